This design comes from an exercise in tuning for small area, a short achievable clock period and few clock cycles per item on the open sky130 flow, not from production work.
At most, simulation tests tie the RTL to the original design; equivalence was not proved.
Runs are listed by start time; runs that overlapped did not see each other's results, and the first one shown may already differ from the original design.
Not every run is shown, and edits may drop behaviour that the tests do not exercise.
Only the layout flow was run in runs 3 to 5 and 7 to 9; the RTL was not checked for function there.

<file path="design/flow/run.sh">
#!/bin/bash
# synth_recipe.tcl (not shown) runs the flow's synth.tcl, then flattens the netlist and writes it again
# the make line also repeats each setting of config.mk as NAME=value (left out here)
make -C /OpenROAD-flow-scripts/flow DESIGN_CONFIG=/design/flow/config.mk WORK_HOME=/design/flow/orfs CLKGATE_MAP_FILE= SYNTH_SCRIPT=/design/flow/synth_recipe.tcl finish
</file>
<file path="design/flow/config.mk">
export PLATFORM = sky130hd
export DESIGN_NAME = part_2_TOP
export DESIGN_NICKNAME = part_2_TOP
export VERILOG_FILES = /design/flow/design.v
export SDC_FILE = /design/flow/constraint.sdc
export NUM_CORES = 4
export LEC_CHECK = 0
export CAP_MARGIN = 20
export CORE_MARGIN = 2
export CORE_UTILIZATION = 40
export PLACE_DENSITY = 0.6
export SLEW_MARGIN = 20
</file>
<file path="design/flow/constraint.sdc">
create_clock -name core_clock -period 10.0 [get_ports {clk}]
set_input_delay 2.0000 -clock core_clock [delete_from_list [all_inputs] [get_ports {clk}]]
set_output_delay 2.0000 -clock core_clock [all_outputs]
set_load 0.01 [all_outputs]
</file>
<file path="design/flow/design.v">
module part_1 (input clk , rst , ldx , ldt , init_t , init_counter , counter_en , select , input[15:0] Xbus , output [15:0] out , output co , output reg [2:0] count  );
    reg [15:0] Mux_in , X_reg ,T_reg;
    wire[15:0] Mux_out ;
    wire[31:0] Mult_out;
    always @(posedge clk , posedge rst) begin     
        if(rst==1)
            X_reg <= 0;
        else begin
            if(ldx==1)
                X_reg <= Xbus;
        end
    end
    always @(posedge clk , posedge rst) begin     
        if(rst==1)
            T_reg <= 0;
        else begin
            if(init_t==1)
                T_reg <= 16'hFFFF;
            else begin
                if(ldt==1)
                    T_reg <= Mult_out[31:16];
            end
        end
    end
    always @(posedge clk , posedge rst ) begin     
        if(rst==1)
            count <= 0 ;
        else begin
            if(init_counter==1)
                count <= 0 ;
                else begin
                    if(counter_en==1)
                        count <= count+1;
                end
        end
    end
    assign co = (count==3'b111) ? 1 : 0 ;           
    always @(*) begin
         case (count)
            0: Mux_in = 16'hFFFF;
            1: Mux_in = 16'h8000;
            2: Mux_in = 16'h5555;
            3: Mux_in = 16'h4000;
            4: Mux_in = 16'h3333;
            5: Mux_in = 16'h2AAA;
            6: Mux_in = 16'h2492;
            7: Mux_in = 16'h2000;
        endcase
    end
    assign Mux_out = (select==1) ? Mux_in : X_reg ;
    assign Mult_out= Mux_out * T_reg ;
    assign out = T_reg ;
endmodule
module part_1CO (input clk , rst , start , co, output reg ldx , ldt , Init_t , counter_en , Init_counter , select , Done );   
    reg [2:0] ps , ns ;
    parameter IDLE = 0 , START = 1 , load = 2 , Mult1 = 3 , Mult2 = 4 , adding = 5 ;
    always @( posedge clk or posedge rst ) begin
        if(rst==1)
            ps <= IDLE ;
        else
            ps <= ns ;
    end
    always @(*) begin
         ns = IDLE ;
        {ldx , ldt , Init_t , counter_en , Init_counter , select , Done} = 0 ;
        case (ps)
            IDLE: begin
                ns = start ? START : IDLE ;
            end
            START: begin
                ns = start ? START : load ;
            end
            load: begin
                ldx = 1 ; Init_t = 1 ; Init_counter = 1 ;
                ns = Mult1;
            end
            Mult1: begin
                ns = Mult2 ;
                select = 1 ; ldt = 1 ;
            end
            Mult2: begin
                select = 0 ; ldt = 1 ;
                ns = adding ;
            end
            adding: begin
                counter_en = 1 ; Done = 1 ;
                ns = co ? IDLE : Mult1 ;
            end
            default: ns = IDLE ;
        endcase
    end
endmodule
module part_1_TOP (input clk , rst , start , input [15:0] Xbus , output [15:0] Tbus , output Done , co , output [2:0] count );        
    wire ldx , ldt , init_t , init_counter , counter_en , select ;
    part_1 par1(clk , rst , ldx , ldt , init_t , init_counter , counter_en , select , Xbus ,  Tbus ,  co , count );
    part_1CO par2( clk , rst , start , co,  ldx , ldt , init_t , counter_en , init_counter , select , Done );
endmodule
module part_2_DP (input clk , rst , start , ldE , init_E1,init_E2 , input [15:0] Xbus , input [1:0] MOD , output Done , co , output[2:0] count , output [17:0] RBUS );
    reg [17:0] add_out ;
    wire [15:0] Tbus ;
    reg [17:0] E_reg ;
    wire [17:0] add_in ;
    assign add_in = {2'b00,Tbus} ;    
    part_1_TOP ut( clk , rst , start , Xbus , Tbus , Done , co , count);
    always @(posedge clk , posedge rst) begin          
        if(rst==1)
            E_reg <= 0;
        else begin
            if(init_E1==1)
                E_reg <= 18'h10000 ;
            else begin
                if(init_E2==1)
                    E_reg <= 0 ;
                    else begin
                        if(ldE==1)
                            E_reg <= add_out ;
                    end
            end
        end
    end
    parameter e = 0 , sin = 1 , cos = 2 , ln = 3 ;
    always @(posedge clk , posedge rst) begin      
        if(rst==1)
            add_out <= 0;
        else if(Done==1) begin
        add_out <= 0 ;
        case (MOD)
            e:begin
                    add_out <= E_reg + add_in ;
            end
            sin:begin
                if(count==3'b000)
                    add_out <= E_reg + add_in;
                else begin
                    if(count==3'b100)
                        add_out <= E_reg + add_in;
                    else begin
                        if(count==3'b010)
                            add_out <= E_reg - add_in;
                        else begin
                            if(count==3'b110)
                                add_out <= E_reg - add_in;
                        end
                    end
                end
            end
            cos:begin
                if(count==3'b011)
                    add_out <= E_reg + add_in;
                else begin
                    if(count==3'b101)
                        add_out <= E_reg - add_in;
                    else begin
                        if(count==3'b001)
                            add_out <= E_reg - add_in;
                        else begin
                            if(count==3'b111)
                                add_out <= E_reg + add_in;
                        end
                    end
                end
            end
            default: ;
        endcase
        end
    end
    assign RBUS = E_reg ;                          
endmodule
module part_2_CO ( input clk , rst , start , Done , co , input [1:0] MOD , input [2:0] count , output reg Ready , ldE , init_E1 , init_E2 );   
    reg[1:0] ns , ps ;
    parameter IDLE = 0 , START = 1 , WAIT = 2 , ADD = 3 ;
    always @( posedge clk , posedge rst ) begin
        if(rst==1)
            ps <= IDLE ;
        else
            ps <= ns ;
    end
    always @(*) begin
         ns = 0 ;
        {ldE , init_E2,init_E1, Ready} = 0 ;
        case (ps)
            IDLE: begin
                ns = start ? START : IDLE ;
                Ready = 1 ;
            end
            START: begin
                ns = start ? START : WAIT ;
                if(MOD==1)
                    init_E2 = 1 ;
                else
                    init_E1 = 1 ;
            end
            WAIT: begin
                ns = Done ? ADD : WAIT ;
            end
            ADD: begin                          
                ns = co ? IDLE : WAIT ;
                if(MOD==0)
                    ldE = 1 ;
                else begin
                    if(MOD==1) begin
                        if(count[0]==1)
                            ldE=1;
                    end
                    else begin
                        if(MOD==2)
                            if(count[0]==0)
                            ldE=1;
                    end
                end
            end
        endcase
    end
endmodule
module part_Ln (input clk , rst , ldx , ldt , init_t , ldE , init_E , init_counter , counter_en , select , input[15:0] Xbus , output [17:0] out , output co );
    reg[2:0] count ;
    reg [15:0] Mux_in , X_reg , T_reg ;
    wire[15:0] Mux_out ;
    wire[31:0] Mult_out;
    wire [17:0] add_in ;
    reg [17:0] add_out ,E_reg ;
    assign add_in = {2'b00 , T_reg };
    always @(posedge clk , posedge rst) begin
        if(rst==1)
            X_reg <= 0;
        else begin
            if(ldx==1)
                X_reg <= Xbus;
        end
    end
    always @(posedge clk , posedge rst) begin
        if(rst==1)
            T_reg <= 0;
        else begin
            if(init_t==1)
                T_reg <= 16'hFFFF;
            else begin
                if(ldt==1)
                    T_reg <= Mult_out[31:16];
            end
        end
    end
    always @(posedge clk , posedge rst) begin
        if(rst==1)
            E_reg <= 0;
        else begin
            if(init_E==1)
                E_reg <= 18'h0000;
            else begin
                if(ldE==1)
                    E_reg <= add_out ;
            end
        end
    end
    always @(posedge clk , posedge rst ) begin
        if(rst==1)
            count <= 0 ;
        else begin
            if(init_counter==1)
                count <= 0 ;
            else begin
                if(counter_en==1)
                    count <= count+1;
            end
        end
    end
    assign co = (count==3'b111) ? 1 : 0 ;
    always @(*) begin
         case (count)
            0: Mux_in = 16'hFFFF;
            1: Mux_in = 16'h8000;
            2: Mux_in = 16'hAAAA;
            3: Mux_in = 16'hC000;
            4: Mux_in = 16'hCCCC;
            5: Mux_in = 16'hD555;
            6: Mux_in = 16'hD999;
            7: Mux_in = 16'hE000;
        endcase
    end
    assign Mux_out = (select==1) ? Mux_in : X_reg ;
    assign Mult_out= Mux_out * T_reg ;
    always @(*) begin
        case (count)
            0: add_out =  E_reg + add_in ;
            1: add_out =  E_reg - add_in ;
            2: add_out =  E_reg + add_in ;
            3: add_out =  E_reg - add_in ;
            4: add_out =  E_reg + add_in ;
            5: add_out =  E_reg - add_in ;
            6: add_out =  E_reg + add_in ;
            7: add_out =  E_reg - add_in ;
            default: add_out = 0;
        endcase
    end
    assign out = E_reg;
endmodule
module part_LnCO (input clk , rst , start , co, output reg ldx , ldt , init_t , ldE , init_E , counter_en , init_counter , select , Ready );
    reg [2:0] ps , ns ;
    parameter IDLE = 0 , START = 1 , load = 2 , Mult1 = 3 , Mult2 = 4 , adding = 5 ;
    always @( posedge clk or posedge rst ) begin
        if(rst==1)
            ps <= IDLE ;
        else
            ps <= ns ;
    end
    always @(*) begin
         ns = IDLE ;
        { ldx , ldt , init_t , counter_en , init_counter , select , ldE , init_E  , Ready } = 0 ;
        case (ps)
            IDLE: begin
                ns = start ? START : IDLE ;
                Ready = 1 ;
            end
            START: begin
                ns = start ? START : load ;
            end
            load: begin
                ldx = 1 ; init_t = 1 ; init_E = 1 ; init_counter = 1 ;
                ns = Mult1 ;
            end
            Mult1: begin
                ns = Mult2 ;
                select = 1 ; ldt = 1 ;
            end
            Mult2: begin
                select = 0 ; ldt = 1 ;
                ns = adding ;
            end
            adding: begin
                counter_en = 1 ; ldE = 1 ;
                ns = co ? IDLE : Mult1 ;
            end
            default: ns = IDLE ;
        endcase
    end
endmodule
module part_Ln_TOP (input clk , rst , start , input [15:0] Xbus , output Ready , output [17:0] RBUS);
    wire ldx , ldt , init_t , ldE , init_E , init_counter , counter_en , select , co ;
    part_Ln uut(clk , rst , ldx , ldt , init_t , ldE , init_E , init_counter , counter_en , select , Xbus , RBUS ,  co );
    part_LnCO ut( clk , rst , start , co, ldx , ldt , init_t , ldE , init_E , counter_en , init_counter , select , Ready );
endmodule
module part_2_TOP (input clk , rst , start , input [1:0] MOD , input [15:0] Xbus , output Ready , output [17:0] RBUS);
    wire ldE ,  init_E1,init_E2 , Done ,Done1 , Done2 , co ;
    wire [2:0] count ;
    wire [17:0] out1 , out2 ;
    reg [17:0] Final_output ;
    part_2_DP uut1( clk , rst , start , ldE , init_E1,init_E2 , Xbus , MOD , Done , co , count , out1 );      
    part_2_CO uut2(  clk , rst , start , Done , co , MOD , count , Done1 , ldE , init_E1,init_E2 );
    part_Ln_TOP uut3( clk , rst , start , Xbus , Done2 , out2 );                                            
    always @(*) begin
        case (MOD)
           3 : Final_output = out2 ;
           default : Final_output = out1 ;
        endcase
    end
    assign RBUS = Final_output ;
    assign Ready = Done1 & Done2 ;    
endmodule
</file>
==> flow_metrics.py, run 1 <==
metrics = {
    "run_status": {
        "status": "timing/DRC/antenna clean",
    },
    "critical_path": {
        "r2r_cells": 26,
        "r2r-end": "uut3.uut.T_reg[13]$_DFFE_PP0P_",
        "worstSetupEndpoint": "uut3.uut.T_reg[13]$_DFFE_PP0P_",
        "regToRegSetupSlack_ns": 1.58,
        "worstPathArrival_ns": 8.79,
        "r2r-start": "uut3.uut.count[0]$_DFFE_PP0P_",
        "path_class": "reg2reg",
        "startpoint": "uut3.uut.count[0]$_DFFE_PP0P_",
        "worstPathMaxFanout": 24,
        "required_ns": 10.37,
        "start_kind": "register",
        "end_kind": "register",
    },
    "sta": {
        "worst_pin_slew_ns": 1.191,
        "slew_headroom_pct": 20.32,
        "period_needed_ns": 8.421,
        "hold_viol_final": 0,
        "fin_setup_tns_ns": 0,
        "clock.fmax_mhz": 118.8,
        "timing.final.crit_share_pct": 84.21,
        "setup_viol": 0,
        "rsz0062_at_grt": "no",
        "clock_skew_ns": 0.01165,
        "drv_slew": 0,
    },
    "drt": {
        "dr.pass1.iters": 6,
        "num_vias": 18746,
        "viasPerCell": 5.342,
        "drt_wl_total_um": 64400,
        "drtAntennaViolNets": 0,
        "drtIter0Drc": 1119,
        "wl_per_cell_um": 18.35,
        "route.detailed.drc": 0,
    },
    "cts": {
        "post_cts_buffers": 0,
        "clk_pin_slew_worst_paths_ns": 0.07,
        "hold_buffers": 0,
        "ctsResizeCount": 0,
        "cts_sinks": 132,
        "cts_tree": "done",
        "cts-buffers-inserted": 17,
        "cts-root-buf": "clkbuf_16",
        "cts_htree_levels": 4,
        "clk_path_buf_depth": 2,
        "clk_latency_ns": 0.44,
    },
    "synthesis": {
        "synth_seq_cells": 132,
        "syn_area_sq_mm": 0.02438,
        "async_flop_share_pct": 100.0,
        "synth_top_family_by_area": "adder cells",
        "yosysSeqAreaShare_pct": 13.55,
        "synth.distinct_cells": 75,
        "ys_top_cells_by_area": "fa_1, dfrtp_1, ha_1",
        "yosysMostFrequentCell": "inv_1",
        "synth_top_cell_by_area": "fa_1",
        "yosys.area.top_type_share_pct": 31.95,
        "synth-main-ff-cell": "dfrtp_1",
        "syn_avg_cell_area_sq_um": 8.861,
        "synthesis.nets": 3423,
        "synthCells": 2751,
        "synth-simple-area-share_pct": 16.87,
        "synthAdderAreaFrac_pct": 45.39,
        "synth_compound_area_share_pct": 9.229,
        "synth_commonest_cells": "inv_1, nand2_1, fa_1",
        "synth_edf_count": 0,
        "muxShareOfSynthArea_pct": 2.659,
        "synthXorXnorAreaFrac_pct": 2.479,
        "yosysWarnings": 7,
    },
    "floorplan": {
        "boundaryPins": 40,
        "fp.coreArea_sq_mm": 0.06036,
        "die_h_um": 250.9,
        "initial_core_util_pct": 40.39,
        "die_area_sq_mm": 0.06293,
        "num_rows": 90,
        "dieWidth_um": 250.9,
    },
    "finish": {
        "fin_util_pct": 43.39,
        "antennaDiodeCount": 0,
        "fillCellCount": 5887,
        "drive_gt1_share_pct": 5.391,
        "areaGrowthSynthToFinish_pct": 7.443,
        "finalNetCount": 3386,
    },
    "global_route": {
        "grt_pass1_vias": 20123,
        "grt_pass1_wl_um": 107200,
        "grt_antenna_before_repair": 2,
        "grt_max_degree": 70,
        "grt_usage_pct": 21.35,
        "overflow": 0,
    },
    "placed_design": {
        "place_congestion": 0.8673,
        "io_buffer_count": 39,
        "hpwl_um": 51160,
    },
    "min_path": {
        "min_path_type": "reg2reg",
    },
    "flow_run": {
        "maxCapViolCount": 0,
    },
}
==> worst min-delay path by stage <==
| stage | start | to | slack (ns) | depth (start not counted) |
|---|---|---|---|---|
| CTS | uut1.add_out[13]$_DFFE_PP0P_ | uut1.add_out[13]$_DFFE_PP0P_ | 0.48 | 2 |
| floorplan | uut1.add_out[7]$_DFFE_PP0P_ | uut1.add_out[7]$_DFFE_PP0P_ | 0.44 | 2 |
| global placement | uut1.add_out[13]$_DFFE_PP0P_ | uut1.add_out[13]$_DFFE_PP0P_ | 0.45 | 2 |
| global route | uut1.add_out[0]$_DFFE_PP0P_ | uut1.add_out[0]$_DFFE_PP0P_ | 0.50 | 2 |
| detailed placement | uut1.add_out[13]$_DFFE_PP0P_ | uut1.add_out[13]$_DFFE_PP0P_ | 0.46 | 2 |
| finish | uut1.add_out[13]$_DFFE_PP0P_ | uut1.add_out[13]$_DFFE_PP0P_ | 0.48 | 2 |
==> cell families (layout without fill, tap and decap cells) <==
kind of cell / after synthesis / in the layout
buf+inv: 633 / 609
mux: 57 / 57
compound gates: 349 / 349
simple gates: 860 / 860
flops: 132 / 132
xor+xnor: 69 / 69
fa+ha+maj: 651 / 651
==> metrics by stage <==
step	cell area, sq um	setup slack, ns	cells	hold WS, ns
floorplan	24380	2.763	2751	0.4385
global placement	25530	1.812	3477	0.4548
detailed placement	25540	1.641	3477	0.4600
CTS	26190	1.609	3509	0.4754
global route	26190	0.9861	3509	0.5004
finish	26190	1.579	3509	0.4766
==> critical path, cell delays in order (launching register included) <==
cell and delay, ns:
dfrtp_1 0.85, inv_1 0.20, ha_1 0.37, mux2i_1 0.13
nand2_1 0.15, o21a_1 0.72, nand2_1 0.18, fa_1 0.56
fa_1 0.55, fa_1 0.52, inv_1 0.05, fa_1 0.51
fa_1 0.50, inv_1 0.06, fa_1 0.48, inv_1 0.04
ha_1 0.30, nand3_1 0.13, nor4_1 0.50, a221oi_1 0.19
a21oi_2 0.31, nor4_4 0.11, o31ai_1 0.39, a21oi_1 0.17
o21ai_1 0.14, o211ai_1 0.10, a21oi_1 0.15
==> routing by layer <==
metal	track usage (%)	routed length [um]
met3	3.230	3641
met1	28.49	28190
met4	6.224	1649
met5	0	11
met2	36.02	30900
==> layout make-up <==
class / count / area, sq um / area share (%)
well taps: 782 / 978.4 / 3.736
clock inverters: 14 / 212.7 / 0.8121
clock buffers: 18 / 439.2 / 1.677
repair buffers: 71 / 630.6 / 2.408
flip-flops and latches: 132 / 3303 / 12.61
multi-input cells: 1986 / 18720 / 71.49
inverters: 506 / 1904 / 7.271
==> placed cells by master, fill, tap and decap left out, drive strengths merged, types with 47 or more instances in the layout <==
cell / instances
inv: 511
nand2: 394
fa: 389
ha: 262
and2: 191
dfrtp: 132
nor2: 98
a21oi: 94
o21ai: 90
nor3: 63
mux2: 49
xnor2: 47
Testbench counts, summed over its fixed seeds: cycles 34,560, items 1,280.
Power of run 1 is left out: the tool's default activity adds up to more than one toggle a clock period on the data nets, which glitch-free logic cannot reach.
==> inputs of run 2 (changes only) <==
==> design/flow/design.v (replaced) <==
module part_2_TOP (input clk, rst, start, input [1:0] MOD, input [15:0] Xbus,
                   output Ready, output [17:0] RBUS);
    reg        busy;       
    reg        ph;         
    reg        pend;       
    reg [1:0]  mr;         
    reg [2:0]  k;          
    reg [15:0] D;          
    reg [15:0] U;          
    reg [17:0] acc;        
    wire [15:0] t0 = Xbus - {15'd0, Xbus > 16'h8000} - {15'd0, Xbus != 16'd0};
    wire [31:0] prod = D * U;
    wire [15:0] pm = prod[31:16];
    reg [2:0] last;
    always @(*) begin
        case (mr)
            2'd0: last = 3'd6;
            2'd1: last = 3'd6;
            2'd2: last = 3'd5;
            default: last = 3'd7;
        endcase
    end
    wire [2:0] kn = k + 3'd1;
    reg [15:0] cn;
    always @(*) begin
        case ({mr == 2'd3, kn})
            {1'b0, 3'd2}: cn = 16'h5555;
            {1'b0, 3'd3}: cn = 16'h4000;
            {1'b0, 3'd4}: cn = 16'h3333;
            {1'b0, 3'd5}: cn = 16'h2AAA;
            {1'b0, 3'd6}: cn = 16'h2492;
            {1'b0, 3'd7}: cn = 16'h2000;
            {1'b1, 3'd2}: cn = 16'hAAAA;
            {1'b1, 3'd3}: cn = 16'hC000;
            {1'b1, 3'd4}: cn = 16'hCCCC;
            {1'b1, 3'd5}: cn = 16'hD555;
            {1'b1, 3'd6}: cn = 16'hD999;
            {1'b1, 3'd7}: cn = 16'hE000;
            default:      cn = 16'h0000;
        endcase
    end
    reg inc, neg;
    always @(*) begin
        case (mr)
            2'd0: begin inc = (k != 3'd7); neg = 1'b0;  end    
            2'd1: begin inc = ~k[0];       neg = k[1];  end    
            2'd2: begin inc = k[0];        neg = ~k[1]; end    
            default: begin inc = 1'b1;     neg = k[0];  end    
        endcase
    end
    wire [17:0] addend = (pend & inc) ? (neg ? -{2'b00, U} : {2'b00, U}) : 18'd0;
    wire [17:0] sum = acc + addend;
    assign RBUS  = sum;
    assign Ready = ~busy;
    always @(posedge clk or posedge rst) begin
        if (rst) begin
            busy <= 1'b0;
            ph   <= 1'b0;
            pend <= 1'b0;
            mr   <= 2'd0;
            k    <= 3'd0;
        end else if (!busy) begin
            if (start) begin
                busy <= 1'b1;
                ph   <= 1'b1;
                pend <= 1'b0;
                mr   <= MOD;
                k    <= 3'd1;
            end else
                pend <= 1'b0;
        end else if (ph) begin
            ph   <= 1'b0;
            pend <= 1'b1;
            if (k == last)
                busy <= 1'b0;
        end else begin
            ph   <= 1'b1;
            pend <= 1'b0;
            k    <= kn;
        end
    end
    always @(posedge clk) begin
        if (!busy) begin
            if (start) begin
                U <= {1'b0, t0[15:1]};
                D <= Xbus;
                case (MOD)
                    2'd0: acc <= {2'b01, t0};
                    2'd2: acc <= 18'h10000;
                    default: acc <= {2'b00, t0};
                endcase
            end else
                acc <= sum;
        end else begin
            U <= pm;
            if (ph) begin
                D <= cn;
            end else begin
                D <= Xbus;
                acc <= sum;
            end
        end
    end
endmodule
==> run 2 against run 1 <==
  * Die area decreased by 48%
  * Synthesized area fell by 49%
  * Synthesized cell count is 49% lower
  * Core utilization rose by 0.50 points
  * Critical path depth is 13 lower
  * Setup slack better by 1.6 ns
  * Final area shrank 49%
  * Count of clock-buffer cells in the layout fell by 6
  * Worst hold slack gained 0.036 ns
==> flow_metrics.py, run 2 <==
metrics = {
    "critical_path": {
        "start_kind": "register",
        "end_kind": "primary output",
        "required_ns": 8.00,
        "startpoint": "U[10]$_DFFE_PP_",
        "worstPathMaxFanout": 18,
        "r2r-start": "U[7]$_DFFE_PP_",
        "r2r-end": "U[11]$_DFFE_PP_",
        "path_class": "reg2out",
        "regToRegSetupSlack_ns": 3.22,
        "worstSetupEndpoint": "RBUS[17]",
        "worstPathArrival_ns": 4.79,
        "r2r_cells": 21,
    },
    "synthesis": {
        "async_flop_share_pct": 13.79,
        "synth_top_cell_by_area": "fa_1",
        "synthesis.nets": 1753,
        "synth.distinct_cells": 58,
        "yosysMostFrequentCell": "inv_1",
        "yosysSeqAreaShare_pct": 13.69,
        "synth_seq_cells": 58,
        "syn_area_sq_mm": 0.01243,
        "syn_avg_cell_area_sq_um": 8.824,
        "yosysWarnings": 1,
        "synth_commonest_cells": "inv_1, nand2_1, fa_1",
        "synth_edf_count": 50,
        "synth-main-ff-cell": "edfxtp_1",
        "yosys.area.top_type_share_pct": 31.40,
        "synthCells": 1409,
        "ys_top_cells_by_area": "fa_1, ha_1, edfxtp_1",
    },
    "finish": {
        "regMostFlops": "acc",
        "drive_gt1_share_pct": 3.056,
        "fillCellCount": 3033,
        "areaGrowthSynthToFinish_pct": 8.001,
        "finalNetCount": 1746,
        "largest_reg_flops": 18,
        "antennaDiodeCount": 0,
        "final_common_cell": "inv_1",
        "final_cell_mix": "inv_1, nand2_1, fa_1, ha_1, and2_1",
    },
    "floorplan": {
        "initial_core_util_pct": 40.65,
        "boundaryPins": 40,
        "num_rows": 64,
        "die_h_um": 180.3,
        "fp.coreArea_sq_mm": 0.03059,
        "die_area_sq_mm": 0.03251,
        "dieWidth_um": 180.3,
    },
    "flow_run": {
        "maxCapViolCount": 0,
    },
    "sta": {
        "drv_slew": 0,
        "timing.final.crit_share_pct": 67.86,
        "worst_pin_slew_ns": 0.9994,
        "period_needed_ns": 6.786,
        "slew_headroom_pct": 33.37,
        "clock_skew_ns": 0.007634,
        "hold_viol_final": 0,
        "fin_setup_tns_ns": 0,
        "setup_viol": 0,
        "rsz0062_at_grt": "no",
        "clock.fmax_mhz": 147.4,
    },
    "global_route": {
        "use_met2_pct": 33.30,
        "use_met3_pct": 1.880,
        "top_usage_layer": "met2",
        "met1_usage_pct": 28.96,
        "grt_max_degree": 36,
        "grt_pass1_wl_um": 52100,
        "grt_antenna_before_repair": 0,
        "grt_usage_pct": 20.16,
        "overflow": 0,
        "grt_pass1_vias": 9799,
    },
    "cts": {
        "clk_path_buf_depth": 2,
        "cts_sinks": 58,
        "clk_pin_slew_worst_paths_ns": 0.05,
        "cts-root-buf": "clkbuf_16",
        "cts_tree": "done",
        "ctsResizeCount": 0,
        "cts_htree_levels": 3,
        "hold_buffers": 0,
        "post_cts_buffers": 0,
        "clk_latency_ns": 0.34,
        "cts-buffers-inserted": 9,
    },
    "drt": {
        "dr.pass1.iters": 5,
        "wl_per_cell_um": 17.79,
        "drtAntennaViolNets": 0,
        "drt_wl_total_um": 32070,
        "viasPerCell": 5.246,
        "drtIter0Drc": 694,
        "route.detailed.drc": 0,
        "num_vias": 9458,
    },
    "min_path": {
        "min_path_type": "reg2reg",
    },
    "placed_design": {
        "hpwl_um": 24800,
        "io_buffer_count": 39,
        "place_congestion": 0.8647,
    },
    "run_status": {
        "status": "timing/DRC/antenna clean",
    },
}
==> run 2: worst max-delay path, stage by stage, from the launching register on <==
cell	delay (ns)
edfxtp_1	0.79
or4_1	0.72
or3_1	0.42
o31ai_1	0.29
xor2_1	0.20
nor2_1	0.07
ha_1	0.38
a21o_1	0.19
a21oi_1	0.15
o21ai_0	0.11
a21o_1	0.18
a31oi_1	0.17
xnor2_1	0.18
clkdlybuf4s50_1	0.58
==> run 2: cell families (layout without fill, tap and decap cells) <==
| group | count (synthesis) | in the layout | share of synthesized area (%) |
|---|---|---|---|
| and+or+nand+nor | 446 | 446 | 17.29 |
| buffers and inverters | 322 | 320 | 9.741 |
| muxes | 11 | 11 | 0.8856 |
| adders and majority gates | 323 | 323 | 44.28 |
| xor gates and xnor gates | 58 | 58 | 4.086 |
| DFF | 58 | 58 | 13.69 |
| AOI/OAI and AO/OA | 191 | 191 | 10.03 |
==> run 2: layer usage <==
layer / wire, um / vias to the layer above
li1: - / 4435
met1: 14880 / 4780
met2: 15480 / 211
met3: 1216 / 32
met4: 498 / 0
met5: 0 / -
==> run 2: layout make-up <==
class                      count  area [sq um]  area share (%)
clock inverter                 4         23.77          0.1770
timing repair buffer          48         457.9           3.410
clock buffer                  12         267.8           1.994
inverter                     256         960.9           7.156
sequential                    58          1702           12.67
tap                          396         495.5           3.690
multi-input combinational   1029          9520           70.90
==> run 2: worst min-delay path by stage <==
stage / startpoint / cells after the start / endpoint / slack, ns
2_1_floorplan: k[2]$_DFFE_PP0P_ / 1 / busy$_DFF_PP0_ / 0.46
3_3_place_gp: k[2]$_DFFE_PP0P_ / 1 / busy$_DFF_PP0_ / 0.51
3_5_place_dp: k[2]$_DFFE_PP0P_ / 1 / busy$_DFF_PP0_ / 0.51
4_1_cts: k[2]$_DFFE_PP0P_ / 1 / busy$_DFF_PP0_ / 0.52
5_1_grt: ph$_DFFE_PP0P_ / 1 / ph$_DFFE_PP0P_ / 0.55
6_report: k[2]$_DFFE_PP0P_ / 1 / busy$_DFF_PP0_ / 0.51
==> run 2: through the flow <==
step                      cell area [sq um]  cells  hold WS, ns  util [%]  setup WS [ns]
final                                 13430   1803       0.5124     43.90          3.214
after global routing                  13430   1803       0.5541     43.90          2.801
after CTS                             13430   1803       0.5155     43.90          3.217
after detailed placement              13140   1787       0.5071     42.94          3.267
after global placement                13130   1786       0.5091     42.92          3.378
after floorplan                       12430   1409       0.4596         -          3.831
Testbench counts for the RTL of run 2, summed over its fixed seeds: cycles 15,422, items 1,280.
Power of run 2 is left out for the same reason.
==> inputs of run 3 (changes only) <==
--- a/design/flow/design.v
+++ b/design/flow/design.v
@@ -10,6 +10,6 @@
     reg [17:0] acc;        
     wire [15:0] t0 = Xbus - {15'd0, Xbus > 16'h8000} - {15'd0, Xbus != 16'd0};
-    wire [31:0] prod = D * U;
-    wire [15:0] pm = prod[31:16];
+    wire [15:0] pm;
+    mul16hi mu (.a(U), .b(D), .y(pm));
     reg [2:0] last;
     always @(*) begin
@@ -60,45 +60,57 @@
             mr   <= 2'd0;
             k    <= 3'd0;
-        end else if (!busy) begin
-            if (start) begin
-                busy <= 1'b1;
-                ph   <= 1'b1;
-                pend <= 1'b0;
-                mr   <= MOD;
-                k    <= 3'd1;
-            end else
-                pend <= 1'b0;
-        end else if (ph) begin
-            ph   <= 1'b0;
-            pend <= 1'b1;
-            if (k == last)
-                busy <= 1'b0;
         end else begin
-            ph   <= 1'b1;
-            pend <= 1'b0;
-            k    <= kn;
+            pend <= busy & ph;
+            if (!busy) begin
+                if (start) begin
+                    busy <= 1'b1;
+                    ph   <= 1'b1;
+                    mr   <= MOD;
+                    k    <= 3'd1;
+                end
+            end else if (ph) begin
+                ph <= 1'b0;
+                if (k == last)
+                    busy <= 1'b0;
+            end else begin
+                ph <= 1'b1;
+                k  <= kn;
+            end
         end
     end
     always @(posedge clk) begin
-        if (!busy) begin
-            if (start) begin
-                U <= {1'b0, t0[15:1]};
-                D <= Xbus;
-                case (MOD)
-                    2'd0: acc <= {2'b01, t0};
-                    2'd2: acc <= 18'h10000;
-                    default: acc <= {2'b00, t0};
-                endcase
-            end else
-                acc <= sum;
-        end else begin
-            U <= pm;
-            if (ph) begin
-                D <= cn;
-            end else begin
-                D <= Xbus;
-                acc <= sum;
-            end
-        end
+        U <= busy ? pm : {1'b0, t0[15:1]};
+        D <= (busy & ph) ? cn : Xbus;
+        if (!busy & start) begin
+            case (MOD)
+                2'd0: acc <= {2'b01, t0};
+                2'd2: acc <= 18'h10000;
+                default: acc <= {2'b00, t0};
+            endcase
+        end else
+            acc <= sum;
     end
 endmodule
+module mul16hi (input [15:0] a, input [15:0] b, output [15:0] y);
+    wire [17:0] bb = {1'b0, b, 1'b0};
+    wire [31:0] rows [0:8];
+    genvar j;
+    generate
+        for (j = 0; j < 8; j = j + 1) begin : g
+            wire [2:0] r = bb[2*j+2:2*j];
+            wire one = r[0] ^ r[1];
+            wire two = (r == 3'b011) | (r == 3'b100);
+            wire neg = r[2];
+            wire [16:0] m = ({17{one}} & {1'b0, a}) | ({17{two}} & {a, 1'b0});
+            wire [16:0] p = m ^ {17{neg}};
+            wire [31:0] pr = {14'd0, ~neg, p} << (2*j);
+            if (j == 0) assign rows[0] = pr;
+            else        assign rows[j] = pr | ({31'd0, g[j-1].neg} << (2*j-2));
+        end
+    endgenerate
+    assign rows[8] = {b[15] ? a : 16'd0, 1'b0, g[7].neg, 14'd0};
+    localparam [31:0] K = 32'h5556_0000;
+    wire [31:0] s = rows[0] + rows[1] + rows[2] + rows[3] + rows[4] + rows[5]
+                  + rows[6] + rows[7] + rows[8] + K;
+    assign y = s[31:16];
+endmodule
==> run 3 against run 2 <==
  * Die area decreased by 16%
  * Clock skew barely moved
  * Core utilization up 0.68 points
  * Final cell count is 14% lower
  * Setup slack worse by 1.7 ns
  * Synthesized cell count down 14%
  * Fmax is 20% lower
  * Worst hold slack improved by 0.052 ns
  * Count of clock-buffer cells in the layout decreased by 1
  * Critical endpoint is now U[15]$_SDFF_PN0_
  * Still clean on timing, DRC and antenna
  * Critical path depth up 18
  * Sequential share of layout area fell by 2.0 points
  * Routed wire length shrank 12%
==> flow_metrics.py, run 3 <==
metrics = {
    "floorplan": {
        "num_rows": 58,
        "initial_core_util_pct": 40.90,
        "die_area_sq_mm": 0.02720,
        "die_h_um": 164.9,
        "boundaryPins": 40,
        "fp.coreArea_sq_mm": 0.02533,
        "dieWidth_um": 164.9,
    },
    "placed_design": {
        "hpwl_um": 21490,
        "place_congestion": 0.8948,
        "io_buffer_count": 39,
        "place_inst": 1526,
    },
    "cts": {
        "clk_pin_slew_worst_paths_ns": 0.06,
        "cts_sinks": 58,
        "ctsResizeCount": 0,
        "cts_htree_levels": 3,
        "cts_tree": "done",
        "hold_buffers": 0,
        "post_cts_buffers": 0,
        "clk_latency_ns": 0.33,
        "clk_path_buf_depth": 2,
        "cts-root-buf": "clkbuf_16",
        "cts-buffers-inserted": 9,
    },
    "sta": {
        "fin_setup_tns_ns": 0,
        "hold_viol_final": 0,
        "period_needed_ns": 8.446,
        "setup_viol": 0,
        "rsz0062_at_grt": "no",
        "slew_headroom_pct": 29.05,
        "clock_skew_ns": 0.008085,
        "worst_pin_slew_ns": 1.063,
        "drv_slew": 0,
        "timing.final.crit_share_pct": 84.46,
        "clock.fmax_mhz": 118.4,
    },
    "synthesis": {
        "synth_seq_cells": 58,
        "ys_top_cells_by_area": "fa_1, ha_1, xnor2_1",
        "syn_avg_cell_area_sq_um": 8.512,
        "synth_top_cell_by_area": "fa_1",
        "synth_commonest_cells": "xnor2_1, ha_1, inv_1",
        "yosysMostFrequentCell": "xnor2_1",
        "synthCells": 1217,
        "syn_area_sq_mm": 0.01036,
        "synthesis.nets": 1451,
        "synth.distinct_cells": 66,
        "yosys.area.top_type_share_pct": 16.81,
        "synth_edf_count": 0,
        "yosysWarnings": 2,
        "yosysSeqAreaShare_pct": 11.60,
        "synth-main-ff-cell": "dfxtp_1",
        "async_flop_share_pct": 13.79,
    },
    "finish": {
        "regMostFlops": "acc",
        "finalNetCount": 1441,
        "antennaDiodeCount": 0,
        "largest_reg_flops": 18,
        "final_cell_mix": "xnor2_1, ha_1, inv_1, a22oi_1, fa_1",
        "drive_gt1_share_pct": 5.116,
        "instances_no_fill": 1542,
        "register_area_sq_mm": 0.001201,
        "areaGrowthSynthToFinish_pct": 8.987,
        "fin_util_pct": 44.58,
        "multi_input_area_sq_mm": 0.008358,
        "fillCellCount": 2535,
        "final_common_cell": "xnor2_1",
    },
    "drt": {
        "dr.pass1.iters": 7,
        "route.detailed.drc": 0,
        "num_vias": 8657,
        "drtAntennaViolNets": 0,
        "wl_per_cell_um": 18.27,
        "drtIter0Drc": 536,
        "viasPerCell": 5.614,
        "drt_wl_total_um": 28180,
    },
    "critical_path": {
        "worstPathMaxFanout": 20,
        "slowest_delay_ns": 0.60,
        "startpoint": "D[1]$_DFF_P_",
        "r2r_cells": 31,
        "end_kind": "register",
        "path_class": "reg2reg",
        "r2r-start": "D[1]$_DFF_P_",
        "slowest_stage": "ha_1",
        "start_kind": "register",
        "worstPathArrival_ns": 8.62,
        "required_ns": 10.18,
    },
    "global_route": {
        "grt_pass1_vias": 8496,
        "grt_max_degree": 36,
        "grt_pass1_wl_um": 45280,
        "grt_usage_pct": 21.31,
        "grt_antenna_before_repair": 0,
        "overflow": 0,
    },
    "min_path": {
        "min_path_type": "reg2reg",
        "hold_path_depth": 1,
        "worstHoldStart": "k[2]$_DFFE_PP0P_",
    },
    "run_status": {
        "status": "timing/DRC/antenna clean",
    },
    "flow_run": {
        "maxCapViolCount": 0,
    },
}
-- run 3: worst paths after layout --
path                                     endpoint  slack (ns)
worst max-delay path             U[15]$_SDFF_PN0_        1.55
worst min-delay path               busy$_DFF_PP0_        0.56
worst max register to register   U[15]$_SDFF_PN0_        1.55
worst min register to register     busy$_DFF_PP0_        0.56
max in group asynchronous       mr[0]$_DFFE_PP0P_        7.85
min in group asynchronous          ph$_DFFE_PP0P_        1.91
-- run 3: final cells by class --
| class | instances | share of cell area [%] |
|---|---|---|
| multi-input combinational | 949 | 74.03 |
| sequential | 58 | 10.64 |
| timing repair buffer | 64 | 5.120 |
| inverter | 125 | 4.200 |
| tap | 330 | 3.657 |
| clock buffer | 11 | 2.061 |
| clock inverter | 5 | 0.2882 |
-- run 3: metrics by stage --
step	instance area (sq um)	setup slack [ns]	hold slack (ns)
final	11290	1.554	0.5646
after global placement	11020	1.923	0.5458
after CTS	11290	1.647	0.5583
after global routing	11290	0.9030	0.5965
after detailed placement	11020	1.681	0.5527
after floorplan	10360	1.733	0.5033
-- run 3: cells by family (layout without fill, tap and decap cells) --
group,count (synthesis),in the layout,synth area share [%]
xor+xnor,198,198,16.89
buf+inv,210,205,7.767
flops,58,58,11.60
compound gates,291,291,19.42
simple gates,229,229,10.46
mux,18,18,1.836
fa+ha+maj,213,213,32.03
-- run 3: routing by layer --
layer  GRT usage (%)  vias up  routed length [um]  part of all wire [%]
li1                -     4145                   -                     -
met1           29.07     4222               12750                    45
met2           36.06      251               13540                    48
met3           2.361       39                1336                   4.7
met4           5.178        0                 554                   2.0
met5               0        -                   0                     0
-- run 3: critical path: cells and delay by family, from the launching register on --
kind	cells	cell delay, ns
adders and majority gates	7	3.11
DFF	1	0.30
AOI/OAI and AO/OA	15	3.43
buffers and inverters	3	0.45
xor gates and xnor gates	2	0.34
and+or+nand+nor	4	0.66
Power of run 3 is left out for the same reason.
==> inputs of run 4 (changes only) <==
--- a/design/flow/design.v
+++ b/design/flow/design.v
@@ -3,13 +3,15 @@
     reg        busy;       
     reg        ph;         
+    reg        dl;         
     reg        pend;       
     reg [1:0]  mr;         
     reg [2:0]  k;          
-    reg [15:0] D;          
+    reg [7:0]  D;          
     reg [15:0] U;          
+    reg [15:0] P;          
     reg [17:0] acc;        
     wire [15:0] t0 = Xbus - {15'd0, Xbus > 16'h8000} - {15'd0, Xbus != 16'd0};
-    wire [15:0] pm;
-    mul16hi mu (.a(U), .b(D), .y(pm));
+    wire [23:0] s  = {8'd0, P} + U * D;
+    wire [15:0] pn = s[23:8];
     reg [2:0] last;
     always @(*) begin
@@ -40,4 +42,5 @@
         endcase
     end
+    wire cshort = (cn[7:0] == 8'd0);    
     reg inc, neg;
     always @(*) begin
@@ -57,22 +60,28 @@
             busy <= 1'b0;
             ph   <= 1'b0;
+            dl   <= 1'b0;
             pend <= 1'b0;
             mr   <= 2'd0;
             k    <= 3'd0;
         end else begin
-            pend <= busy & ph;
+            pend <= busy & ph & dl;
             if (!busy) begin
                 if (start) begin
                     busy <= 1'b1;
                     ph   <= 1'b1;
+                    dl   <= 1'b0;
                     mr   <= MOD;
                     k    <= 3'd1;
                 end
+            end else if (!dl) begin
+                dl <= 1'b1;
             end else if (ph) begin
                 ph <= 1'b0;
+                dl <= cshort;
                 if (k == last)
                     busy <= 1'b0;
             end else begin
                 ph <= 1'b1;
+                dl <= 1'b0;
                 k  <= kn;
             end
@@ -80,6 +89,18 @@
     end
     always @(posedge clk) begin
-        U <= busy ? pm : {1'b0, t0[15:1]};
-        D <= (busy & ph) ? cn : Xbus;
+        if (!busy) begin
+            U <= {1'b0, t0[15:1]};
+            P <= 16'd0;
+            D <= Xbus[7:0];
+        end else begin
+            U <= dl ? pn : U;
+            P <= dl ? 16'd0 : pn;
+            if (!dl)
+                D <= ph ? Xbus[15:8] : cn[15:8];
+            else if (ph)
+                D <= cshort ? cn[15:8] : cn[7:0];
+            else
+                D <= Xbus[7:0];
+        end
         if (!busy & start) begin
             case (MOD)
@@ -92,25 +113,2 @@
     end
 endmodule
-module mul16hi (input [15:0] a, input [15:0] b, output [15:0] y);
-    wire [17:0] bb = {1'b0, b, 1'b0};
-    wire [31:0] rows [0:8];
-    genvar j;
-    generate
-        for (j = 0; j < 8; j = j + 1) begin : g
-            wire [2:0] r = bb[2*j+2:2*j];
-            wire one = r[0] ^ r[1];
-            wire two = (r == 3'b011) | (r == 3'b100);
-            wire neg = r[2];
-            wire [16:0] m = ({17{one}} & {1'b0, a}) | ({17{two}} & {a, 1'b0});
-            wire [16:0] p = m ^ {17{neg}};
-            wire [31:0] pr = {14'd0, ~neg, p} << (2*j);
-            if (j == 0) assign rows[0] = pr;
-            else        assign rows[j] = pr | ({31'd0, g[j-1].neg} << (2*j-2));
-        end
-    endgenerate
-    assign rows[8] = {b[15] ? a : 16'd0, 1'b0, g[7].neg, 14'd0};
-    localparam [31:0] K = 32'h5556_0000;
-    wire [31:0] s = rows[0] + rows[1] + rows[2] + rows[3] + rows[4] + rows[5]
-                  + rows[6] + rows[7] + rows[8] + K;
-    assign y = s[31:16];
-endmodule
==> run 4 against run 3 <==
  * Still clean on timing, DRC and antenna
  * Routed wire length fell by 19%
  * Non-clock buffer count fell by 20
  * Final cell count fell by 15%
  * Count of clock-buffer cells in the layout rose by 2
  * Register-to-register slack improved by 2.9 ns
  * Highest routed layer unchanged
==> flow_metrics.py, run 4 <==
metrics = {
    "sta": {
        "timing.final.crit_share_pct": 65.88,
        "slew_headroom_pct": 44.53,
        "fin_setup_tns_ns": 0,
        "worst_pin_slew_ns": 0.8300,
        "hold_viol_final": 0,
        "rsz0062_at_grt": "no",
        "drv_slew": 0,
        "clock.fmax_mhz": 151.8,
        "setup_viol": 0,
        "period_needed_ns": 6.588,
        "clock_skew_ns": 0.009446,
    },
    "finish": {
        "multi_input_area_sq_mm": 0.006430,
        "design_area_sq_mm": 0.009627,
        "fillCellCount": 2150,
        "areaGrowthSynthToFinish_pct": 10.26,
        "final_cell_mix": "inv_1, fa_1, nand2_1, and2_1, nor2_1",
        "finalNetCount": 1222,
        "largest_reg_flops": 18,
        "antennaDiodeCount": 0,
        "drive_gt1_share_pct": 3.468,
        "register_area_sq_mm": 0.001536,
        "regMostFlops": "acc",
        "final_common_cell": "inv_1",
    },
    "min_path": {
        "hold_path_depth": 1,
        "min_path_type": "reg2reg",
    },
    "critical_path": {
        "crit_buf_inv": 1,
        "required_ns": 8.00,
        "path_depth": 13,
        "end_kind": "primary output",
        "path_class": "reg2out",
        "cpMostUsedCell": "o21ai_1",
        "slowest_stage": "or4_4",
        "r2r_cells": 15,
        "path_cells": "or4_4, nor3_1, nand2b_1, nor4_1, o21ai_0, a21oi_1, ha_1, a21o_1, a2111o_1, o21ai_1, o21ai_1, xor2_1, clkdlybuf4s50_1",
        "worstPathMaxFanout": 11,
        "start_kind": "register",
        "slowest_delay_ns": 0.64,
        "cp_top_family": "simple AND/OR/NAND/NOR gates",
        "worstPathArrival_ns": 4.59,
    },
    "synthesis": {
        "yosys.area.top_type_share_pct": 23.16,
        "synth_seq_cells": 67,
        "synthesis.nets": 1217,
        "synthCells": 1028,
        "synth-main-ff-cell": "dfxtp_1",
        "yosysSeqAreaShare_pct": 17.60,
        "synth_commonest_cells": "inv_1, fa_1, nand2_1",
        "ys_top_cells_by_area": "fa_1, dfxtp_1, ha_1",
        "syn_area_sq_mm": 0.008731,
        "synth_edf_count": 15,
        "synth.distinct_cells": 67,
        "synth_top_cell_by_area": "fa_1",
        "yosysMostFrequentCell": "inv_1",
        "async_flop_share_pct": 13.43,
        "yosysWarnings": 1,
        "syn_avg_cell_area_sq_um": 8.493,
    },
    "cts": {
        "hold_buffers": 0,
        "clk_latency_ns": 0.34,
        "cts-buffers-inserted": 9,
        "clk_path_buf_depth": 2,
        "clk_pin_slew_worst_paths_ns": 0.06,
        "cts_tree": "done",
        "post_cts_buffers": 0,
        "ctsResizeCount": 0,
        "cts-root-buf": "clkbuf_16",
        "cts_htree_levels": 3,
        "cts_sinks": 67,
    },
    "global_route": {
        "use_met2_pct": 34.53,
        "grt_usage_pct": 21.12,
        "use_met3_pct": 2.605,
        "grt_antenna_before_repair": 0,
        "grt_pass1_wl_um": 37690,
        "met1_usage_pct": 29.32,
        "grt_max_degree": 29,
        "overflow": 0,
        "grt_pass1_vias": 7069,
        "top_usage_layer": "met2",
    },
    "floorplan": {
        "initial_core_util_pct": 40.38,
        "die_area_sq_mm": 0.02303,
        "boundaryPins": 40,
        "num_rows": 54,
        "fp.coreArea_sq_mm": 0.02162,
        "die_h_um": 151.7,
        "dieWidth_um": 151.7,
    },
    "drt": {
        "viasPerCell": 5.282,
        "dr.pass1.iters": 5,
        "drtIter0Drc": 366,
        "num_vias": 6962,
        "drtAntennaViolNets": 0,
        "route.detailed.drc": 0,
        "drt_wl_total_um": 22760,
        "wl_per_cell_um": 17.27,
    },
    "placed_design": {
        "placement.cell_area_sq_mm": 0.009311,
        "hpwl_um": 17900,
        "place_congestion": 0.8524,
        "io_buffer_count": 39,
    },
    "flow_run": {
        "maxCapViolCount": 0,
    },
    "run_status": {
        "status": "timing/DRC/antenna clean",
    },
}
[run 4: per-layer routing]
layer,vias up,routed length [um]
met5,-,0
met4,0,570
met3,38,949
met2,185,10650
met1,3351,10590
li1,3388,-
[run 4: cells by family (layout without fill, tap and decap cells)]
logic type	after synthesis	in the layout	share of synthesized area, %
muxes	21	21	2.436
and+or+nand+nor	334	334	19.76
xor gates and xnor gates	52	52	5.216
AOI/OAI and AO/OA	185	185	13.47
DFF	67	67	17.60
buffers and inverters	201	211	8.756
adders and majority gates	168	168	32.76
[run 4: cell type report]
cell class	count	share of cell area, %
multi-input cells	760	66.79
flip-flops and latches	67	15.96
repair buffers	44	4.445
well taps	280	3.639
inverters	151	5.888
clock inverters	3	0.4549
clock buffers	13	2.820
[run 4: worst paths after layout]
path,start,to,slack [ns]
min in group asynchronous,rst,ph$_DFFE_PP0P_,1.94
worst min-delay path,k[2]$_DFFE_PP0P_,busy$_DFF_PP0_,0.59
worst max-delay path,U[5]$_DFFE_PN_,RBUS[16],3.41
worst max register to register,D[6]$_DFF_P_,U[15]$_SDFFE_PN0P_,4.46
max in group asynchronous,rst,dl$_DFFE_PP0P_,7.80
worst min register to register,k[2]$_DFFE_PP0P_,busy$_DFF_PP0_,0.59
[run 4: through the flow]
| step | std cells | worst slack [ns] | hold WS [ns] | utilization [%] |
|---|---|---|---|---|
| floorplan | 1028 | 4.486 | 0.5167 | - |
| global placement | 1302 | 3.735 | 0.5678 | 43.07 |
| detailed placement | 1302 | 3.581 | 0.5799 | 43.07 |
| CTS | 1318 | 3.399 | 0.5879 | 44.53 |
| global route | 1318 | 3.034 | 0.6536 | 44.53 |
| finish | 1318 | 3.412 | 0.5924 | 44.53 |
[run 4: worst register-to-register path: cells and delay by family, from the launching register on]
kind                     cells  cell delay, ns
AND/OR/NAND/NOR              2            0.82
flip-flops                   1            0.83
adder cells (fa/ha/maj)      5            2.48
AO/OA/AOI/OAI                6            1.23
buffers and inverters        2            0.11
Power of run 4 is left out for the same reason.
==> inputs of run 5 (changes only) <==
--- a/design/flow/config.mk
+++ b/design/flow/config.mk
@@ -6,7 +6,9 @@
 export NUM_CORES = 4
 export LEC_CHECK = 0
+export ABC_CLOCK_PERIOD_IN_PS = 4000
 export CAP_MARGIN = 20
 export CORE_MARGIN = 2
 export CORE_UTILIZATION = 40
 export PLACE_DENSITY = 0.6
+export SETUP_SLACK_MARGIN = 5
 export SLEW_MARGIN = 20
==> run 5 against run 4 <==
  * Critical path depth grew 7
  * Synthesized cell count is the same
  * Highest routed layer unchanged
  * Critical endpoint is now RBUS[17]
  * Largest cell class unchanged
  * Critical path type unchanged
  * Final area grew 19%
  * Sequential share of layout area shrank 2.4 points
  * Still clean on timing, DRC and antenna
==> flow_metrics.py, run 5 <==
metrics = {
    "cts": {
        "hold_buffers": 0,
        "clk_pin_slew_worst_paths_ns": 0.05,
        "cts-root-buf": "clkbuf_16",
        "cts_sinks": 67,
        "clk_latency_ns": 0.34,
        "cts-buffers-inserted": 9,
        "clk_path_buf_depth": 2,
        "cts_tree": "done",
        "cts_htree_levels": 3,
    },
    "critical_path": {
        "r2r_cells": 16,
        "regToRegSetupSlack_ns": 5.04,
        "slowest_delay_ns": 0.42,
        "worstPathMaxFanout": 5,
        "r2r-end": "U[7]$_DFFE_PN_",
        "start_kind": "register",
        "cpMostUsedCell": "buf_6",
        "path_class": "reg2out",
        "required_ns": 8.00,
        "end_kind": "primary output",
        "slowest_stage": "dfrtp_2",
        "path_cells": "buf_6, nor2_2, nor2_1, o21ai_2, buf_6, buf_12, buf_8, buf_6, nor2_4, xnor2_2, nor2_1, ha_1, and3_4, a221oi_2, buf_4, o21a_1, a31oi_4, nor4_2, nor4_4, buf_2",
        "r2r-start": "U[3]$_DFFE_PN_",
        "worstPathArrival_ns": 3.67,
    },
    "global_route": {
        "grt_pass1_wl_um": 40540,
        "grt_usage_pct": 22.85,
        "overflow": 0,
        "grt_pass1_vias": 7525,
        "grt_antenna_before_repair": 0,
        "grt_max_degree": 29,
    },
    "sta": {
        "period_needed_ns": 5.671,
        "fin_setup_tns_ns": 0,
        "hold_viol_final": 0,
        "drv_slew": 0,
        "setup_viol": 0,
        "fin_ws_ns": 4.329,
        "timing.final.crit_share_pct": 56.71,
        "worst_pin_slew_ns": 0.8897,
        "slew_headroom_pct": 40.54,
        "clock_skew_ns": 0.01095,
        "clock.fmax_mhz": 176.3,
        "rsz0062_at_grt": "yes",
    },
    "drt": {
        "wl_met3_um": 1400,
        "dr.max_layer_used": "met4",
        "drtAntennaViolNets": 0,
        "dr.pass1.iters": 5,
        "wl_met1_um": 11640,
        "num_vias": 7780,
        "drt_wl_total_um": 26400,
        "dr_wl_met2_um": 12610,
        "drtIter0Drc": 506,
        "route.detailed.drc": 0,
        "viasPerCell": 5.418,
        "wl_per_cell_um": 18.38,
    },
    "floorplan": {
        "die_area_sq_mm": 0.02303,
        "fp.coreArea_sq_mm": 0.02162,
        "die_h_um": 151.7,
        "num_rows": 54,
        "boundaryPins": 40,
        "dieWidth_um": 151.7,
        "initial_core_util_pct": 40.38,
    },
    "finish": {
        "design_area_sq_mm": 0.01149,
        "regMostFlops": "acc",
        "register_area_sq_mm": 0.001559,
        "areaGrowthSynthToFinish_pct": 31.64,
        "antennaDiodeCount": 0,
        "multi_input_area_sq_mm": 0.007401,
        "finalNetCount": 1340,
        "largest_reg_flops": 18,
        "drive_gt1_share_pct": 27.51,
        "final_common_cell": "inv_1",
        "fillCellCount": 1967,
        "final_cell_mix": "inv_1, buf_4, fa_1, nand2_1, and2_1",
    },
    "placed_design": {
        "hpwl_um": 18100,
        "placement.cell_area_sq_mm": 0.009379,
        "io_buffer_count": 39,
        "place_congestion": 0.9079,
        "dp_slack_ns": 3.874,
    },
    "synthesis": {
        "yosysMostFrequentCell": "inv_1",
        "synth_top_cell_by_area": "fa_1",
        "synth_compound_area_share_pct": 13.47,
        "async_flop_share_pct": 13.43,
        "syn_avg_cell_area_sq_um": 8.493,
        "synth_commonest_cells": "inv_1, fa_1, nand2_1",
        "yosys.area.top_type_share_pct": 23.16,
        "synthCells": 1028,
        "synth-simple-area-share_pct": 19.76,
        "yosysWarnings": 1,
        "synthXorXnorAreaFrac_pct": 5.216,
        "muxShareOfSynthArea_pct": 2.436,
        "synth-main-ff-cell": "dfxtp_1",
        "synth_edf_count": 15,
        "syn_area_sq_mm": 0.008731,
        "synthesis.nets": 1217,
        "synth.distinct_cells": 67,
        "ys_top_cells_by_area": "fa_1, dfxtp_1, ha_1",
        "synth_seq_cells": 67,
        "synth_top_family_by_area": "adder cells",
        "synthAdderAreaFrac_pct": 32.76,
        "yosysSeqAreaShare_pct": 17.60,
    },
    "flow_run": {
        "maxCapViolCount": 0,
    },
    "run_status": {
        "status": "timing/DRC/antenna clean",
    },
    "min_path": {
        "min_path_type": "reg2reg",
        "worstHoldStart": "mr[1]$_DFFE_PP0P_",
        "hold_path_end": "mr[1]$_DFFE_PP0P_",
        "hold_path_depth": 2,
    },
}
-- run 5: cell count changes in the layout (fill, tap and decap cells not counted), sizes merged --
cell | previous run | this run
clkinv | 0 | 3
inv | 152 | 151
dlygate4sd2 | 0 | 4
clkdlybuf4s50 | 39 | 14
dlymetal6s2s | 0 | 1
buf | 5 | 141
clkbuf | 13 | 14
clkinvlp | 1 | 0
-- run 5: cell type report --
cell class	count	area share, %
Clock inverter	4	0.3701
Sequential cell	67	13.56
Multi-Input combinational cell	760	64.39
Tap cell	280	3.048
Clock buffer	12	2.057
Timing Repair Buffer	162	11.64
Inverter	151	4.931
-- run 5: per-layer routing --
metal	global-route usage, %	up-vias
li1	-	3611
met1	31.81	3839
met2	37.36	281
met3	2.605	49
met4	7.037	0
met5	0	-
-- run 5: cells by family after synthesis --
logic type | after synthesis
xor+xnor | 52
buf+inv | 201
simple gates | 334
flops | 67
fa+ha+maj | 168
mux | 21
compound gates | 185
-- run 5: critical path: cells and delay by family (launching register included) --
kind / cells / cell delay (ns)
AOI/OAI and AO/OA: 4 / 0.65
xor gates and xnor gates: 1 / 0.13
adders and majority gates: 1 / 0.34
buffers and inverters: 7 / 0.93
DFF: 1 / 0.42
and+or+nand+nor: 7 / 0.85
-- run 5: stage by stage --
step                util [%]  instances  hold slack, ns
floorplan                  -       1028          0.5167
global placement       43.38       1301          0.5984
detailed placement     43.38       1301          0.5930
CTS                    49.97       1407          0.5750
global route           53.16       1436          0.5934
finish                 53.16       1436          0.5799
-- run 5: worst max-delay path by stage --
| stage | start | endpoint | slack [ns] | cells past startpoint |
|---|---|---|---|---|
| after CTS | U[5]$_DFFE_PN_ | RBUS[17] | 4.33 | 15 |
| after floorplan | Xbus[7] | U[12]$_DFFE_PN_ | 4.74 | 13 |
| final | mr[1]$_DFFE_PP0P_ | RBUS[17] | 4.33 | 20 |
| after detailed placement | Xbus[6] | U[12]$_DFFE_PN_ | 3.87 | 14 |
| after global placement | U[6]$_DFFE_PN_ | RBUS[16] | 3.89 | 13 |
| after global routing | U[5]$_DFFE_PN_ | RBUS[16] | 4.18 | 13 |
-- run 5: timing repair --
item | in CTS | in global routing
gates cloned | 1 | 0
resized for setup | 211 | 98
hold endpoints to repair | 0 | 0
endpoints found under the setup margin | 55 | 44
pin swaps | 69 | 75
buffers inserted | 89 | 29
Power of run 5 is left out for the same reason.
==> inputs of run 6 (changes only) <==
==> design/flow/design.v: back to that of run 2 <==
--- a/design/flow/config.mk
+++ b/design/flow/config.mk
@@ -6,9 +6,9 @@
 export NUM_CORES = 4
 export LEC_CHECK = 0
-export ABC_CLOCK_PERIOD_IN_PS = 4000
+export ABC_CLOCK_PERIOD_IN_PS = 5000
 export CAP_MARGIN = 20
 export CORE_MARGIN = 2
 export CORE_UTILIZATION = 40
 export PLACE_DENSITY = 0.6
-export SETUP_SLACK_MARGIN = 5
+export SETUP_SLACK_MARGIN = 4
 export SLEW_MARGIN = 20
==> run 6 against run 5 <==
  * Via count is 32% higher
  * Critical path depth is 2 higher
  * Sequential share of layout area is 2.3 points lower
  * Register-to-register slack worse by 1.2 ns
  * Fmax is 7.9% lower
  * Clock skew is 0.0034 ns lower
  * Die area is 41% higher
  * Still clean
  * Global-route usage is 1.6 points lower
  * Final cell count is 34% higher
  * Synthesized area is 42% higher
  * Worst hold slack worse by 0.069 ns
  * Final area is 32% higher
==> flow_metrics.py, run 6 <==
metrics = {
    "drt": {
        "route.detailed.drc": 0,
        "viasPerCell": 5.345,
        "drt_wl_total_um": 35160,
        "dr.pass1.iters": 5,
        "drtAntennaViolNets": 0,
        "drtIter0Drc": 687,
        "num_vias": 10305,
        "wl_per_cell_um": 18.24,
    },
    "finish": {
        "finalNetCount": 1871,
        "fillCellCount": 2865,
        "design_area_sq_mm": 0.01515,
        "drive_gt1_share_pct": 16.38,
        "largest_reg_flops": 18,
        "areaGrowthSynthToFinish_pct": 21.82,
        "antennaDiodeCount": 0,
        "regMostFlops": "acc",
        "final_cell_mix": "inv_1, nand2_1, fa_1, ha_1, and2_1",
        "final_common_cell": "inv_1",
        "fin_util_pct": 49.51,
    },
    "synthesis": {
        "synth.distinct_cells": 58,
        "synthesis.nets": 1753,
        "synth_edf_count": 50,
        "ys_top_cells_by_area": "fa_1, ha_1, edfxtp_1",
        "syn_avg_cell_area_sq_um": 8.824,
        "yosysWarnings": 1,
        "synth-main-ff-cell": "edfxtp_1",
        "synth_seq_cells": 58,
        "yosys.area.top_type_share_pct": 31.40,
        "synth_commonest_cells": "inv_1, nand2_1, fa_1",
        "synth_top_cell_by_area": "fa_1",
        "synthCells": 1409,
        "yosysSeqAreaShare_pct": 13.69,
        "yosysMostFrequentCell": "inv_1",
        "syn_area_sq_mm": 0.01243,
        "async_flop_share_pct": 13.79,
    },
    "global_route": {
        "grt_antenna_before_repair": 0,
        "grt_usage_pct": 21.23,
        "grt_pass1_vias": 10498,
        "grt_pass1_wl_um": 55140,
        "overflow": 0,
        "grt_max_degree": 36,
    },
    "floorplan": {
        "dieWidth_um": 180.3,
        "initial_core_util_pct": 40.65,
        "fp.coreArea_sq_mm": 0.03059,
        "num_rows": 64,
        "boundaryPins": 40,
        "die_h_um": 180.3,
        "die_area_sq_mm": 0.03251,
    },
    "placed_design": {
        "placement.cell_area_sq_mm": 0.01313,
        "place_congestion": 0.8602,
        "hpwl_um": 24920,
        "io_buffer_count": 39,
    },
    "critical_path": {
        "slowest_stage": "fa_1",
        "worstPathArrival_ns": 6.21,
        "path_class": "reg2reg",
        "slowest_delay_ns": 0.55,
        "required_ns": 10.06,
        "path_cells": "buf_6, clkbuf_16, and2_4, fa_1, inv_2, fa_2, fa_1, fa_1, inv_2, fa_1, inv_2, fa_1, inv_2, ha_4, nand3_4, o21a_1, a32o_2, a21oi_4, a31oi_4, o31ai_2, xnor2_1, mux2i_1",
        "start_kind": "register",
        "crit_buf_inv": 6,
        "cp_top_family": "adder cells",
        "end_kind": "register",
        "worstPathMaxFanout": 6,
        "cpMostUsedCell": "fa_1",
    },
    "cts": {
        "cts_sinks": 58,
        "hold_buffers": 0,
        "cts-buffers-inserted": 9,
        "clk_pin_slew_worst_paths_ns": 0.05,
        "cts_tree": "done",
        "clk_latency_ns": 0.34,
        "cts_htree_levels": 3,
        "clk_path_buf_depth": 2,
        "cts-root-buf": "clkbuf_16",
    },
    "sta": {
        "period_needed_ns": 6.154,
        "fin_setup_tns_ns": 0,
        "setup_viol": 0,
        "timing.final.crit_share_pct": 61.54,
        "rsz0062_at_grt": "yes",
        "hold_viol_final": 0,
        "clock.fmax_mhz": 162.5,
        "worst_pin_slew_ns": 0.7747,
        "slew_headroom_pct": 48.23,
        "drv_slew": 0,
        "clock_skew_ns": 0.007543,
    },
    "min_path": {
        "min_path_type": "reg2reg",
    },
    "flow_run": {
        "maxCapViolCount": 0,
    },
    "run_status": {
        "status": "timing/DRC/antenna clean",
    },
}
run 6: changes by cell type after synthesis, moves of 7 or more:
cell / before / now
nand2_1: 84 / 198
inv_1: 150 / 256
fa_1: 101 / 195
ha_1: 67 / 128
dfxtp_1: 43 / 0
and2_1: 78 / 113
edfxtp_1: 15 / 50
nor2_1: 76 / 55
clkbuf_1: 45 / 59
mux2i_1: 19 / 11
nand4_1: 2 / 9
run 6: final timing paths:
kind                                        from               end  slack, ns  cells after the start
worst max-delay path              U[4]$_DFFE_PP_   U[13]$_DFFE_PP_       3.85                     22
worst min-delay path            k[2]$_DFFE_PP0P_    busy$_DFF_PP0_       0.51                      1
worst max register to register    U[4]$_DFFE_PP_   U[13]$_DFFE_PP_       3.85                     22
worst min register to register  k[2]$_DFFE_PP0P_    busy$_DFF_PP0_       0.51                      1
max in group asynchronous                    rst  k[0]$_DFFE_PP0P_       7.84                      2
min in group asynchronous                    rst    pend$_DFF_PP0_       1.90                      2
run 6: per-layer routing:
| layer | part of all wire [%] | global-route usage [%] |
|---|---|---|
| met5 | 0 | 0 |
| met4 | 2.6 | 5.097 |
| met1 | 44 | 28.54 |
| met3 | 5.5 | 3.678 |
| met2 | 48 | 35.71 |
run 6: timing repair:
action                     CTS  global route
setup endpoints to repair   27            25
cloned                       0             2
pin swaps                   33            57
setup buffers               99            25
gates resized for setup     56            79
run 6: cell type report:
class	count	area (sq um)	share of cell area (%)
well taps	396	495.5	3.271
repair buffers	173	1657	10.94
clock buffers	10	229.0	1.512
flip-flops and latches	58	1707	11.27
inverters	256	960.9	6.344
multi-input cells	1029	10020	66.13
clock inverters	6	81.33	0.5370
run 6: metrics by stage:
| stage | hold WS, ns | std cells | setup slack (ns) |
|---|---|---|---|
| finish | 0.5110 | 1928 | 3.846 |
| global route | 0.5405 | 1928 | 3.695 |
| CTS | 0.5158 | 1901 | 3.887 |
| detailed placement | 0.5126 | 1786 | 3.229 |
| global placement | 0.5085 | 1786 | 3.376 |
| floorplan | 0.4596 | 1409 | 4.009 |
run 6: logic make-up (layout without fill, tap and decap cells):
logic type      count (synthesis)  in the layout  share of synthesized area, %
simple gates                  446            446                         17.29
fa+ha+maj                     323            323                         44.28
buf+inv                       322            445                         9.741
compound gates                191            191                         10.03
xor+xnor                       58             58                         4.086
flops                          58             58                         13.69
mux                            11             11                        0.8856
Testbench counts for the RTL of run 6, summed over its fixed seeds: cycles 15,422, items 1,280.
Power of run 6 is left out for the same reason.
==> inputs of run 7 (changes only) <==
==> design/flow/design.v (replaced) <==
module part_2_TOP (input clk, rst, start, input [1:0] MOD, input [15:0] Xbus,
                   output Ready, output [17:0] RBUS);
    reg        busy;       
    reg        ph;         
    reg        pend;       
    reg [1:0]  mr;         
    reg [2:0]  k;          
    reg [7:0]  Bone, Btwo, Bneg;   
    reg        Bb15;               
    reg [15:0] U;          
    reg [17:0] acc;        
    wire [15:0] t0 = Xbus - {15'd0, Xbus > 16'h8000} - {15'd0, Xbus != 16'd0};
    wire [15:0] pm;
    mul16hi mu (.a(U), .one(Bone), .two(Btwo), .neg(Bneg), .b15(Bb15), .y(pm));
    reg [2:0] last;
    always @(*) begin
        case (mr)
            2'd0: last = 3'd6;
            2'd1: last = 3'd6;
            2'd2: last = 3'd5;
            default: last = 3'd7;
        endcase
    end
    wire [2:0] kn = k + 3'd1;
    reg [15:0] cn;
    always @(*) begin
        case ({mr == 2'd3, kn})
            {1'b0, 3'd2}: cn = 16'h5555;
            {1'b0, 3'd3}: cn = 16'h4000;
            {1'b0, 3'd4}: cn = 16'h3333;
            {1'b0, 3'd5}: cn = 16'h2AAA;
            {1'b0, 3'd6}: cn = 16'h2492;
            {1'b0, 3'd7}: cn = 16'h2000;
            {1'b1, 3'd2}: cn = 16'hAAAA;
            {1'b1, 3'd3}: cn = 16'hC000;
            {1'b1, 3'd4}: cn = 16'hCCCC;
            {1'b1, 3'd5}: cn = 16'hD555;
            {1'b1, 3'd6}: cn = 16'hD999;
            {1'b1, 3'd7}: cn = 16'hE000;
            default:      cn = 16'h0000;
        endcase
    end
    reg inc, neg;
    always @(*) begin
        case (mr)
            2'd0: begin inc = (k != 3'd7); neg = 1'b0;  end    
            2'd1: begin inc = ~k[0];       neg = k[1];  end    
            2'd2: begin inc = k[0];        neg = ~k[1]; end    
            default: begin inc = 1'b1;     neg = k[0];  end    
        endcase
    end
    wire [17:0] addend = (pend & inc) ? (neg ? -{2'b00, U} : {2'b00, U}) : 18'd0;
    wire [17:0] sum = acc + addend;
    assign RBUS  = sum;
    wire [15:0] dn = (busy & ph) ? cn : Xbus;
    wire [16:0] db = {dn, 1'b0};
    reg [7:0] one_n, two_n, neg_n;
    integer j;
    always @(*) begin
        for (j = 0; j < 8; j = j + 1) begin
            one_n[j] = db[2*j] ^ db[2*j+1];
            two_n[j] = (db[2*j+2] & ~db[2*j+1] & ~db[2*j]) | (~db[2*j+2] & db[2*j+1] & db[2*j]);
            neg_n[j] = db[2*j+2];
        end
    end
    assign Ready = ~busy;
    always @(posedge clk or posedge rst) begin
        if (rst) begin
            busy <= 1'b0;
            ph   <= 1'b0;
            pend <= 1'b0;
            mr   <= 2'd0;
            k    <= 3'd0;
        end else begin
            pend <= busy & ph;
            if (!busy) begin
                if (start) begin
                    busy <= 1'b1;
                    ph   <= 1'b1;
                    mr   <= MOD;
                    k    <= 3'd1;
                end
            end else if (ph) begin
                ph <= 1'b0;
                if (k == last)
                    busy <= 1'b0;
            end else begin
                ph <= 1'b1;
                k  <= kn;
            end
        end
    end
    always @(posedge clk) begin
        U <= busy ? pm : {1'b0, t0[15:1]};
        Bone <= one_n;
        Btwo <= two_n;
        Bneg <= neg_n;
        Bb15 <= dn[15];
        if (!busy & start) begin
            case (MOD)
                2'd0: acc <= {2'b01, t0};
                2'd2: acc <= 18'h10000;
                default: acc <= {2'b00, t0};
            endcase
        end else
            acc <= sum;
    end
endmodule
module mul16hi (input [15:0] a, input [7:0] one, input [7:0] two, input [7:0] neg, input b15, output [15:0] y);
    wire [15:0] b = {b15, 15'd0};
    wire one0 = one[0];
    wire two0 = two[0];
    wire neg0 = neg[0];
    wire one1 = one[1];
    wire two1 = two[1];
    wire neg1 = neg[1];
    wire one2 = one[2];
    wire two2 = two[2];
    wire neg2 = neg[2];
    wire one3 = one[3];
    wire two3 = two[3];
    wire neg3 = neg[3];
    wire one4 = one[4];
    wire two4 = two[4];
    wire neg4 = neg[4];
    wire one5 = one[5];
    wire two5 = two[5];
    wire neg5 = neg[5];
    wire one6 = one[6];
    wire two6 = two[6];
    wire neg6 = neg[6];
    wire one7 = one[7];
    wire two7 = two[7];
    wire neg7 = neg[7];
    wire p0_0 = ((one0 & a[0])) ^ neg0;
    wire p0_1 = ((one0 & a[1]) | (two0 & a[0])) ^ neg0;
    wire p0_2 = ((one0 & a[2]) | (two0 & a[1])) ^ neg0;
    wire p0_3 = ((one0 & a[3]) | (two0 & a[2])) ^ neg0;
    wire p0_4 = ((one0 & a[4]) | (two0 & a[3])) ^ neg0;
    wire p0_5 = ((one0 & a[5]) | (two0 & a[4])) ^ neg0;
    wire p0_6 = ((one0 & a[6]) | (two0 & a[5])) ^ neg0;
    wire p0_7 = ((one0 & a[7]) | (two0 & a[6])) ^ neg0;
    wire p0_8 = ((one0 & a[8]) | (two0 & a[7])) ^ neg0;
    wire p0_9 = ((one0 & a[9]) | (two0 & a[8])) ^ neg0;
    wire p0_10 = ((one0 & a[10]) | (two0 & a[9])) ^ neg0;
    wire p0_11 = ((one0 & a[11]) | (two0 & a[10])) ^ neg0;
    wire p0_12 = ((one0 & a[12]) | (two0 & a[11])) ^ neg0;
    wire p0_13 = ((one0 & a[13]) | (two0 & a[12])) ^ neg0;
    wire p0_14 = ((one0 & a[14]) | (two0 & a[13])) ^ neg0;
    wire p0_15 = ((one0 & a[15]) | (two0 & a[14])) ^ neg0;
    wire p0_16 = ((two0 & a[15])) ^ neg0;
    wire p1_0 = ((one1 & a[0])) ^ neg1;
    wire p1_1 = ((one1 & a[1]) | (two1 & a[0])) ^ neg1;
    wire p1_2 = ((one1 & a[2]) | (two1 & a[1])) ^ neg1;
    wire p1_3 = ((one1 & a[3]) | (two1 & a[2])) ^ neg1;
    wire p1_4 = ((one1 & a[4]) | (two1 & a[3])) ^ neg1;
    wire p1_5 = ((one1 & a[5]) | (two1 & a[4])) ^ neg1;
    wire p1_6 = ((one1 & a[6]) | (two1 & a[5])) ^ neg1;
    wire p1_7 = ((one1 & a[7]) | (two1 & a[6])) ^ neg1;
    wire p1_8 = ((one1 & a[8]) | (two1 & a[7])) ^ neg1;
    wire p1_9 = ((one1 & a[9]) | (two1 & a[8])) ^ neg1;
    wire p1_10 = ((one1 & a[10]) | (two1 & a[9])) ^ neg1;
    wire p1_11 = ((one1 & a[11]) | (two1 & a[10])) ^ neg1;
    wire p1_12 = ((one1 & a[12]) | (two1 & a[11])) ^ neg1;
    wire p1_13 = ((one1 & a[13]) | (two1 & a[12])) ^ neg1;
    wire p1_14 = ((one1 & a[14]) | (two1 & a[13])) ^ neg1;
    wire p1_15 = ((one1 & a[15]) | (two1 & a[14])) ^ neg1;
    wire p1_16 = ((two1 & a[15])) ^ neg1;
    wire p2_0 = ((one2 & a[0])) ^ neg2;
    wire p2_1 = ((one2 & a[1]) | (two2 & a[0])) ^ neg2;
    wire p2_2 = ((one2 & a[2]) | (two2 & a[1])) ^ neg2;
    wire p2_3 = ((one2 & a[3]) | (two2 & a[2])) ^ neg2;
    wire p2_4 = ((one2 & a[4]) | (two2 & a[3])) ^ neg2;
    wire p2_5 = ((one2 & a[5]) | (two2 & a[4])) ^ neg2;
    wire p2_6 = ((one2 & a[6]) | (two2 & a[5])) ^ neg2;
    wire p2_7 = ((one2 & a[7]) | (two2 & a[6])) ^ neg2;
    wire p2_8 = ((one2 & a[8]) | (two2 & a[7])) ^ neg2;
    wire p2_9 = ((one2 & a[9]) | (two2 & a[8])) ^ neg2;
    wire p2_10 = ((one2 & a[10]) | (two2 & a[9])) ^ neg2;
    wire p2_11 = ((one2 & a[11]) | (two2 & a[10])) ^ neg2;
    wire p2_12 = ((one2 & a[12]) | (two2 & a[11])) ^ neg2;
    wire p2_13 = ((one2 & a[13]) | (two2 & a[12])) ^ neg2;
    wire p2_14 = ((one2 & a[14]) | (two2 & a[13])) ^ neg2;
    wire p2_15 = ((one2 & a[15]) | (two2 & a[14])) ^ neg2;
    wire p2_16 = ((two2 & a[15])) ^ neg2;
    wire p3_0 = ((one3 & a[0])) ^ neg3;
    wire p3_1 = ((one3 & a[1]) | (two3 & a[0])) ^ neg3;
    wire p3_2 = ((one3 & a[2]) | (two3 & a[1])) ^ neg3;
    wire p3_3 = ((one3 & a[3]) | (two3 & a[2])) ^ neg3;
    wire p3_4 = ((one3 & a[4]) | (two3 & a[3])) ^ neg3;
    wire p3_5 = ((one3 & a[5]) | (two3 & a[4])) ^ neg3;
    wire p3_6 = ((one3 & a[6]) | (two3 & a[5])) ^ neg3;
    wire p3_7 = ((one3 & a[7]) | (two3 & a[6])) ^ neg3;
    wire p3_8 = ((one3 & a[8]) | (two3 & a[7])) ^ neg3;
    wire p3_9 = ((one3 & a[9]) | (two3 & a[8])) ^ neg3;
    wire p3_10 = ((one3 & a[10]) | (two3 & a[9])) ^ neg3;
    wire p3_11 = ((one3 & a[11]) | (two3 & a[10])) ^ neg3;
    wire p3_12 = ((one3 & a[12]) | (two3 & a[11])) ^ neg3;
    wire p3_13 = ((one3 & a[13]) | (two3 & a[12])) ^ neg3;
    wire p3_14 = ((one3 & a[14]) | (two3 & a[13])) ^ neg3;
    wire p3_15 = ((one3 & a[15]) | (two3 & a[14])) ^ neg3;
    wire p3_16 = ((two3 & a[15])) ^ neg3;
    wire p4_0 = ((one4 & a[0])) ^ neg4;
    wire p4_1 = ((one4 & a[1]) | (two4 & a[0])) ^ neg4;
    wire p4_2 = ((one4 & a[2]) | (two4 & a[1])) ^ neg4;
    wire p4_3 = ((one4 & a[3]) | (two4 & a[2])) ^ neg4;
    wire p4_4 = ((one4 & a[4]) | (two4 & a[3])) ^ neg4;
    wire p4_5 = ((one4 & a[5]) | (two4 & a[4])) ^ neg4;
    wire p4_6 = ((one4 & a[6]) | (two4 & a[5])) ^ neg4;
    wire p4_7 = ((one4 & a[7]) | (two4 & a[6])) ^ neg4;
    wire p4_8 = ((one4 & a[8]) | (two4 & a[7])) ^ neg4;
    wire p4_9 = ((one4 & a[9]) | (two4 & a[8])) ^ neg4;
    wire p4_10 = ((one4 & a[10]) | (two4 & a[9])) ^ neg4;
    wire p4_11 = ((one4 & a[11]) | (two4 & a[10])) ^ neg4;
    wire p4_12 = ((one4 & a[12]) | (two4 & a[11])) ^ neg4;
    wire p4_13 = ((one4 & a[13]) | (two4 & a[12])) ^ neg4;
    wire p4_14 = ((one4 & a[14]) | (two4 & a[13])) ^ neg4;
    wire p4_15 = ((one4 & a[15]) | (two4 & a[14])) ^ neg4;
    wire p4_16 = ((two4 & a[15])) ^ neg4;
    wire p5_0 = ((one5 & a[0])) ^ neg5;
    wire p5_1 = ((one5 & a[1]) | (two5 & a[0])) ^ neg5;
    wire p5_2 = ((one5 & a[2]) | (two5 & a[1])) ^ neg5;
    wire p5_3 = ((one5 & a[3]) | (two5 & a[2])) ^ neg5;
    wire p5_4 = ((one5 & a[4]) | (two5 & a[3])) ^ neg5;
    wire p5_5 = ((one5 & a[5]) | (two5 & a[4])) ^ neg5;
    wire p5_6 = ((one5 & a[6]) | (two5 & a[5])) ^ neg5;
    wire p5_7 = ((one5 & a[7]) | (two5 & a[6])) ^ neg5;
    wire p5_8 = ((one5 & a[8]) | (two5 & a[7])) ^ neg5;
    wire p5_9 = ((one5 & a[9]) | (two5 & a[8])) ^ neg5;
    wire p5_10 = ((one5 & a[10]) | (two5 & a[9])) ^ neg5;
    wire p5_11 = ((one5 & a[11]) | (two5 & a[10])) ^ neg5;
    wire p5_12 = ((one5 & a[12]) | (two5 & a[11])) ^ neg5;
    wire p5_13 = ((one5 & a[13]) | (two5 & a[12])) ^ neg5;
    wire p5_14 = ((one5 & a[14]) | (two5 & a[13])) ^ neg5;
    wire p5_15 = ((one5 & a[15]) | (two5 & a[14])) ^ neg5;
    wire p5_16 = ((two5 & a[15])) ^ neg5;
    wire p6_0 = ((one6 & a[0])) ^ neg6;
    wire p6_1 = ((one6 & a[1]) | (two6 & a[0])) ^ neg6;
    wire p6_2 = ((one6 & a[2]) | (two6 & a[1])) ^ neg6;
    wire p6_3 = ((one6 & a[3]) | (two6 & a[2])) ^ neg6;
    wire p6_4 = ((one6 & a[4]) | (two6 & a[3])) ^ neg6;
    wire p6_5 = ((one6 & a[5]) | (two6 & a[4])) ^ neg6;
    wire p6_6 = ((one6 & a[6]) | (two6 & a[5])) ^ neg6;
    wire p6_7 = ((one6 & a[7]) | (two6 & a[6])) ^ neg6;
    wire p6_8 = ((one6 & a[8]) | (two6 & a[7])) ^ neg6;
    wire p6_9 = ((one6 & a[9]) | (two6 & a[8])) ^ neg6;
    wire p6_10 = ((one6 & a[10]) | (two6 & a[9])) ^ neg6;
    wire p6_11 = ((one6 & a[11]) | (two6 & a[10])) ^ neg6;
    wire p6_12 = ((one6 & a[12]) | (two6 & a[11])) ^ neg6;
    wire p6_13 = ((one6 & a[13]) | (two6 & a[12])) ^ neg6;
    wire p6_14 = ((one6 & a[14]) | (two6 & a[13])) ^ neg6;
    wire p6_15 = ((one6 & a[15]) | (two6 & a[14])) ^ neg6;
    wire p6_16 = ((two6 & a[15])) ^ neg6;
    wire p7_0 = ((one7 & a[0])) ^ neg7;
    wire p7_1 = ((one7 & a[1]) | (two7 & a[0])) ^ neg7;
    wire p7_2 = ((one7 & a[2]) | (two7 & a[1])) ^ neg7;
    wire p7_3 = ((one7 & a[3]) | (two7 & a[2])) ^ neg7;
    wire p7_4 = ((one7 & a[4]) | (two7 & a[3])) ^ neg7;
    wire p7_5 = ((one7 & a[5]) | (two7 & a[4])) ^ neg7;
    wire p7_6 = ((one7 & a[6]) | (two7 & a[5])) ^ neg7;
    wire p7_7 = ((one7 & a[7]) | (two7 & a[6])) ^ neg7;
    wire p7_8 = ((one7 & a[8]) | (two7 & a[7])) ^ neg7;
    wire p7_9 = ((one7 & a[9]) | (two7 & a[8])) ^ neg7;
    wire p7_10 = ((one7 & a[10]) | (two7 & a[9])) ^ neg7;
    wire p7_11 = ((one7 & a[11]) | (two7 & a[10])) ^ neg7;
    wire p7_12 = ((one7 & a[12]) | (two7 & a[11])) ^ neg7;
    wire p7_13 = ((one7 & a[13]) | (two7 & a[12])) ^ neg7;
    wire p7_14 = ((one7 & a[14]) | (two7 & a[13])) ^ neg7;
    wire p7_15 = ((one7 & a[15]) | (two7 & a[14])) ^ neg7;
    wire p7_16 = ((two7 & a[15])) ^ neg7;
    wire n1 = ~neg0 ^ p1_15;
    wire n2 = ~neg0 & p1_15;
    wire n3 = p1_16 ^ p2_14;
    wire n4 = p1_16 & p2_14;
    wire n5 = p0_10 ^ p1_8;
    wire n6 = p0_10 & p1_8;
    wire n7 = p0_11 ^ p1_9;
    wire n8 = p0_11 & p1_9;
    wire n9 = p0_12 ^ p1_10 ^ p2_8;
    wire n10 = (p0_12 & p1_10) | (p0_12 & p2_8) | (p1_10 & p2_8);
    wire n11 = p3_6 ^ p4_4;
    wire n12 = p3_6 & p4_4;
    wire n13 = p0_13 ^ p1_11 ^ p2_9;
    wire n14 = (p0_13 & p1_11) | (p0_13 & p2_9) | (p1_11 & p2_9);
    wire n15 = p3_7 ^ p4_5;
    wire n16 = p3_7 & p4_5;
    wire n17 = p0_14 ^ p1_12 ^ p2_10;
    wire n18 = (p0_14 & p1_12) | (p0_14 & p2_10) | (p1_12 & p2_10);
    wire n19 = p3_8 ^ p4_6 ^ p5_4;
    wire n20 = (p3_8 & p4_6) | (p3_8 & p5_4) | (p4_6 & p5_4);
    wire n21 = p6_2 ^ p7_0;
    wire n22 = p6_2 & p7_0;
    wire n23 = p0_15 ^ p1_13 ^ p2_11;
    wire n24 = (p0_15 & p1_13) | (p0_15 & p2_11) | (p1_13 & p2_11);
    wire n25 = p3_9 ^ p4_7 ^ p5_5;
    wire n26 = (p3_9 & p4_7) | (p3_9 & p5_5) | (p4_7 & p5_5);
    wire n27 = p6_3 ^ p7_1;
    wire n28 = p6_3 & p7_1;
    wire n29 = p0_16 ^ p1_14 ^ p2_12;
    wire n30 = (p0_16 & p1_14) | (p0_16 & p2_12) | (p1_14 & p2_12);
    wire n31 = p3_10 ^ p4_8 ^ p5_6;
    wire n32 = (p3_10 & p4_8) | (p3_10 & p5_6) | (p4_8 & p5_6);
    wire n33 = p6_4 ^ p7_2 ^ (a[0] & b[15]);
    wire n34 = (p6_4 & p7_2) | (p6_4 & (a[0] & b[15])) | (p7_2 & (a[0] & b[15]));
    wire n35 = p2_13 ^ p3_11 ^ p4_9;
    wire n36 = (p2_13 & p3_11) | (p2_13 & p4_9) | (p3_11 & p4_9);
    wire n37 = p5_7 ^ p6_5 ^ p7_3;
    wire n38 = (p5_7 & p6_5) | (p5_7 & p7_3) | (p6_5 & p7_3);
    wire n39 = (a[1] & b[15]) ^ 1'b1 ^ n1;
    wire n40 = ((a[1] & b[15]) & 1'b1) | ((a[1] & b[15]) & n1) | (1'b1 & n1);
    wire n41 = p3_12 ^ p4_10 ^ p5_8;
    wire n42 = (p3_12 & p4_10) | (p3_12 & p5_8) | (p4_10 & p5_8);
    wire n43 = p6_6 ^ p7_4 ^ (a[2] & b[15]);
    wire n44 = (p6_6 & p7_4) | (p6_6 & (a[2] & b[15])) | (p7_4 & (a[2] & b[15]));
    wire n45 = 1'b1 ^ n3 ^ n2;
    wire n46 = (1'b1 & n3) | (1'b1 & n2) | (n3 & n2);
    wire n47 = ~neg1 ^ p2_15 ^ p3_13;
    wire n48 = (~neg1 & p2_15) | (~neg1 & p3_13) | (p2_15 & p3_13);
    wire n49 = p4_11 ^ p5_9 ^ p6_7;
    wire n50 = (p4_11 & p5_9) | (p4_11 & p6_7) | (p5_9 & p6_7);
    wire n51 = p7_5 ^ (a[3] & b[15]) ^ n4;
    wire n52 = (p7_5 & (a[3] & b[15])) | (p7_5 & n4) | ((a[3] & b[15]) & n4);
    wire n53 = p2_16 ^ p3_14 ^ p4_12;
    wire n54 = (p2_16 & p3_14) | (p2_16 & p4_12) | (p3_14 & p4_12);
    wire n55 = p5_10 ^ p6_8 ^ p7_6;
    wire n56 = (p5_10 & p6_8) | (p5_10 & p7_6) | (p6_8 & p7_6);
    wire n57 = (a[4] & b[15]) ^ 1'b1;
    wire n58 = (a[4] & b[15]) & 1'b1;
    wire n59 = ~neg2 ^ p3_15 ^ p4_13;
    wire n60 = (~neg2 & p3_15) | (~neg2 & p4_13) | (p3_15 & p4_13);
    wire n61 = p5_11 ^ p6_9 ^ p7_7;
    wire n62 = (p5_11 & p6_9) | (p5_11 & p7_7) | (p6_9 & p7_7);
    wire n63 = p3_16 ^ p4_14 ^ p5_12;
    wire n64 = (p3_16 & p4_14) | (p3_16 & p5_12) | (p4_14 & p5_12);
    wire n65 = p6_10 ^ p7_8;
    wire n66 = p6_10 & p7_8;
    wire n67 = ~neg3 ^ p4_15 ^ p5_13;
    wire n68 = (~neg3 & p4_15) | (~neg3 & p5_13) | (p4_15 & p5_13);
    wire n69 = p4_16 ^ p5_14;
    wire n70 = p4_16 & p5_14;
    wire n71 = p0_6 ^ p1_4;
    wire n72 = p0_6 & p1_4;
    wire n73 = p0_7 ^ p1_5;
    wire n74 = p0_7 & p1_5;
    wire n75 = p0_8 ^ p1_6 ^ p2_4;
    wire n76 = (p0_8 & p1_6) | (p0_8 & p2_4) | (p1_6 & p2_4);
    wire n77 = p3_2 ^ p4_0;
    wire n78 = p3_2 & p4_0;
    wire n79 = p0_9 ^ p1_7 ^ p2_5;
    wire n80 = (p0_9 & p1_7) | (p0_9 & p2_5) | (p1_7 & p2_5);
    wire n81 = p3_3 ^ p4_1;
    wire n82 = p3_3 & p4_1;
    wire n83 = p2_6 ^ p3_4 ^ p4_2;
    wire n84 = (p2_6 & p3_4) | (p2_6 & p4_2) | (p3_4 & p4_2);
    wire n85 = p5_0 ^ neg5 ^ n5;
    wire n86 = (p5_0 & neg5) | (p5_0 & n5) | (neg5 & n5);
    wire n87 = p2_7 ^ p3_5 ^ p4_3;
    wire n88 = (p2_7 & p3_5) | (p2_7 & p4_3) | (p3_5 & p4_3);
    wire n89 = p5_1 ^ n7 ^ n6;
    wire n90 = (p5_1 & n7) | (p5_1 & n6) | (n7 & n6);
    wire n91 = p5_2 ^ p6_0 ^ neg6;
    wire n92 = (p5_2 & p6_0) | (p5_2 & neg6) | (p6_0 & neg6);
    wire n93 = n9 ^ n11 ^ n8;
    wire n94 = (n9 & n11) | (n9 & n8) | (n11 & n8);
    wire n95 = p5_3 ^ p6_1 ^ n13;
    wire n96 = (p5_3 & p6_1) | (p5_3 & n13) | (p6_1 & n13);
    wire n97 = n15 ^ n10 ^ n12;
    wire n98 = (n15 & n10) | (n15 & n12) | (n10 & n12);
    wire n99 = neg7 ^ n17 ^ n19;
    wire n100 = (neg7 & n17) | (neg7 & n19) | (n17 & n19);
    wire n101 = n21 ^ n14 ^ n16;
    wire n102 = (n21 & n14) | (n21 & n16) | (n14 & n16);
    wire n103 = n23 ^ n25 ^ n27;
    wire n104 = (n23 & n25) | (n23 & n27) | (n25 & n27);
    wire n105 = n18 ^ n20 ^ n22;
    wire n106 = (n18 & n20) | (n18 & n22) | (n20 & n22);
    wire n107 = n29 ^ n31 ^ n33;
    wire n108 = (n29 & n31) | (n29 & n33) | (n31 & n33);
    wire n109 = n24 ^ n26 ^ n28;
    wire n110 = (n24 & n26) | (n24 & n28) | (n26 & n28);
    wire n111 = n35 ^ n37 ^ n39;
    wire n112 = (n35 & n37) | (n35 & n39) | (n37 & n39);
    wire n113 = n30 ^ n32 ^ n34;
    wire n114 = (n30 & n32) | (n30 & n34) | (n32 & n34);
    wire n115 = n41 ^ n43 ^ n45;
    wire n116 = (n41 & n43) | (n41 & n45) | (n43 & n45);
    wire n117 = n36 ^ n38 ^ n40;
    wire n118 = (n36 & n38) | (n36 & n40) | (n38 & n40);
    wire n119 = n47 ^ n49 ^ n51;
    wire n120 = (n47 & n49) | (n47 & n51) | (n49 & n51);
    wire n121 = n42 ^ n44 ^ n46;
    wire n122 = (n42 & n44) | (n42 & n46) | (n44 & n46);
    wire n123 = n53 ^ n55 ^ n57;
    wire n124 = (n53 & n55) | (n53 & n57) | (n55 & n57);
    wire n125 = n48 ^ n50 ^ n52;
    wire n126 = (n48 & n50) | (n48 & n52) | (n50 & n52);
    wire n127 = (a[5] & b[15]) ^ n59 ^ n61;
    wire n128 = ((a[5] & b[15]) & n59) | ((a[5] & b[15]) & n61) | (n59 & n61);
    wire n129 = n54 ^ n56 ^ n58;
    wire n130 = (n54 & n56) | (n54 & n58) | (n56 & n58);
    wire n131 = (a[6] & b[15]) ^ 1'b1 ^ n63;
    wire n132 = ((a[6] & b[15]) & 1'b1) | ((a[6] & b[15]) & n63) | (1'b1 & n63);
    wire n133 = n65 ^ n60 ^ n62;
    wire n134 = (n65 & n60) | (n65 & n62) | (n60 & n62);
    wire n135 = p6_11 ^ p7_9 ^ (a[7] & b[15]);
    wire n136 = (p6_11 & p7_9) | (p6_11 & (a[7] & b[15])) | (p7_9 & (a[7] & b[15]));
    wire n137 = n67 ^ n64 ^ n66;
    wire n138 = (n67 & n64) | (n67 & n66) | (n64 & n66);
    wire n139 = p6_12 ^ p7_10 ^ (a[8] & b[15]);
    wire n140 = (p6_12 & p7_10) | (p6_12 & (a[8] & b[15])) | (p7_10 & (a[8] & b[15]));
    wire n141 = 1'b1 ^ n69 ^ n68;
    wire n142 = (1'b1 & n69) | (1'b1 & n68) | (n69 & n68);
    wire n143 = ~neg4 ^ p5_15 ^ p6_13;
    wire n144 = (~neg4 & p5_15) | (~neg4 & p6_13) | (p5_15 & p6_13);
    wire n145 = p7_11 ^ (a[9] & b[15]) ^ n70;
    wire n146 = (p7_11 & (a[9] & b[15])) | (p7_11 & n70) | ((a[9] & b[15]) & n70);
    wire n147 = p5_16 ^ p6_14 ^ p7_12;
    wire n148 = (p5_16 & p6_14) | (p5_16 & p7_12) | (p6_14 & p7_12);
    wire n149 = (a[10] & b[15]) ^ 1'b1;
    wire n150 = (a[10] & b[15]) & 1'b1;
    wire n151 = ~neg5 ^ p6_15 ^ p7_13;
    wire n152 = (~neg5 & p6_15) | (~neg5 & p7_13) | (p6_15 & p7_13);
    wire n153 = p6_16 ^ p7_14;
    wire n154 = p6_16 & p7_14;
    wire n155 = p0_4 ^ p1_2;
    wire n156 = p0_4 & p1_2;
    wire n157 = p0_5 ^ p1_3;
    wire n158 = p0_5 & p1_3;
    wire n159 = p2_2 ^ p3_0 ^ neg3;
    wire n160 = (p2_2 & p3_0) | (p2_2 & neg3) | (p3_0 & neg3);
    wire n161 = p2_3 ^ p3_1 ^ n73;
    wire n162 = (p2_3 & p3_1) | (p2_3 & n73) | (p3_1 & n73);
    wire n163 = neg4 ^ n75 ^ n77;
    wire n164 = (neg4 & n75) | (neg4 & n77) | (n75 & n77);
    wire n165 = n79 ^ n81 ^ n76;
    wire n166 = (n79 & n81) | (n79 & n76) | (n81 & n76);
    wire n167 = n83 ^ n85 ^ n80;
    wire n168 = (n83 & n85) | (n83 & n80) | (n85 & n80);
    wire n169 = n87 ^ n89 ^ n84;
    wire n170 = (n87 & n89) | (n87 & n84) | (n89 & n84);
    wire n171 = n91 ^ n93 ^ n88;
    wire n172 = (n91 & n93) | (n91 & n88) | (n93 & n88);
    wire n173 = n95 ^ n97 ^ n92;
    wire n174 = (n95 & n97) | (n95 & n92) | (n97 & n92);
    wire n175 = n99 ^ n101 ^ n96;
    wire n176 = (n99 & n101) | (n99 & n96) | (n101 & n96);
    wire n177 = n103 ^ n105 ^ n100;
    wire n178 = (n103 & n105) | (n103 & n100) | (n105 & n100);
    wire n179 = n107 ^ n109 ^ n104;
    wire n180 = (n107 & n109) | (n107 & n104) | (n109 & n104);
    wire n181 = n111 ^ n113 ^ n108;
    wire n182 = (n111 & n113) | (n111 & n108) | (n113 & n108);
    wire n183 = n115 ^ n117 ^ n112;
    wire n184 = (n115 & n117) | (n115 & n112) | (n117 & n112);
    wire n185 = n119 ^ n121 ^ n116;
    wire n186 = (n119 & n121) | (n119 & n116) | (n121 & n116);
    wire n187 = n123 ^ n125 ^ n120;
    wire n188 = (n123 & n125) | (n123 & n120) | (n125 & n120);
    wire n189 = n127 ^ n129 ^ n124;
    wire n190 = (n127 & n129) | (n127 & n124) | (n129 & n124);
    wire n191 = n131 ^ n133 ^ n128;
    wire n192 = (n131 & n133) | (n131 & n128) | (n133 & n128);
    wire n193 = n135 ^ n137 ^ n132;
    wire n194 = (n135 & n137) | (n135 & n132) | (n137 & n132);
    wire n195 = n139 ^ n141 ^ n136;
    wire n196 = (n139 & n141) | (n139 & n136) | (n141 & n136);
    wire n197 = n143 ^ n145 ^ n140;
    wire n198 = (n143 & n145) | (n143 & n140) | (n145 & n140);
    wire n199 = n147 ^ n149 ^ n144;
    wire n200 = (n147 & n149) | (n147 & n144) | (n149 & n144);
    wire n201 = (a[11] & b[15]) ^ n151 ^ n148;
    wire n202 = ((a[11] & b[15]) & n151) | ((a[11] & b[15]) & n148) | (n151 & n148);
    wire n203 = (a[12] & b[15]) ^ 1'b1 ^ n153;
    wire n204 = ((a[12] & b[15]) & 1'b1) | ((a[12] & b[15]) & n153) | (1'b1 & n153);
    wire n205 = ~neg6 ^ p7_15 ^ (a[13] & b[15]);
    wire n206 = (~neg6 & p7_15) | (~neg6 & (a[13] & b[15])) | (p7_15 & (a[13] & b[15]));
    wire n207 = p7_16 ^ (a[14] & b[15]);
    wire n208 = p7_16 & (a[14] & b[15]);
    wire n209 = p0_2 ^ p1_0;
    wire n210 = p0_2 & p1_0;
    wire n211 = p0_3 ^ p1_1;
    wire n212 = p0_3 & p1_1;
    wire n213 = p2_0 ^ neg2 ^ n155;
    wire n214 = (p2_0 & neg2) | (p2_0 & n155) | (neg2 & n155);
    wire n215 = p2_1 ^ n157 ^ n156;
    wire n216 = (p2_1 & n157) | (p2_1 & n156) | (n157 & n156);
    wire n217 = n71 ^ n159 ^ n158;
    wire n218 = (n71 & n159) | (n71 & n158) | (n159 & n158);
    wire n219 = n72 ^ n161 ^ n160;
    wire n220 = (n72 & n161) | (n72 & n160) | (n161 & n160);
    wire n221 = n74 ^ n163 ^ n162;
    wire n222 = (n74 & n163) | (n74 & n162) | (n163 & n162);
    wire n223 = n78 ^ n165 ^ n164;
    wire n224 = (n78 & n165) | (n78 & n164) | (n165 & n164);
    wire n225 = n82 ^ n167 ^ n166;
    wire n226 = (n82 & n167) | (n82 & n166) | (n167 & n166);
    wire n227 = n86 ^ n169 ^ n168;
    wire n228 = (n86 & n169) | (n86 & n168) | (n169 & n168);
    wire n229 = n90 ^ n171 ^ n170;
    wire n230 = (n90 & n171) | (n90 & n170) | (n171 & n170);
    wire n231 = n94 ^ n173 ^ n172;
    wire n232 = (n94 & n173) | (n94 & n172) | (n173 & n172);
    wire n233 = n98 ^ n175 ^ n174;
    wire n234 = (n98 & n175) | (n98 & n174) | (n175 & n174);
    wire n235 = n102 ^ n177 ^ n176;
    wire n236 = (n102 & n177) | (n102 & n176) | (n177 & n176);
    wire n237 = n106 ^ n179 ^ n178;
    wire n238 = (n106 & n179) | (n106 & n178) | (n179 & n178);
    wire n239 = n110 ^ n181 ^ n180;
    wire n240 = (n110 & n181) | (n110 & n180) | (n181 & n180);
    wire n241 = n114 ^ n183 ^ n182;
    wire n242 = (n114 & n183) | (n114 & n182) | (n183 & n182);
    wire n243 = n118 ^ n185 ^ n184;
    wire n244 = (n118 & n185) | (n118 & n184) | (n185 & n184);
    wire n245 = n122 ^ n187 ^ n186;
    wire n246 = (n122 & n187) | (n122 & n186) | (n187 & n186);
    wire n247 = n126 ^ n189 ^ n188;
    wire n248 = (n126 & n189) | (n126 & n188) | (n189 & n188);
    wire n249 = n130 ^ n191 ^ n190;
    wire n250 = (n130 & n191) | (n130 & n190) | (n191 & n190);
    wire n251 = n134 ^ n193 ^ n192;
    wire n252 = (n134 & n193) | (n134 & n192) | (n193 & n192);
    wire n253 = n138 ^ n195 ^ n194;
    wire n254 = (n138 & n195) | (n138 & n194) | (n195 & n194);
    wire n255 = n142 ^ n197 ^ n196;
    wire n256 = (n142 & n197) | (n142 & n196) | (n197 & n196);
    wire n257 = n146 ^ n199 ^ n198;
    wire n258 = (n146 & n199) | (n146 & n198) | (n199 & n198);
    wire n259 = n150 ^ n201 ^ n200;
    wire n260 = (n150 & n201) | (n150 & n200) | (n201 & n200);
    wire n261 = n152 ^ n203 ^ n202;
    wire n262 = (n152 & n203) | (n152 & n202) | (n203 & n202);
    wire n263 = n154 ^ n205 ^ n204;
    wire n264 = (n154 & n205) | (n154 & n204) | (n205 & n204);
    wire n265 = 1'b1 ^ n207 ^ n206;
    wire n266 = (1'b1 & n207) | (1'b1 & n206) | (n207 & n206);
    wire n267 = ~neg7 ^ (a[15] & b[15]) ^ n208;
    wire n268 = (~neg7 & (a[15] & b[15])) | (~neg7 & n208) | ((a[15] & b[15]) & n208);
    wire [31:0] s = {n267, n265, n263, n261, n259, n257, n255, n253, n251, n249, n247, n245, n243, n241, n239, n237, n235, n233, n231, n229, n227, n225, n223, n221, n219, n217, n215, n213, n211, neg1, p0_1, p0_0} + {n266, n264, n262, n260, n258, n256, n254, n252, n250, n248, n246, n244, n242, n240, n238, n236, n234, n232, n230, n228, n226, n224, n222, n220, n218, n216, n214, n212, n210, n209, 1'b0, neg0};
    assign y = s[31:16];
endmodule
--- a/design/flow/config.mk
+++ b/design/flow/config.mk
@@ -6,9 +6,7 @@
 export NUM_CORES = 4
 export LEC_CHECK = 0
-export ABC_CLOCK_PERIOD_IN_PS = 5000
 export CAP_MARGIN = 20
 export CORE_MARGIN = 2
 export CORE_UTILIZATION = 40
 export PLACE_DENSITY = 0.6
-export SETUP_SLACK_MARGIN = 4
 export SLEW_MARGIN = 20
==> run 7 against run 6 <==
  * Count of clock-buffer cells in the layout decreased by 1
  * Worst hold slack gained 0.018 ns
  * Still clean
  * First-iteration DRC count down 14%
  * Sequential share of layout area up 0.97 points
  * Final area is 27% lower
  * Routed wire length shrank 21%
  * Largest cell class unchanged
  * Global-route usage is 0.076 points lower
  * Core utilization shrank 5.2 points
  * Fmax fell by 8.7%
  * Synthesized cell count decreased by 16%
  * Non-clock buffer count decreased by 120
  * Final cell count decreased by 22%
==> flow_metrics.py, run 7 <==
metrics = {
    "cts": {
        "hold_buffers": 0,
        "clk_pin_slew_worst_paths_ns": 0.06,
        "cts_tree": "done",
        "cts-buffers-inserted": 9,
        "post_cts_buffers": 0,
        "ctsResizeCount": 0,
        "cts_htree_levels": 3,
        "cts_sinks": 66,
        "cts-root-buf": "clkbuf_16",
        "clk_latency_ns": 0.34,
        "clk_path_buf_depth": 2,
    },
    "floorplan": {
        "boundaryPins": 40,
        "initial_core_util_pct": 40.73,
        "fp.coreArea_sq_mm": 0.02511,
        "die_area_sq_mm": 0.02686,
        "num_rows": 58,
        "dieWidth_um": 163.9,
        "die_h_um": 163.9,
    },
    "synthesis": {
        "async_flop_share_pct": 12.12,
        "ys_top_cells_by_area": "fa_1, xnor2_1, dfxtp_1",
        "synth_edf_count": 0,
        "yosys.area.top_type_share_pct": 20.16,
        "syn_area_sq_mm": 0.01023,
        "yosysWarnings": 1,
        "yosysSeqAreaShare_pct": 13.31,
        "syn_avg_cell_area_sq_um": 8.638,
        "synth_seq_cells": 66,
        "synthCells": 1184,
        "synth.distinct_cells": 64,
        "yosysMostFrequentCell": "xnor2_1",
        "synth-main-ff-cell": "dfxtp_1",
        "synth_top_cell_by_area": "fa_1",
        "synthesis.nets": 1390,
        "synth_commonest_cells": "xnor2_1, inv_1, a22oi_1",
    },
    "placed_design": {
        "io_buffer_count": 39,
        "place_congestion": 0.8832,
        "hpwl_um": 21620,
    },
    "sta": {
        "setup_viol": 0,
        "period_needed_ns": 6.740,
        "timing.hold.ws_ns": 0.5288,
        "timing.final.crit_share_pct": 67.40,
        "slew_headroom_pct": 39.02,
        "drv_slew": 0,
        "fin_setup_tns_ns": 0,
        "rsz0062_at_grt": "no",
        "clock_skew_ns": 0.006420,
        "hold_viol_final": 0,
        "clock.fmax_mhz": 148.4,
        "worst_pin_slew_ns": 0.9135,
    },
    "drt": {
        "drtAntennaViolNets": 0,
        "dr.pass1.iters": 5,
        "num_vias": 8363,
        "drt_wl_total_um": 27610,
        "route.detailed.drc": 0,
        "wl_per_cell_um": 18.47,
        "drtIter0Drc": 590,
        "viasPerCell": 5.594,
    },
    "critical_path": {
        "slowest_delay_ns": 0.60,
        "slowest_stage": "or4b_1",
        "startpoint": "U[0]$_DFF_P_",
        "r2r_cells": 19,
        "worstPathMaxFanout": 19,
        "worstSetupEndpoint": "RBUS[17]",
        "regToRegSetupSlack_ns": 4.01,
        "r2r-end": "U[7]$_DFF_P_",
        "path_class": "reg2out",
        "worstPathArrival_ns": 4.74,
        "r2r-start": "Bneg[3]$_DFF_P_",
        "path_cells": "inv_1, ha_1, nand2_1, or4b_1, o31ai_1, xor2_1, nor2_1, ha_1, nor2_1, o31ai_1, a21o_1, a41o_1, a311o_1, a21oi_1, xnor2_1, clkdlybuf4s50_1",
        "end_kind": "primary output",
        "required_ns": 8.00,
        "start_kind": "register",
    },
    "global_route": {
        "grt_max_degree": 27,
        "overflow": 0,
        "grt_usage_pct": 21.16,
        "grt_pass1_vias": 8167,
        "grt_antenna_before_repair": 0,
        "grt_pass1_wl_um": 44480,
    },
    "finish": {
        "final_common_cell": "xnor2_1",
        "antennaDiodeCount": 0,
        "areaGrowthSynthToFinish_pct": 8.796,
        "drive_gt1_share_pct": 5.236,
        "final_cell_mix": "xnor2_1, inv_1, a22oi_1, fa_1, ha_1",
        "finalNetCount": 1366,
        "regMostFlops": "acc",
        "largest_reg_flops": 18,
    },
    "flow_run": {
        "maxCapViolCount": 0,
    },
    "run_status": {
        "status": "timing/DRC/antenna clean",
    },
    "min_path": {
        "min_path_type": "reg2reg",
    },
}
==> run 7: changes by cell type after synthesis, moves of 13 or more <==
| cell | previous run | this run |
|---|---|---|
| ha_1 | 128 | 82 |
| a22oi_1 | 0 | 119 |
| o21ai_0 | 46 | 32 |
| xnor2_1 | 37 | 159 |
| fa_1 | 195 | 103 |
| xor2_1 | 21 | 38 |
| nand2_1 | 198 | 74 |
| edfxtp_1 | 50 | 0 |
| inv_1 | 256 | 122 |
| dfxtp_1 | 0 | 58 |
| and2_1 | 113 | 15 |
| clkbuf_1 | 59 | 72 |
==> run 7: cells by family (layout without fill, tap and decap cells) <==
family / after synthesis / count (layout) / synth area share [%]
buffers and inverters: 215 / 196 / 7.989
and+or+nand+nor: 213 / 213 / 9.848
adders and majority gates: 185 / 185 / 30.19
xor gates and xnor gates: 197 / 197 / 16.87
muxes: 16 / 16 / 1.639
AOI/OAI and AO/OA: 292 / 292 / 20.15
DFF: 66 / 66 / 13.31
==> run 7: layout make-up <==
type,count,area (sq um)
clock buffers,9,225.2
clock inverters,7,101.3
fillers,2542,13980
inverters,127,476.7
multi-input cells,903,8054
flip-flops and latches,66,1361
well taps,330,412.9
repair buffers,53,495.5
==> run 7: worst max-delay path, delay by kind of cell, from the launching register on <==
family / cells / cell delay [ns]
buf+inv: 2 / 0.72
compound gates: 6 / 1.31
simple gates: 4 / 1.01
fa+ha+maj: 2 / 0.51
xor+xnor: 2 / 0.32
flops: 1 / 0.52
==> run 7: worst min path at each step <==
stage,startpoint,end,slack (ns),cells after the start
after floorplan,k[2]$_DFFE_PP0P_,busy$_DFF_PP0_,0.46,1
after detailed placement,k[2]$_DFFE_PP0P_,busy$_DFF_PP0_,0.51,1
final,k[2]$_DFFE_PP0P_,busy$_DFF_PP0_,0.53,1
after CTS,k[2]$_DFFE_PP0P_,busy$_DFF_PP0_,0.52,1
after global placement,k[2]$_DFFE_PP0P_,busy$_DFF_PP0_,0.51,1
after global routing,k[2]$_DFFE_PP0P_,busy$_DFF_PP0_,0.55,1
==> run 7: routing by layer <==
metal / routed length (um) / GRT usage, %
met5: 0 / 0
met2: 13140 / 34.30
met1: 12190 / 29.45
met4: 614 / 5.861
met3: 1665 / 3.030
==> run 7: per-stage QoR <==
step	cell area, sq um	util, %	cells	setup slack (ns)
after floorplan	10230	-	1184	4.336
after global placement	10800	43.01	1479	3.739
after detailed placement	10800	43.01	1479	3.676
after CTS	11130	44.31	1495	3.265
after global routing	11130	44.31	1495	2.890
final	11130	44.31	1495	3.260
Power of run 7 is left out for the same reason.
==> inputs of run 8 (changes only) <==
--- a/design/flow/design.v
+++ b/design/flow/design.v
@@ -3,5 +3,4 @@
     reg        busy;       
     reg        ph;         
-    reg        pend;       
     reg [1:0]  mr;         
     reg [2:0]  k;          
@@ -10,5 +9,15 @@
     reg [15:0] U;          
     reg [17:0] acc;        
-    wire [15:0] t0 = Xbus - {15'd0, Xbus > 16'h8000} - {15'd0, Xbus != 16'd0};
+    wire        nz = |Xbus;
+    wire        gt = Xbus[15] & (|Xbus[14:0]);
+    wire        c0 = nz & (~Xbus[0] | gt);
+    wire [14:0] y  = Xbus[15:1];
+    reg  [14:0] h;                     
+    integer i;
+    always @(*) begin
+        for (i = 0; i < 15; i = i + 1)
+            h[i] = y[i] ^ (c0 & ~|(y & ((15'd1 << i) - 15'd1)));
+    end
+    wire [15:0] t0 = {h, Xbus[0] ^ (nz & ~gt)};
     wire [15:0] pm;
     mul16hi mu (.a(U), .one(Bone), .two(Btwo), .neg(Bneg), .b15(Bb15), .y(pm));
@@ -50,6 +59,8 @@
         endcase
     end
-    wire [17:0] addend = (pend & inc) ? (neg ? -{2'b00, U} : {2'b00, U}) : 18'd0;
-    wire [17:0] sum = acc + addend;
+    reg aen, aneg;    
+    wire [17:0] addend = {18{aen}} & ({18{aneg}} ^ {2'b00, U});
+    wire [18:0] sum1 = {acc, 1'b1} + {addend, aen & aneg};
+    wire [17:0] sum = sum1[18:1];
     assign RBUS  = sum;
     wire [15:0] dn = (busy & ph) ? cn : Xbus;
@@ -69,9 +80,11 @@
             busy <= 1'b0;
             ph   <= 1'b0;
-            pend <= 1'b0;
+            aen  <= 1'b0;
+            aneg <= 1'b0;
             mr   <= 2'd0;
             k    <= 3'd0;
         end else begin
-            pend <= busy & ph;
+            aen  <= busy & ph & inc;
+            aneg <= neg;
             if (!busy) begin
                 if (start) begin
==> run 8 against run 7 <==
  * Count of clock-buffer cells in the layout grew 5
  * Global-route usage grew 1.6 points
  * Critical path depth shrank 5
  * Sequential share of layout area is essentially flat
  * Worst hold slack lost 0.017 ns
  * Synthesized area grew 3.1%
  * Critical endpoint unchanged
  * Sequential cell count grew 1
==> flow_metrics.py, run 8 <==
metrics = {
    "run_status": {
        "status": "timing/DRC/antenna clean",
    },
    "cts": {
        "ctsResizeCount": 0,
        "clk_latency_ns": 0.35,
        "clk_pin_slew_worst_paths_ns": 0.05,
        "hold_buffers": 0,
        "post_cts_buffers": 0,
        "cts-buffers-inserted": 9,
        "cts_tree": "done",
        "clk_path_buf_depth": 2,
        "cts-root-buf": "clkbuf_16",
        "cts_htree_levels": 3,
        "cts_sinks": 67,
    },
    "placed_design": {
        "io_buffer_count": 39,
        "place_congestion": 0.8944,
        "hpwl_um": 23070,
    },
    "critical_path": {
        "worstPathArrival_ns": 4.37,
        "path_class": "reg2out",
        "required_ns": 8.00,
        "cp_top_family": "simple AND/OR/NAND/NOR gates",
        "crit_buf_inv": 1,
        "r2r_cells": 15,
        "end_kind": "primary output",
        "worstPathMaxFanout": 18,
        "r2r-end": "U[13]$_DFF_P_",
        "slowest_stage": "dfrtp_1",
        "path_cells": "nand2_1, fa_1, nor2b_1, o21ai_1, a21boi_1, or4b_1, nand3_1, a31o_2, o2111ai_1, nor3b_1, clkdlybuf4s50_1",
        "regToRegSetupSlack_ns": 4.02,
        "r2r-start": "Btwo[3]$_DFF_P_",
        "slowest_delay_ns": 0.99,
        "start_kind": "register",
    },
    "floorplan": {
        "initial_core_util_pct": 40.57,
        "die_area_sq_mm": 0.02767,
        "fp.coreArea_sq_mm": 0.02598,
        "num_rows": 59,
        "die_h_um": 166.3,
        "boundaryPins": 40,
        "dieWidth_um": 166.3,
    },
    "synthesis": {
        "yosysMostFrequentCell": "xnor2_1",
        "synth-main-ff-cell": "dfxtp_1",
        "yosys.area.top_type_share_pct": 19.37,
        "synth_edf_count": 0,
        "async_flop_share_pct": 13.43,
        "synth_top_cell_by_area": "fa_1",
        "yosysWarnings": 1,
        "ys_top_cells_by_area": "fa_1, xnor2_1, dfxtp_1",
        "synthCells": 1256,
        "syn_avg_cell_area_sq_um": 8.393,
        "synth_commonest_cells": "xnor2_1, inv_1, a22oi_1",
        "syn_area_sq_mm": 0.01054,
        "synth_seq_cells": 67,
        "synthesis.nets": 1458,
        "synth.distinct_cells": 62,
        "yosysSeqAreaShare_pct": 13.15,
    },
    "global_route": {
        "grt_pass1_wl_um": 49870,
        "grt_usage_pct": 22.73,
        "grt_pass1_vias": 9053,
        "grt_antenna_before_repair": 0,
        "overflow": 0,
        "grt_max_degree": 28,
    },
    "drt": {
        "drtAntennaViolNets": 0,
        "num_vias": 9046,
        "drt_wl_total_um": 31310,
        "dr_wl_met2_um": 14820,
        "route.detailed.drc": 0,
        "wl_per_cell_um": 20.04,
        "dr.pass1.iters": 6,
        "dr.max_layer_used": "met4",
        "wl_met1_um": 13460,
        "viasPerCell": 5.791,
        "wl_met3_um": 2134,
        "drtIter0Drc": 780,
    },
    "finish": {
        "largest_reg_flops": 18,
        "areaGrowthSynthToFinish_pct": 7.786,
        "regMostFlops": "acc",
        "final_cell_mix": "xnor2_1, inv_1, a22oi_1, fa_1, nand2_1",
        "antennaDiodeCount": 0,
        "drive_gt1_share_pct": 3.097,
        "final_common_cell": "xnor2_1",
        "fillCellCount": 2602,
        "finalNetCount": 1424,
    },
    "sta": {
        "fin_setup_tns_ns": 0,
        "setup_viol": 0,
        "timing.final.crit_share_pct": 63.66,
        "period_needed_ns": 6.366,
        "clock.fmax_mhz": 157.1,
        "drv_slew": 0,
        "hold_viol_final": 0,
        "worst_pin_slew_ns": 0.9985,
        "rsz0062_at_grt": "no",
        "slew_headroom_pct": 33.44,
        "clock_skew_ns": 0.008757,
    },
    "min_path": {
        "hold_path_depth": 1,
        "worstHoldStart": "k[2]$_DFFE_PP0P_",
        "hold_path_end": "busy$_DFF_PP0_",
        "min_path_type": "reg2reg",
    },
    "flow_run": {
        "maxCapViolCount": 0,
    },
}
## run 8: per-layer routing
layer | global-route usage [%] | vias up
met2 | 37.13 | 334
li1 | - | 4216
met1 | 30.49 | 4440
met3 | 4.147 | 56
met4 | 7.496 | 0
met5 | 0 | -
## run 8: final cells by class
class / count / area, sq um / share of cell area [%]
inverter: 131 / 491.7 / 4.328
timing repair buffer: 50 / 473.0 / 4.163
multi-input combinational: 963 / 8303 / 73.08
sequential: 67 / 1386 / 12.20
clock buffer: 14 / 254.0 / 2.235
clock inverter: 2 / 35.03 / 0.3083
tap: 335 / 419.2 / 3.689
## run 8: logic make-up (layout without fill, tap and decap cells)
group                      after synthesis  count (layout)  synth area share (%)
and+or+nand+nor                        239             239                 10.87
muxes                                   13              13                 1.282
xor gates and xnor gates               197             197                 16.37
AOI/OAI and AO/OA                      333             333                 21.50
adders and majority gates              181             181                 28.75
buffers and inverters                  226             197                 8.083
DFF                                     67              67                 13.15
## run 8: stage by stage
step | area, sq um | cells | hold slack [ns] | setup slack [ns] | utilization [%]
after global placement | 11070 | 1546 | 0.5098 | 4.016 | 42.61
after global routing | 11360 | 1562 | 0.5398 | 3.331 | 43.73
final | 11360 | 1562 | 0.5121 | 3.634 | 43.73
after detailed placement | 11070 | 1546 | 0.5123 | 4.013 | 42.61
after CTS | 11360 | 1562 | 0.5179 | 3.621 | 43.73
after floorplan | 10540 | 1256 | 0.4559 | 4.457 | -
## run 8: worst max path at each step
stage                    end             from  cells after the start
6_report            RBUS[17]   aneg$_DFF_PP0_                     11
2_1_floorplan  U[13]$_DFF_P_  Bneg[4]$_DFF_P_                     19
3_5_place_dp        RBUS[17]   aneg$_DFF_PP0_                     11
3_3_place_gp        RBUS[17]   aneg$_DFF_PP0_                     11
5_1_grt             RBUS[17]   aneg$_DFF_PP0_                     11
4_1_cts             RBUS[17]   aneg$_DFF_PP0_                     11
Power of run 8 is left out for the same reason.
==> inputs of run 9 (changes only) <==
--- a/design/flow/config.mk
+++ b/design/flow/config.mk
@@ -10,3 +10,4 @@
 export CORE_UTILIZATION = 40
 export PLACE_DENSITY = 0.6
+export SETUP_SLACK_MARGIN = 4
 export SLEW_MARGIN = 20
==> run 9 against run 8 <==
  * Synthesized cell count unchanged
  * Die area unchanged
  * Final cell count increased by 0.32%
==> flow_metrics.py, run 9 <==
metrics = {
    "sta": {
        "worst_pin_slew_ns": 0.9001,
        "fin_setup_tns_ns": 0,
        "hold_viol_final": 0,
        "period_needed_ns": 5.779,
        "slew_headroom_pct": 39.99,
        "setup_viol": 0,
        "rsz0062_at_grt": "no",
        "timing.hold.ws_ns": 0.5113,
        "clock.fmax_mhz": 173.0,
        "timing.final.crit_share_pct": 57.79,
        "clock_skew_ns": 0.007830,
        "drv_slew": 0,
    },
    "synthesis": {
        "synth_top_cell_by_area": "fa_1",
        "syn_avg_cell_area_sq_um": 8.393,
        "synth.distinct_cells": 62,
        "synthCells": 1256,
        "synth_edf_count": 0,
        "yosysWarnings": 1,
        "synthesis.nets": 1458,
        "syn_area_sq_mm": 0.01054,
        "ys_top_cells_by_area": "fa_1, xnor2_1, dfxtp_1",
        "synth_commonest_cells": "xnor2_1, inv_1, a22oi_1",
        "yosys.area.top_type_share_pct": 19.37,
        "synth-main-ff-cell": "dfxtp_1",
        "yosysSeqAreaShare_pct": 13.15,
        "yosysMostFrequentCell": "xnor2_1",
        "synth_seq_cells": 67,
        "async_flop_share_pct": 13.43,
    },
    "drt": {
        "drtIter0Drc": 746,
        "wl_per_cell_um": 19.90,
        "num_vias": 9020,
        "dr.pass1.iters": 5,
        "route.detailed.drc": 0,
        "drt_wl_total_um": 31180,
        "viasPerCell": 5.756,
        "drtAntennaViolNets": 0,
    },
    "critical_path": {
        "worstPathMaxFanout": 11,
        "path_class": "reg2out",
        "r2r_cells": 18,
        "slowest_delay_ns": 0.56,
        "worstPathArrival_ns": 3.78,
        "required_ns": 8.00,
        "start_kind": "register",
        "slowest_stage": "clkdlybuf4s50_1",
        "cp_top_family": "simple AND/OR/NAND/NOR gates",
        "crit_buf_inv": 2,
        "path_depth": 11,
        "path_cells": "buf_4, xor2_1, and2_1, ha_1, a21oi_1, or4b_4, nand3_1, a31o_2, nor3_1, nor3b_1, clkdlybuf4s50_1",
        "regToRegSetupSlack_ns": 4.37,
        "end_kind": "primary output",
    },
    "global_route": {
        "overflow": 0,
        "grt_usage_pct": 22.73,
        "grt_max_degree": 28,
        "grt_antenna_before_repair": 0,
        "grt_pass1_vias": 9053,
        "grt_pass1_wl_um": 49870,
    },
    "floorplan": {
        "initial_core_util_pct": 40.57,
        "fp.coreArea_sq_mm": 0.02598,
        "die_area_sq_mm": 0.02767,
        "die_h_um": 166.3,
        "dieWidth_um": 166.3,
        "num_rows": 59,
        "boundaryPins": 40,
    },
    "min_path": {
        "min_path_type": "reg2reg",
        "hold_path_depth": 1,
    },
    "finish": {
        "fin_util_pct": 44.05,
        "regMostFlops": "acc",
        "final_common_cell": "xnor2_1",
        "largest_reg_flops": 18,
        "areaGrowthSynthToFinish_pct": 8.582,
        "final_cell_mix": "xnor2_1, inv_1, a22oi_1, fa_1, nand2_1",
        "antennaDiodeCount": 0,
        "fillCellCount": 2599,
        "drive_gt1_share_pct": 5.844,
        "finalNetCount": 1429,
    },
    "cts": {
        "clk_path_buf_depth": 2,
        "cts-buffers-inserted": 9,
        "clk_pin_slew_worst_paths_ns": 0.05,
        "clk_latency_ns": 0.35,
        "cts_htree_levels": 3,
        "cts_sinks": 67,
        "cts_tree": "done",
        "cts-root-buf": "clkbuf_16",
    },
    "placed_design": {
        "io_buffer_count": 39,
        "hpwl_um": 23070,
        "place_congestion": 0.8944,
    },
    "run_status": {
        "status": "timing/DRC/antenna clean",
    },
    "flow_run": {
        "maxCapViolCount": 0,
    },
}
## run 9: through the flow
stage | worst slack [ns] | instance area, sq um | cells
6_report | 4.221 | 11450 | 1567
2_1_floorplan | 4.457 | 10540 | 1256
5_1_grt | 4.000 | 11450 | 1567
3_5_place_dp | 4.013 | 11070 | 1546
4_1_cts | 4.019 | 11360 | 1562
3_3_place_gp | 4.016 | 11070 | 1546
## run 9: routing by layer
| layer | track usage (%) | part of all wire [%] | vias up |
|---|---|---|---|
| li1 | - | - | 4226 |
| met1 | 30.49 | 44 | 4435 |
| met2 | 37.13 | 47 | 303 |
| met3 | 4.147 | 5.9 | 56 |
| met4 | 7.496 | 2.8 | 0 |
| met5 | 0 | 0 | - |
## run 9: logic make-up after synthesis
kind of cell               Yosys count  synth area share, %
AOI/OAI and AO/OA                  333                21.50
and+or+nand+nor                    239                10.87
buffers and inverters              226                8.083
xor gates and xnor gates           197                16.37
adders and majority gates          181                28.75
DFF                                 67                13.15
muxes                               13                1.282
## run 9: final timing paths
path                             startpoint               end
setup reg to reg            Btwo[0]$_DFF_P_     U[13]$_DFF_P_
hold reg to reg            k[2]$_DFFE_PP0P_    busy$_DFF_PP0_
max in group asynchronous               rst    aneg$_DFF_PP0_
min in group asynchronous               rst  k[2]$_DFFE_PP0P_
hold / removal             k[2]$_DFFE_PP0P_    busy$_DFF_PP0_
setup / recovery             aneg$_DFF_PP0_          RBUS[17]
## run 9: final cells by class
class / count / area [sq um] / area share [%]
multi-input combinational: 963 / 8308 / 72.58
sequential: 67 / 1424 / 12.44
timing repair buffer: 55 / 514.2 / 4.493
inverter: 131 / 491.7 / 4.296
tap: 335 / 419.2 / 3.662
clock buffer: 14 / 254.0 / 2.219
clock inverter: 2 / 35.03 / 0.3061
## run 9: what timing repair did
item | CTS | global route
resized for setup | 2 | 30
endpoints found under the setup margin | 9 | 12
hold buffers | 0 | 0
buffers inserted | 0 | 5
cloned | 0 | 0
Power of run 9 is left out for the same reason.
==> inputs of run 10 (changes only) <==
--- a/design/flow/design.v
+++ b/design/flow/design.v
@@ -9,4 +9,6 @@
     reg [15:0] U;          
     reg [17:0] acc;        
+    reg        sh;         
+    reg [1:0]  lo2;
     wire        nz = |Xbus;
     wire        gt = Xbus[15] & (|Xbus[14:0]);
@@ -60,9 +62,11 @@
     end
     reg aen, aneg;    
-    wire [17:0] addend = {18{aen}} & ({18{aneg}} ^ {2'b00, U});
+    wire [15:0] ua = sh ? {U[13:0], lo2} : U;
+    wire [17:0] addend = {18{aen}} & ({18{aneg}} ^ {2'b00, ua});
     wire [18:0] sum1 = {acc, 1'b1} + {addend, aen & aneg};
     wire [17:0] sum = sum1[18:1];
     assign RBUS  = sum;
-    wire [15:0] dn = (busy & ph) ? cn : Xbus;
+    wire skip = busy & ph & (k == 3'd2) & (mr != 2'd3);
+    wire [15:0] dn = (busy & ph & ~skip) ? cn : Xbus;
     wire [16:0] db = {dn, 1'b0};
     reg [7:0] one_n, two_n, neg_n;
@@ -94,4 +98,6 @@
                     k    <= 3'd1;
                 end
+            end else if (skip) begin
+                k <= 3'd3;
             end else if (ph) begin
                 ph <= 1'b0;
@@ -105,5 +111,7 @@
     end
     always @(posedge clk) begin
-        U <= busy ? pm : {1'b0, t0[15:1]};
+        U <= !busy ? {1'b0, t0[15:1]} : skip ? {2'b00, pm[15:2]} : pm;
+        sh <= skip;
+        lo2 <= pm[1:0];
         Bone <= one_n;
         Btwo <= two_n;
--- a/design/flow/config.mk
+++ b/design/flow/config.mk
@@ -10,4 +10,4 @@
 export CORE_UTILIZATION = 40
 export PLACE_DENSITY = 0.6
-export SETUP_SLACK_MARGIN = 4
+export SETUP_SLACK_MARGIN = 5
 export SLEW_MARGIN = 20
==> run 10 against run 9 <==
  * Global-route usage up 1.0 points
  * Still clean on timing, DRC and antenna
  * Clock skew shrank 0.0013 ns
  * Synthesized area up 3.0%
  * Routed wire length increased by 9.1%
==> flow_metrics.py, run 10 <==
metrics = {
    "critical_path": {
        "required_ns": 10.20,
        "r2r_cells": 19,
        "path_class": "reg2reg",
        "worstPathMaxFanout": 5,
        "end_kind": "register",
        "start_kind": "register",
        "worstPathArrival_ns": 5.38,
    },
    "finish": {
        "final_common_cell": "xnor2_1",
        "areaGrowthSynthToFinish_pct": 23.76,
        "finalNetCount": 1527,
        "final_cell_mix": "xnor2_1, inv_1, a22oi_1, fa_1, buf_4",
        "regMostFlops": "acc",
        "largest_reg_flops": 18,
        "antennaDiodeCount": 0,
        "fillCellCount": 2442,
        "drive_gt1_share_pct": 24.02,
    },
    "floorplan": {
        "die_h_um": 168.8,
        "fp.coreArea_sq_mm": 0.02680,
        "die_area_sq_mm": 0.02849,
        "initial_core_util_pct": 40.52,
        "boundaryPins": 40,
        "dieWidth_um": 168.8,
        "num_rows": 60,
    },
    "placed_design": {
        "hpwl_um": 23600,
        "io_buffer_count": 39,
        "place_congestion": 0.9069,
    },
    "drt": {
        "num_vias": 9622,
        "wl_per_cell_um": 20.37,
        "viasPerCell": 5.765,
        "route.detailed.drc": 0,
        "drtIter0Drc": 712,
        "dr.pass1.iters": 6,
        "drt_wl_total_um": 34000,
        "drtAntennaViolNets": 0,
    },
    "sta": {
        "timing.final.crit_share_pct": 51.80,
        "clock.fmax_mhz": 193.1,
        "hold_viol_final": 0,
        "worst_pin_slew_ns": 0.8021,
        "fin_setup_tns_ns": 0,
        "rsz0062_at_grt": "yes",
        "setup_viol": 0,
        "slew_headroom_pct": 45.83,
        "clock_skew_ns": 0.006574,
        "drv_slew": 0,
        "period_needed_ns": 5.180,
    },
    "run_status": {
        "status": "timing/DRC/antenna clean",
    },
    "min_path": {
        "min_path_type": "reg2reg",
        "hold_path_depth": 1,
    },
    "synthesis": {
        "yosys.area.top_type_share_pct": 18.80,
        "synthesis.nets": 1459,
        "synth.distinct_cells": 75,
        "syn_area_sq_mm": 0.01086,
        "ys_top_cells_by_area": "fa_1, xnor2_1, dfxtp_1",
        "async_flop_share_pct": 12.86,
        "synth_commonest_cells": "xnor2_1, a22oi_1, inv_1",
        "yosysSeqAreaShare_pct": 13.32,
        "yosysWarnings": 1,
        "synth_seq_cells": 70,
        "synth_top_cell_by_area": "fa_1",
        "synth-main-ff-cell": "dfxtp_1",
        "yosysMostFrequentCell": "xnor2_1",
        "synthCells": 1256,
        "synth_edf_count": 0,
        "syn_avg_cell_area_sq_um": 8.647,
    },
    "cts": {
        "clk_pin_slew_worst_paths_ns": 0.06,
        "clk_latency_ns": 0.34,
        "cts_sinks": 70,
        "cts-buffers-inserted": 9,
        "cts-root-buf": "clkbuf_16",
        "cts_tree": "done",
        "cts_htree_levels": 3,
        "hold_buffers": 0,
        "clk_path_buf_depth": 2,
    },
    "global_route": {
        "grt_antenna_before_repair": 0,
        "grt_usage_pct": 23.78,
        "grt_pass1_wl_um": 53070,
        "overflow": 0,
        "grt_max_degree": 22,
        "grt_pass1_vias": 9523,
    },
    "flow_run": {
        "maxCapViolCount": 0,
    },
}
## run 10: layer usage
metal	GRT usage [%]	vias up	part of all wire, %
met5	0	-	0
met4	6.484	0	2.0
met3	3.203	53	6.1
met2	39.43	314	48
met1	32.61	4809	44
li1	-	4446	-
## run 10: cells by family (layout without fill, tap and decap cells)
family | count (synthesis) | in the layout | share of synthesized area [%]
mux | 24 | 24 | 2.258
simple gates | 234 | 234 | 11.11
flops | 70 | 70 | 13.32
xor+xnor | 196 | 196 | 15.88
compound gates | 330 | 330 | 21.71
buf+inv | 220 | 292 | 7.719
fa+ha+maj | 182 | 182 | 28.02
## run 10: final timing paths
path	startpoint	to	slack (ns)
setup / recovery	U[5]$_DFF_P_	U[5]$_DFF_P_	4.82
hold / removal	k[2]$_DFFE_PP0P_	busy$_DFF_PP0_	0.57
setup reg to reg	U[5]$_DFF_P_	U[5]$_DFF_P_	4.82
hold reg to reg	k[2]$_DFFE_PP0P_	busy$_DFF_PP0_	0.57
max in group asynchronous	rst	aneg$_DFF_PP0_	7.80
min in group asynchronous	rst	aneg$_DFF_PP0_	1.92
## run 10: timing repair
action / 4_1_cts / 5_1_grt
buffers inserted: 63 / 41
gates cloned: 2 / 0
setup endpoints to repair: 35 / 28
resized for setup: 219 / 56
pin swaps: 61 / 42
## run 10: through the flow
step	hold slack (ns)	utilization (%)	setup WS [ns]	instance area [sq um]	std cells
final	0.5702	50.15	4.820	13440	1669
after global routing	0.6004	50.15	4.671	13440	1669
after CTS	0.5690	48.08	4.831	12890	1628
after detailed placement	0.5545	42.45	3.900	11380	1548
after global placement	0.5628	42.45	3.961	11380	1548
after floorplan	0.5013	-	4.967	10940	1256
## run 10: cell type report
class	count	area, sq um	share of cell area (%)
multi-input combinational	966	9214	68.55
sequential	70	1582	11.77
timing repair buffer	156	1464	10.89
inverter	121	464.2	3.454
tap	341	426.7	3.174
clock buffer	11	242.7	1.806
clock inverter	4	47.55	0.3538
## run 10: worst max-delay path, stage by stage, from the launching register on
cell       delay [ns]
dfxtp_4          0.36
buf_8            0.14
a22oi_2          0.23
xnor2_2          0.10
fa_1             0.57
inv_2            0.05
fa_1             0.47
fa_1             0.54
fa_1             0.46
ha_4             0.26
a21o_1           0.21
nand2b_4         0.15
or3_4            0.34
a211oi_4         0.31
buf_4            0.19
nor3_4           0.05
buf_4            0.17
xor2_2           0.18
nand2b_4         0.15
o2bb2ai_2        0.11
Testbench counts for the RTL of run 10, summed over its fixed seeds: cycles 14,484, items 1,280.
Power of run 10 is left out for the same reason.
==> inputs of run 11 (changes only) <==
--- a/design/flow/config.mk
+++ b/design/flow/config.mk
@@ -10,4 +10,4 @@
 export CORE_UTILIZATION = 40
 export PLACE_DENSITY = 0.6
-export SETUP_SLACK_MARGIN = 5
+export SETUP_SLACK_MARGIN = 4
 export SLEW_MARGIN = 20
==> run 11 against run 10 <==
  * Still clean
  * Setup slack lost 0.65 ns
  * Core utilization shrank 6.2 points
  * Synthesized cell count is the same
  * Clock skew is essentially flat
  * First-iteration DRC count grew 0.70%
  * Critical path type is now reg2out
  * Largest cell class unchanged
==> flow_metrics.py, run 11 <==
metrics = {
    "global_route": {
        "grt_pass1_vias": 8902,
        "grt_max_degree": 27,
        "grt_pass1_wl_um": 49690,
        "grt_antenna_before_repair": 0,
        "overflow": 0,
        "grt_usage_pct": 22.19,
    },
    "min_path": {
        "worstHoldStart": "k[2]$_DFFE_PP0P_",
        "hold_path_end": "busy$_DFF_PP0_",
        "hold_path_depth": 1,
        "min_path_type": "reg2reg",
    },
    "critical_path": {
        "cp_top_family": "compound AO/OA/AOI/OAI gates",
        "regToRegSetupSlack_ns": 4.25,
        "slowest_stage": "dfxtp_2",
        "r2r-start": "Bone[2]$_DFF_P_",
        "worstPathMaxFanout": 19,
        "path_cells": "mux2i_1, xnor2_1, and2_1, ha_1, and2_1, o21ai_0, o21ai_2, a41oi_2, o31ai_4, a221o_1, xnor2_2, clkdlybuf4s50_1",
        "end_kind": "primary output",
        "r2r-end": "U[9]$_DFF_P_",
        "startpoint": "U[3]$_DFF_P_",
        "slowest_delay_ns": 0.64,
        "path_class": "reg2out",
        "start_kind": "register",
        "required_ns": 8.00,
        "crit_buf_inv": 1,
        "cpMostUsedCell": "and2_1",
        "worstPathArrival_ns": 3.83,
        "r2r_cells": 15,
    },
    "synthesis": {
        "synth-main-ff-cell": "dfxtp_1",
        "synth_seq_cells": 70,
        "synth_top_family_by_area": "adder cells",
        "synthAdderAreaFrac_pct": 28.02,
        "syn_avg_cell_area_sq_um": 8.647,
        "synth.distinct_cells": 75,
        "ys_top_cells_by_area": "fa_1, xnor2_1, dfxtp_1",
        "synth_top_cell_by_area": "fa_1",
        "synth_compound_area_share_pct": 21.71,
        "yosysSeqAreaShare_pct": 13.32,
        "yosysMostFrequentCell": "xnor2_1",
        "async_flop_share_pct": 12.86,
        "synth_edf_count": 0,
        "synthXorXnorAreaFrac_pct": 15.88,
        "synthCells": 1256,
        "synth_commonest_cells": "xnor2_1, a22oi_1, inv_1",
        "synth-simple-area-share_pct": 11.11,
        "synthesis.nets": 1459,
        "syn_area_sq_mm": 0.01086,
        "yosys.area.top_type_share_pct": 18.80,
        "muxShareOfSynthArea_pct": 2.258,
        "yosysWarnings": 1,
    },
    "cts": {
        "clk_pin_slew_worst_paths_ns": 0.06,
        "clk_latency_ns": 0.34,
        "cts_sinks": 70,
        "cts_tree": "done",
        "cts-buffers-inserted": 9,
        "cts_htree_levels": 3,
        "hold_buffers": 0,
        "cts-root-buf": "clkbuf_16",
        "clk_path_buf_depth": 2,
    },
    "finish": {
        "final_cell_mix": "xnor2_1, a22oi_1, inv_1, fa_1, nand2_1",
        "regMostFlops": "acc",
        "fin_util_pct": 43.97,
        "finalNetCount": 1427,
        "areaGrowthSynthToFinish_pct": 8.514,
        "antennaDiodeCount": 0,
        "final_common_cell": "xnor2_1",
        "instances_no_fill": 1570,
        "drive_gt1_share_pct": 7.974,
        "largest_reg_flops": 18,
    },
    "drt": {
        "num_vias": 9114,
        "drtIter0Drc": 717,
        "drt_wl_total_um": 31150,
        "route.detailed.drc": 0,
        "viasPerCell": 5.805,
        "wl_per_cell_um": 19.84,
        "drtAntennaViolNets": 0,
        "dr.pass1.iters": 5,
    },
    "sta": {
        "period_needed_ns": 5.829,
        "hold_viol_final": 0,
        "timing.final.crit_share_pct": 58.29,
        "clock.fmax_mhz": 171.6,
        "timing.hold.ws_ns": 0.5539,
        "worst_pin_slew_ns": 0.7938,
        "clock_skew_ns": 0.006296,
        "slew_headroom_pct": 46.95,
        "rsz0062_at_grt": "yes",
        "fin_setup_tns_ns": 0,
        "setup_viol": 0,
        "drv_slew": 0,
    },
    "run_status": {
        "status": "timing/DRC/antenna clean",
    },
    "flow_run": {
        "maxCapViolCount": 0,
    },
    "floorplan": {
        "num_rows": 60,
        "fp.coreArea_sq_mm": 0.02680,
        "die_h_um": 168.8,
        "die_area_sq_mm": 0.02849,
        "boundaryPins": 40,
        "initial_core_util_pct": 40.52,
        "dieWidth_um": 168.8,
    },
    "placed_design": {
        "io_buffer_count": 39,
        "place_inst": 1549,
        "hpwl_um": 23710,
        "place_congestion": 0.8985,
    },
}
==> run 11: per-layer routing <==
metal	global-route usage, %	wire (um)	part of all wire, %
met1	31.30	14340	46
met2	36.53	14620	47
met3	2.923	1682	5.4
met4	4.498	500	1.6
met5	0	0	0
==> run 11: final cells by class <==
class,instances,area [sq um]
flip-flops and latches,70,1488
clock inverters,5,56.30
clock buffers,11,252.7
repair buffers,56,518.0
well taps,341,426.7
inverters,121,454.2
multi-input cells,966,8589
fillers,2689,15020
==> run 11: worst register-to-register path, stage by stage, from the launching register on <==
cell,delay (ns)
dfxtp_1,0.78
a22oi_1,0.24
xnor2_1,0.21
fa_1,0.58
fa_1,0.43
fa_1,0.54
fa_1,0.43
ha_1,0.34
and3_1,0.19
o2111ai_1,0.10
a41oi_1,0.46
a2111o_1,0.33
nand2_1,0.15
o221ai_1,0.31
o221ai_1,0.26
a221oi_2,0.30
==> run 11: stage by stage <==
step	worst slack [ns]	cell area (sq um)
floorplan	4.538	10860
global placement	3.963	11380
detailed placement	3.872	11380
CTS	3.988	11710
global route	3.956	11790
finish	4.171	11790
==> run 11: what timing repair did <==
item,4_1_cts,5_1_grt
gates resized for setup,10,25
endpoints found under the setup margin,10,16
setup buffers,0,5
pin swaps,0,1
==> run 11: logic make-up after synthesis <==
logic type / Yosys count
compound gates: 330
simple gates: 234
buf+inv: 220
xor+xnor: 196
fa+ha+maj: 182
flops: 70
mux: 24
==> run 11: worst max path at each step <==
stage                     to  slack [ns]  cells after the start
3_3_place_gp        RBUS[13]        3.96                     12
3_5_place_dp        RBUS[13]        3.87                     12
4_1_cts             RBUS[13]        3.99                     13
5_1_grt         U[9]$_DFF_P_        3.96                     16
6_report            RBUS[16]        4.17                     12
2_1_floorplan  U[11]$_DFF_P_        4.54                     17
Power of run 11 is left out for the same reason.
==> inputs of run 12 (changes only) <==
--- a/design/flow/config.mk
+++ b/design/flow/config.mk
@@ -6,4 +6,5 @@
 export NUM_CORES = 4
 export LEC_CHECK = 0
+export ABC_CLOCK_PERIOD_IN_PS = 4500
 export CAP_MARGIN = 20
 export CORE_MARGIN = 2
==> run 12 against run 11 <==
  * Core utilization did not move
  * Still clean on timing, DRC and antenna
  * Sequential cell count unchanged
  * Synthesized area is the same
  * Fmax unchanged
  * Critical path type unchanged
  * Die area stayed put
  * First-iteration DRC count unchanged
==> flow_metrics.py, run 12 <==
metrics = {
    "sta": {
        "clock_skew_ns": 0.006296,
        "worst_pin_slew_ns": 0.7938,
        "fin_setup_tns_ns": 0,
        "slew_headroom_pct": 46.95,
        "period_needed_ns": 5.829,
        "hold_viol_final": 0,
        "timing.final.crit_share_pct": 58.29,
        "rsz0062_at_grt": "yes",
        "timing.hold.ws_ns": 0.5539,
        "setup_viol": 0,
        "drv_slew": 0,
        "clock.fmax_mhz": 171.6,
    },
    "finish": {
        "fillCellCount": 2689,
        "finalNetCount": 1427,
        "multi_input_area_sq_mm": 0.008589,
        "final_cell_mix": "xnor2_1, a22oi_1, inv_1, fa_1, nand2_1",
        "final_common_cell": "xnor2_1",
        "largest_reg_flops": 18,
        "drive_gt1_share_pct": 7.974,
        "regMostFlops": "acc",
        "areaGrowthSynthToFinish_pct": 8.514,
        "antennaDiodeCount": 0,
        "register_area_sq_mm": 0.001488,
        "design_area_sq_mm": 0.01179,
    },
    "drt": {
        "num_vias": 9114,
        "drtIter0Drc": 717,
        "dr.pass1.iters": 5,
        "wl_per_cell_um": 19.84,
        "drtAntennaViolNets": 0,
        "route.detailed.drc": 0,
        "drt_wl_total_um": 31150,
        "viasPerCell": 5.805,
    },
    "global_route": {
        "grt_pass1_vias": 8902,
        "grt_usage_pct": 22.19,
        "grt_pass1_wl_um": 49690,
        "grt_max_degree": 27,
        "overflow": 0,
        "grt_antenna_before_repair": 0,
    },
    "flow_run": {
        "maxCapViolCount": 0,
    },
    "placed_design": {
        "place_congestion": 0.8985,
        "placement.cell_area_sq_mm": 0.01138,
        "hpwl_um": 23710,
        "io_buffer_count": 39,
    },
    "synthesis": {
        "synth_top_cell_by_area": "fa_1",
        "synth-main-ff-cell": "dfxtp_1",
        "synthCells": 1256,
        "synth_seq_cells": 70,
        "synthesis.nets": 1459,
        "synth_commonest_cells": "xnor2_1, a22oi_1, inv_1",
        "synth.distinct_cells": 75,
        "async_flop_share_pct": 12.86,
        "syn_area_sq_mm": 0.01086,
        "synth_edf_count": 0,
        "yosysSeqAreaShare_pct": 13.32,
        "ys_top_cells_by_area": "fa_1, xnor2_1, dfxtp_1",
        "syn_avg_cell_area_sq_um": 8.647,
        "yosysMostFrequentCell": "xnor2_1",
        "yosysWarnings": 1,
        "yosys.area.top_type_share_pct": 18.80,
    },
    "critical_path": {
        "r2r_cells": 15,
        "path_class": "reg2out",
        "startpoint": "U[3]$_DFF_P_",
        "path_cells": "mux2i_1, xnor2_1, and2_1, ha_1, and2_1, o21ai_0, o21ai_2, a41oi_2, o31ai_4, a221o_1, xnor2_2, clkdlybuf4s50_1",
        "start_kind": "register",
        "r2r-end": "U[9]$_DFF_P_",
        "worstPathMaxFanout": 19,
        "end_kind": "primary output",
        "required_ns": 8.00,
        "slowest_stage": "dfxtp_2",
        "regToRegSetupSlack_ns": 4.25,
        "slowest_delay_ns": 0.64,
        "worstPathArrival_ns": 3.83,
        "cpMostUsedCell": "and2_1",
        "r2r-start": "Bone[2]$_DFF_P_",
        "worstSetupEndpoint": "RBUS[16]",
    },
    "cts": {
        "clk_path_buf_depth": 2,
        "cts_htree_levels": 3,
        "cts-buffers-inserted": 9,
        "cts_tree": "done",
        "hold_buffers": 0,
        "cts_sinks": 70,
        "clk_pin_slew_worst_paths_ns": 0.06,
        "clk_latency_ns": 0.34,
        "cts-root-buf": "clkbuf_16",
    },
    "floorplan": {
        "boundaryPins": 40,
        "initial_core_util_pct": 40.52,
        "dieWidth_um": 168.8,
        "fp.coreArea_sq_mm": 0.02680,
        "die_area_sq_mm": 0.02849,
        "num_rows": 60,
        "die_h_um": 168.8,
    },
    "min_path": {
        "min_path_type": "reg2reg",
    },
    "run_status": {
        "status": "timing/DRC/antenna clean",
    },
}
run 12: cell counts in the layout (fill, tap and decap cells not counted):
Identical to the previous run, type by type.
run 12: final cells by class:
class                           count  area share [%]
Clock inverter                      5          0.4778
Sequential cell                    70           12.62
Timing Repair Buffer               56           4.395
Clock buffer                       11           2.145
Multi-Input combinational cell    966           72.88
Tap cell                          341           3.620
Inverter                          121           3.854
run 12: stage by stage:
stage / utilization, % / setup WS, ns / std cells
final: 43.97 / 4.171 / 1570
after global routing: 43.97 / 3.956 / 1570
after CTS: 43.69 / 3.988 / 1565
after detailed placement: 42.47 / 3.872 / 1549
after global placement: 42.47 / 3.963 / 1549
after floorplan: - / 4.538 / 1256
run 12: critical path: cells and delay by family (launching register included):
family                   cells  cell delay (ns)
multiplexers                 1             0.18
flip-flops                   1             0.64
adder cells (fa/ha/maj)      1             0.33
AO/OA/AOI/OAI                5             1.15
AND/OR/NAND/NOR              2             0.31
buffers and inverters        1             0.55
XOR/XNOR                     2             0.30
run 12: routing by layer:
metal | GRT usage [%] | share of wire (%) | up-vias
li1 | - | - | 4251
met1 | 31.30 | 46 | 4520
met2 | 36.53 | 47 | 298
met3 | 2.923 | 5.4 | 45
met4 | 4.498 | 1.6 | 0
met5 | 0 | 0 | -
run 12: repair_timing:
action,CTS,global route
resized for setup,10,25
endpoints found under the setup margin,10,16
pin swaps,0,1
endpoints found under the hold margin,0,0
buffers inserted,0,5
run 12: kinds of logic after synthesis:
logic type / synth area share (%)
AO/OA/AOI/OAI: 21.71
AND/OR/NAND/NOR: 11.11
buffers and inverters: 7.719
XOR/XNOR: 15.88
adder cells (fa/ha/maj): 28.02
flip-flops: 13.32
multiplexers: 2.258
run 12: how the worst min path moves through the flow:
stage / startpoint / to / slack [ns] / cells after the start
final: k[2]$_DFFE_PP0P_ / busy$_DFF_PP0_ / 0.55 / 1
after global routing: k[2]$_DFFE_PP0P_ / busy$_DFF_PP0_ / 0.60 / 1
after CTS: k[2]$_DFFE_PP0P_ / busy$_DFF_PP0_ / 0.56 / 1
after detailed placement: k[2]$_DFFE_PP0P_ / busy$_DFF_PP0_ / 0.56 / 1
after global placement: k[2]$_DFFE_PP0P_ / busy$_DFF_PP0_ / 0.57 / 1
after floorplan: k[2]$_DFFE_PP0P_ / busy$_DFF_PP0_ / 0.50 / 1
Power of run 12 is left out for the same reason.
==> inputs of run 13 (changes only) <==
--- a/design/flow/config.mk
+++ b/design/flow/config.mk
@@ -6,9 +6,8 @@
 export NUM_CORES = 4
 export LEC_CHECK = 0
-export ABC_CLOCK_PERIOD_IN_PS = 4500
 export CAP_MARGIN = 20
 export CORE_MARGIN = 2
-export CORE_UTILIZATION = 40
-export PLACE_DENSITY = 0.6
+export CORE_UTILIZATION = 65
+export PLACE_DENSITY = 0.8
 export SETUP_SLACK_MARGIN = 4
 export SLEW_MARGIN = 20
==> run 13 against run 12 <==
  * Synthesized area unchanged
  * Synthesized cell count unchanged
  * Largest cell class unchanged
  * Sequential share of layout area increased by 0.20 points
  * Global-route usage increased by 13 points
  * Register-to-register slack got worse by 0.04 ns
  * Worst hold slack improved by 0.034 ns
  * Via count increased by 4.7%
  * Critical path type unchanged
  * Core utilization increased by 27 points
  * Fmax increased by 0.39%
==> flow_metrics.py, run 13 <==
metrics = {
    "synthesis": {
        "synth_seq_cells": 70,
        "synthesis.nets": 1459,
        "synthAdderAreaFrac_pct": 28.02,
        "syn_avg_cell_area_sq_um": 8.647,
        "synthCells": 1256,
        "async_flop_share_pct": 12.86,
        "synthXorXnorAreaFrac_pct": 15.88,
        "yosys.area.top_type_share_pct": 18.80,
        "synth_edf_count": 0,
        "synth.distinct_cells": 75,
        "muxShareOfSynthArea_pct": 2.258,
        "ys_top_cells_by_area": "fa_1, xnor2_1, dfxtp_1",
        "synth_top_family_by_area": "adder cells",
        "yosysMostFrequentCell": "xnor2_1",
        "yosysSeqAreaShare_pct": 13.32,
        "yosysWarnings": 1,
        "synth_top_cell_by_area": "fa_1",
        "synth_compound_area_share_pct": 21.71,
        "synth_commonest_cells": "xnor2_1, a22oi_1, inv_1",
        "syn_area_sq_mm": 0.01086,
        "synth-simple-area-share_pct": 11.11,
        "synth-main-ff-cell": "dfxtp_1",
    },
    "placed_design": {
        "place_inst": 1425,
        "io_buffer_count": 39,
        "hpwl_um": 22050,
        "place_congestion": 0.9505,
    },
    "floorplan": {
        "dieWidth_um": 133.3,
        "num_rows": 47,
        "boundaryPins": 40,
        "initial_core_util_pct": 65.96,
        "die_h_um": 133.3,
        "fp.coreArea_sq_mm": 0.01647,
        "die_area_sq_mm": 0.01776,
    },
    "drt": {
        "wl_per_cell_um": 21.36,
        "drtAntennaViolNets": 0,
        "viasPerCell": 6.600,
        "dr.pass1.iters": 8,
        "num_vias": 9544,
        "drtIter0Drc": 943,
        "drt_wl_total_um": 30890,
        "route.detailed.drc": 0,
    },
    "sta": {
        "fin_setup_tns_ns": 0,
        "clock.fmax_mhz": 172.2,
        "setup_viol": 0,
        "period_needed_ns": 5.806,
        "rsz0062_at_grt": "yes",
        "hold_viol_final": 0,
        "clock_skew_ns": 0.009422,
        "worst_pin_slew_ns": 0.8249,
        "slew_headroom_pct": 44.29,
        "timing.final.crit_share_pct": 58.06,
        "drv_slew": 0,
    },
    "critical_path": {
        "worstPathArrival_ns": 3.81,
        "slowest_delay_ns": 0.58,
        "path_cells": "mux2i_1, xnor2_1, and2_1, ha_1, nor2b_1, o21a_1, o21ai_0, a21boi_0, o21a_1, o21ai_0, nor2b_1, xnor2_1, clkdlybuf4s50_1",
        "slowest_stage": "dfxtp_2",
        "required_ns": 8.00,
        "worstPathMaxFanout": 19,
        "path_class": "reg2out",
        "start_kind": "register",
        "end_kind": "primary output",
    },
    "finish": {
        "instances_no_fill": 1446,
        "register_area_sq_mm": 0.001489,
        "regMostFlops": "acc",
        "multi_input_area_sq_mm": 0.008581,
        "finalNetCount": 1424,
        "drive_gt1_share_pct": 7.749,
        "final_cell_mix": "xnor2_1, a22oi_1, inv_1, fa_1, nand2_1",
        "final_common_cell": "xnor2_1",
        "largest_reg_flops": 18,
        "areaGrowthSynthToFinish_pct": 6.924,
        "antennaDiodeCount": 0,
        "fillCellCount": 1280,
    },
    "cts": {
        "clk_pin_slew_worst_paths_ns": 0.06,
        "clk_path_buf_depth": 2,
        "clk_latency_ns": 0.34,
        "cts-buffers-inserted": 9,
        "cts_tree": "done",
        "cts_sinks": 70,
        "cts_htree_levels": 3,
        "hold_buffers": 0,
        "cts-root-buf": "clkbuf_16",
    },
    "global_route": {
        "grt_pass1_wl_um": 48620,
        "grt_pass1_vias": 9324,
        "overflow": 0,
        "grt_max_degree": 27,
        "grt_antenna_before_repair": 0,
        "grt_usage_pct": 34.73,
    },
    "run_status": {
        "status": "timing/DRC/antenna clean",
    },
    "flow_run": {
        "maxCapViolCount": 0,
    },
    "min_path": {
        "min_path_type": "reg2reg",
    },
}
## run 13: cell types whose count changed in the layout (fill, tap and decap cells not counted), moves of 2 or more
cell      delta
buf_4        -3
clkbuf_8     -2
clkinv_2     -2
clkinv_4     +2
o21ai_0      +2
o21ai_1      -2
## run 13: layer usage
metal	wire (um)	track usage, %	part of all wire [%]
met2	14360	55.61	46
met1	12520	47.45	41
met3	3083	6.088	10
met5	0	0	0
met4	935	12.65	3.0
## run 13: cell families after synthesis
kind of cell	after synthesis
AND/OR/NAND/NOR	234
AO/OA/AOI/OAI	330
buffers and inverters	220
adder cells (fa/ha/maj)	182
XOR/XNOR	196
flip-flops	70
multiplexers	24
## run 13: layout make-up
| class | count | area share [%] |
|---|---|---|
| clock buffers | 11 | 2.187 |
| multi-input cells | 966 | 73.89 |
| well taps | 220 | 2.370 |
| flip-flops and latches | 70 | 12.82 |
| clock inverters | 5 | 0.5495 |
| repair buffers | 53 | 4.267 |
| inverters | 121 | 3.911 |
## run 13: worst max-delay path: cells and delay by family (launching register included)
family,cells,cell delay (ns)
AOI/OAI and AO/OA,5,1.09
DFF,1,0.58
xor gates and xnor gates,2,0.27
and+or+nand+nor,3,0.51
buffers and inverters,1,0.54
muxes,1,0.16
adders and majority gates,1,0.32
## run 13: stage by stage
step	area [sq um]	worst slack, ns	hold WS [ns]	util (%)
finish	11610	4.194	0.5875	70.52
floorplan	10860	4.538	0.5013	-
detailed placement	11210	4.037	0.5770	68.08
global placement	11210	4.134	0.5398	68.08
global route	11610	3.950	0.6211	70.52
CTS	11540	4.017	0.5855	70.08
## run 13: worst paths after layout
path / startpoint / endpoint / slack [ns] / cells after the start
max in group asynchronous: rst / aneg$_DFF_PP0_ / 7.78 / 2
min: k[2]$_DFFE_PP0P_ / busy$_DFF_PP0_ / 0.59 / 1
max reg2reg: Bone[1]$_DFF_P_ / U[11]$_DFF_P_ / 4.21 / 17
min in group asynchronous: rst / mr[1]$_DFFE_PP0P_ / 1.92 / 2
min reg2reg: k[2]$_DFFE_PP0P_ / busy$_DFF_PP0_ / 0.59 / 1
max: U[1]$_DFF_P_ / RBUS[7] / 4.19 / 13
## run 13: repair_timing
action,4_1_cts,5_1_grt
gates resized for setup,9,24
cloned,0,0
pin swaps,0,1
setup endpoints to repair,10,17
setup buffers,0,5
Power of run 13 is left out for the same reason.
==> inputs of run 14 (changes only) <==
==> design/flow/design.v (replaced) <==
module part_2_TOP (input clk, rst, start, input [1:0] MOD, input [15:0] Xbus,
                   output Ready, output [17:0] RBUS);
    reg        busy;       
    reg        ph;         
    reg [1:0]  mr;         
    reg [2:0]  k;          
    reg [7:0]  Bone, Btwo, Bneg;   
    reg        Bb15;               
    reg [15:0] U;          
    reg [17:0] acc;        
    reg        sh;         
    reg [1:0]  lo2;
    wire        nz = |Xbus;
    wire        gt = Xbus[15] & (|Xbus[14:0]);
    wire        c0 = nz & (~Xbus[0] | gt);
    wire [14:0] y  = Xbus[15:1];
    reg  [14:0] h;                     
    integer i;
    always @(*) begin
        for (i = 0; i < 15; i = i + 1)
            h[i] = y[i] ^ (c0 & ~|(y & ((15'd1 << i) - 15'd1)));
    end
    wire [15:0] t0 = {h, Xbus[0] ^ (nz & ~gt)};
    wire [15:0] pm;
    mul16hi mu (.a(U), .one(Bone), .two(Btwo), .neg(Bneg), .b15(Bb15), .y(pm));
    reg [2:0] last;
    always @(*) begin
        case (mr)
            2'd0: last = 3'd6;
            2'd1: last = 3'd6;
            2'd2: last = 3'd5;
            default: last = 3'd7;
        endcase
    end
    wire [2:0] kn = k + 3'd1;
    reg [15:0] cn;
    always @(*) begin
        case ({mr == 2'd3, kn})
            {1'b0, 3'd2}: cn = 16'h5555;
            {1'b0, 3'd3}: cn = 16'h4000;
            {1'b0, 3'd4}: cn = 16'h3333;
            {1'b0, 3'd5}: cn = 16'h2AAA;
            {1'b0, 3'd6}: cn = 16'h2492;
            {1'b0, 3'd7}: cn = 16'h2000;
            {1'b1, 3'd2}: cn = 16'hAAAA;
            {1'b1, 3'd3}: cn = 16'hC000;
            {1'b1, 3'd4}: cn = 16'hCCCC;
            {1'b1, 3'd5}: cn = 16'hD555;
            {1'b1, 3'd6}: cn = 16'hD999;
            {1'b1, 3'd7}: cn = 16'hE000;
            default:      cn = 16'h0000;
        endcase
    end
    reg inc, neg;
    always @(*) begin
        case (mr)
            2'd0: begin inc = (k != 3'd7); neg = 1'b0;  end    
            2'd1: begin inc = ~k[0];       neg = k[1];  end    
            2'd2: begin inc = k[0];        neg = ~k[1]; end    
            default: begin inc = 1'b1;     neg = k[0];  end    
        endcase
    end
    reg aen, aneg;    
    wire [15:0] ua = sh ? {U[13:0], lo2} : U;
    wire [17:0] addend = {18{aen}} & ({18{aneg}} ^ {2'b00, ua});
    wire [18:0] sum1 = {acc, 1'b1} + {addend, aen & aneg};
    wire [17:0] sum = sum1[18:1];
    assign RBUS  = sum;
    wire skip = busy & ph & (k == 3'd2) & (mr != 2'd3);
    wire [15:0] dn = (busy & ph & ~skip) ? cn : Xbus;
    wire [16:0] db = {dn, 1'b0};
    reg [7:0] one_n, two_n, neg_n;
    integer j;
    always @(*) begin
        for (j = 0; j < 8; j = j + 1) begin
            one_n[j] = db[2*j] ^ db[2*j+1];
            two_n[j] = (db[2*j+2] & ~db[2*j+1] & ~db[2*j]) | (~db[2*j+2] & db[2*j+1] & db[2*j]);
            neg_n[j] = db[2*j+2];
        end
    end
    assign Ready = ~busy;
    always @(posedge clk or posedge rst) begin
        if (rst) begin
            busy <= 1'b0;
            ph   <= 1'b0;
            aen  <= 1'b0;
            aneg <= 1'b0;
            mr   <= 2'd0;
            k    <= 3'd0;
        end else begin
            aen  <= busy & ph & inc;
            aneg <= neg;
            if (!busy) begin
                if (start) begin
                    busy <= 1'b1;
                    ph   <= 1'b1;
                    mr   <= MOD;
                    k    <= 3'd1;
                end
            end else if (skip) begin
                k <= 3'd3;
            end else if (ph) begin
                ph <= 1'b0;
                if (k == last)
                    busy <= 1'b0;
            end else begin
                ph <= 1'b1;
                k  <= kn;
            end
        end
    end
    always @(posedge clk) begin
        U <= !busy ? {1'b0, t0[15:1]} : skip ? {2'b00, pm[15:2]} : pm;
        sh <= skip;
        lo2 <= pm[1:0];
        Bone <= one_n;
        Btwo <= two_n;
        Bneg <= neg_n;
        Bb15 <= dn[15];
        if (!busy & start) begin
            case (MOD)
                2'd0: acc <= {2'b01, t0};
                2'd2: acc <= 18'h10000;
                default: acc <= {2'b00, t0};
            endcase
        end else
            acc <= sum;
    end
endmodule
module mul16hi (input [15:0] a, input [7:0] one, input [7:0] two, input [7:0] neg, input b15, output [15:0] y);
    wire [15:0] b = {b15, 15'd0};
    wire one0 = one[0];
    wire two0 = two[0];
    wire neg0 = neg[0];
    wire one1 = one[1];
    wire two1 = two[1];
    wire neg1 = neg[1];
    wire one2 = one[2];
    wire two2 = two[2];
    wire neg2 = neg[2];
    wire one3 = one[3];
    wire two3 = two[3];
    wire neg3 = neg[3];
    wire one4 = one[4];
    wire two4 = two[4];
    wire neg4 = neg[4];
    wire one5 = one[5];
    wire two5 = two[5];
    wire neg5 = neg[5];
    wire one6 = one[6];
    wire two6 = two[6];
    wire neg6 = neg[6];
    wire one7 = one[7];
    wire two7 = two[7];
    wire neg7 = neg[7];
    wire p0_0 = ((one0 & a[0])) ^ neg0;
    wire p0_1 = ((one0 & a[1]) | (two0 & a[0])) ^ neg0;
    wire p0_2 = ((one0 & a[2]) | (two0 & a[1])) ^ neg0;
    wire p0_3 = ((one0 & a[3]) | (two0 & a[2])) ^ neg0;
    wire p0_4 = ((one0 & a[4]) | (two0 & a[3])) ^ neg0;
    wire p0_5 = ((one0 & a[5]) | (two0 & a[4])) ^ neg0;
    wire p0_6 = ((one0 & a[6]) | (two0 & a[5])) ^ neg0;
    wire p0_7 = ((one0 & a[7]) | (two0 & a[6])) ^ neg0;
    wire p0_8 = ((one0 & a[8]) | (two0 & a[7])) ^ neg0;
    wire p0_9 = ((one0 & a[9]) | (two0 & a[8])) ^ neg0;
    wire p0_10 = ((one0 & a[10]) | (two0 & a[9])) ^ neg0;
    wire p0_11 = ((one0 & a[11]) | (two0 & a[10])) ^ neg0;
    wire p0_12 = ((one0 & a[12]) | (two0 & a[11])) ^ neg0;
    wire p0_13 = ((one0 & a[13]) | (two0 & a[12])) ^ neg0;
    wire p0_14 = ((one0 & a[14]) | (two0 & a[13])) ^ neg0;
    wire p0_15 = ((one0 & a[15]) | (two0 & a[14])) ^ neg0;
    wire p0_16 = ((two0 & a[15])) ^ neg0;
    wire p1_0 = ((one1 & a[0])) ^ neg1;
    wire p1_1 = ((one1 & a[1]) | (two1 & a[0])) ^ neg1;
    wire p1_2 = ((one1 & a[2]) | (two1 & a[1])) ^ neg1;
    wire p1_3 = ((one1 & a[3]) | (two1 & a[2])) ^ neg1;
    wire p1_4 = ((one1 & a[4]) | (two1 & a[3])) ^ neg1;
    wire p1_5 = ((one1 & a[5]) | (two1 & a[4])) ^ neg1;
    wire p1_6 = ((one1 & a[6]) | (two1 & a[5])) ^ neg1;
    wire p1_7 = ((one1 & a[7]) | (two1 & a[6])) ^ neg1;
    wire p1_8 = ((one1 & a[8]) | (two1 & a[7])) ^ neg1;
    wire p1_9 = ((one1 & a[9]) | (two1 & a[8])) ^ neg1;
    wire p1_10 = ((one1 & a[10]) | (two1 & a[9])) ^ neg1;
    wire p1_11 = ((one1 & a[11]) | (two1 & a[10])) ^ neg1;
    wire p1_12 = ((one1 & a[12]) | (two1 & a[11])) ^ neg1;
    wire p1_13 = ((one1 & a[13]) | (two1 & a[12])) ^ neg1;
    wire p1_14 = ((one1 & a[14]) | (two1 & a[13])) ^ neg1;
    wire p1_15 = ((one1 & a[15]) | (two1 & a[14])) ^ neg1;
    wire p1_16 = ((two1 & a[15])) ^ neg1;
    wire p2_0 = ((one2 & a[0])) ^ neg2;
    wire p2_1 = ((one2 & a[1]) | (two2 & a[0])) ^ neg2;
    wire p2_2 = ((one2 & a[2]) | (two2 & a[1])) ^ neg2;
    wire p2_3 = ((one2 & a[3]) | (two2 & a[2])) ^ neg2;
    wire p2_4 = ((one2 & a[4]) | (two2 & a[3])) ^ neg2;
    wire p2_5 = ((one2 & a[5]) | (two2 & a[4])) ^ neg2;
    wire p2_6 = ((one2 & a[6]) | (two2 & a[5])) ^ neg2;
    wire p2_7 = ((one2 & a[7]) | (two2 & a[6])) ^ neg2;
    wire p2_8 = ((one2 & a[8]) | (two2 & a[7])) ^ neg2;
    wire p2_9 = ((one2 & a[9]) | (two2 & a[8])) ^ neg2;
    wire p2_10 = ((one2 & a[10]) | (two2 & a[9])) ^ neg2;
    wire p2_11 = ((one2 & a[11]) | (two2 & a[10])) ^ neg2;
    wire p2_12 = ((one2 & a[12]) | (two2 & a[11])) ^ neg2;
    wire p2_13 = ((one2 & a[13]) | (two2 & a[12])) ^ neg2;
    wire p2_14 = ((one2 & a[14]) | (two2 & a[13])) ^ neg2;
    wire p2_15 = ((one2 & a[15]) | (two2 & a[14])) ^ neg2;
    wire p2_16 = ((two2 & a[15])) ^ neg2;
    wire p3_0 = ((one3 & a[0])) ^ neg3;
    wire p3_1 = ((one3 & a[1]) | (two3 & a[0])) ^ neg3;
    wire p3_2 = ((one3 & a[2]) | (two3 & a[1])) ^ neg3;
    wire p3_3 = ((one3 & a[3]) | (two3 & a[2])) ^ neg3;
    wire p3_4 = ((one3 & a[4]) | (two3 & a[3])) ^ neg3;
    wire p3_5 = ((one3 & a[5]) | (two3 & a[4])) ^ neg3;
    wire p3_6 = ((one3 & a[6]) | (two3 & a[5])) ^ neg3;
    wire p3_7 = ((one3 & a[7]) | (two3 & a[6])) ^ neg3;
    wire p3_8 = ((one3 & a[8]) | (two3 & a[7])) ^ neg3;
    wire p3_9 = ((one3 & a[9]) | (two3 & a[8])) ^ neg3;
    wire p3_10 = ((one3 & a[10]) | (two3 & a[9])) ^ neg3;
    wire p3_11 = ((one3 & a[11]) | (two3 & a[10])) ^ neg3;
    wire p3_12 = ((one3 & a[12]) | (two3 & a[11])) ^ neg3;
    wire p3_13 = ((one3 & a[13]) | (two3 & a[12])) ^ neg3;
    wire p3_14 = ((one3 & a[14]) | (two3 & a[13])) ^ neg3;
    wire p3_15 = ((one3 & a[15]) | (two3 & a[14])) ^ neg3;
    wire p3_16 = ((two3 & a[15])) ^ neg3;
    wire p4_0 = ((one4 & a[0])) ^ neg4;
    wire p4_1 = ((one4 & a[1]) | (two4 & a[0])) ^ neg4;
    wire p4_2 = ((one4 & a[2]) | (two4 & a[1])) ^ neg4;
    wire p4_3 = ((one4 & a[3]) | (two4 & a[2])) ^ neg4;
    wire p4_4 = ((one4 & a[4]) | (two4 & a[3])) ^ neg4;
    wire p4_5 = ((one4 & a[5]) | (two4 & a[4])) ^ neg4;
    wire p4_6 = ((one4 & a[6]) | (two4 & a[5])) ^ neg4;
    wire p4_7 = ((one4 & a[7]) | (two4 & a[6])) ^ neg4;
    wire p4_8 = ((one4 & a[8]) | (two4 & a[7])) ^ neg4;
    wire p4_9 = ((one4 & a[9]) | (two4 & a[8])) ^ neg4;
    wire p4_10 = ((one4 & a[10]) | (two4 & a[9])) ^ neg4;
    wire p4_11 = ((one4 & a[11]) | (two4 & a[10])) ^ neg4;
    wire p4_12 = ((one4 & a[12]) | (two4 & a[11])) ^ neg4;
    wire p4_13 = ((one4 & a[13]) | (two4 & a[12])) ^ neg4;
    wire p4_14 = ((one4 & a[14]) | (two4 & a[13])) ^ neg4;
    wire p4_15 = ((one4 & a[15]) | (two4 & a[14])) ^ neg4;
    wire p4_16 = ((two4 & a[15])) ^ neg4;
    wire p5_0 = ((one5 & a[0])) ^ neg5;
    wire p5_1 = ((one5 & a[1]) | (two5 & a[0])) ^ neg5;
    wire p5_2 = ((one5 & a[2]) | (two5 & a[1])) ^ neg5;
    wire p5_3 = ((one5 & a[3]) | (two5 & a[2])) ^ neg5;
    wire p5_4 = ((one5 & a[4]) | (two5 & a[3])) ^ neg5;
    wire p5_5 = ((one5 & a[5]) | (two5 & a[4])) ^ neg5;
    wire p5_6 = ((one5 & a[6]) | (two5 & a[5])) ^ neg5;
    wire p5_7 = ((one5 & a[7]) | (two5 & a[6])) ^ neg5;
    wire p5_8 = ((one5 & a[8]) | (two5 & a[7])) ^ neg5;
    wire p5_9 = ((one5 & a[9]) | (two5 & a[8])) ^ neg5;
    wire p5_10 = ((one5 & a[10]) | (two5 & a[9])) ^ neg5;
    wire p5_11 = ((one5 & a[11]) | (two5 & a[10])) ^ neg5;
    wire p5_12 = ((one5 & a[12]) | (two5 & a[11])) ^ neg5;
    wire p5_13 = ((one5 & a[13]) | (two5 & a[12])) ^ neg5;
    wire p5_14 = ((one5 & a[14]) | (two5 & a[13])) ^ neg5;
    wire p5_15 = ((one5 & a[15]) | (two5 & a[14])) ^ neg5;
    wire p5_16 = ((two5 & a[15])) ^ neg5;
    wire p6_0 = ((one6 & a[0])) ^ neg6;
    wire p6_1 = ((one6 & a[1]) | (two6 & a[0])) ^ neg6;
    wire p6_2 = ((one6 & a[2]) | (two6 & a[1])) ^ neg6;
    wire p6_3 = ((one6 & a[3]) | (two6 & a[2])) ^ neg6;
    wire p6_4 = ((one6 & a[4]) | (two6 & a[3])) ^ neg6;
    wire p6_5 = ((one6 & a[5]) | (two6 & a[4])) ^ neg6;
    wire p6_6 = ((one6 & a[6]) | (two6 & a[5])) ^ neg6;
    wire p6_7 = ((one6 & a[7]) | (two6 & a[6])) ^ neg6;
    wire p6_8 = ((one6 & a[8]) | (two6 & a[7])) ^ neg6;
    wire p6_9 = ((one6 & a[9]) | (two6 & a[8])) ^ neg6;
    wire p6_10 = ((one6 & a[10]) | (two6 & a[9])) ^ neg6;
    wire p6_11 = ((one6 & a[11]) | (two6 & a[10])) ^ neg6;
    wire p6_12 = ((one6 & a[12]) | (two6 & a[11])) ^ neg6;
    wire p6_13 = ((one6 & a[13]) | (two6 & a[12])) ^ neg6;
    wire p6_14 = ((one6 & a[14]) | (two6 & a[13])) ^ neg6;
    wire p6_15 = ((one6 & a[15]) | (two6 & a[14])) ^ neg6;
    wire p6_16 = ((two6 & a[15])) ^ neg6;
    wire p7_0 = ((one7 & a[0])) ^ neg7;
    wire p7_1 = ((one7 & a[1]) | (two7 & a[0])) ^ neg7;
    wire p7_2 = ((one7 & a[2]) | (two7 & a[1])) ^ neg7;
    wire p7_3 = ((one7 & a[3]) | (two7 & a[2])) ^ neg7;
    wire p7_4 = ((one7 & a[4]) | (two7 & a[3])) ^ neg7;
    wire p7_5 = ((one7 & a[5]) | (two7 & a[4])) ^ neg7;
    wire p7_6 = ((one7 & a[6]) | (two7 & a[5])) ^ neg7;
    wire p7_7 = ((one7 & a[7]) | (two7 & a[6])) ^ neg7;
    wire p7_8 = ((one7 & a[8]) | (two7 & a[7])) ^ neg7;
    wire p7_9 = ((one7 & a[9]) | (two7 & a[8])) ^ neg7;
    wire p7_10 = ((one7 & a[10]) | (two7 & a[9])) ^ neg7;
    wire p7_11 = ((one7 & a[11]) | (two7 & a[10])) ^ neg7;
    wire p7_12 = ((one7 & a[12]) | (two7 & a[11])) ^ neg7;
    wire p7_13 = ((one7 & a[13]) | (two7 & a[12])) ^ neg7;
    wire p7_14 = ((one7 & a[14]) | (two7 & a[13])) ^ neg7;
    wire p7_15 = ((one7 & a[15]) | (two7 & a[14])) ^ neg7;
    wire p7_16 = ((two7 & a[15])) ^ neg7;
    wire w1 = p0_10 ^ p1_8;
    wire w2 = p0_10 & p1_8;
    wire w3 = p0_11 ^ p1_9;
    wire w4 = p0_11 & p1_9;
    wire w5 = p0_12 ^ p1_10 ^ p2_8;
    wire w6 = (p0_12 & p1_10) | (p0_12 & p2_8) | (p1_10 & p2_8);
    wire w7 = p3_6 ^ p4_4;
    wire w8 = p3_6 & p4_4;
    wire w9 = p0_13 ^ p1_11 ^ p2_9;
    wire w10 = (p0_13 & p1_11) | (p0_13 & p2_9) | (p1_11 & p2_9);
    wire w11 = p3_7 ^ p4_5;
    wire w12 = p3_7 & p4_5;
    wire w13 = p0_14 ^ p1_12 ^ p2_10;
    wire w14 = (p0_14 & p1_12) | (p0_14 & p2_10) | (p1_12 & p2_10);
    wire w15 = p3_8 ^ p4_6 ^ p5_4;
    wire w16 = (p3_8 & p4_6) | (p3_8 & p5_4) | (p4_6 & p5_4);
    wire w17 = p6_2 ^ p7_0;
    wire w18 = p6_2 & p7_0;
    wire w19 = p0_15 ^ p1_13 ^ p2_11;
    wire w20 = (p0_15 & p1_13) | (p0_15 & p2_11) | (p1_13 & p2_11);
    wire w21 = p3_9 ^ p4_7 ^ p5_5;
    wire w22 = (p3_9 & p4_7) | (p3_9 & p5_5) | (p4_7 & p5_5);
    wire w23 = p6_3 ^ p7_1;
    wire w24 = p6_3 & p7_1;
    wire w25 = p0_16 ^ p1_14 ^ p2_12;
    wire w26 = (p0_16 & p1_14) | (p0_16 & p2_12) | (p1_14 & p2_12);
    wire w27 = p3_10 ^ p4_8 ^ p5_6;
    wire w28 = (p3_10 & p4_8) | (p3_10 & p5_6) | (p4_8 & p5_6);
    wire w29 = p6_4 ^ p7_2 ^ (a[0] & b[15]);
    wire w30 = (p6_4 & p7_2) | (p6_4 & (a[0] & b[15])) | (p7_2 & (a[0] & b[15]));
    wire w31 = neg0 ^ p1_15 ^ p2_13;
    wire w32 = (neg0 & p1_15) | (neg0 & p2_13) | (p1_15 & p2_13);
    wire w33 = p3_11 ^ p4_9 ^ p5_7;
    wire w34 = (p3_11 & p4_9) | (p3_11 & p5_7) | (p4_9 & p5_7);
    wire w35 = p6_5 ^ p7_3 ^ (a[1] & b[15]);
    wire w36 = (p6_5 & p7_3) | (p6_5 & (a[1] & b[15])) | (p7_3 & (a[1] & b[15]));
    wire w37 = neg0 ^ p1_16 ^ p2_14;
    wire w38 = (neg0 & p1_16) | (neg0 & p2_14) | (p1_16 & p2_14);
    wire w39 = p3_12 ^ p4_10 ^ p5_8;
    wire w40 = (p3_12 & p4_10) | (p3_12 & p5_8) | (p4_10 & p5_8);
    wire w41 = p6_6 ^ p7_4 ^ (a[2] & b[15]);
    wire w42 = (p6_6 & p7_4) | (p6_6 & (a[2] & b[15])) | (p7_4 & (a[2] & b[15]));
    wire w43 = ~neg0 ^ ~neg1 ^ p2_15;
    wire w44 = (~neg0 & ~neg1) | (~neg0 & p2_15) | (~neg1 & p2_15);
    wire w45 = p3_13 ^ p4_11 ^ p5_9;
    wire w46 = (p3_13 & p4_11) | (p3_13 & p5_9) | (p4_11 & p5_9);
    wire w47 = p6_7 ^ p7_5 ^ (a[3] & b[15]);
    wire w48 = (p6_7 & p7_5) | (p6_7 & (a[3] & b[15])) | (p7_5 & (a[3] & b[15]));
    wire w49 = p2_16 ^ p3_14 ^ p4_12;
    wire w50 = (p2_16 & p3_14) | (p2_16 & p4_12) | (p3_14 & p4_12);
    wire w51 = p5_10 ^ p6_8 ^ p7_6;
    wire w52 = (p5_10 & p6_8) | (p5_10 & p7_6) | (p6_8 & p7_6);
    wire w53 = (a[4] & b[15]) ^ 1'b1;
    wire w54 = (a[4] & b[15]) & 1'b1;
    wire w55 = ~neg2 ^ p3_15 ^ p4_13;
    wire w56 = (~neg2 & p3_15) | (~neg2 & p4_13) | (p3_15 & p4_13);
    wire w57 = p5_11 ^ p6_9 ^ p7_7;
    wire w58 = (p5_11 & p6_9) | (p5_11 & p7_7) | (p6_9 & p7_7);
    wire w59 = p3_16 ^ p4_14 ^ p5_12;
    wire w60 = (p3_16 & p4_14) | (p3_16 & p5_12) | (p4_14 & p5_12);
    wire w61 = p6_10 ^ p7_8;
    wire w62 = p6_10 & p7_8;
    wire w63 = ~neg3 ^ p4_15 ^ p5_13;
    wire w64 = (~neg3 & p4_15) | (~neg3 & p5_13) | (p4_15 & p5_13);
    wire w65 = p4_16 ^ p5_14;
    wire w66 = p4_16 & p5_14;
    wire w67 = p0_6 ^ p1_4;
    wire w68 = p0_6 & p1_4;
    wire w69 = p0_7 ^ p1_5;
    wire w70 = p0_7 & p1_5;
    wire w71 = p0_8 ^ p1_6 ^ p2_4;
    wire w72 = (p0_8 & p1_6) | (p0_8 & p2_4) | (p1_6 & p2_4);
    wire w73 = p3_2 ^ p4_0;
    wire w74 = p3_2 & p4_0;
    wire w75 = p0_9 ^ p1_7 ^ p2_5;
    wire w76 = (p0_9 & p1_7) | (p0_9 & p2_5) | (p1_7 & p2_5);
    wire w77 = p3_3 ^ p4_1;
    wire w78 = p3_3 & p4_1;
    wire w79 = p2_6 ^ p3_4 ^ p4_2;
    wire w80 = (p2_6 & p3_4) | (p2_6 & p4_2) | (p3_4 & p4_2);
    wire w81 = p5_0 ^ neg5 ^ w1;
    wire w82 = (p5_0 & neg5) | (p5_0 & w1) | (neg5 & w1);
    wire w83 = p2_7 ^ p3_5 ^ p4_3;
    wire w84 = (p2_7 & p3_5) | (p2_7 & p4_3) | (p3_5 & p4_3);
    wire w85 = p5_1 ^ w3 ^ w2;
    wire w86 = (p5_1 & w3) | (p5_1 & w2) | (w3 & w2);
    wire w87 = p5_2 ^ p6_0 ^ neg6;
    wire w88 = (p5_2 & p6_0) | (p5_2 & neg6) | (p6_0 & neg6);
    wire w89 = w5 ^ w7 ^ w4;
    wire w90 = (w5 & w7) | (w5 & w4) | (w7 & w4);
    wire w91 = p5_3 ^ p6_1 ^ w9;
    wire w92 = (p5_3 & p6_1) | (p5_3 & w9) | (p6_1 & w9);
    wire w93 = w11 ^ w6 ^ w8;
    wire w94 = (w11 & w6) | (w11 & w8) | (w6 & w8);
    wire w95 = neg7 ^ w13 ^ w15;
    wire w96 = (neg7 & w13) | (neg7 & w15) | (w13 & w15);
    wire w97 = w17 ^ w10 ^ w12;
    wire w98 = (w17 & w10) | (w17 & w12) | (w10 & w12);
    wire w99 = w19 ^ w21 ^ w23;
    wire w100 = (w19 & w21) | (w19 & w23) | (w21 & w23);
    wire w101 = w14 ^ w16 ^ w18;
    wire w102 = (w14 & w16) | (w14 & w18) | (w16 & w18);
    wire w103 = w25 ^ w27 ^ w29;
    wire w104 = (w25 & w27) | (w25 & w29) | (w27 & w29);
    wire w105 = w20 ^ w22 ^ w24;
    wire w106 = (w20 & w22) | (w20 & w24) | (w22 & w24);
    wire w107 = w31 ^ w33 ^ w35;
    wire w108 = (w31 & w33) | (w31 & w35) | (w33 & w35);
    wire w109 = w26 ^ w28 ^ w30;
    wire w110 = (w26 & w28) | (w26 & w30) | (w28 & w30);
    wire w111 = w37 ^ w39 ^ w41;
    wire w112 = (w37 & w39) | (w37 & w41) | (w39 & w41);
    wire w113 = w32 ^ w34 ^ w36;
    wire w114 = (w32 & w34) | (w32 & w36) | (w34 & w36);
    wire w115 = w43 ^ w45 ^ w47;
    wire w116 = (w43 & w45) | (w43 & w47) | (w45 & w47);
    wire w117 = w38 ^ w40 ^ w42;
    wire w118 = (w38 & w40) | (w38 & w42) | (w40 & w42);
    wire w119 = w49 ^ w51 ^ w53;
    wire w120 = (w49 & w51) | (w49 & w53) | (w51 & w53);
    wire w121 = w44 ^ w46 ^ w48;
    wire w122 = (w44 & w46) | (w44 & w48) | (w46 & w48);
    wire w123 = (a[5] & b[15]) ^ w55 ^ w57;
    wire w124 = ((a[5] & b[15]) & w55) | ((a[5] & b[15]) & w57) | (w55 & w57);
    wire w125 = w50 ^ w52 ^ w54;
    wire w126 = (w50 & w52) | (w50 & w54) | (w52 & w54);
    wire w127 = (a[6] & b[15]) ^ 1'b1 ^ w59;
    wire w128 = ((a[6] & b[15]) & 1'b1) | ((a[6] & b[15]) & w59) | (1'b1 & w59);
    wire w129 = w61 ^ w56 ^ w58;
    wire w130 = (w61 & w56) | (w61 & w58) | (w56 & w58);
    wire w131 = p6_11 ^ p7_9 ^ (a[7] & b[15]);
    wire w132 = (p6_11 & p7_9) | (p6_11 & (a[7] & b[15])) | (p7_9 & (a[7] & b[15]));
    wire w133 = w63 ^ w60 ^ w62;
    wire w134 = (w63 & w60) | (w63 & w62) | (w60 & w62);
    wire w135 = p6_12 ^ p7_10 ^ (a[8] & b[15]);
    wire w136 = (p6_12 & p7_10) | (p6_12 & (a[8] & b[15])) | (p7_10 & (a[8] & b[15]));
    wire w137 = 1'b1 ^ w65 ^ w64;
    wire w138 = (1'b1 & w65) | (1'b1 & w64) | (w65 & w64);
    wire w139 = ~neg4 ^ p5_15 ^ p6_13;
    wire w140 = (~neg4 & p5_15) | (~neg4 & p6_13) | (p5_15 & p6_13);
    wire w141 = p7_11 ^ (a[9] & b[15]) ^ w66;
    wire w142 = (p7_11 & (a[9] & b[15])) | (p7_11 & w66) | ((a[9] & b[15]) & w66);
    wire w143 = p5_16 ^ p6_14 ^ p7_12;
    wire w144 = (p5_16 & p6_14) | (p5_16 & p7_12) | (p6_14 & p7_12);
    wire w145 = (a[10] & b[15]) ^ 1'b1;
    wire w146 = (a[10] & b[15]) & 1'b1;
    wire w147 = ~neg5 ^ p6_15 ^ p7_13;
    wire w148 = (~neg5 & p6_15) | (~neg5 & p7_13) | (p6_15 & p7_13);
    wire w149 = p6_16 ^ p7_14;
    wire w150 = p6_16 & p7_14;
    wire w151 = p0_4 ^ p1_2;
    wire w152 = p0_4 & p1_2;
    wire w153 = p0_5 ^ p1_3;
    wire w154 = p0_5 & p1_3;
    wire w155 = p2_2 ^ p3_0 ^ neg3;
    wire w156 = (p2_2 & p3_0) | (p2_2 & neg3) | (p3_0 & neg3);
    wire w157 = p2_3 ^ p3_1 ^ w69;
    wire w158 = (p2_3 & p3_1) | (p2_3 & w69) | (p3_1 & w69);
    wire w159 = neg4 ^ w71 ^ w73;
    wire w160 = (neg4 & w71) | (neg4 & w73) | (w71 & w73);
    wire w161 = w75 ^ w77 ^ w72;
    wire w162 = (w75 & w77) | (w75 & w72) | (w77 & w72);
    wire w163 = w79 ^ w81 ^ w76;
    wire w164 = (w79 & w81) | (w79 & w76) | (w81 & w76);
    wire w165 = w83 ^ w85 ^ w80;
    wire w166 = (w83 & w85) | (w83 & w80) | (w85 & w80);
    wire w167 = w87 ^ w89 ^ w84;
    wire w168 = (w87 & w89) | (w87 & w84) | (w89 & w84);
    wire w169 = w91 ^ w93 ^ w88;
    wire w170 = (w91 & w93) | (w91 & w88) | (w93 & w88);
    wire w171 = w95 ^ w97 ^ w92;
    wire w172 = (w95 & w97) | (w95 & w92) | (w97 & w92);
    wire w173 = w99 ^ w101 ^ w96;
    wire w174 = (w99 & w101) | (w99 & w96) | (w101 & w96);
    wire w175 = w103 ^ w105 ^ w100;
    wire w176 = (w103 & w105) | (w103 & w100) | (w105 & w100);
    wire w177 = w107 ^ w109 ^ w104;
    wire w178 = (w107 & w109) | (w107 & w104) | (w109 & w104);
    wire w179 = w111 ^ w113 ^ w108;
    wire w180 = (w111 & w113) | (w111 & w108) | (w113 & w108);
    wire w181 = w115 ^ w117 ^ w112;
    wire w182 = (w115 & w117) | (w115 & w112) | (w117 & w112);
    wire w183 = w119 ^ w121 ^ w116;
    wire w184 = (w119 & w121) | (w119 & w116) | (w121 & w116);
    wire w185 = w123 ^ w125 ^ w120;
    wire w186 = (w123 & w125) | (w123 & w120) | (w125 & w120);
    wire w187 = w127 ^ w129 ^ w124;
    wire w188 = (w127 & w129) | (w127 & w124) | (w129 & w124);
    wire w189 = w131 ^ w133 ^ w128;
    wire w190 = (w131 & w133) | (w131 & w128) | (w133 & w128);
    wire w191 = w135 ^ w137 ^ w132;
    wire w192 = (w135 & w137) | (w135 & w132) | (w137 & w132);
    wire w193 = w139 ^ w141 ^ w136;
    wire w194 = (w139 & w141) | (w139 & w136) | (w141 & w136);
    wire w195 = w143 ^ w145 ^ w140;
    wire w196 = (w143 & w145) | (w143 & w140) | (w145 & w140);
    wire w197 = (a[11] & b[15]) ^ w147 ^ w144;
    wire w198 = ((a[11] & b[15]) & w147) | ((a[11] & b[15]) & w144) | (w147 & w144);
    wire w199 = (a[12] & b[15]) ^ 1'b1 ^ w149;
    wire w200 = ((a[12] & b[15]) & 1'b1) | ((a[12] & b[15]) & w149) | (1'b1 & w149);
    wire w201 = ~neg6 ^ p7_15 ^ (a[13] & b[15]);
    wire w202 = (~neg6 & p7_15) | (~neg6 & (a[13] & b[15])) | (p7_15 & (a[13] & b[15]));
    wire w203 = p7_16 ^ (a[14] & b[15]);
    wire w204 = p7_16 & (a[14] & b[15]);
    wire w205 = p0_2 ^ p1_0;
    wire w206 = p0_2 & p1_0;
    wire w207 = p0_3 ^ p1_1;
    wire w208 = p0_3 & p1_1;
    wire w209 = p2_0 ^ neg2 ^ w151;
    wire w210 = (p2_0 & neg2) | (p2_0 & w151) | (neg2 & w151);
    wire w211 = p2_1 ^ w153 ^ w152;
    wire w212 = (p2_1 & w153) | (p2_1 & w152) | (w153 & w152);
    wire w213 = w67 ^ w155 ^ w154;
    wire w214 = (w67 & w155) | (w67 & w154) | (w155 & w154);
    wire w215 = w68 ^ w157 ^ w156;
    wire w216 = (w68 & w157) | (w68 & w156) | (w157 & w156);
    wire w217 = w70 ^ w159 ^ w158;
    wire w218 = (w70 & w159) | (w70 & w158) | (w159 & w158);
    wire w219 = w74 ^ w161 ^ w160;
    wire w220 = (w74 & w161) | (w74 & w160) | (w161 & w160);
    wire w221 = w78 ^ w163 ^ w162;
    wire w222 = (w78 & w163) | (w78 & w162) | (w163 & w162);
    wire w223 = w82 ^ w165 ^ w164;
    wire w224 = (w82 & w165) | (w82 & w164) | (w165 & w164);
    wire w225 = w86 ^ w167 ^ w166;
    wire w226 = (w86 & w167) | (w86 & w166) | (w167 & w166);
    wire w227 = w90 ^ w169 ^ w168;
    wire w228 = (w90 & w169) | (w90 & w168) | (w169 & w168);
    wire w229 = w94 ^ w171 ^ w170;
    wire w230 = (w94 & w171) | (w94 & w170) | (w171 & w170);
    wire w231 = w98 ^ w173 ^ w172;
    wire w232 = (w98 & w173) | (w98 & w172) | (w173 & w172);
    wire w233 = w102 ^ w175 ^ w174;
    wire w234 = (w102 & w175) | (w102 & w174) | (w175 & w174);
    wire w235 = w106 ^ w177 ^ w176;
    wire w236 = (w106 & w177) | (w106 & w176) | (w177 & w176);
    wire w237 = w110 ^ w179 ^ w178;
    wire w238 = (w110 & w179) | (w110 & w178) | (w179 & w178);
    wire w239 = w114 ^ w181 ^ w180;
    wire w240 = (w114 & w181) | (w114 & w180) | (w181 & w180);
    wire w241 = w118 ^ w183 ^ w182;
    wire w242 = (w118 & w183) | (w118 & w182) | (w183 & w182);
    wire w243 = w122 ^ w185 ^ w184;
    wire w244 = (w122 & w185) | (w122 & w184) | (w185 & w184);
    wire w245 = w126 ^ w187 ^ w186;
    wire w246 = (w126 & w187) | (w126 & w186) | (w187 & w186);
    wire w247 = w130 ^ w189 ^ w188;
    wire w248 = (w130 & w189) | (w130 & w188) | (w189 & w188);
    wire w249 = w134 ^ w191 ^ w190;
    wire w250 = (w134 & w191) | (w134 & w190) | (w191 & w190);
    wire w251 = w138 ^ w193 ^ w192;
    wire w252 = (w138 & w193) | (w138 & w192) | (w193 & w192);
    wire w253 = w142 ^ w195 ^ w194;
    wire w254 = (w142 & w195) | (w142 & w194) | (w195 & w194);
    wire w255 = w146 ^ w197 ^ w196;
    wire w256 = (w146 & w197) | (w146 & w196) | (w197 & w196);
    wire w257 = w148 ^ w199 ^ w198;
    wire w258 = (w148 & w199) | (w148 & w198) | (w199 & w198);
    wire w259 = w150 ^ w201 ^ w200;
    wire w260 = (w150 & w201) | (w150 & w200) | (w201 & w200);
    wire w261 = 1'b1 ^ w203 ^ w202;
    wire w262 = (1'b1 & w203) | (1'b1 & w202) | (w203 & w202);
    wire w263 = ~neg7 ^ (a[15] & b[15]) ^ w204;
    wire w264 = (~neg7 & (a[15] & b[15])) | (~neg7 & w204) | ((a[15] & b[15]) & w204);
    wire [31:0] s = {w263, w261, w259, w257, w255, w253, w251, w249, w247, w245, w243, w241, w239, w237, w235, w233, w231, w229, w227, w225, w223, w221, w219, w217, w215, w213, w211, w209, w207, neg1, p0_1, p0_0} + {w262, w260, w258, w256, w254, w252, w250, w248, w246, w244, w242, w240, w238, w236, w234, w232, w230, w228, w226, w224, w222, w220, w218, w216, w214, w212, w210, w208, w206, w205, 1'b0, neg0};
    assign y = s[31:16];
endmodule
--- a/design/flow/config.mk
+++ b/design/flow/config.mk
@@ -8,6 +8,6 @@
 export CAP_MARGIN = 20
 export CORE_MARGIN = 2
-export CORE_UTILIZATION = 65
-export PLACE_DENSITY = 0.8
+export CORE_UTILIZATION = 40
+export PLACE_DENSITY = 0.6
 export SETUP_SLACK_MARGIN = 4
 export SLEW_MARGIN = 20
==> run 14 against run 13 <==
  * Core utilization decreased by 26 points
  * Critical path depth decreased by 1
  * Still clean on timing, DRC and antenna
  * Non-clock buffer count increased by 9
  * Worst hold slack got worse by 0.032 ns
==> flow_metrics.py, run 14 <==
metrics = {
    "sta": {
        "slew_headroom_pct": 50.64,
        "timing.hold.ws_ns": 0.5554,
        "rsz0062_at_grt": "no",
        "hold_viol_final": 0,
        "timing.final.crit_share_pct": 57.91,
        "drv_slew": 0,
        "clock.fmax_mhz": 172.7,
        "period_needed_ns": 5.791,
        "fin_setup_tns_ns": 0,
        "setup_viol": 0,
        "worst_pin_slew_ns": 0.7405,
        "clock_skew_ns": 0.003131,
    },
    "floorplan": {
        "die_area_sq_mm": 0.02756,
        "boundaryPins": 40,
        "die_h_um": 166.0,
        "fp.coreArea_sq_mm": 0.02591,
        "dieWidth_um": 166.0,
        "initial_core_util_pct": 40.52,
        "num_rows": 59,
    },
    "placed_design": {
        "io_buffer_count": 39,
        "place_inst": 1483,
        "hpwl_um": 22020,
        "placement.cell_area_sq_mm": 0.01097,
        "place_congestion": 0.8917,
    },
    "synthesis": {
        "synth_top_cell_by_area": "fa_1",
        "synth-main-ff-cell": "dfxtp_1",
        "synthesis.nets": 1405,
        "yosys.area.top_type_share_pct": 19.83,
        "yosysWarnings": 1,
        "synth_commonest_cells": "xnor2_1, a22oi_1, fa_1, inv_1, clkbuf_1",
        "ys_top_cells_by_area": "fa_1, xnor2_1, dfxtp_1",
        "synthCells": 1204,
        "synth.distinct_cells": 63,
        "synth_seq_cells": 70,
        "yosysSeqAreaShare_pct": 13.78,
        "async_flop_share_pct": 12.86,
        "syn_avg_cell_area_sq_um": 8.720,
        "yosysMostFrequentCell": "xnor2_1",
        "synth_edf_count": 0,
        "syn_area_sq_mm": 0.01050,
    },
    "global_route": {
        "overflow": 0,
        "grt_max_degree": 25,
        "grt_usage_pct": 21.97,
        "grt_pass1_vias": 8696,
        "grt_pass1_wl_um": 48390,
        "grt_antenna_before_repair": 0,
    },
    "drt": {
        "dr.pass1.iters": 5,
        "num_vias": 8687,
        "drtIter0Drc": 638,
        "wl_per_cell_um": 19.86,
        "drt_wl_total_um": 30090,
        "drtAntennaViolNets": 0,
        "route.detailed.drc": 0,
        "viasPerCell": 5.734,
    },
    "finish": {
        "instances_no_fill": 1515,
        "drive_gt1_share_pct": 7.881,
        "multi_input_area_sq_mm": 0.008260,
        "final_common_cell": "xnor2_1",
        "antennaDiodeCount": 0,
        "design_area_sq_mm": 0.01148,
        "finalNetCount": 1376,
        "fillCellCount": 2570,
        "regMostFlops": "acc",
        "largest_reg_flops": 18,
        "final_cell_mix": "xnor2_1, a22oi_1, fa_1, inv_1, ha_1",
        "register_area_sq_mm": 0.001500,
        "areaGrowthSynthToFinish_pct": 9.308,
    },
    "cts": {
        "cts-buffers-inserted": 9,
        "clk_pin_slew_worst_paths_ns": 0.05,
        "clk_path_buf_depth": 2,
        "cts-root-buf": "clkbuf_16",
        "cts_sinks": 70,
        "cts_htree_levels": 3,
        "cts_tree": "done",
        "hold_buffers": 0,
        "clk_latency_ns": 0.33,
    },
    "flow_run": {
        "maxCapViolCount": 0,
    },
    "critical_path": {
        "worstPathArrival_ns": 3.79,
        "worstPathMaxFanout": 19,
        "required_ns": 8.00,
        "path_class": "reg2out",
        "start_kind": "register",
        "end_kind": "primary output",
    },
    "run_status": {
        "status": "timing/DRC/antenna clean",
    },
    "min_path": {
        "min_path_type": "reg2reg",
    },
}
## run 14: layer usage
metal,wire [um],vias up,track usage (%)
met3,1620,36,2.645
met4,640,0,5.633
met2,14050,281,35.25
met5,0,-,0
met1,13780,4323,31.45
li1,-,4047,-
## run 14: worst paths after layout
path / to / slack [ns] / startpoint / depth (start not counted)
min reg2reg: busy$_DFF_PP0_ / 0.56 / k[2]$_DFFE_PP0P_ / 1
min in group asynchronous: busy$_DFF_PP0_ / 1.93 / rst / 2
max: RBUS[17] / 4.21 / U[7]$_DFF_P_ / 12
min: busy$_DFF_PP0_ / 0.56 / k[2]$_DFFE_PP0P_ / 1
max in group asynchronous: aneg$_DFF_PP0_ / 7.78 / rst / 2
max reg2reg: U[12]$_DFF_P_ / 4.25 / Bone[1]$_DFF_P_ / 16
## run 14: what timing repair did
action                                 4_1_cts  5_1_grt
setup endpoints to repair                   13       18
pin swaps                                    0        1
buffers inserted                             2       14
resized for setup                           12       30
endpoints found under the hold margin        0        0
## run 14: logic make-up (layout without fill, tap and decap cells)
group / Yosys count / count (layout) / share of synthesized area, %
and+or+nand+nor: 208 / 208 / 9.546
buffers and inverters: 211 / 187 / 7.639
xor gates and xnor gates: 200 / 200 / 16.68
AOI/OAI and AO/OA: 310 / 310 / 21.00
adders and majority gates: 180 / 180 / 28.89
muxes: 25 / 25 / 2.467
DFF: 70 / 70 / 13.78
## run 14: critical path, stage by stage, from the launching register on
cell and delay, ns:
dfxtp_2 0.68, mux2i_1 0.17, xnor2_1 0.16, and2_1 0.16, ha_1 0.32, and3_1 0.23
o21a_1 0.13, o31ai_1 0.09, a31o_2 0.27, o21a_1 0.20, a311o_1 0.27, xnor2_1 0.19
clkdlybuf4s50_1 0.56
## run 14: area by class of cell
type / count / area share, %
Clock inverter: 1 / 0.06542
Inverter: 109 / 3.631
Tap cell: 335 / 3.652
Clock buffer: 15 / 2.693
Multi-Input combinational cell: 923 / 71.98
Timing Repair Buffer: 62 / 4.906
Sequential cell: 70 / 13.07
## run 14: stage by stage
stage | util [%] | worst slack [ns]
after floorplan | - | 4.488
after global placement | 42.33 | 3.982
after detailed placement | 42.33 | 3.983
after CTS | 43.68 | 4.010
after global routing | 44.29 | 4.011
final | 44.29 | 4.209
Testbench counts for the RTL of run 14, summed over its fixed seeds: cycles 14,484, items 1,280.
Power of run 14 is left out for the same reason.
==> inputs of run 15 (changes only) <==
--- a/design/flow/config.mk
+++ b/design/flow/config.mk
@@ -10,4 +10,4 @@
 export CORE_UTILIZATION = 40
 export PLACE_DENSITY = 0.6
-export SETUP_SLACK_MARGIN = 4
+export SETUP_SLACK_MARGIN = 5
 export SLEW_MARGIN = 20
==> run 15 against run 14 <==
  * Critical path type unchanged
  * Fmax up 7.1%
  * Worst hold slack better by 0.0087 ns
  * Final cell count up 8.3%
  * Core utilization up 8.0 points
  * Largest cell class unchanged
  * Global-route usage up 2.4 points
  * Register-to-register slack gained 0.44 ns
  * Synthesized area unchanged
  * Setup slack improved by 0.38 ns
  * Still clean
==> flow_metrics.py, run 15 <==
metrics = {
    "critical_path": {
        "worstPathArrival_ns": 3.41,
        "path_class": "reg2out",
        "end_kind": "primary output",
        "cpMostUsedCell": "o21a_1",
        "regToRegSetupSlack_ns": 4.69,
        "r2r_cells": 32,
        "worstPathMaxFanout": 6,
        "slowest_stage": "dfxtp_4",
        "start_kind": "register",
        "required_ns": 8.00,
        "slowest_delay_ns": 0.39,
        "path_cells": "buf_4, buf_8, mux2i_2, xnor2_1, and2_1, ha_4, and3_4, o21a_1, o31ai_2, a31o_2, o21a_1, a311o_1, xnor2_2, clkdlybuf4s15_2",
    },
    "sta": {
        "slew_headroom_pct": 51.28,
        "fin_setup_tns_ns": 0,
        "period_needed_ns": 5.409,
        "drv_slew": 0,
        "timing.final.crit_share_pct": 54.09,
        "rsz0062_at_grt": "yes",
        "hold_viol_final": 0,
        "clock.fmax_mhz": 184.9,
        "setup_viol": 0,
        "clock_skew_ns": 0.009711,
        "worst_pin_slew_ns": 0.7308,
    },
    "drt": {
        "wl_per_cell_um": 20.99,
        "dr.pass1.iters": 7,
        "viasPerCell": 5.748,
        "num_vias": 9432,
        "drtAntennaViolNets": 0,
        "drt_wl_total_um": 34450,
        "route.detailed.drc": 0,
        "drtIter0Drc": 741,
    },
    "synthesis": {
        "synth_seq_cells": 70,
        "ys_top_cells_by_area": "fa_1, xnor2_1, dfxtp_1",
        "syn_area_sq_mm": 0.01050,
        "yosysWarnings": 1,
        "yosysMostFrequentCell": "xnor2_1",
        "async_flop_share_pct": 12.86,
        "yosys.area.top_type_share_pct": 19.83,
        "synthesis.nets": 1405,
        "synth_commonest_cells": "xnor2_1, a22oi_1, fa_1, inv_1, clkbuf_1",
        "syn_avg_cell_area_sq_um": 8.720,
        "synth_top_cell_by_area": "fa_1",
        "synth-main-ff-cell": "dfxtp_1",
        "synth_edf_count": 0,
        "synthCells": 1204,
        "yosysSeqAreaShare_pct": 13.78,
        "synth.distinct_cells": 63,
    },
    "global_route": {
        "overflow": 0,
        "grt_usage_pct": 24.39,
        "grt_antenna_before_repair": 0,
        "grt_pass1_wl_um": 53060,
        "grt_max_degree": 23,
        "grt_pass1_vias": 9425,
    },
    "cts": {
        "hold_buffers": 0,
        "cts-root-buf": "clkbuf_16",
        "cts_tree": "done",
        "clk_path_buf_depth": 2,
        "cts-buffers-inserted": 9,
        "clk_latency_ns": 0.35,
        "clk_pin_slew_worst_paths_ns": 0.06,
        "cts_sinks": 70,
        "cts_htree_levels": 3,
    },
    "run_status": {
        "status": "timing/DRC/antenna clean",
    },
    "floorplan": {
        "fp.coreArea_sq_mm": 0.02591,
        "initial_core_util_pct": 40.52,
        "num_rows": 59,
        "die_area_sq_mm": 0.02756,
        "dieWidth_um": 166.0,
        "die_h_um": 166.0,
        "boundaryPins": 40,
    },
    "finish": {
        "largest_reg_flops": 18,
        "final_cell_mix": "xnor2_1, buf_4, a22oi_1, inv_1, fa_1",
        "drive_gt1_share_pct": 26.34,
        "finalNetCount": 1502,
        "antennaDiodeCount": 0,
        "final_common_cell": "xnor2_1",
        "fillCellCount": 2293,
        "areaGrowthSynthToFinish_pct": 28.95,
        "register_area_sq_mm": 0.001577,
        "multi_input_area_sq_mm": 0.009010,
        "regMostFlops": "acc",
    },
    "placed_design": {
        "place_congestion": 0.8945,
        "io_buffer_count": 39,
        "hpwl_um": 22180,
    },
    "min_path": {
        "min_path_type": "reg2reg",
        "hold_path_depth": 1,
    },
    "flow_run": {
        "maxCapViolCount": 0,
    },
}
[run 15: final timing paths]
kind                                     to              from
min in group asynchronous  k[1]$_DFFE_PP0P_               rst
setup / recovery                   RBUS[17]        sh$_DFF_P_
hold reg to reg              busy$_DFF_PP0_  k[2]$_DFFE_PP0P_
setup reg to reg            acc[12]$_DFF_P_        sh$_DFF_P_
hold / removal               busy$_DFF_PP0_  k[2]$_DFFE_PP0P_
max in group asynchronous    aneg$_DFF_PP0_               rst
[run 15: area by class of cell]
class	instances	share of cell area [%]
clock buffer	10	1.765
clock inverter	6	0.8041
inverter	109	3.124
multi-input combinational	923	66.55
sequential	70	11.65
tap	335	3.096
timing repair buffer	188	13.01
[run 15: worst max-delay path: cells and delay by family, from the launching register on]
family                   cells  cell delay [ns]
AO/OA/AOI/OAI                5             1.01
buffers and inverters        3             0.49
flip-flops                   1             0.39
AND/OR/NAND/NOR              2             0.38
adder cells (fa/ha/maj)      1             0.29
XOR/XNOR                     2             0.26
multiplexers                 1             0.25
[run 15: metal layers]
layer / up-vias / GRT usage, % / part of all wire [%]
met5: - / 0 / 0
met4: 0 / 9.414 / 3.3
met3: 73 / 3.956 / 6.3
met2: 354 / 39.64 / 48
met1: 4691 / 32.62 / 42
li1: 4314 / - / -
[run 15: stage by stage]
step	hold slack (ns)	instances	setup slack [ns]	cell area [sq um]	util, %
finish	0.5640	1641	4.591	13540	52.25
global route	0.6117	1641	4.491	13540	52.25
CTS	0.5601	1621	4.714	13060	50.39
detailed placement	0.5487	1487	4.025	11050	42.66
global placement	0.5520	1487	4.029	11050	42.66
floorplan	0.5013	1204	5.000	10700	-
[run 15: logic make-up (layout without fill, tap and decap cells)]
family                     after synthesis  in the layout  share of synthesized area (%)
and+or+nand+nor                        208            208                          9.546
AOI/OAI and AO/OA                      310            310                          21.00
xor gates and xnor gates               200            200                          16.68
adders and majority gates              180            180                          28.89
muxes                                   25             25                          2.467
DFF                                     70             70                          13.78
buffers and inverters                  211            313                          7.639
[run 15: repair_timing]
item	in CTS	in global routing
resized for setup	216	78
cloned	2	0
setup buffers	116	20
setup endpoints to repair	35	31
pin swaps	86	36
Power of run 15 is left out for the same reason.
==> inputs of run 16 (changes only) <==
--- a/design/flow/config.mk
+++ b/design/flow/config.mk
@@ -10,4 +10,4 @@
 export CORE_UTILIZATION = 40
 export PLACE_DENSITY = 0.6
-export SETUP_SLACK_MARGIN = 5
+export SETUP_SLACK_MARGIN = 4.5
 export SLEW_MARGIN = 20
==> run 16 against run 15 <==
  * Still clean on timing, DRC and antenna
  * Core utilization shrank 6.6 points
  * Count of clock-buffer cells in the layout shrank 1
  * Routed wire length shrank 12%
  * Final cell count shrank 6.6%
  * First-iteration DRC count shrank 6.6%
  * Sequential cell count is the same
  * Global-route usage shrank 2.5 points
==> flow_metrics.py, run 16 <==
metrics = {
    "critical_path": {
        "regToRegSetupSlack_ns": 4.71,
        "worstPathArrival_ns": 3.43,
        "start_kind": "register",
        "slowest_delay_ns": 0.40,
        "path_cells": "buf_4, buf_4, mux2i_1, xnor2_1, and2_1, ha_1, and3_1, o21a_1, o31ai_2, a31o_2, o21a_1, a21oi_1, xor2_1, dlygate4sd2_1",
        "path_class": "reg2out",
        "required_ns": 8.00,
        "r2r-end": "U[13]$_DFF_P_",
        "startpoint": "sh$_DFF_P_",
        "worstPathMaxFanout": 7,
        "r2r_cells": 17,
        "slowest_stage": "dfxtp_4",
        "r2r-start": "Bneg[5]$_DFF_P_",
        "worstSetupEndpoint": "RBUS[15]",
        "end_kind": "primary output",
    },
    "synthesis": {
        "synth_top_cell_by_area": "fa_1",
        "synth_commonest_cells": "xnor2_1, a22oi_1, fa_1, inv_1, clkbuf_1",
        "synthesis.nets": 1405,
        "syn_avg_cell_area_sq_um": 8.720,
        "yosysSeqAreaShare_pct": 13.78,
        "async_flop_share_pct": 12.86,
        "yosys.area.top_type_share_pct": 19.83,
        "synthCells": 1204,
        "yosysWarnings": 1,
        "yosysMostFrequentCell": "xnor2_1",
        "synth-main-ff-cell": "dfxtp_1",
        "synth.distinct_cells": 63,
        "synth_seq_cells": 70,
        "syn_area_sq_mm": 0.01050,
        "synth_edf_count": 0,
        "ys_top_cells_by_area": "fa_1, xnor2_1, dfxtp_1",
    },
    "floorplan": {
        "die_area_sq_mm": 0.02756,
        "fp.coreArea_sq_mm": 0.02591,
        "initial_core_util_pct": 40.52,
        "die_h_um": 166.0,
        "num_rows": 59,
        "boundaryPins": 40,
        "dieWidth_um": 166.0,
    },
    "cts": {
        "hold_buffers": 0,
        "clk_latency_ns": 0.34,
        "cts-root-buf": "clkbuf_16",
        "cts_htree_levels": 3,
        "cts_tree": "done",
        "clk_path_buf_depth": 2,
        "cts-buffers-inserted": 9,
        "cts_sinks": 70,
        "clk_pin_slew_worst_paths_ns": 0.06,
    },
    "drt": {
        "drtAntennaViolNets": 0,
        "num_vias": 8835,
        "viasPerCell": 5.763,
        "route.detailed.drc": 0,
        "drtIter0Drc": 692,
        "dr.pass1.iters": 5,
        "wl_per_cell_um": 19.88,
        "drt_wl_total_um": 30480,
    },
    "sta": {
        "period_needed_ns": 5.431,
        "hold_viol_final": 0,
        "setup_viol": 0,
        "slew_headroom_pct": 51.16,
        "clock.fmax_mhz": 184.1,
        "timing.final.crit_share_pct": 54.31,
        "drv_slew": 0,
        "clock_skew_ns": 0.005786,
        "worst_pin_slew_ns": 0.7326,
        "fin_setup_tns_ns": 0,
        "rsz0062_at_grt": "yes",
    },
    "finish": {
        "regMostFlops": "acc",
        "finalNetCount": 1394,
        "final_common_cell": "xnor2_1",
        "multi_input_area_sq_mm": 0.008387,
        "areaGrowthSynthToFinish_pct": 12.68,
        "register_area_sq_mm": 0.001569,
        "fillCellCount": 2551,
        "antennaDiodeCount": 0,
        "largest_reg_flops": 18,
        "drive_gt1_share_pct": 11.52,
        "final_cell_mix": "xnor2_1, a22oi_1, fa_1, inv_1, ha_1",
    },
    "global_route": {
        "grt_antenna_before_repair": 0,
        "grt_pass1_wl_um": 48170,
        "use_met2_pct": 35.85,
        "grt_pass1_vias": 8703,
        "use_met3_pct": 2.169,
        "overflow": 0,
        "top_usage_layer": "met2",
        "grt_usage_pct": 21.88,
        "met1_usage_pct": 31.17,
        "grt_max_degree": 25,
    },
    "run_status": {
        "status": "timing/DRC/antenna clean",
    },
    "placed_design": {
        "io_buffer_count": 39,
        "hpwl_um": 22190,
        "place_congestion": 0.8823,
    },
    "min_path": {
        "min_path_type": "reg2reg",
    },
    "flow_run": {
        "maxCapViolCount": 0,
    },
}
-- run 16: cell counts after synthesis --
No cell type changed its count.
-- run 16: how the worst min path moves through the flow --
stage	depth (start not counted)	from	slack (ns)	endpoint
after global placement	1	k[2]$_DFFE_PP0P_	0.56	k[2]$_DFFE_PP0P_
after floorplan	1	k[2]$_DFFE_PP0P_	0.50	busy$_DFF_PP0_
final	1	k[2]$_DFFE_PP0P_	0.58	busy$_DFF_PP0_
after global routing	1	mr[1]$_DFFE_PP0P_	0.62	aneg$_DFF_PP0_
after CTS	1	k[2]$_DFFE_PP0P_	0.57	busy$_DFF_PP0_
after detailed placement	1	k[2]$_DFFE_PP0P_	0.56	k[2]$_DFFE_PP0P_
-- run 16: logic make-up after synthesis --
kind of cell,after synthesis,synth area share [%]
xor gates and xnor gates,200,16.68
DFF,70,13.78
muxes,25,2.467
and+or+nand+nor,208,9.546
AOI/OAI and AO/OA,310,21.00
adders and majority gates,180,28.89
buffers and inverters,211,7.639
-- run 16: area by class of cell --
cell class	count	share of cell area, %
clock buffer	9	1.904
clock inverter	7	0.6240
inverter	109	3.522
multi-input combinational	923	70.89
sequential	70	13.26
tap	335	3.543
timing repair buffer	80	6.251
-- run 16: through the flow --
| step | cells | worst slack (ns) | hold slack (ns) | instance area, sq um | util [%] |
|---|---|---|---|---|---|
| finish | 1533 | 4.569 | 0.5800 | 11830 | 45.66 |
| floorplan | 1204 | 4.516 | 0.5013 | 10500 | - |
| global route | 1533 | 4.373 | 0.6244 | 11830 | 45.66 |
| detailed placement | 1483 | 3.938 | 0.5603 | 10970 | 42.33 |
| global placement | 1483 | 4.000 | 0.5575 | 10970 | 42.33 |
| CTS | 1511 | 4.276 | 0.5728 | 11460 | 44.25 |
-- run 16: per-layer routing --
layer / up-vias / wire, um
li1: 4087 / -
met5: - / 0
met3: 30 / 1664
met1: 4422 / 13630
met2: 296 / 14740
met4: 0 / 447
-- run 16: critical path, delay by kind of cell (launching register included) --
family	cells	cell delay (ns)
AO/OA/AOI/OAI	5	0.86
XOR/XNOR	2	0.31
adder cells (fa/ha/maj)	1	0.35
buffers and inverters	3	0.57
flip-flops	1	0.40
multiplexers	1	0.21
AND/OR/NAND/NOR	2	0.40
-- run 16: what timing repair did --
action	4_1_cts	5_1_grt
gates resized for setup	65	53
setup buffers	12	22
setup endpoints to repair	27	22
pin swaps	1	5
endpoints found under the hold margin	0	0
Power of run 16 is left out for the same reason.
==> inputs of run 17 (changes only) <==
--- a/design/flow/design.v
+++ b/design/flow/design.v
@@ -9,6 +9,5 @@
     reg [15:0] U;          
     reg [17:0] acc;        
-    reg        sh;         
-    reg [1:0]  lo2;
+    reg [1:0]  lo2;        
     wire        nz = |Xbus;
     wire        gt = Xbus[15] & (|Xbus[14:0]);
@@ -61,8 +60,9 @@
         endcase
     end
-    reg aen, aneg;    
-    wire [15:0] ua = sh ? {U[13:0], lo2} : U;
-    wire [17:0] addend = {18{aen}} & ({18{aneg}} ^ {2'b00, ua});
-    wire [18:0] sum1 = {acc, 1'b1} + {addend, aen & aneg};
+    reg sp, sn, sp2, sn2, asub;
+    wire [15:0] u2 = {U[13:0], lo2};
+    wire [15:0] ad = ({16{sp}} & U) | ({16{sn}} & ~U) | ({16{sp2}} & u2) | ({16{sn2}} & ~u2);
+    wire [17:0] addend = {{2{asub}}, ad};
+    wire [18:0] sum1 = {acc, 1'b1} + {addend, asub};
     wire [17:0] sum = sum1[18:1];
     assign RBUS  = sum;
@@ -84,11 +84,17 @@
             busy <= 1'b0;
             ph   <= 1'b0;
-            aen  <= 1'b0;
-            aneg <= 1'b0;
+            sp   <= 1'b0;
+            sn   <= 1'b0;
+            sp2  <= 1'b0;
+            sn2  <= 1'b0;
+            asub <= 1'b0;
             mr   <= 2'd0;
             k    <= 3'd0;
         end else begin
-            aen  <= busy & ph & inc;
-            aneg <= neg;
+            sp   <= busy & ph & inc & ~neg & ~skip;
+            sn   <= busy & ph & inc & neg & ~skip;
+            sp2  <= busy & ph & inc & ~neg & skip;
+            sn2  <= busy & ph & inc & neg & skip;
+            asub <= busy & ph & inc & neg;
             if (!busy) begin
                 if (start) begin
@@ -112,5 +118,4 @@
     always @(posedge clk) begin
         U <= !busy ? {1'b0, t0[15:1]} : skip ? {2'b00, pm[15:2]} : pm;
-        sh <= skip;
         lo2 <= pm[1:0];
         Bone <= one_n;
--- a/design/flow/config.mk
+++ b/design/flow/config.mk
@@ -10,4 +10,4 @@
 export CORE_UTILIZATION = 40
 export PLACE_DENSITY = 0.6
-export SETUP_SLACK_MARGIN = 4.5
+export SETUP_SLACK_MARGIN = 4.75
 export SLEW_MARGIN = 20
==> run 17 against run 16 <==
  * Sequential cell count up 2
  * Still clean on timing, DRC and antenna
  * Non-clock buffer count up 51
  * Critical endpoint is now RBUS[16]
  * Final area up 5.9%
  * Via count up 2.4%
  * Largest cell class unchanged
==> flow_metrics.py, run 17 <==
metrics = {
    "run_status": {
        "status": "timing/DRC/antenna clean",
    },
    "synthesis": {
        "synth-main-ff-cell": "dfxtp_1",
        "synth_edf_count": 0,
        "async_flop_share_pct": 16.67,
        "syn_avg_cell_area_sq_um": 8.642,
        "synthesis.nets": 1411,
        "yosysWarnings": 1,
        "synthCells": 1210,
        "yosysSeqAreaShare_pct": 14.36,
        "synth_top_cell_by_area": "fa_1",
        "yosys.area.top_type_share_pct": 19.91,
        "syn_area_sq_mm": 0.01046,
        "ys_top_cells_by_area": "fa_1, xnor2_1, dfxtp_1",
        "synth.distinct_cells": 67,
        "synth_commonest_cells": "xnor2_1, a22oi_1, inv_1",
        "yosysMostFrequentCell": "xnor2_1",
        "synth_seq_cells": 72,
    },
    "drt": {
        "drt_wl_total_um": 30660,
        "num_vias": 9045,
        "route.detailed.drc": 0,
        "dr.pass1.iters": 5,
        "viasPerCell": 5.674,
        "drtIter0Drc": 672,
        "wl_per_cell_um": 19.23,
        "drtAntennaViolNets": 0,
    },
    "cts": {
        "cts_sinks": 72,
        "clk_latency_ns": 0.34,
        "hold_buffers": 0,
        "clk_pin_slew_worst_paths_ns": 0.06,
        "cts-root-buf": "clkbuf_16",
        "cts-buffers-inserted": 9,
        "cts_htree_levels": 3,
        "cts_tree": "done",
        "clk_path_buf_depth": 2,
    },
    "placed_design": {
        "io_buffer_count": 39,
        "place_inst": 1504,
        "dp_slack_ns": 4.185,
        "place_congestion": 0.8996,
        "hpwl_um": 21670,
    },
    "floorplan": {
        "die_area_sq_mm": 0.02745,
        "num_rows": 59,
        "initial_core_util_pct": 40.47,
        "boundaryPins": 40,
        "die_h_um": 165.7,
        "dieWidth_um": 165.7,
        "fp.coreArea_sq_mm": 0.02584,
    },
    "finish": {
        "final_common_cell": "xnor2_1",
        "drive_gt1_share_pct": 17.16,
        "instances_no_fill": 1594,
        "fillCellCount": 2434,
        "regMostFlops": "acc",
        "antennaDiodeCount": 0,
        "areaGrowthSynthToFinish_pct": 19.84,
        "multi_input_area_sq_mm": 0.008462,
        "register_area_sq_mm": 0.001615,
        "largest_reg_flops": 18,
        "final_cell_mix": "xnor2_1, a22oi_1, inv_1, fa_1, nand2_1",
        "finalNetCount": 1456,
    },
    "sta": {
        "drv_slew": 0,
        "period_needed_ns": 5.258,
        "worst_pin_slew_ns": 0.7301,
        "clock_skew_ns": 0.006894,
        "timing.final.crit_share_pct": 52.58,
        "clock.fmax_mhz": 190.2,
        "fin_ws_ns": 4.742,
        "fin_setup_tns_ns": 0,
        "hold_viol_final": 0,
        "setup_viol": 0,
        "slew_headroom_pct": 50.91,
        "rsz0062_at_grt": "yes",
    },
    "global_route": {
        "overflow": 0,
        "use_met2_pct": 36.03,
        "grt_antenna_before_repair": 0,
        "use_met3_pct": 2.485,
        "grt_pass1_wl_um": 48100,
        "grt_usage_pct": 21.49,
        "met1_usage_pct": 29.63,
        "grt_pass1_vias": 8864,
        "top_usage_layer": "met2",
        "grt_max_degree": 25,
    },
    "critical_path": {
        "worstPathMaxFanout": 6,
        "slowest_delay_ns": 0.45,
        "required_ns": 8.00,
        "slowest_stage": "dfrtp_2",
        "regToRegSetupSlack_ns": 4.86,
        "path_class": "reg2out",
        "end_kind": "primary output",
        "start_kind": "register",
        "path_cells": "buf_4, mux2i_1, nand2_1, ha_4, a21o_1, a21o_1, a21o_1, nor3_2, a21oi_2, buf_4, buf_4, a211o_1, a31oi_2, xnor2_1, buf_2",
        "worstPathArrival_ns": 3.26,
    },
    "min_path": {
        "min_path_type": "reg2reg",
    },
    "flow_run": {
        "maxCapViolCount": 0,
    },
}
==> run 17: worst paths after layout <==
kind / from / end / cells past startpoint
worst min register to register: k[2]$_DFFE_PP0P_ / busy$_DFF_PP0_ / 1
worst max register to register: Bneg[7]$_DFF_P_ / U[11]$_DFF_P_ / 19
worst max-delay path: sp2$_DFF_PP0_ / RBUS[16] / 15
max in group asynchronous: rst / sp2$_DFF_PP0_ / 2
min in group asynchronous: rst / k[0]$_DFFE_PP0P_ / 2
worst min-delay path: k[2]$_DFFE_PP0P_ / busy$_DFF_PP0_ / 1
==> run 17: routing by layer <==
metal	vias up	routed length [um]
met3	58	1721
li1	4193	-
met2	323	14750
met1	4471	13560
met4	0	626
met5	-	0
==> run 17: cell type report <==
| type | count | area share, % |
|---|---|---|
| clock buffer | 10 | 1.827 |
| clock inverter | 5 | 0.8487 |
| inverter | 116 | 3.575 |
| multi-input combinational | 925 | 67.53 |
| sequential | 72 | 12.89 |
| tap | 335 | 3.345 |
| timing repair buffer | 131 | 9.985 |
==> run 17: logic make-up after synthesis <==
family | Yosys count | synth area share (%)
AO/OA/AOI/OAI | 299 | 19.79
XOR/XNOR | 183 | 15.33
adder cells (fa/ha/maj) | 180 | 29.01
buffers and inverters | 213 | 7.742
flip-flops | 72 | 14.36
multiplexers | 40 | 3.901
AND/OR/NAND/NOR | 223 | 9.872
==> run 17: critical path: cells and delay by family (launching register included) <==
family | cells | cell delay [ns]
AOI/OAI and AO/OA | 6 | 1.14
xor gates and xnor gates | 1 | 0.16
adders and majority gates | 1 | 0.20
buffers and inverters | 4 | 0.58
DFF | 1 | 0.45
muxes | 1 | 0.14
and+or+nand+nor | 2 | 0.26
==> run 17: timing repair <==
action,in CTS,in global routing
pin swaps,13,47
setup endpoints to repair,30,26
gates cloned,0,2
gates resized for setup,66,101
buffers inserted,35,38
==> run 17: metrics by stage <==
step	cell area [sq um]	hold WS, ns	util [%]
detailed placement	11020	0.5995	42.65
global route	12530	0.6504	48.50
global placement	11020	0.6127	42.65
finish	12530	0.6123	48.50
CTS	11770	0.6086	45.56
floorplan	10460	0.5427	-
Testbench counts for the RTL of run 17, summed over its fixed seeds: cycles 14,484, items 1,280.
Power of run 17 is left out for the same reason.
==> inputs of run 18 (changes only) <==
--- a/design/flow/config.mk
+++ b/design/flow/config.mk
@@ -10,4 +10,4 @@
 export CORE_UTILIZATION = 40
 export PLACE_DENSITY = 0.6
-export SETUP_SLACK_MARGIN = 4.75
+export SETUP_SLACK_MARGIN = 4.25
 export SLEW_MARGIN = 20
==> run 18 against run 17 <==
  * Fmax shrank 6.7%
  * Sequential cell count did not move
  * Core utilization is 4.4 points lower
  * Synthesized area is the same
  * Synthesized cell count is the same
  * Clock skew rose by 0.0020 ns
  * Routed wire length is 3.3% lower
  * Setup slack got worse by 0.38 ns
  * Non-clock buffer count fell by 71
==> flow_metrics.py, run 18 <==
metrics = {
    "run_status": {
        "status": "timing/DRC/antenna clean",
    },
    "synthesis": {
        "synthesis.nets": 1411,
        "synth_edf_count": 0,
        "synth_seq_cells": 72,
        "ys_top_cells_by_area": "fa_1, xnor2_1, dfxtp_1",
        "syn_avg_cell_area_sq_um": 8.642,
        "synth_top_family_by_area": "adder cells",
        "synth_top_cell_by_area": "fa_1",
        "synthXorXnorAreaFrac_pct": 15.33,
        "synth_compound_area_share_pct": 19.79,
        "synth-main-ff-cell": "dfxtp_1",
        "yosysWarnings": 1,
        "synth.distinct_cells": 67,
        "synthCells": 1210,
        "yosysSeqAreaShare_pct": 14.36,
        "synth_commonest_cells": "xnor2_1, a22oi_1, inv_1",
        "yosysMostFrequentCell": "xnor2_1",
        "yosys.area.top_type_share_pct": 19.91,
        "synth-simple-area-share_pct": 9.872,
        "synthAdderAreaFrac_pct": 29.01,
        "muxShareOfSynthArea_pct": 3.901,
        "async_flop_share_pct": 16.67,
        "syn_area_sq_mm": 0.01046,
    },
    "critical_path": {
        "end_kind": "primary output",
        "slowest_stage": "clkdlybuf4s50_1",
        "worstPathMaxFanout": 16,
        "worstPathArrival_ns": 3.64,
        "slowest_delay_ns": 0.57,
        "crit_buf_inv": 1,
        "cp_top_family": "compound AO/OA/AOI/OAI gates",
        "start_kind": "register",
        "path_cells": "mux2i_1, nand2_1, fa_1, a211oi_1, nor2_1, o31ai_2, a211oi_1, nor2_1, a21oi_1, a31o_2, xnor2_1, clkdlybuf4s50_1",
        "required_ns": 8.00,
        "path_class": "reg2out",
    },
    "floorplan": {
        "die_h_um": 165.7,
        "die_area_sq_mm": 0.02745,
        "initial_core_util_pct": 40.47,
        "dieWidth_um": 165.7,
        "boundaryPins": 40,
        "fp.coreArea_sq_mm": 0.02584,
        "num_rows": 59,
    },
    "sta": {
        "clock.fmax_mhz": 177.3,
        "timing.final.crit_share_pct": 56.39,
        "slew_headroom_pct": 36.96,
        "period_needed_ns": 5.639,
        "clock_skew_ns": 0.008906,
        "drv_slew": 0,
        "rsz0062_at_grt": "yes",
        "hold_viol_final": 0,
        "setup_viol": 0,
        "fin_setup_tns_ns": 0,
        "worst_pin_slew_ns": 0.9416,
    },
    "global_route": {
        "overflow": 0,
        "grt_antenna_before_repair": 0,
        "grt_pass1_wl_um": 48260,
        "grt_usage_pct": 21.69,
        "grt_max_degree": 24,
        "grt_pass1_vias": 8822,
    },
    "finish": {
        "multi_input_area_sq_mm": 0.008168,
        "final_cell_mix": "xnor2_1, a22oi_1, inv_1, fa_1, nand2_1",
        "areaGrowthSynthToFinish_pct": 9.058,
        "regMostFlops": "acc",
        "fillCellCount": 2591,
        "largest_reg_flops": 18,
        "finalNetCount": 1385,
        "antennaDiodeCount": 0,
        "final_common_cell": "xnor2_1",
        "register_area_sq_mm": 0.001548,
        "drive_gt1_share_pct": 7.653,
    },
    "drt": {
        "drt_wl_total_um": 29640,
        "num_vias": 8589,
        "viasPerCell": 5.636,
        "drtAntennaViolNets": 0,
        "wl_per_cell_um": 19.45,
        "drtIter0Drc": 621,
        "dr.pass1.iters": 5,
        "route.detailed.drc": 0,
    },
    "cts": {
        "cts_htree_levels": 3,
        "cts_sinks": 72,
        "cts-buffers-inserted": 9,
        "clk_pin_slew_worst_paths_ns": 0.06,
        "cts-root-buf": "clkbuf_16",
        "clk_latency_ns": 0.34,
        "clk_path_buf_depth": 2,
        "cts_tree": "done",
    },
    "placed_design": {
        "io_buffer_count": 39,
        "place_congestion": 0.9021,
        "hpwl_um": 22010,
    },
    "min_path": {
        "min_path_type": "reg2reg",
    },
    "flow_run": {
        "maxCapViolCount": 0,
    },
}
[run 18: cell count changes in the layout (fill, tap and decap cells not counted), moves of 9 or more]
cell,change
buf_4,-52
dfxtp_4,-23
dfxtp_2,+15
ha_1,+12
ha_4,-10
clkdlybuf4s50_1,+9
[run 18: final cells by class]
| cell class | instances | area share (%) |
|---|---|---|
| multi-input combinational | 925 | 71.63 |
| sequential | 72 | 13.57 |
| timing repair buffer | 60 | 4.894 |
| inverter | 116 | 3.851 |
| tap | 335 | 3.676 |
| clock buffer | 10 | 2.008 |
| clock inverter | 6 | 0.3731 |
[run 18: tightest hold or removal path, delay by kind of cell, from the launching register on]
| family | cells | cell delay, ns |
|---|---|---|
| AOI/OAI and AO/OA | 1 | 0.13 |
| buffers and inverters | 1 | 0.09 |
| DFF | 1 | 0.36 |
[run 18: cell families after synthesis]
kind of cell / after synthesis
simple gates: 223
flops: 72
compound gates: 299
xor+xnor: 183
mux: 40
buf+inv: 213
fa+ha+maj: 180
[run 18: final timing paths]
check	slack (ns)	cells past startpoint	to	startpoint
max	4.36	12	RBUS[17]	sp2$_DFF_PP0_
min	0.62	2	ph$_DFFE_PP0P_	ph$_DFFE_PP0P_
max reg2reg	4.59	18	U[13]$_DFF_P_	Bneg[3]$_DFF_P_
min reg2reg	0.62	2	ph$_DFFE_PP0P_	ph$_DFFE_PP0P_
max in group asynchronous	7.69	2	sp$_DFF_PP0_	rst
min in group asynchronous	1.96	2	busy$_DFF_PP0_	rst
[run 18: repair_timing]
action                     in CTS  in global routing
hold endpoints to repair        0                  0
buffers inserted                0                  3
hold buffers                    0                  0
pin swaps                       0                  1
setup endpoints to repair       6                 21
gates resized for setup        13                 28
[run 18: routing by layer]
metal | track usage (%) | vias up | wire length (um) | part of all wire (%)
met4 | 7.524 | 0 | 800 | 2.7
met5 | 0 | - | 0 | 0
met1 | 30.15 | 4151 | 13450 | 45
met3 | 2.461 | 50 | 1742 | 5.9
met2 | 35.07 | 321 | 13640 | 46
li1 | - | 4067 | - | -
[run 18: metrics by stage]
stage	instance area (sq um)	util [%]	hold slack [ns]	setup slack, ns	cells
2_1_floorplan	10460	-	0.5427	4.670	1210
3_3_place_gp	11030	42.68	0.6227	4.346	1505
3_5_place_dp	11030	42.69	0.6149	4.326	1505
4_1_cts	11320	43.82	0.6276	4.237	1521
5_1_grt	11400	44.14	0.6790	4.055	1524
6_report	11400	44.14	0.6235	4.361	1524
Power of run 18 is left out for the same reason.
==> inputs of run 19 (changes only) <==
--- a/design/flow/config.mk
+++ b/design/flow/config.mk
@@ -10,4 +10,4 @@
 export CORE_UTILIZATION = 40
 export PLACE_DENSITY = 0.6
-export SETUP_SLACK_MARGIN = 4.25
+export SETUP_SLACK_MARGIN = 4.5
 export SLEW_MARGIN = 20
==> run 19 against run 18 <==
  * Routed wire length grew 0.80%
  * Via count grew 1.8%
  * Sequential share of layout area shrank 0.10 points
  * Worst hold slack gained 0.0043 ns
  * Non-clock buffer count grew 17
  * First-iteration DRC count grew 0.32%
  * Sequential cell count is the same
  * Final area grew 2.5%
  * Count of clock-buffer cells in the layout is the same
  * Critical endpoint is now RBUS[7]
  * Highest routed layer unchanged
==> flow_metrics.py, run 19 <==
metrics = {
    "synthesis": {
        "synthesis.nets": 1411,
        "synth_edf_count": 0,
        "yosysMostFrequentCell": "xnor2_1",
        "muxShareOfSynthArea_pct": 3.901,
        "synth_top_cell_by_area": "fa_1",
        "synthAdderAreaFrac_pct": 29.01,
        "synth.distinct_cells": 67,
        "async_flop_share_pct": 16.67,
        "syn_area_sq_mm": 0.01046,
        "synth_compound_area_share_pct": 19.79,
        "synth-main-ff-cell": "dfxtp_1",
        "yosysWarnings": 1,
        "ys_top_cells_by_area": "fa_1, xnor2_1, dfxtp_1",
        "synth-simple-area-share_pct": 9.872,
        "synthCells": 1210,
        "synthXorXnorAreaFrac_pct": 15.33,
        "synth_top_family_by_area": "adder cells",
        "synth_seq_cells": 72,
        "yosysSeqAreaShare_pct": 14.36,
        "yosys.area.top_type_share_pct": 19.91,
        "synth_commonest_cells": "xnor2_1, a22oi_1, inv_1",
        "syn_avg_cell_area_sq_um": 8.642,
    },
    "critical_path": {
        "end_kind": "primary output",
        "slowest_stage": "clkdlybuf4s50_1",
        "path_cells": "buf_4, mux2i_1, nand2_1, ha_1, a211oi_2, nor2_1, buf_4, o21a_1, nor2_1, o21bai_1, a21oi_1, xnor2_1, clkdlybuf4s50_1",
        "path_class": "reg2out",
        "required_ns": 8.00,
        "start_kind": "register",
        "worstPathMaxFanout": 14,
        "worstPathArrival_ns": 3.34,
        "slowest_delay_ns": 0.60,
    },
    "cts": {
        "cts-buffers-inserted": 9,
        "clk_path_buf_depth": 2,
        "hold_buffers": 0,
        "cts_tree": "done",
        "clk_pin_slew_worst_paths_ns": 0.06,
        "cts_sinks": 72,
        "cts-root-buf": "clkbuf_16",
        "cts_htree_levels": 3,
        "clk_latency_ns": 0.34,
    },
    "finish": {
        "multi_input_area_sq_mm": 0.008214,
        "fillCellCount": 2552,
        "drive_gt1_share_pct": 10.12,
        "areaGrowthSynthToFinish_pct": 11.76,
        "final_common_cell": "xnor2_1",
        "design_area_sq_mm": 0.01169,
        "regMostFlops": "acc",
        "instances_no_fill": 1541,
        "largest_reg_flops": 18,
        "antennaDiodeCount": 0,
        "finalNetCount": 1402,
        "register_area_sq_mm": 0.001574,
        "final_cell_mix": "xnor2_1, a22oi_1, inv_1, fa_1, nand2_1",
    },
    "placed_design": {
        "hpwl_um": 22010,
        "placement.cell_area_sq_mm": 0.01103,
        "io_buffer_count": 39,
        "place_inst": 1505,
        "place_congestion": 0.9021,
        "dp_slack_ns": 4.326,
    },
    "global_route": {
        "grt_usage_pct": 21.69,
        "overflow": 0,
        "grt_max_degree": 24,
        "grt_antenna_before_repair": 0,
        "grt_pass1_wl_um": 48300,
        "grt_pass1_vias": 8841,
    },
    "floorplan": {
        "num_rows": 59,
        "initial_core_util_pct": 40.47,
        "die_h_um": 165.7,
        "die_area_sq_mm": 0.02745,
        "fp.coreArea_sq_mm": 0.02584,
        "dieWidth_um": 165.7,
        "boundaryPins": 40,
    },
    "drt": {
        "dr.pass1.iters": 6,
        "drt_wl_total_um": 29870,
        "num_vias": 8742,
        "wl_per_cell_um": 19.38,
        "drtIter0Drc": 623,
        "viasPerCell": 5.673,
        "drtAntennaViolNets": 0,
        "route.detailed.drc": 0,
    },
    "sta": {
        "setup_viol": 0,
        "fin_ws_ns": 4.663,
        "clock.fmax_mhz": 187.4,
        "timing.final.crit_share_pct": 53.37,
        "rsz0062_at_grt": "no",
        "drv_slew": 0,
        "hold_viol_final": 0,
        "period_needed_ns": 5.337,
        "fin_setup_tns_ns": 0,
        "slew_headroom_pct": 36.75,
        "worst_pin_slew_ns": 0.9447,
        "clock_skew_ns": 0.008952,
    },
    "min_path": {
        "min_path_type": "reg2reg",
    },
    "run_status": {
        "status": "timing/DRC/antenna clean",
    },
    "flow_run": {
        "maxCapViolCount": 0,
    },
}
run 19: through the flow:
stage	hold WS [ns]	utilization, %
finish	0.6278	45.23
global route	0.6790	45.23
CTS	0.6276	44.11
detailed placement	0.6149	42.69
global placement	0.6227	42.68
floorplan	0.5427	-
run 19: path summary, 6_finish.rpt:
check,to,cells past startpoint,slack (ns),startpoint
worst max register to register,U[13]$_DFF_P_,18,4.74,U[4]$_DFF_P_
max in group asynchronous,sp$_DFF_PP0_,2,7.69,rst
min in group asynchronous,busy$_DFF_PP0_,2,1.96,rst
worst min-delay path,ph$_DFFE_PP0P_,2,0.63,ph$_DFFE_PP0P_
worst max-delay path,RBUS[7],13,4.66,sn2$_DFF_PP0_
worst min register to register,ph$_DFFE_PP0P_,2,0.63,ph$_DFFE_PP0P_
run 19: cells by family after synthesis:
group / after synthesis
AO/OA/AOI/OAI: 299
buffers and inverters: 213
multiplexers: 40
XOR/XNOR: 183
adder cells (fa/ha/maj): 180
flip-flops: 72
AND/OR/NAND/NOR: 223
run 19: critical path, delay by kind of cell, from the launching register on:
family	cells	cell delay, ns
and+or+nand+nor	3	0.35
muxes	1	0.13
AOI/OAI and AO/OA	4	0.63
buffers and inverters	3	0.93
DFF	1	0.42
xor gates and xnor gates	1	0.19
adders and majority gates	1	0.34
run 19: timing repair:
action,4_1_cts,5_1_grt
gates resized for setup,27,55
pin swaps,0,8
endpoints found under the setup margin,20,27
setup buffers,3,17
run 19: area by class of cell:
| cell class | count | share of cell area (%) |
|---|---|---|
| clock buffers | 10 | 1.959 |
| clock inverters | 6 | 0.3640 |
| inverters | 116 | 3.822 |
| multi-input cells | 925 | 70.29 |
| flip-flops and latches | 72 | 13.47 |
| well taps | 335 | 3.587 |
| repair buffers | 77 | 6.510 |
run 19: layer usage:
| layer | track usage (%) | vias to the layer above | part of all wire (%) |
|---|---|---|---|
| met4 | 7.750 | 0 | 2.5 |
| met5 | 0 | - | 0 |
| met1 | 30.27 | 4230 | 45 |
| li1 | - | 4097 | - |
| met2 | 34.80 | 360 | 46 |
| met3 | 2.509 | 55 | 6.4 |
Power of run 19 is left out for the same reason.
==> inputs of run 20 (changes only) <==
--- a/design/flow/config.mk
+++ b/design/flow/config.mk
@@ -9,5 +9,5 @@
 export CORE_MARGIN = 2
 export CORE_UTILIZATION = 40
-export PLACE_DENSITY = 0.6
+export PLACE_DENSITY = 0.75
 export SETUP_SLACK_MARGIN = 4.5
 export SLEW_MARGIN = 20
==> run 20 against run 19 <==
  * Still clean
  * First-iteration DRC count increased by 44%
  * Clock skew decreased by 0.0024 ns
  * Core utilization decreased by 0.097 points
  * Sequential cell count unchanged
  * Synthesized cell count unchanged
  * Non-clock buffer count decreased by 2
  * Worst hold slack got worse by 0.0058 ns
  * Sequential share of layout area increased by 0.14 points
  * Routed wire length decreased by 5.0%
  * Register-to-register slack got worse by 0.06 ns
==> flow_metrics.py, run 20 <==
metrics = {
    "floorplan": {
        "num_rows": 59,
        "die_area_sq_mm": 0.02745,
        "boundaryPins": 40,
        "fp.coreArea_sq_mm": 0.02584,
        "dieWidth_um": 165.7,
        "die_h_um": 165.7,
        "initial_core_util_pct": 40.47,
    },
    "sta": {
        "period_needed_ns": 5.378,
        "timing.hold.ws_ns": 0.6220,
        "timing.final.crit_share_pct": 53.78,
        "worst_pin_slew_ns": 0.9997,
        "clock_skew_ns": 0.006570,
        "drv_slew": 0,
        "slew_headroom_pct": 32.91,
        "setup_viol": 0,
        "hold_viol_final": 0,
        "clock.fmax_mhz": 185.9,
        "rsz0062_at_grt": "yes",
        "fin_setup_tns_ns": 0,
    },
    "global_route": {
        "grt_antenna_before_repair": 0,
        "grt_usage_pct": 20.56,
        "grt_pass1_vias": 8880,
        "overflow": 0,
        "grt_pass1_wl_um": 46570,
        "grt_max_degree": 25,
    },
    "finish": {
        "fillCellCount": 2476,
        "antennaDiodeCount": 0,
        "final_common_cell": "xnor2_1",
        "regMostFlops": "acc",
        "largest_reg_flops": 18,
        "design_area_sq_mm": 0.01166,
        "areaGrowthSynthToFinish_pct": 11.52,
        "finalNetCount": 1400,
        "final_cell_mix": "xnor2_1, a22oi_1, inv_1, fa_1, nand2_1",
        "register_area_sq_mm": 0.001587,
        "drive_gt1_share_pct": 10.63,
        "multi_input_area_sq_mm": 0.008230,
        "fin_util_pct": 45.13,
    },
    "synthesis": {
        "syn_avg_cell_area_sq_um": 8.642,
        "syn_area_sq_mm": 0.01046,
        "synth-main-ff-cell": "dfxtp_1",
        "yosysWarnings": 1,
        "yosys.area.top_type_share_pct": 19.91,
        "synth_seq_cells": 72,
        "yosysMostFrequentCell": "xnor2_1",
        "synth_commonest_cells": "xnor2_1, a22oi_1, inv_1",
        "async_flop_share_pct": 16.67,
        "yosysSeqAreaShare_pct": 14.36,
        "synth.distinct_cells": 67,
        "synthesis.nets": 1411,
        "ys_top_cells_by_area": "fa_1, xnor2_1, dfxtp_1",
        "synth_top_cell_by_area": "fa_1",
        "synthCells": 1210,
        "synth_edf_count": 0,
    },
    "critical_path": {
        "required_ns": 8.00,
        "path_class": "reg2out",
        "start_kind": "register",
        "r2r_cells": 18,
        "worstPathMaxFanout": 7,
        "end_kind": "primary output",
        "r2r-end": "U[7]$_DFF_P_",
        "worstPathArrival_ns": 3.38,
        "regToRegSetupSlack_ns": 4.68,
        "r2r-start": "Bneg[3]$_DFF_P_",
    },
    "drt": {
        "drtAntennaViolNets": 0,
        "route.detailed.drc": 0,
        "num_vias": 8913,
        "drtIter0Drc": 898,
        "wl_per_cell_um": 18.44,
        "drt_wl_total_um": 28380,
        "viasPerCell": 5.791,
        "dr.pass1.iters": 6,
    },
    "cts": {
        "clk_latency_ns": 0.34,
        "cts-buffers-inserted": 9,
        "cts_sinks": 72,
        "cts-root-buf": "clkbuf_16",
        "clk_pin_slew_worst_paths_ns": 0.06,
        "clk_path_buf_depth": 2,
        "hold_buffers": 0,
        "cts_tree": "done",
        "cts_htree_levels": 3,
    },
    "flow_run": {
        "maxCapViolCount": 0,
    },
    "min_path": {
        "hold_path_depth": 1,
        "hold_path_end": "busy$_DFF_PP0_",
        "worstHoldStart": "k[2]$_DFFE_PP0P_",
        "min_path_type": "reg2reg",
    },
    "run_status": {
        "status": "timing/DRC/antenna clean",
    },
    "placed_design": {
        "placement.cell_area_sq_mm": 0.01096,
        "hpwl_um": 20760,
        "place_congestion": 0.9053,
        "io_buffer_count": 39,
    },
}
-- run 20: cell count changes in the layout (fill, tap and decap cells not counted), sizes merged --
cell / change
buf: -2
dlygate4sd2: -1
dlymetal6s2s: +2
clkdlybuf4s50: -1
-- run 20: kinds of logic (layout without fill, tap and decap cells) --
group | count (synthesis) | in the layout | share of synthesized area (%)
AOI/OAI and AO/OA | 299 | 299 | 19.79
xor gates and xnor gates | 183 | 183 | 15.33
adders and majority gates | 180 | 180 | 29.01
buffers and inverters | 213 | 207 | 7.742
DFF | 72 | 72 | 14.36
muxes | 40 | 40 | 3.901
and+or+nand+nor | 223 | 223 | 9.872
-- run 20: cell type report --
type,count,share of cell area [%]
well taps,335,3.594
clock inverters,6,0.4506
multi-input cells,925,70.58
inverters,116,3.830
clock buffers,10,2.049
flip-flops and latches,72,13.61
repair buffers,75,5.891
-- run 20: worst max-delay path by stage --
| stage | start | end | slack (ns) | cells past startpoint |
|---|---|---|---|---|
| after floorplan | Bneg[4]$_DFF_P_ | U[11]$_DFF_P_ | 4.67 | 17 |
| after global placement | Bneg[7]$_DFF_P_ | U[11]$_DFF_P_ | 4.12 | 17 |
| after global routing | sp2$_DFF_PP0_ | RBUS[12] | 4.43 | 13 |
| after CTS | sp$_DFF_PP0_ | RBUS[17] | 4.47 | 12 |
| final | sp$_DFF_PP0_ | RBUS[12] | 4.62 | 13 |
| after detailed placement | Bneg[7]$_DFF_P_ | U[11]$_DFF_P_ | 3.97 | 17 |
-- run 20: through the flow --
| step | instances | worst slack, ns |
|---|---|---|
| after global placement | 1496 | 4.118 |
| after detailed placement | 1496 | 3.973 |
| after global routing | 1539 | 4.435 |
| final | 1539 | 4.622 |
| after floorplan | 1210 | 4.670 |
| after CTS | 1529 | 4.471 |
-- run 20: critical path, cell delays in order, from the launching register on --
cell and delay (ns):
dfrtp_2 0.46, mux2i_1 0.15, nand2_1 0.08, ha_2 0.31, a21o_1 0.18, a21o_1 0.16
a21o_1 0.20, nor3_2 0.23, a21oi_2 0.12, a21o_1 0.19, a21oi_1 0.17, xor2_1 0.25
inv_1 0.06, clkdlybuf4s50_1 0.47
-- run 20: metal layers --
layer  vias up  GRT usage (%)  share of wire (%)
met2       452          33.54                 48
li1       4087              -                  -
met5         -              0                  0
met4         0          6.767                2.3
met1      4308          27.86                 41
met3        66          3.345                8.6
-- run 20: repair_timing --
action / in CTS / in global routing
endpoints found under the setup margin: 24 / 26
cloned: 0 / 0
buffers inserted: 17 / 10
pin swaps: 1 / 7
resized for setup: 32 / 50
Power of run 20 is left out for the same reason.
==> inputs of run 21 (changes only) <==
--- a/design/flow/config.mk
+++ b/design/flow/config.mk
@@ -9,5 +9,5 @@
 export CORE_MARGIN = 2
 export CORE_UTILIZATION = 40
-export PLACE_DENSITY = 0.75
+export PLACE_DENSITY = 0.45
 export SETUP_SLACK_MARGIN = 4.5
 export SLEW_MARGIN = 20
==> run 21 against run 20 <==
  * Still clean on timing, DRC and antenna
  * Via count shrank 4.1%
  * Critical path depth is 1 higher
  * First-iteration DRC count is 40% lower
  * Sequential share of layout area shrank 0.55 points
  * Routed wire length rose by 13%
  * Synthesized area did not move
  * Die area is the same
  * Non-clock buffer count grew 15
  * Final area grew 1.2%
  * Global-route usage rose by 3.3 points
  * Sequential cell count unchanged
  * Highest routed layer unchanged
==> flow_metrics.py, run 21 <==
metrics = {
    "drt": {
        "drtIter0Drc": 543,
        "drtAntennaViolNets": 0,
        "route.detailed.drc": 0,
        "drt_wl_total_um": 32200,
        "dr.pass1.iters": 7,
        "num_vias": 8549,
        "wl_per_cell_um": 20.72,
        "viasPerCell": 5.501,
    },
    "global_route": {
        "grt_pass1_vias": 8994,
        "grt_antenna_before_repair": 0,
        "overflow": 0,
        "grt_usage_pct": 23.89,
        "grt_max_degree": 24,
        "grt_pass1_wl_um": 51780,
    },
    "placed_design": {
        "hpwl_um": 23980,
        "io_buffer_count": 39,
        "place_inst": 1516,
        "place_congestion": 0.8396,
    },
    "sta": {
        "period_needed_ns": 5.314,
        "rsz0062_at_grt": "no",
        "slew_headroom_pct": 33.06,
        "clock_skew_ns": 0.006019,
        "drv_slew": 0,
        "worst_pin_slew_ns": 1.000,
        "fin_setup_tns_ns": 0,
        "hold_viol_final": 0,
        "timing.final.crit_share_pct": 53.14,
        "setup_viol": 0,
        "clock.fmax_mhz": 188.2,
    },
    "finish": {
        "finalNetCount": 1415,
        "final_cell_mix": "xnor2_1, a22oi_1, inv_1, fa_1, nand2_1",
        "fillCellCount": 2633,
        "final_common_cell": "xnor2_1",
        "areaGrowthSynthToFinish_pct": 12.91,
        "multi_input_area_sq_mm": 0.008232,
        "regMostFlops": "acc",
        "register_area_sq_mm": 0.001541,
        "antennaDiodeCount": 0,
        "largest_reg_flops": 18,
        "drive_gt1_share_pct": 10.25,
        "instances_no_fill": 1554,
    },
    "critical_path": {
        "worstPathMaxFanout": 5,
        "r2r-end": "U[13]$_DFF_P_",
        "path_class": "reg2out",
        "regToRegSetupSlack_ns": 4.76,
        "r2r-start": "Btwo[6]$_DFF_P_",
        "startpoint": "sp$_DFF_PP0_",
        "start_kind": "register",
        "r2r_cells": 17,
        "end_kind": "primary output",
        "worstPathArrival_ns": 3.31,
        "required_ns": 8.00,
    },
    "synthesis": {
        "async_flop_share_pct": 16.67,
        "synth-main-ff-cell": "dfxtp_1",
        "ys_top_cells_by_area": "fa_1, xnor2_1, dfxtp_1",
        "yosysWarnings": 1,
        "synthesis.nets": 1411,
        "syn_area_sq_mm": 0.01046,
        "yosysSeqAreaShare_pct": 14.36,
        "synthCells": 1210,
        "synth_top_cell_by_area": "fa_1",
        "yosys.area.top_type_share_pct": 19.91,
        "synth_edf_count": 0,
        "synth.distinct_cells": 67,
        "yosysMostFrequentCell": "xnor2_1",
        "synth_seq_cells": 72,
        "syn_avg_cell_area_sq_um": 8.642,
        "synth_commonest_cells": "xnor2_1, a22oi_1, inv_1",
    },
    "cts": {
        "cts-root-buf": "clkbuf_16",
        "clk_pin_slew_worst_paths_ns": 0.06,
        "cts_sinks": 72,
        "clk_path_buf_depth": 2,
        "cts-buffers-inserted": 9,
        "hold_buffers": 0,
        "clk_latency_ns": 0.35,
        "cts_tree": "done",
        "cts_htree_levels": 3,
    },
    "min_path": {
        "min_path_type": "reg2reg",
        "hold_path_depth": 1,
        "worstHoldStart": "k[2]$_DFFE_PP0P_",
        "hold_path_end": "busy$_DFF_PP0_",
    },
    "run_status": {
        "status": "timing/DRC/antenna clean",
    },
    "floorplan": {
        "die_area_sq_mm": 0.02745,
        "fp.coreArea_sq_mm": 0.02584,
        "initial_core_util_pct": 40.47,
        "boundaryPins": 40,
        "num_rows": 59,
        "die_h_um": 165.7,
        "dieWidth_um": 165.7,
    },
    "flow_run": {
        "maxCapViolCount": 0,
    },
}
==> run 21: cell counts after synthesis <==
Identical to the previous run, type by type.
==> run 21: area by class of cell <==
cell class	instances	share of cell area, %
inverters	116	3.783
flip-flops and latches	72	13.06
multi-input cells	925	69.72
clock inverters	6	0.4239
clock buffers	10	2.120
repair buffers	90	7.344
well taps	335	3.550
==> run 21: cell families (layout without fill, tap and decap cells) <==
group	Yosys count	in the layout	synth area share, %
DFF	72	72	14.36
and+or+nand+nor	223	223	9.872
xor gates and xnor gates	183	183	15.33
muxes	40	40	3.901
buffers and inverters	213	222	7.742
AOI/OAI and AO/OA	299	299	19.79
adders and majority gates	180	180	29.01
==> run 21: worst max path at each step <==
stage	end	slack (ns)	cells after the start
2_1_floorplan	U[11]$_DFF_P_	4.67	17
3_3_place_gp	RBUS[17]	4.32	12
3_5_place_dp	RBUS[17]	4.23	12
4_1_cts	U[11]$_DFF_P_	4.50	17
5_1_grt	RBUS[12]	4.49	13
6_report	RBUS[12]	4.69	14
==> run 21: timing repair <==
action	4_1_cts	5_1_grt
cloned	0	0
setup buffers	11	11
endpoints found under the setup margin	19	21
pin swaps	2	12
resized for setup	19	47
==> run 21: routing by layer <==
metal  wire length [um]  track usage (%)  part of all wire (%)  up-vias
li1                   -                -                     -     4118
met3               1183            2.437                   3.7       37
met1              15050            32.89                    47     4219
met2              15210            39.89                    47      175
met5                  0                0                     0        -
met4                758            6.957                   2.4        0
==> run 21: stage by stage <==
stage	utilization [%]	hold WS [ns]	setup WS (ns)	area [sq um]
3_5_place_dp	43.01	0.6181	4.226	11110
4_1_cts	44.81	0.6318	4.500	11580
3_3_place_gp	43.00	0.6270	4.315	11110
2_1_floorplan	-	0.5427	4.670	10460
5_1_grt	45.69	0.6801	4.491	11810
6_report	45.69	0.6319	4.686	11810
==> run 21: critical path, stage by stage, from the launching register on <==
cell             delay, ns
dfrtp_2               0.44
buf_4                 0.16
mux2i_1               0.14
nand2_1               0.09
ha_2                  0.22
a21o_1                0.16
a21o_1                0.17
a21o_1                0.19
nor3_2                0.20
a21oi_2               0.10
a21o_1                0.18
a21oi_1               0.16
xor2_1                0.20
inv_1                 0.06
clkdlybuf4s50_1       0.47
Power of run 21 is left out for the same reason.
==> inputs of run 22 (changes only) <==
--- a/design/flow/config.mk
+++ b/design/flow/config.mk
@@ -6,8 +6,8 @@
 export NUM_CORES = 4
 export LEC_CHECK = 0
-export CAP_MARGIN = 20
+export CAP_MARGIN = 0
 export CORE_MARGIN = 2
 export CORE_UTILIZATION = 40
-export PLACE_DENSITY = 0.45
+export PLACE_DENSITY = 0.6
 export SETUP_SLACK_MARGIN = 4.5
-export SLEW_MARGIN = 20
+export SLEW_MARGIN = 0
==> run 22 against run 21 <==
  * Worst hold slack worse by 0.00084 ns
  * Register-to-register slack hardly changed
  * Core utilization decreased by 0.55 points
  * Critical path type unchanged
  * Clock skew up 0.0036 ns
  * Highest routed layer unchanged
  * Routed wire length is 7.1% lower
  * Sequential share of layout area grew 0.46 points
  * Global-route usage shrank 2.1 points
  * Fmax rose by 0.50%
==> flow_metrics.py, run 22 <==
metrics = {
    "run_status": {
        "status": "timing/DRC/antenna clean",
    },
    "synthesis": {
        "syn_area_sq_mm": 0.01046,
        "yosysSeqAreaShare_pct": 14.36,
        "synth.distinct_cells": 67,
        "synth_seq_cells": 72,
        "synthesis.nets": 1411,
        "yosys.area.top_type_share_pct": 19.91,
        "syn_avg_cell_area_sq_um": 8.642,
        "synthXorXnorAreaFrac_pct": 15.33,
        "synth-simple-area-share_pct": 9.872,
        "synthCells": 1210,
        "async_flop_share_pct": 16.67,
        "synth-main-ff-cell": "dfxtp_1",
        "yosysMostFrequentCell": "xnor2_1",
        "synth_top_cell_by_area": "fa_1",
        "ys_top_cells_by_area": "fa_1, xnor2_1, dfxtp_1",
        "synth_top_family_by_area": "adder cells",
        "synth_edf_count": 0,
        "synthAdderAreaFrac_pct": 29.01,
        "synth_commonest_cells": "xnor2_1, a22oi_1, inv_1",
        "yosysWarnings": 1,
        "synth_compound_area_share_pct": 19.79,
        "muxShareOfSynthArea_pct": 3.901,
    },
    "drt": {
        "drtIter0Drc": 675,
        "dr.pass1.iters": 5,
        "drt_wl_total_um": 29910,
        "num_vias": 8690,
        "route.detailed.drc": 0,
        "wl_per_cell_um": 19.38,
        "drtAntennaViolNets": 0,
        "viasPerCell": 5.632,
    },
    "flow_run": {
        "maxCapViolCount": 0,
    },
    "sta": {
        "clock.fmax_mhz": 189.1,
        "clock_skew_ns": 0.009613,
        "hold_viol_final": 0,
        "timing.final.crit_share_pct": 52.88,
        "period_needed_ns": 5.288,
        "rsz0062_at_grt": "no",
        "worst_pin_slew_ns": 1.127,
        "slew_headroom_pct": 24.37,
        "drv_slew": 0,
        "fin_setup_tns_ns": 0,
        "setup_viol": 0,
    },
    "global_route": {
        "overflow": 0,
        "grt_pass1_wl_um": 48360,
        "grt_antenna_before_repair": 0,
        "grt_max_degree": 24,
        "top_usage_layer": "met2",
        "grt_usage_pct": 21.81,
        "use_met2_pct": 35.00,
        "met1_usage_pct": 30.49,
        "use_met3_pct": 2.509,
        "grt_pass1_vias": 8787,
    },
    "placed_design": {
        "io_buffer_count": 39,
        "place_congestion": 0.9021,
        "hpwl_um": 22040,
    },
    "finish": {
        "fillCellCount": 2568,
        "drive_gt1_share_pct": 10.10,
        "final_common_cell": "xnor2_1",
        "fin_util_pct": 45.14,
        "antennaDiodeCount": 0,
        "finalNetCount": 1404,
        "multi_input_area_sq_mm": 0.008208,
        "areaGrowthSynthToFinish_pct": 11.55,
        "largest_reg_flops": 18,
        "final_cell_mix": "xnor2_1, a22oi_1, inv_1, fa_1, nand2_1",
        "register_area_sq_mm": 0.001577,
        "regMostFlops": "acc",
    },
    "cts": {
        "clk_pin_slew_worst_paths_ns": 0.06,
        "hold_buffers": 0,
        "cts-buffers-inserted": 9,
        "cts_htree_levels": 3,
        "cts_sinks": 72,
        "clk_path_buf_depth": 2,
        "cts-root-buf": "clkbuf_16",
        "cts_tree": "done",
        "clk_latency_ns": 0.34,
    },
    "floorplan": {
        "die_h_um": 165.7,
        "boundaryPins": 40,
        "fp.coreArea_sq_mm": 0.02584,
        "die_area_sq_mm": 0.02745,
        "num_rows": 59,
        "initial_core_util_pct": 40.47,
        "dieWidth_um": 165.7,
    },
    "critical_path": {
        "worstPathMaxFanout": 19,
        "r2r-end": "U[13]$_DFF_P_",
        "start_kind": "register",
        "required_ns": 8.00,
        "path_class": "reg2out",
        "end_kind": "primary output",
        "regToRegSetupSlack_ns": 4.76,
        "worstPathArrival_ns": 3.29,
        "r2r_cells": 18,
        "r2r-start": "U[4]$_DFF_P_",
        "worstSetupEndpoint": "RBUS[16]",
        "startpoint": "U[2]$_DFF_P_",
    },
    "min_path": {
        "min_path_type": "reg2reg",
    },
}
## run 22: layout make-up
cell class | instances | share of cell area, %
multi-input cells | 925 | 70.37
flip-flops and latches | 72 | 13.52
inverters | 116 | 3.830
clock buffers | 10 | 1.963
repair buffers | 79 | 6.361
well taps | 335 | 3.594
clock inverters | 6 | 0.3647
## run 22: what timing repair did
item	CTS	global route
pin swaps	0	8
resized for setup	26	55
endpoints found under the setup margin	20	26
endpoints found under the hold margin	0	0
cloned	0	0
setup buffers	3	19
## run 22: worst min path at each step
| stage | start | to | slack (ns) | depth (start not counted) |
|---|---|---|---|---|
| 5_1_grt | k[2]$_DFFE_PP0P_ | busy$_DFF_PP0_ | 0.68 | 1 |
| 4_1_cts | ph$_DFFE_PP0P_ | ph$_DFFE_PP0P_ | 0.62 | 2 |
| 2_1_floorplan | k[2]$_DFFE_PP0P_ | busy$_DFF_PP0_ | 0.54 | 1 |
| 6_report | ph$_DFFE_PP0P_ | ph$_DFFE_PP0P_ | 0.63 | 2 |
| 3_3_place_gp | ph$_DFFE_PP0P_ | ph$_DFFE_PP0P_ | 0.62 | 2 |
| 3_5_place_dp | ph$_DFFE_PP0P_ | ph$_DFFE_PP0P_ | 0.61 | 2 |
## run 22: cells by family (layout without fill, tap and decap cells)
| kind of cell | Yosys count | count (layout) |
|---|---|---|
| xor gates and xnor gates | 183 | 183 |
| adders and majority gates | 180 | 180 |
| muxes | 40 | 40 |
| buffers and inverters | 213 | 211 |
| AOI/OAI and AO/OA | 299 | 299 |
| and+or+nand+nor | 223 | 223 |
| DFF | 72 | 72 |
## run 22: critical path, stage by stage (launching register included)
cell and delay, ns:
dfxtp_4 0.53, mux2i_1 0.23, nand2_1 0.07, ha_1 0.25, a21o_1 0.18, a21o_1 0.17
a21o_1 0.19, nor3_2 0.13, a21oi_2 0.11, buf_4 0.14, a211o_1 0.29, a31oi_1 0.21
xnor2_1 0.16, dlygate4sd2_1 0.30
## run 22: routing by layer
metal | vias up | part of all wire [%]
li1 | 4094 | -
met1 | 4220 | 45
met2 | 311 | 46
met3 | 65 | 5.8
met4 | 0 | 3.0
met5 | - | 0
## run 22: metrics by stage
step / hold slack [ns] / worst slack [ns] / instance area [sq um] / std cells
4_1_cts: 0.6240 / 4.340 / 11380 / 1524
5_1_grt: 0.6778 / 4.499 / 11660 / 1543
3_5_place_dp: 0.6105 / 4.326 / 11030 / 1505
6_report: 0.6310 / 4.712 / 11660 / 1543
3_3_place_gp: 0.6227 / 4.346 / 11030 / 1505
2_1_floorplan: 0.5427 / 4.670 / 10460 / 1210
Power of run 22 is left out for the same reason.
==> inputs of run 23 (changes only) <==
--- a/design/flow/config.mk
+++ b/design/flow/config.mk
@@ -6,8 +6,8 @@
 export NUM_CORES = 4
 export LEC_CHECK = 0
-export CAP_MARGIN = 0
+export CAP_MARGIN = 5
 export CORE_MARGIN = 2
 export CORE_UTILIZATION = 40
 export PLACE_DENSITY = 0.6
 export SETUP_SLACK_MARGIN = 4.5
-export SLEW_MARGIN = 0
+export SLEW_MARGIN = 5
==> run 23 against run 22 <==
  * Final area unchanged
  * Via count did not move
  * Setup slack did not move
  * Routed wire length is the same
  * First-iteration DRC count did not move
  * Sequential share of layout area did not move
  * Global-route usage unchanged
  * Synthesized cell count is the same
  * Sequential cell count unchanged
==> flow_metrics.py, run 23 <==
metrics = {
    "run_status": {
        "status": "timing/DRC/antenna clean",
    },
    "placed_design": {
        "io_buffer_count": 39,
        "place_inst": 1505,
        "place_congestion": 0.9021,
        "placement.cell_area_sq_mm": 0.01103,
        "hpwl_um": 22040,
    },
    "critical_path": {
        "r2r-start": "U[4]$_DFF_P_",
        "end_kind": "primary output",
        "crit_buf_inv": 2,
        "cpMostUsedCell": "a21o_1",
        "worstPathArrival_ns": 3.29,
        "slowest_stage": "dfxtp_4",
        "cp_top_family": "compound AO/OA/AOI/OAI gates",
        "path_cells": "mux2i_1, nand2_1, ha_1, a21o_1, a21o_1, a21o_1, nor3_2, a21oi_2, buf_4, a211o_1, a31oi_1, xnor2_1, dlygate4sd2_1",
        "slowest_delay_ns": 0.53,
        "worstPathMaxFanout": 19,
        "required_ns": 8.00,
        "path_class": "reg2out",
        "start_kind": "register",
        "startpoint": "U[2]$_DFF_P_",
    },
    "cts": {
        "cts_htree_levels": 3,
        "clk_path_buf_depth": 2,
        "hold_buffers": 0,
        "clk_pin_slew_worst_paths_ns": 0.06,
        "cts_sinks": 72,
        "cts_tree": "done",
        "clk_latency_ns": 0.34,
        "cts-root-buf": "clkbuf_16",
        "cts-buffers-inserted": 9,
    },
    "min_path": {
        "worstHoldStart": "ph$_DFFE_PP0P_",
        "min_path_type": "reg2reg",
    },
    "sta": {
        "setup_viol": 0,
        "period_needed_ns": 5.288,
        "slew_headroom_pct": 24.37,
        "rsz0062_at_grt": "no",
        "clock_skew_ns": 0.009613,
        "hold_viol_final": 0,
        "drv_slew": 0,
        "timing.final.crit_share_pct": 52.88,
        "clock.fmax_mhz": 189.1,
        "timing.hold.ws_ns": 0.6310,
        "worst_pin_slew_ns": 1.127,
        "fin_setup_tns_ns": 0,
    },
    "finish": {
        "finalNetCount": 1404,
        "areaGrowthSynthToFinish_pct": 11.55,
        "register_area_sq_mm": 0.001577,
        "antennaDiodeCount": 0,
        "final_common_cell": "xnor2_1",
        "regMostFlops": "acc",
        "largest_reg_flops": 18,
        "fillCellCount": 2568,
        "design_area_sq_mm": 0.01166,
        "multi_input_area_sq_mm": 0.008208,
        "final_cell_mix": "xnor2_1, a22oi_1, inv_1, fa_1, nand2_1",
        "instances_no_fill": 1543,
        "drive_gt1_share_pct": 10.10,
    },
    "global_route": {
        "grt_pass1_vias": 8787,
        "grt_pass1_wl_um": 48360,
        "overflow": 0,
        "grt_antenna_before_repair": 0,
        "grt_usage_pct": 21.81,
        "grt_max_degree": 24,
    },
    "synthesis": {
        "synthAdderAreaFrac_pct": 29.01,
        "yosys.area.top_type_share_pct": 19.91,
        "synthXorXnorAreaFrac_pct": 15.33,
        "synth_seq_cells": 72,
        "synth-main-ff-cell": "dfxtp_1",
        "syn_area_sq_mm": 0.01046,
        "synth_top_cell_by_area": "fa_1",
        "synth_top_family_by_area": "adder cells",
        "synthesis.nets": 1411,
        "yosysWarnings": 1,
        "synth.distinct_cells": 67,
        "ys_top_cells_by_area": "fa_1, xnor2_1, dfxtp_1",
        "muxShareOfSynthArea_pct": 3.901,
        "synth_edf_count": 0,
        "yosysMostFrequentCell": "xnor2_1",
        "synthCells": 1210,
        "syn_avg_cell_area_sq_um": 8.642,
        "yosysSeqAreaShare_pct": 14.36,
        "synth_commonest_cells": "xnor2_1, a22oi_1, inv_1",
        "async_flop_share_pct": 16.67,
        "synth-simple-area-share_pct": 9.872,
        "synth_compound_area_share_pct": 19.79,
    },
    "drt": {
        "drt_wl_total_um": 29910,
        "viasPerCell": 5.632,
        "route.detailed.drc": 0,
        "drtAntennaViolNets": 0,
        "wl_per_cell_um": 19.38,
        "dr.pass1.iters": 5,
        "num_vias": 8690,
        "drtIter0Drc": 675,
    },
    "floorplan": {
        "initial_core_util_pct": 40.47,
        "dieWidth_um": 165.7,
        "die_area_sq_mm": 0.02745,
        "num_rows": 59,
        "boundaryPins": 40,
        "fp.coreArea_sq_mm": 0.02584,
        "die_h_um": 165.7,
    },
    "flow_run": {
        "maxCapViolCount": 0,
    },
}
run 23: cell counts in the layout (fill, tap and decap cells not counted):
Identical to the previous run, type by type.
run 23: kinds of logic after synthesis:
logic type / Yosys count
xor+xnor: 183
mux: 40
simple gates: 223
fa+ha+maj: 180
flops: 72
buf+inv: 213
compound gates: 299
run 23: worst min-delay path, stage by stage, from the launching register on:
cell and delay (ns):
dfrtp_1 0.36, inv_1 0.10, a21oi_1 0.13
run 23: per-layer routing:
layer | global-route usage (%) | wire length [um] | up-vias
met3 | 2.509 | 1726 | 65
met5 | 0 | 0 | -
met4 | 7.713 | 889 | 0
met2 | 35.00 | 13810 | 311
li1 | - | - | 4094
met1 | 30.49 | 13490 | 4220
run 23: repair_timing:
item                                    in CTS  in global routing
endpoints found under the setup margin      20                 26
pin swaps                                    0                  8
buffers inserted                             3                 19
gates resized for setup                     26                 55
run 23: cell type report:
type | count | area share [%]
Clock buffer | 10 | 1.963
Sequential cell | 72 | 13.52
Inverter | 116 | 3.830
Clock inverter | 6 | 0.3647
Timing Repair Buffer | 79 | 6.361
Multi-Input combinational cell | 925 | 70.37
Tap cell | 335 | 3.594
run 23: final timing paths:
kind / to / slack [ns] / depth (start not counted)
max: RBUS[16] / 4.71 / 13
min: ph$_DFFE_PP0P_ / 0.63 / 2
max reg2reg: U[13]$_DFF_P_ / 4.76 / 18
min reg2reg: ph$_DFFE_PP0P_ / 0.63 / 2
max in group asynchronous: sp$_DFF_PP0_ / 7.69 / 2
min in group asynchronous: busy$_DFF_PP0_ / 1.97 / 2
run 23: per-stage QoR:
stage / utilization, % / worst slack [ns]
6_report: 45.14 / 4.712
2_1_floorplan: - / 4.670
4_1_cts: 44.04 / 4.340
3_3_place_gp: 42.68 / 4.346
3_5_place_dp: 42.68 / 4.326
5_1_grt: 45.14 / 4.499
Power of run 23 is left out for the same reason.
==> inputs of run 24 (changes only) <==
--- a/design/flow/config.mk
+++ b/design/flow/config.mk
@@ -10,4 +10,4 @@
 export CORE_UTILIZATION = 40
 export PLACE_DENSITY = 0.6
-export SETUP_SLACK_MARGIN = 4.5
+export SETUP_SLACK_MARGIN = 4.4
 export SLEW_MARGIN = 5
==> run 24 against run 23 <==
  * Critical endpoint is now RBUS[12]
  * Sequential share of layout area is 0.11 points lower
  * Clock skew decreased by 0.00056 ns
  * Worst hold slack got worse by 0.0058 ns
  * Setup slack worse by 0.090 ns
  * Count of clock-buffer cells in the layout unchanged
  * Routed wire length is essentially flat
  * Final cell count unchanged
  * Critical path depth is 1 higher
  * Fmax fell by 1.7%
  * Sequential cell count is the same
==> flow_metrics.py, run 24 <==
metrics = {
    "run_status": {
        "status": "timing/DRC/antenna clean",
    },
    "drt": {
        "drt_wl_total_um": 29930,
        "wl_per_cell_um": 19.39,
        "num_vias": 8675,
        "dr.pass1.iters": 5,
        "drtIter0Drc": 596,
        "route.detailed.drc": 0,
        "viasPerCell": 5.622,
        "drtAntennaViolNets": 0,
    },
    "floorplan": {
        "initial_core_util_pct": 40.47,
        "die_area_sq_mm": 0.02745,
        "die_h_um": 165.7,
        "boundaryPins": 40,
        "num_rows": 59,
        "dieWidth_um": 165.7,
        "fp.coreArea_sq_mm": 0.02584,
    },
    "cts": {
        "cts-buffers-inserted": 9,
        "cts_htree_levels": 3,
        "cts_sinks": 72,
        "clk_path_buf_depth": 2,
        "clk_pin_slew_worst_paths_ns": 0.06,
        "cts-root-buf": "clkbuf_16",
        "cts_tree": "done",
        "clk_latency_ns": 0.34,
    },
    "synthesis": {
        "synthesis.nets": 1411,
        "synth_top_cell_by_area": "fa_1",
        "yosysWarnings": 1,
        "synth_commonest_cells": "xnor2_1, a22oi_1, inv_1",
        "ys_top_cells_by_area": "fa_1, xnor2_1, dfxtp_1",
        "yosys.area.top_type_share_pct": 19.91,
        "syn_avg_cell_area_sq_um": 8.642,
        "synth_seq_cells": 72,
        "yosysMostFrequentCell": "xnor2_1",
        "synth-main-ff-cell": "dfxtp_1",
        "yosysSeqAreaShare_pct": 14.36,
        "async_flop_share_pct": 16.67,
        "synthCells": 1210,
        "synth.distinct_cells": 67,
        "syn_area_sq_mm": 0.01046,
        "synth_edf_count": 0,
    },
    "sta": {
        "period_needed_ns": 5.378,
        "hold_viol_final": 0,
        "setup_viol": 0,
        "timing.final.crit_share_pct": 53.78,
        "clock.fmax_mhz": 186.0,
        "fin_setup_tns_ns": 0,
        "drv_slew": 0,
        "clock_skew_ns": 0.009056,
        "rsz0062_at_grt": "no",
        "slew_headroom_pct": 23.99,
        "worst_pin_slew_ns": 1.132,
    },
    "critical_path": {
        "end_kind": "primary output",
        "path_class": "reg2out",
        "slowest_delay_ns": 0.53,
        "regToRegSetupSlack_ns": 4.69,
        "r2r_cells": 17,
        "r2r-start": "U[12]$_DFF_P_",
        "required_ns": 8.00,
        "worstSetupEndpoint": "RBUS[12]",
        "worstPathArrival_ns": 3.38,
        "start_kind": "register",
        "cpMostUsedCell": "buf_4",
        "slowest_stage": "clkdlybuf4s50_1",
        "path_cells": "buf_4, buf_4, mux2i_1, nand2_1, ha_1, nand3_1, nor4_2, nor2_1, a21oi_2, a21o_1, a21oi_1, xor2_1, inv_1, clkdlybuf4s50_1",
        "r2r-end": "U[13]$_DFF_P_",
        "startpoint": "sp$_DFF_PP0_",
        "worstPathMaxFanout": 9,
    },
    "global_route": {
        "grt_max_degree": 24,
        "grt_usage_pct": 21.81,
        "grt_pass1_wl_um": 48380,
        "grt_antenna_before_repair": 0,
        "overflow": 0,
        "grt_pass1_vias": 8775,
    },
    "finish": {
        "final_common_cell": "xnor2_1",
        "final_cell_mix": "xnor2_1, a22oi_1, inv_1, fa_1, nand2_1",
        "regMostFlops": "acc",
        "largest_reg_flops": 18,
        "areaGrowthSynthToFinish_pct": 11.24,
        "finalNetCount": 1404,
        "antennaDiodeCount": 0,
        "drive_gt1_share_pct": 9.851,
    },
    "flow_run": {
        "maxCapViolCount": 0,
    },
    "min_path": {
        "min_path_type": "reg2reg",
    },
    "placed_design": {
        "io_buffer_count": 39,
        "hpwl_um": 22040,
        "place_congestion": 0.9021,
    },
}
==> run 24: cell counts after synthesis <==
No cell type changed its count.
==> run 24: worst min path at each step <==
stage,start,end,slack [ns],cells past startpoint
6_report,ph$_DFFE_PP0P_,ph$_DFFE_PP0P_,0.63,2
5_1_grt,k[2]$_DFFE_PP0P_,busy$_DFF_PP0_,0.68,1
4_1_cts,ph$_DFFE_PP0P_,ph$_DFFE_PP0P_,0.62,2
3_5_place_dp,ph$_DFFE_PP0P_,ph$_DFFE_PP0P_,0.61,2
3_3_place_gp,ph$_DFFE_PP0P_,ph$_DFFE_PP0P_,0.62,2
2_1_floorplan,k[2]$_DFFE_PP0P_,busy$_DFF_PP0_,0.54,1
==> run 24: logic make-up (layout without fill, tap and decap cells) <==
logic type	after synthesis	count (layout)	share of synthesized area [%]
xor gates and xnor gates	183	183	15.33
DFF	72	72	14.36
AOI/OAI and AO/OA	299	299	19.79
adders and majority gates	180	180	29.01
and+or+nand+nor	223	223	9.872
muxes	40	40	3.901
buffers and inverters	213	211	7.742
==> run 24: what timing repair did <==
| action | 4_1_cts | 5_1_grt |
|---|---|---|
| pin swaps | 0 | 4 |
| gates resized for setup | 20 | 44 |
| hold buffers | 0 | 0 |
| buffers inserted | 1 | 21 |
| endpoints found under the setup margin | 15 | 22 |
==> run 24: routing by layer <==
| layer | vias up | GRT usage (%) | wire [um] |
|---|---|---|---|
| li1 | 4092 | - | - |
| met1 | 4216 | 30.55 | 13630 |
| met2 | 300 | 34.98 | 13750 |
| met3 | 67 | 2.366 | 1609 |
| met4 | 0 | 7.826 | 932 |
| met5 | - | 0 | 0 |
==> run 24: critical path: cells and delay by family (launching register included) <==
| family | cells | cell delay [ns] |
|---|---|---|
| AND/OR/NAND/NOR | 4 | 0.62 |
| flip-flops | 1 | 0.40 |
| buffers and inverters | 4 | 0.91 |
| multiplexers | 1 | 0.13 |
| AO/OA/AOI/OAI | 3 | 0.47 |
| XOR/XNOR | 1 | 0.16 |
| adder cells (fa/ha/maj) | 1 | 0.34 |
==> run 24: per-stage QoR <==
| stage | area [sq um] | std cells | hold slack (ns) | utilization (%) | setup WS, ns |
|---|---|---|---|---|---|
| 5_1_grt | 11630 | 1543 | 0.6778 | 45.02 | 4.396 |
| 2_1_floorplan | 10460 | 1210 | 0.5427 | - | 4.670 |
| 3_5_place_dp | 11030 | 1505 | 0.6105 | 42.68 | 4.326 |
| 4_1_cts | 11340 | 1522 | 0.6240 | 43.89 | 4.336 |
| 3_3_place_gp | 11030 | 1505 | 0.6227 | 42.68 | 4.346 |
| 6_report | 11630 | 1543 | 0.6252 | 45.02 | 4.622 |
==> run 24: area by class of cell <==
| type | instances | area (sq um) |
|---|---|---|
| flip-flops and latches | 72 | 1559 |
| repair buffers | 79 | 747.0 |
| fillers | 2572 | 14210 |
| clock buffers | 10 | 229.0 |
| multi-input cells | 925 | 8188 |
| well taps | 335 | 419.2 |
| clock inverters | 6 | 42.54 |
| inverters | 116 | 446.7 |
Power of run 24 is left out for the same reason.
==> inputs of run 25 (changes only) <==
--- a/design/flow/config.mk
+++ b/design/flow/config.mk
@@ -10,4 +10,4 @@
 export CORE_UTILIZATION = 40
 export PLACE_DENSITY = 0.6
-export SETUP_SLACK_MARGIN = 4.4
+export SETUP_SLACK_MARGIN = 4.6
 export SLEW_MARGIN = 5
==> run 25 against run 24 <==
  * Still clean
  * Via count grew 1.1%
  * Register-to-register slack gained 0.16 ns
  * Global-route usage grew 0.13 points
  * Die area is the same
  * Routed wire length grew 0.68%
  * Count of clock-buffer cells in the layout is the same
  * Setup slack gained 0.14 ns
  * Critical endpoint unchanged
==> flow_metrics.py, run 25 <==
metrics = {
    "cts": {
        "hold_buffers": 0,
        "clk_path_buf_depth": 2,
        "cts-buffers-inserted": 9,
        "cts_sinks": 72,
        "cts_tree": "done",
        "cts_htree_levels": 3,
        "cts-root-buf": "clkbuf_16",
        "clk_latency_ns": 0.34,
        "clk_pin_slew_worst_paths_ns": 0.06,
    },
    "critical_path": {
        "regToRegSetupSlack_ns": 4.85,
        "required_ns": 8.00,
        "r2r-end": "U[2]$_DFF_P_",
        "path_class": "reg2out",
        "end_kind": "primary output",
        "r2r_cells": 19,
        "r2r-start": "U[4]$_DFF_P_",
        "worstPathArrival_ns": 3.23,
        "start_kind": "register",
        "worstPathMaxFanout": 8,
    },
    "sta": {
        "fin_setup_tns_ns": 0,
        "worst_pin_slew_ns": 1.142,
        "clock_skew_ns": 0.008985,
        "rsz0062_at_grt": "yes",
        "hold_viol_final": 0,
        "timing.final.crit_share_pct": 52.35,
        "drv_slew": 0,
        "setup_viol": 0,
        "slew_headroom_pct": 23.38,
        "clock.fmax_mhz": 191.0,
        "timing.hold.ws_ns": 0.6338,
        "period_needed_ns": 5.235,
    },
    "synthesis": {
        "synth_top_family_by_area": "adder cells",
        "synthCells": 1210,
        "synth-main-ff-cell": "dfxtp_1",
        "synth_commonest_cells": "xnor2_1, a22oi_1, inv_1",
        "yosysMostFrequentCell": "xnor2_1",
        "async_flop_share_pct": 16.67,
        "synthesis.nets": 1411,
        "yosysSeqAreaShare_pct": 14.36,
        "synthXorXnorAreaFrac_pct": 15.33,
        "syn_avg_cell_area_sq_um": 8.642,
        "synth_top_cell_by_area": "fa_1",
        "synth.distinct_cells": 67,
        "synthAdderAreaFrac_pct": 29.01,
        "ys_top_cells_by_area": "fa_1, xnor2_1, dfxtp_1",
        "yosysWarnings": 1,
        "synth-simple-area-share_pct": 9.872,
        "synth_compound_area_share_pct": 19.79,
        "muxShareOfSynthArea_pct": 3.901,
        "synth_edf_count": 0,
        "syn_area_sq_mm": 0.01046,
        "yosys.area.top_type_share_pct": 19.91,
        "synth_seq_cells": 72,
    },
    "floorplan": {
        "initial_core_util_pct": 40.47,
        "fp.coreArea_sq_mm": 0.02584,
        "die_area_sq_mm": 0.02745,
        "num_rows": 59,
        "die_h_um": 165.7,
        "dieWidth_um": 165.7,
        "boundaryPins": 40,
    },
    "finish": {
        "final_common_cell": "xnor2_1",
        "fillCellCount": 2536,
        "fin_util_pct": 46.09,
        "antennaDiodeCount": 0,
        "areaGrowthSynthToFinish_pct": 13.88,
        "final_cell_mix": "xnor2_1, a22oi_1, inv_1, fa_1, nand2_1",
        "drive_gt1_share_pct": 11.96,
        "finalNetCount": 1417,
        "largest_reg_flops": 18,
        "regMostFlops": "acc",
    },
    "flow_run": {
        "maxCapViolCount": 0,
    },
    "run_status": {
        "status": "timing/DRC/antenna clean",
    },
    "min_path": {
        "hold_path_depth": 2,
        "hold_path_end": "ph$_DFFE_PP0P_",
        "min_path_type": "reg2reg",
        "worstHoldStart": "ph$_DFFE_PP0P_",
    },
    "global_route": {
        "grt_pass1_wl_um": 48670,
        "grt_antenna_before_repair": 0,
        "overflow": 0,
        "grt_usage_pct": 21.95,
        "grt_pass1_vias": 8852,
        "grt_max_degree": 24,
    },
    "drt": {
        "dr.pass1.iters": 6,
        "drtIter0Drc": 723,
        "route.detailed.drc": 0,
        "drtAntennaViolNets": 0,
        "viasPerCell": 5.635,
        "num_vias": 8768,
        "drt_wl_total_um": 30130,
        "wl_per_cell_um": 19.36,
    },
    "placed_design": {
        "io_buffer_count": 39,
        "hpwl_um": 22040,
        "place_congestion": 0.9021,
    },
}
-- run 25: cells by family (layout without fill, tap and decap cells) --
| family | count (synthesis) | count (layout) |
|---|---|---|
| compound gates | 299 | 299 |
| xor+xnor | 183 | 183 |
| fa+ha+maj | 180 | 180 |
| buf+inv | 213 | 224 |
| flops | 72 | 72 |
| mux | 40 | 40 |
| simple gates | 223 | 223 |
-- run 25: cell type report --
type | count | area, sq um | share of cell area [%]
clock buffers | 10 | 229.0 | 1.923
clock inverters | 6 | 42.54 | 0.3573
inverters | 116 | 445.4 | 3.741
multi-input cells | 925 | 8257 | 69.34
flip-flops and latches | 72 | 1589 | 13.34
well taps | 335 | 419.2 | 3.520
repair buffers | 92 | 925.9 | 7.776
-- run 25: per-stage QoR --
| step | area (sq um) | instances | setup slack [ns] |
|---|---|---|---|
| after floorplan | 10460 | 1210 | 4.670 |
| after global placement | 11030 | 1505 | 4.346 |
| after detailed placement | 11030 | 1505 | 4.326 |
| after CTS | 11570 | 1537 | 4.608 |
| after global routing | 11910 | 1556 | 4.472 |
| final | 11910 | 1556 | 4.765 |
-- run 25: worst max-delay path: stages (launching register included) --
cell             delay (ns)
dfrtp_2                0.43
buf_12                 0.14
mux2i_1                0.12
nand2_1                0.10
ha_4                   0.25
a21o_1                 0.17
a21o_1                 0.17
a21o_1                 0.19
nor3_2                 0.13
a21oi_2                0.11
a21o_1                 0.18
a21oi_1                0.16
xor2_1                 0.21
inv_1                  0.06
clkdlybuf4s50_1        0.48
-- run 25: worst max path at each step --
stage / startpoint / endpoint / slack, ns / cells after the start
finish: sp$_DFF_PP0_ / RBUS[12] / 4.77 / 14
global route: U[3]$_DFF_P_ / RBUS[12] / 4.47 / 14
CTS: Btwo[3]$_DFF_P_ / U[13]$_DFF_P_ / 4.61 / 16
detailed placement: U[1]$_DFF_P_ / RBUS[17] / 4.33 / 12
global placement: U[1]$_DFF_P_ / RBUS[17] / 4.35 / 12
floorplan: Bneg[4]$_DFF_P_ / U[11]$_DFF_P_ / 4.67 / 17
-- run 25: layer usage --
metal  vias to the layer above  part of all wire (%)  global-route usage (%)
li1                       4123                     -                       -
met1                      4238                    45                   30.52
met2                       353                    46                   35.23
met3                        54                   6.3                   2.748
met4                         0                   2.7                   7.750
met5                         -                     0                       0
-- run 25: what timing repair did --
action                     CTS  global route
hold endpoints to repair     0             0
buffers inserted            16            19
gates resized for setup     47            60
setup endpoints to repair   26            26
pin swaps                    1            17
Power of run 25 is left out for the same reason.

==> static timing again, ports no longer ideal <==
No port has a modelled driver above. Below, the same layouts with a new extraction and two added sets of constraints.
Step 1: set_driving_cell puts a clkbuf_16 on clk and a buf_2 on each other input, an assumption about the parent block.
Step 2 also shifts input and output timing later by t, the mid clock arrival at the registers, as if the neighbouring blocks saw the same clock.
a / b / c = ideal / step 1 / step 2; a / b = the first two.
run | t (ns) | slack for setup (ns) | worst data-port slew with drivers (ns) | cell pins on the clock port's net
run 1 | 0.482 | 1.579 / 1.579 / 1.579 | 0.11 | 1
run 2 | 0.369 | 3.214 / 3.178 / 3.221 | 0.04 | 1
run 3 | 0.362 | 1.554 / 1.554 / 1.554 | 0.04 | 1
run 4 | 0.369 | 3.412 / 3.376 / 3.540 | 0.04 | 1
run 5 | 0.379 | 4.329 / 4.286 / 4.374 | 0.06 | 1
run 6 | 0.368 | 3.846 / 3.846 / 3.846 | 0.04 | 1
run 7 | 0.367 | 3.260 / 3.227 / 3.594 | 0.04 | 1
run 8 | 0.383 | 3.634 / 3.595 / 3.977 | 0.04 | 1
run 9 | 0.384 | 4.221 / 4.181 / 4.372 | 0.03 | 1
run 10 | 0.372 | 4.820 / 4.820 / 4.820 | 0.05 | 1
run 11 | 0.378 | 4.171 / 4.129 / 4.250 | 0.05 | 1
run 12 | 0.378 | 4.171 / 4.129 / 4.250 | 0.05 | 1
run 13 | 0.374 | 4.194 / 4.159 / 4.208 | 0.04 | 1
run 14 | 0.375 | 4.209 / 4.167 / 4.248 | 0.04 | 1
run 15 | 0.382 | 4.591 / 4.551 / 4.686 | 0.03 | 1
run 16 | 0.372 | 4.569 / 4.530 / 4.709 | 0.04 | 1
run 17 | 0.381 | 4.742 / 4.702 / 4.858 | 0.03 | 1
run 18 | 0.377 | 4.361 / 4.320 / 4.593 | 0.04 | 1
run 19 | 0.382 | 4.663 / 4.622 / 4.742 | 0.04 | 1
run 20 | 0.373 | 4.622 / 4.585 / 4.683 | 0.05 | 1
run 21 | 0.394 | 4.686 / 4.639 / 4.757 | 0.03 | 1
run 22 | 0.380 | 4.712 / 4.671 / 4.758 | 0.03 | 1
run 23 | 0.380 | 4.712 / 4.671 / 4.758 | 0.03 | 1
run 24 | 0.383 | 4.622 / 4.579 / 4.691 | 0.03 | 1
run 25 | 0.380 | 4.765 / 4.724 / 4.849 | 0.03 | 1
After both steps setup and hold are still met in every run listed.
